This design comes from an exercise in tuning for small area on the open sky130 flow, not from production work.
At most, simulation tests tie the RTL to the original design; equivalence was not proved.
Runs are listed by start time; runs that overlapped did not see each other's results, and the first one shown may already differ from the original design.
Not every run is shown, and edits may drop behaviour that the tests do not exercise.
For runs 1, 3, 4, 8, 9 and 23, only the layout was checked, not whether the RTL still works.
Power and IR drop assume default switching activity.

--- flow/run.sh ---
#!/bin/bash
# synth_recipe.tcl (not shown) runs the flow's synth.tcl, then flattens the netlist and writes it again
# the make line also repeats each setting of config.mk as NAME=value (left out here)
make -C /OpenROAD-flow-scripts/flow DESIGN_CONFIG=/design/flow/config.mk WORK_HOME=/design/flow/orfs CLKGATE_MAP_FILE= SYNTH_SCRIPT=/design/flow/synth_recipe.tcl finish
--- flow/config.mk ---
export PLATFORM = sky130hd
export DESIGN_NAME = chan_ctrl
export DESIGN_NICKNAME = chan_ctrl
export VERILOG_FILES = /design/flow/design.v
export SDC_FILE = /design/flow/constraint.sdc
export NUM_CORES = 4
export LEC_CHECK = 0
export CAP_MARGIN = 20
export CORE_MARGIN = 2
export CORE_UTILIZATION = 40
export SLEW_MARGIN = 20
--- flow/constraint.sdc ---
create_clock -name core_clock -period 5.0 [get_ports {clk}]
set_input_delay 1.0000 -clock core_clock [delete_from_list [all_inputs] [get_ports {clk}]]
set_output_delay 1.0000 -clock core_clock [all_outputs]
set_load 0.01 [all_outputs]
--- flow/design.v ---
module chan_ctrl
(
	input  wire clk,  
	input  wire rst_n,
	output wire [ 6:0] rd_addr,
	input  wire [31:0] rd_data,
	output wire [ 6:0] wr_addr,
	output wire [31:0] wr_data,
	output wire        wr_stb,
	input  wire        sync_stb,
	input  wire [31:0] ch_enas,
	output reg  [ 7:0] out_data,
	output wire        out_stb_addr,  
	output wire        out_stb_mix    
);
	localparam [4:0] W0  = 5'd0;   
	localparam [4:0] W2  = 5'd1;
	localparam [4:0] W3  = 5'd2;
	localparam [4:0] B0  = 5'd3;   
	localparam [4:0] B1  = 5'd4;
	localparam [4:0] B3  = 5'd5;
	localparam [4:0] BS  = 5'd6;   
	localparam [4:0] O0  = 5'd7;   
	localparam [4:0] O2  = 5'd8;
	localparam [4:0] A0  = 5'd9;   
	localparam [4:0] A3  = 5'd10;
	localparam [4:0] SZ  = 5'd11;  
	localparam [4:0] LP  = 5'd12;  
	localparam [4:0] SV  = 5'd13;  
	localparam [4:0] NE  = 5'd14;  
	localparam [4:0] ND0 = 5'd15;  
	localparam [4:0] ND2 = 5'd16;
	reg [4:0] st, next_st;
	reg [4:0] curr_ch;
	reg [31:0] offset;
	reg        flag;     
	reg [5:0]  vol_l;    
	reg [5:0]  vol_r;    
	reg [13:0] base;     
	wire ch_ena = ch_enas[curr_ch];
	wire last   = &curr_ch;
	always @*
	case( st )
	W0:  next_st = sync_stb ? B0 : W0;
	W2:  next_st = sync_stb ? B3 : W3;
	W3:  next_st = sync_stb ? B0 : W0;
	B0:  next_st = ch_ena ? O0 : ND0;
	B3:  next_st = ch_ena ? O0 : ND0;
	B1:  next_st = ch_ena ? O2 : ND2;
	BS:  next_st = W2;
	O0:  next_st = A0;
	O2:  next_st = A3;
	A0:  next_st = SZ;
	A3:  next_st = SZ;
	SZ:  next_st = LP;
	LP:  next_st = SV;
	SV:  next_st = NE;
	NE:  next_st = last ? BS : B1;
	ND0: next_st = last ? BS : B1;
	ND2: next_st = last ? BS : B1;
	default: next_st = W0;
	endcase
	always @(posedge clk)
	if( !rst_n )
		st <= W0;
	else
		st <= next_st;
	wire s_next = (st==NE) || (st==ND0) || (st==ND2);
	wire s_offs = (st==O0) || (st==O2);
	wire s_add  = (st==A0) || (st==A3);
	wire s_size = (st==SZ);
	wire s_loop = (st==LP);
	always @(posedge clk)
	if( !rst_n )
		curr_ch <= 5'd0;
	else if( s_next )
		curr_ch <= curr_ch + 5'd1;
	wire [12:0] lo = {1'b0, offset[11:0]} + {1'b0, rd_data[25:14]};
	reg  [19:0] bop;
	always @*
	if( s_add )
		bop = {14'd0, rd_data[31:26]};
	else if( s_size )
		bop = ~rd_data[27:8];
	else if( s_loop )
		bop = rd_data[27:8];
	else
		bop = {base[11:0], 8'd0};
	wire        cin = s_add ? lo[12] : s_size;
	wire [20:0] hi  = {1'b0, offset[31:12]} + {1'b0, bop} + {20'd0, cin};
	wire [1:0]  top = base[13:12] + {1'b0, hi[20]};
	always @(posedge clk)
	if( s_offs )
		offset <= rd_data;
	else if( s_add )
		offset <= {hi[19:0], lo[11:0]};
	else if( s_loop && flag )
		offset[31:12] <= hi[19:0];
	always @(posedge clk)
	if( s_add )
		flag <= hi[20];
	else if( s_size )
		flag <= flag | hi[20];
	always @(posedge clk)
	if( s_add )
	begin
		vol_l <= rd_data[11:6];
		vol_r <= rd_data[5:0] ^ {6{rd_data[12]}};
	end
	else if( s_next )
		{vol_r[1:0], vol_l} <= offset[19:12];
	always @(posedge clk)
	if( s_size )
		base[7:0] <= rd_data[7:0];
	else if( s_loop )
		base[13:8] <= rd_data[5:0];
	reg [1:0] ra;
	always @*
	case( st )
	W2, O0, O2, ND0, ND2: ra = 2'd1;
	A0, A3:               ra = 2'd2;
	SZ, LP, SV, NE:       ra = 2'd3;
	default:              ra = 2'd0;
	endcase
	assign rd_addr = {curr_ch, ra};
	assign wr_addr = {curr_ch, 2'd0};
	assign wr_data = offset;
	assign wr_stb  = (st==NE);
	assign out_stb_mix  = rst_n && ( (st==LP) || (st==SV) || (st==NE) );
	assign out_stb_addr = rst_n && ( (st==B1) || (st==BS) || (st==O2) || (st==ND2) ||
	                                 (st==W2) || (st==A3) || (st==B3) || (st==W3) );
	always @*
	case( st )
	LP:          out_data = offset[11:4];
	SV:          out_data = {2'd0, vol_l};
	NE:          out_data = {2'd0, vol_r};
	B1, BS:      out_data = {2'd0, top, hi[19:16]};
	O2, ND2, W2: out_data = hi[15:8];
	default:     out_data = {vol_r[1:0], vol_l};
	endcase
endmodule
==> impl_metrics.json, run 1 <==
{
  "cts_tree": "done",
  "track_usage": 0.281,
  "violations": "setup timing",
  "rsz0062_at_grt": "yes",
  "antenna_found_initial": 0,
  "max_cap_viol_count": 0,
  "ir_worst_vdd_uv": 153,
  "avgViaCountPerCell": 5.62,
  "dieArea_um2": 15400,
  "first_pass_iters": 6,
  "fin_crit_sh": 1.31,
  "die_w_um": 124,
  "holdCritPathClass": "reg -> reg",
  "core_area_um2": 14000,
  "path_class": "in -> out",
  "synthCells": 634,
  "nets": 1016,
  "grt_start_max_net_pins": 36,
  "cts_made_buffers": 9,
  "drc": 0,
  "cp_max_fo": 2,
  "required_ps": 4000,
  "clk_latency_ps": 340,
  "cts_max_path_buffers": 2,
  "drtIter0Drc": 641,
  "p_leak_nw": 3.59,
  "utilization": 0.636,
  "drtAntennaViolNets": 0,
  "whs_ps": 554,
  "drv_slew": 0,
  "cp-end-kind": "output pin",
  "ios": 124,
  "ys_warn_count": 1,
  "diodes": 0,
  "layout.cells.most_common": "buf_4",
  "synth_seq_area_share": 0.349,
  "port_buffers": 121,
  "syn_area_um2": 5770,
  "hpwl_mm": 16.6,
  "cts_sinks": 71,
  "chipHeight_um": 124,
  "cts.clk_slew.worst_paths_ps": 50,
  "post_synth_num_cell_types": 68,
  "fmax_ghz": 0.152,
  "final_cell_mix": "buf_4, clkdlybuf4s50_1, nand2_1, edfxtp_1, o21ai_0",
  "fin_skew_ps": 10.5,
  "ys_ff_latch": 71,
  "hold_viol_final": 0,
  "power.internal_w": 0.00156,
  "ctsHoldBuffers": 0,
  "place_congestion": 0.942,
  "clkPwrFrac": 0.244,
  "grt_pass1_wl_mm": 32.0,
  "yosysTopAreaCell": "edfxtp_1",
  "final.fill_count": 1181,
  "min_path_cells": 2,
  "root_buffer": "clkbuf_16",
  "switchingPower_w": 0.000806,
  "routed_wl_mm": 21.8,
  "power_frac_comb": 0.445,
  "seqCellArea_um2": 2010,
  "rows": 43,
  "synth.area.top_cells": "edfxtp_1, ha_1, o21ai_0, nand2_1, a21oi_1",
  "drive_gt1_frac": 0.299,
  "cp_data_arrival_time_ps": 5570,
  "swShare": 0.340,
  "worst_pin_slew_ps": 1120,
  "synth_area_per_cell_um2": 9.09,
  "ff2ff_path_depth": 25,
  "multi_input_area_um2": 3790,
  "pre_cts_slack_ps": -2360,
  "yosys.area.top_type_share": 0.307,
  "vias": 6132,
  "seq_power_share": 0.311,
  "start_util": 0.412,
  "period_needed_ps": 6570,
  "synth_ff_type": "edfxtp_1",
  "h-tree-depth": 3,
  "cp-start-kind": "input port",
  "setup_viol_count_final": 9,
  "wire_per_inst_um": 19.9,
  "grt_pass1_vias": 5955,
  "powerDensity_nw_per_um2": 266,
  "synth-async-reset-ratio": 0,
  "syn_to_final_growth_pct": 54.2,
  "outcome": "failed layout checks",
  "grt_overflow": 0,
  "power_w": 0.00237,
  "slew_headroom": 0.252,
  "fin_ws_ps": -1570,
  "synth_edf_count": 59
}
[power groups by stage]
stage                     Sequential (W)  Combinational (W)  Clock, W
after floorplan                 0.000750           0.000471         0
after detailed placement        0.000747           0.000953         0
after CTS                       0.000736            0.00103  0.000580
after global placement          0.000747           0.000937         0
after global routing            0.000739            0.00113  0.000601
final                           0.000737            0.00106  0.000577
[metal layers]
layer	vias up	track usage	share of wire
met5	-	0	0
met3	38	0.0600	0.086
met1	2903	0.384	0.44
met2	283	0.449	0.46
met4	0	0.0822	0.019
li1	2908	-	-
[critical path: stages]
cell      delay (ps)
buf_6            100
ha_4             150
fa_2             340
a21o_1           180
a21oi_2          140
nor2b_1           70
o21ai_2          170
a211oi_2         100
o31a_1           260
o21ai_1          130
a21o_1           150
fa_2             210
inv_2             50
fa_2             340
a21o_1           180
a21oi_2          200
o21ai_2          110
a31oi_2          260
o21ai_2          130
o211ai_1         240
a21oi_2          120
ha_4             210
a222oi_1         410
o21ai_1          140
buf_2            170
[area by class of cell]
class                   instances  share of cell area
flip-flops and latches         71               0.226
clock inverters                 4             0.00267
well taps                     180              0.0253
multi-input cells             506               0.427
inverters                      18             0.00760
clock buffers                  11              0.0262
repair buffers                302               0.285
[registers in the layout, summed over array words and instances (netlist names)]
| signal | cells |
|---|---|
| vol_r | 6 |
| curr_ch | 5 |
| offset | 32 |
| vol_l | 6 |
| ra | 2 |
| flag | 1 |
| st | 5 |
| base | 14 |
[stage by stage]
step | instance area [um^2] | instances | TNS (ps)
floorplan | 5830 | 635 | -4350
global placement | 8260 | 1053 | -19910
detailed placement | 8260 | 1053 | -21490
CTS | 8800 | 1096 | -9460
global route | 8890 | 1092 | -10590
finish | 8890 | 1092 | -8870
[Yosys cell counts, drive strengths merged, types with 4 or more instances]
cell and count:
a211oi 26, nor4 5, buf 17, o21a 5, edfxtp 59, xor2 18
nor2 39, nand3 8, nor3 12, mux2 12, a31oi 4, nand2b 5
dfxtp 12, o211ai 4, xnor2 20, inv 18, o21bai 4, clkbuf 23
o21ai 60, a21o 15, o22ai 9, mux4 4, nand2 76, a21oi 52
and2 7, a31o 4, and3 4, mux2i 17, ha 38, nor2b 11
[path summary, 6_finish.rpt]
check | from | endpoint | slack (ps)
max reg2reg | offset[0] | offset[30] | 40
max | rd_data[14] | out_data[4] | -1570
min | curr_ch[4] | curr_ch[4] | 550
min reg2reg | curr_ch[4] | curr_ch[4] | 550
[what timing repair did]
action | CTS | global route
setup buffers | 29 | 9
setup endpoints to repair | 17 | 14
pin swaps | 41 | 30
resized for setup | 65 | 21
[logic make-up (layout without fill, tap and decap cells)]
group                      count (synthesis)  in the layout  share of synthesized area
and+or+nand+nor                          180            180                      0.144
buffers and inverters                     58            335                     0.0462
AOI/OAI and AO/OA                        212            212                      0.240
xor gates and xnor gates                  38             38                     0.0577
DFF                                       71             71                      0.349
other                                      1              2                   0.000650
muxes                                     33             33                     0.0699
adders and majority gates                 41             41                     0.0929
==> run 2, diff against run 1 <==
==> flow/design.v (replaced) <==
module chan_ctrl
(
	input  wire clk,  
	input  wire rst_n,
	output reg  [ 6:0] rd_addr,
	input  wire [31:0] rd_data,
	output reg  [ 6:0] wr_addr,
	output wire [31:0] wr_data,
	output reg         wr_stb,
	input  wire        sync_stb,
	input  wire [31:0] ch_enas,
	output reg  [ 7:0] out_data, 
	output reg         out_stb_addr,  
	output reg         out_stb_mix    
);
	reg [ 5:0] curr_ch;  
	wire       stop = curr_ch[5];
	reg [3:0] st;
	reg [3:0] next_st;
	wire ch_ena = ch_enas[curr_ch[4:0]];
	reg [31:0] offset;
	reg        off_cy;  
	reg oversize;
	reg [5:0] vol_left;
	reg [5:0] vol_right;
	reg loopena;
	reg surround;
	reg [21:0] base;
	reg [1:0] addr_emit;
	localparam ST_BEGIN     = 4'd0;
	localparam ST_GETOFFS   = 4'd1;  
	localparam ST_GETADDVOL = 4'd2;  
	localparam ST_GETSIZE   = 4'd3;  
	localparam ST_GETLOOP   = 4'd4;  
	localparam ST_SAVEOFFS  = 4'd5;
	localparam ST_NEXT = 4'd14;
	localparam ST_WAIT = 4'd15;
	always @(posedge clk)
	     if( st==ST_WAIT )
		curr_ch[5:0] <= 6'd0;
	else if( st==ST_NEXT )
		curr_ch[5:0] <= curr_ch[5:0] + 6'd1;
	always @(posedge clk, negedge rst_n)
	if( !rst_n )
		st <= ST_WAIT;
	else
		st <= next_st;
	always @*
	case( st )
	ST_BEGIN:
	if( stop )
		next_st = ST_WAIT;
	else if( !ch_ena )
		next_st = ST_NEXT;
	else
		next_st = ST_GETOFFS;
	ST_GETOFFS:
		next_st = ST_GETADDVOL;
	ST_GETADDVOL:
		next_st = ST_GETSIZE;
	ST_GETSIZE:
		next_st = ST_GETLOOP;
	ST_GETLOOP:
		next_st = ST_SAVEOFFS;
	ST_SAVEOFFS:
		next_st = ST_NEXT;
	ST_NEXT:
		next_st = ST_BEGIN;
	ST_WAIT:
	if( sync_stb )
		next_st = ST_BEGIN;
	else
		next_st = ST_WAIT;
	default: next_st = ST_WAIT;
	endcase
	always @*
		rd_addr[6:2] <= curr_ch[4:0];
	always @*
		wr_addr[6:2] <= curr_ch[4:0];
	always @(posedge clk)
		wr_addr[1:0] <= 2'd0;
	always @(posedge clk)
	if( st==ST_NEXT || st==ST_WAIT )
	begin
		rd_addr[1:0] <= 2'd0;
	end
	else if( st==ST_BEGIN || st==ST_GETOFFS || st==ST_GETADDVOL )
	begin
		rd_addr[1:0] <= rd_addr[1:0] + 2'd1;
	end
	always @(posedge clk)
	if( st==ST_GETOFFS )
		offset <= rd_data;
	else if( st==ST_GETADDVOL )
		{off_cy, offset} <= {1'b0, offset} + {1'b0, 14'd0, rd_data[31:14]};
	else if( st==ST_GETLOOP )
		offset[31:12] <= oversize ? (offset[31:12]+rd_data[27:8]) : offset[31:12];  
	always @(posedge clk)
	if( st==ST_GETSIZE )
		oversize <= ( {off_cy,offset[31:12]} >= {1'b0, rd_data[27:8]} );
	always @(posedge clk)
		wr_stb <= st==ST_SAVEOFFS;
	assign wr_data = offset;
	always @(posedge clk)
	if( st==ST_GETADDVOL )
	begin
		vol_left  <= rd_data[11:6];
		vol_right <= rd_data[ 5:0];
		loopena  <= rd_data[13];
		surround <= rd_data[12];
	end
	always @(posedge clk)
	if( st==ST_GETSIZE )
		base[15:8] <= rd_data[7:0];
	else if( st==ST_GETLOOP )
		base[21:16] <= rd_data[5:0];
	else if( st==ST_SAVEOFFS )
	begin
		base[7:0] <= offset[19:12];
		base[21:8] <= base[21:8] + {2'd0,offset[31:20]};
	end
	always @(posedge clk, negedge rst_n)
	if( !rst_n )
		addr_emit <= 2'd0;
	else
		addr_emit[1:0] <= {addr_emit[0], st==ST_NEXT};
	always @(posedge clk)
	     if( st==ST_GETSIZE )
		out_data <= offset[11:4];
	else if( st==ST_GETLOOP )
		out_data <= {2'd0, vol_left[5:0]};
	else if( st==ST_SAVEOFFS )
		out_data <= {2'd0, vol_right[5:0] ^ {6{surround}}};
	else if( st==ST_NEXT )
		out_data <= {2'd0, base[21:16]};
	else if( addr_emit[0] )
		out_data <= base[15:8];
	else
		out_data <= base[7:0];
	always @(posedge clk, negedge rst_n)
	if( !rst_n )
		out_stb_mix <= 1'b0;
	else
		out_stb_mix <= (st==ST_GETSIZE)  ||
		               (st==ST_GETLOOP)  ||
		               (st==ST_SAVEOFFS) ;
	always @(posedge clk, negedge rst_n)
	if( !rst_n )
		out_stb_addr <= 1'b0;
	else
		out_stb_addr <= (st==ST_NEXT) || addr_emit;
endmodule
==> flow/flow/run.sh (new file) <==
#!/bin/bash
# Own layout flow: the standard synthesis and the standard ORFS layout steps,
# with the port buffers made from the smallest buffer cell instead of the
# cell buffer_ports picks by default. Each tool's output goes to its own log.
set -euo pipefail
bash standard.sh synth > synth.log 2>&1
export BUFFER_PORTS_ARGS="-buffer_cell sky130_fd_sc_hd__buf_1"
bash standard.sh finish > layout.log 2>&1
==> flow/standard.sh (new file) <==
#!/bin/bash
# synth_recipe.tcl (not shown) runs the flow's synth.tcl, then flattens the netlist and writes it again
# the make line also repeats each setting of config.mk as NAME=value (left out here)
make -C /OpenROAD-flow-scripts/flow DESIGN_CONFIG=/design/flow/config.mk WORK_HOME=/design/flow/orfs CLKGATE_MAP_FILE= SYNTH_SCRIPT=/design/flow/synth_recipe.tcl "${@:-finish}"
removed: flow/run.sh
==> impl_metrics.json, run 2 <==
{
  "layout.cells.most_common": "buf_1",
  "ctsHoldBuffers": 0,
  "cp_common_cell": "a221oi_2",
  "setup_viol_count_final": 0,
  "synth_ff_type": "edfxtp_1",
  "outcome": "timing/DRC/antenna clean",
  "rsz0062_at_grt": "no",
  "grt_overflow": 0,
  "grt_pass1_vias": 6073,
  "nets": 1035,
  "dieArea_um2": 19800,
  "fin_crit_sh": 0.706,
  "powerDensity_nw_per_um2": 407,
  "cts.clk_slew.worst_paths_ps": 80,
  "hpwl_mm": 17.5,
  "chipHeight_um": 141,
  "reg_top3": "offset: 32 flops, base: 22 flops, out_data: 8 flops",
  "drv_slew": 0,
  "syn_area_um2": 7460,
  "worstPathCellList": "buf_1 > ha_1 > inv_1 > fa_1 > nor2_1 > o221ai_2 > a211oi_1 > a211oi_2 > o21ai_1 > a221oi_2 > xnor2_1 > a221oi_2",
  "largest_register_ffs": 32,
  "slowest_stage": "a211oi_1",
  "yosys.area.top_type_share": 0.278,
  "drtAntennaViolNets": 0,
  "rows": 49,
  "slew_headroom": 0.320,
  "path_class": "in -> reg",
  "fin_cells": 1129,
  "h-tree-depth": 3,
  "die_w_um": 141,
  "p_leak_nw": 3.18,
  "synth_edf_count": 69,
  "cp_max_fo": 4,
  "cts_sinks": 94,
  "setup_tns_ps": 0,
  "cp_data_arrival_time_ps": 3720,
  "dpl-instance-area_um2": 8050,
  "cts_tree": "done",
  "grt_pass1_wl_mm": 34.3,
  "crit_buf_inv": 2,
  "cp-end-kind": "register",
  "cp-start-kind": "input port",
  "cts_max_path_buffers": 2,
  "worst_pin_slew_ps": 1020,
  "ir_worst_vdd_uv": 205,
  "max_cap_viol_count": 0,
  "synthCells": 792,
  "final_cell_mix": "buf_1, a21oi_1, ha_1, edfxtp_1, nand2_1",
  "whs_ps": 435,
  "root_buffer": "clkbuf_16",
  "cp_top_family": "compound AO/OA/AOI/OAI gates",
  "vias": 6485,
  "synth_seq_area_share": 0.351,
  "yosysTopAreaCell": "edfxtp_1",
  "diodes": 0,
  "final_area_um2": 8340,
  "fmax_ghz": 0.283,
  "port_buffers": 121,
  "cts_resized": 0,
  "clk_latency_ps": 360,
  "avgViaCountPerCell": 5.74,
  "dp_cells": 1113,
  "first_pass_iters": 7,
  "drive_gt1_frac": 0.0678,
  "core_area_um2": 18100,
  "synth_area_per_cell_um2": 9.43,
  "synth.area.top_cells": "edfxtp_1, ha_1, a21oi_1, dfxtp_1, o21ai_0",
  "start_util": 0.411,
  "place_congestion": 0.956,
  "utilization": 0.460,
  "post_synth_num_cell_types": 79,
  "antenna_found_initial": 0,
  "cts_made_buffers": 9,
  "slowest_delay_ps": 520,
  "ys_warn_count": 1,
  "wire_per_inst_um": 20.1,
  "drtIter0Drc": 556,
  "hold_viol_final": 0,
  "track_usage": 0.228,
  "synth-async-reset-ratio": 0.0851,
  "period_needed_ps": 3530,
  "top_register": "offset",
  "routed_wl_mm": 22.6,
  "ys_ff_latch": 94,
  "synthTopCellsByCount": "a21oi_1, ha_1, edfxtp_1",
  "ios": 124,
  "cts_setup_buffers": 0,
  "fin_skew_ps": 9.27,
  "syn_to_final_growth_pct": 11.7,
  "required_ps": 5190,
  "grt_start_max_net_pins": 28,
  "drc": 0,
  "yosys.cell_count.top_type": "a21oi_1",
  "holdCritPathClass": "reg -> reg"
}
-- run 2: worst paths after layout --
path | start | end | slack, ps | cells past startpoint
worst min-delay path | addr_emit[1] | out_stb_addr | 430 | 1
max in group asynchronous | rst_n | st[0] | 4100 | 1
worst max-delay path | rd_data[8] | offset[30] | 1470 | 12
min in group asynchronous | rst_n | out_stb_mix | 560 | 1
worst min register to register | addr_emit[1] | out_stb_addr | 430 | 1
worst max register to register | offset[12] | offset[30] | 1740 | 11
-- run 2: per-layer routing --
metal	track usage	vias up	share of wire
met5	0	-	0
met4	0.0705	0	0.022
met3	0.0455	34	0.072
met2	0.369	235	0.46
met1	0.309	3090	0.44
li1	-	3126	-
-- run 2: power by group --
group          switching [W]  internal, W  total, W
combinational       0.000818     0.000602   0.00142
clock               0.000354     0.000350  0.000704
sequential          0.000197      0.00108   0.00127
total                0.00137      0.00203   0.00340
-- run 2: cells by family (layout without fill, tap and decap cells) --
logic type               after synthesis  in the layout  share of synthesized area
AO/OA/AOI/OAI                        246            246                      0.218
XOR/XNOR                              59             59                     0.0692
multiplexers                          23             23                     0.0479
flip-flops                            94             94                      0.351
other                                  1              2                   0.000502
AND/OR/NAND/NOR                      207            207                      0.135
adder cells (fa/ha/maj)               73             73                      0.125
buffers and inverters                 89            196                     0.0526
-- run 2: cell type report --
class	count	area, um^2
fillers	1816	9810
multi-input cells	610	4460
flip-flops and latches	94	2620
repair buffers	125	484
well taps	229	287
clock buffers	9	225
inverters	55	206
clock inverters	7	61.3
-- run 2: worst register-to-register path, delay by kind of cell (launching register included) --
| family | cells | cell delay (ps) |
|---|---|---|
| compound gates | 6 | 1520 |
| xor+xnor | 1 | 160 |
| fa+ha+maj | 2 | 690 |
| buf+inv | 1 | 70 |
| flops | 1 | 510 |
| simple gates | 1 | 140 |
-- run 2: metrics by stage --
step / power [W] / setup WS, ps
after global placement: 0.00269 / 1200
after global routing: 0.00362 / 1230
after detailed placement: 0.00270 / 1110
after CTS: 0.00340 / 1480
after floorplan: 0.00231 / 1640
final: 0.00340 / 1470
==> run 3, diff against run 2 <==
==> flow/design.v (replaced) <==
module chan_ctrl
(
	input  wire clk,  
	input  wire rst_n,
	output wire [ 6:0] rd_addr,
	input  wire [31:0] rd_data,
	output wire [ 6:0] wr_addr,
	output wire [31:0] wr_data,
	output wire        wr_stb,
	input  wire        sync_stb,
	input  wire [31:0] ch_enas,
	output reg  [ 7:0] out_data,
	output wire        out_stb_addr,  
	output wire        out_stb_mix    
);
	localparam [4:0] W0  = 5'd0;   
	localparam [4:0] W2  = 5'd1;
	localparam [4:0] W3  = 5'd2;
	localparam [4:0] B0  = 5'd3;   
	localparam [4:0] B1  = 5'd4;
	localparam [4:0] B3  = 5'd5;
	localparam [4:0] BS  = 5'd6;   
	localparam [4:0] O0  = 5'd7;   
	localparam [4:0] O2  = 5'd8;
	localparam [4:0] A0  = 5'd9;   
	localparam [4:0] A3  = 5'd10;
	localparam [4:0] SZ  = 5'd11;  
	localparam [4:0] LP  = 5'd12;  
	localparam [4:0] SV  = 5'd13;  
	localparam [4:0] NE  = 5'd14;  
	localparam [4:0] ND0 = 5'd15;  
	localparam [4:0] ND2 = 5'd16;
	reg [4:0] st, next_st;
	reg [4:0] curr_ch;
	reg [31:0] offset;
	reg        c12;      
	reg        flag;     
	reg [5:0]  vol_l;    
	reg [5:0]  vol_r;    
	reg [13:0] base;     
	wire ch_ena = ch_enas[curr_ch];
	wire last   = &curr_ch;
	always @*
	case( st )
	W0:  next_st = sync_stb ? B0 : W0;
	W2:  next_st = sync_stb ? B3 : W3;
	W3:  next_st = sync_stb ? B0 : W0;
	B0:  next_st = ch_ena ? O0 : ND0;
	B3:  next_st = ch_ena ? O0 : ND0;
	B1:  next_st = ch_ena ? O2 : ND2;
	BS:  next_st = W2;
	O0:  next_st = A0;
	O2:  next_st = A3;
	A0:  next_st = SZ;
	A3:  next_st = SZ;
	SZ:  next_st = LP;
	LP:  next_st = SV;
	SV:  next_st = NE;
	NE:  next_st = last ? BS : B1;
	ND0: next_st = last ? BS : B1;
	ND2: next_st = last ? BS : B1;
	default: next_st = W0;
	endcase
	always @(posedge clk)
	if( !rst_n )
		st <= W0;
	else
		st <= next_st;
	wire s_next = (st==NE) || (st==ND0) || (st==ND2);
	wire s_offs = (st==O0) || (st==O2);
	wire s_add  = (st==A0) || (st==A3);
	wire s_size = (st==SZ);
	wire s_loop = (st==LP);
	wire s_save = (st==SV);
	always @(posedge clk)
	if( !rst_n )
		curr_ch <= 5'd0;
	else if( s_next )
		curr_ch <= curr_ch + 5'd1;
	wire [12:0] lo = {1'b0, offset[11:0]} + {1'b0, rd_data[25:14]};
	reg  [19:0] bop;
	always @*
	if( s_add )
		bop = {14'd0, rd_data[31:26]};
	else if( s_size )
		bop = ~rd_data[27:8];
	else if( s_loop )
		bop = flag ? rd_data[27:8] : 20'd0;
	else if( s_save )
		bop = 20'hFFFFF;
	else
		bop = {base[11:0], 8'd0};
	wire        cin = s_add || ((s_size || s_save) && c12);
	wire [20:0] hi  = {1'b0, offset[31:12]} + {1'b0, bop} + {20'd0, cin};
	always @(posedge clk)
	if( s_offs )
		offset <= rd_data;
	else if( s_add )
		offset <= {hi[19:0], lo[11:0]};
	else if( s_loop || s_save )
		offset[31:12] <= hi[19:0];
	always @(posedge clk)
	if( s_add )
		c12 <= lo[12];
	always @(posedge clk)
	if( s_add )
		flag <= hi[20];
	else if( s_size )
		flag <= flag | hi[20];
	always @(posedge clk)
	if( s_add )
	begin
		vol_l <= rd_data[11:6];
		vol_r <= rd_data[5:0] ^ {6{rd_data[12]}};
	end
	else if( s_next )
		{vol_r[1:0], vol_l} <= offset[19:12];
	always @(posedge clk)
	if( s_size )
		base[7:0] <= rd_data[7:0];
	else if( s_loop )
		base[13:8] <= rd_data[5:0];
	else if( st==NE )
		base <= {base[13:12] + {1'b0, hi[20]}, hi[19:8]};
	reg [1:0] ra;
	always @*
	case( st )
	W2, O0, O2, ND0, ND2: ra = 2'd1;
	A0, A3:               ra = 2'd2;
	SZ, LP, SV, NE:       ra = 2'd3;
	default:              ra = 2'd0;
	endcase
	assign rd_addr = {curr_ch, ra};
	assign wr_addr = {curr_ch, 2'd0};
	assign wr_data = offset;
	assign wr_stb  = (st==NE);
	assign out_stb_mix  = rst_n && ( (st==LP) || (st==SV) || (st==NE) );
	assign out_stb_addr = rst_n && ( (st==B1) || (st==BS) || (st==O2) || (st==ND2) ||
	                                 (st==W2) || (st==A3) || (st==B3) || (st==W3) );
	always @*
	case( st )
	LP:          out_data = offset[11:4];
	SV:          out_data = {2'd0, vol_l};
	NE:          out_data = {2'd0, vol_r};
	B1, BS:      out_data = {2'd0, base[13:8]};
	O2, ND2, W2: out_data = base[7:0];
	default:     out_data = {vol_r[1:0], vol_l};
	endcase
endmodule
==> impl_metrics.json, run 3 <==
{
  "outcome": "timing/DRC/antenna clean",
  "synth_edf_count": 60,
  "synth_top_family_by_area": "compound AO/OA/AOI/OAI gates",
  "vias": 5659,
  "max_cap_viol_count": 0,
  "layout.cells.most_common": "buf_1",
  "track_usage": 0.241,
  "grt_overflow": 0,
  "cp_data_arrival_time_ps": 4600,
  "dieArea_um2": 16100,
  "powerDensity_nw_per_um2": 394,
  "cts.clk_slew.worst_paths_ps": 60,
  "yosysTopAreaCell": "edfxtp_1",
  "place_congestion": 0.916,
  "avgViaCountPerCell": 5.86,
  "synth_fa_ha_area_frac": 0.0886,
  "largest_register_ffs": 32,
  "hp-start": "curr_ch[4]",
  "rsz0062_at_grt": "no",
  "r2r_start": "st[1]",
  "cts_made_buffers": 9,
  "holdCritPathClass": "reg -> reg",
  "hpwl_mm": 14.9,
  "muxShareOfSynthArea": 0.101,
  "ys_warn_count": 1,
  "synth_compound_area_frac": 0.198,
  "cts_resized": 0,
  "h-tree-depth": 3,
  "min_to": "curr_ch[4]",
  "drive_gt1_frac": 0.0896,
  "dp_cells": 949,
  "drtIter0Drc": 482,
  "setup_viol_count_final": 0,
  "cts_max_path_buffers": 2,
  "first_pass_iters": 6,
  "cp-start-kind": "register",
  "reg_top3": "offset: 32 flops, base: 14 flops",
  "fin_cells": 965,
  "antenna_found_initial": 0,
  "core_area_um2": 14600,
  "wire_per_inst_um": 20.0,
  "synth_seq_area_share": 0.338,
  "power_w": 0.00274,
  "port_buffers": 121,
  "die_w_um": 127,
  "multi_input_area_um2": 3740,
  "drc": 0,
  "fmax_ghz": 0.221,
  "grt_start_max_net_pins": 40,
  "synth_ff_type": "edfxtp_1",
  "synth_area_per_cell_um2": 9.06,
  "ir_worst_vdd_uv": 329,
  "ios": 124,
  "ys_ff_latch": 72,
  "synthTopCellsByCount": "nand2_1, nor2_1, edfxtp_1",
  "fin_crit_sh": 0.903,
  "cp_max_fo": 18,
  "start_util": 0.413,
  "top_register": "offset",
  "slowest_stage": "dfxtp_1",
  "synth-async-reset-ratio": 0,
  "r2r_end": "base[13]",
  "ff2ff_path_depth": 16,
  "final.fill_count": 1487,
  "cts_setup_buffers": 0,
  "required_ps": 5090,
  "diodes": 0,
  "seqCellArea_um2": 2040,
  "synth.area.top_cells": "edfxtp_1, ha_1, nand2_1, o21ai_0, mux2_2",
  "path_class": "reg -> reg",
  "routed_wl_mm": 19.3,
  "p_leak_nw": 2.61,
  "grt_pass1_wl_mm": 29.7,
  "synthSimpleGateAreaFrac": 0.181,
  "post_synth_num_cell_types": 66,
  "drtAntennaViolNets": 0,
  "yosys.area.top_type_share": 0.298,
  "clk_latency_ps": 350,
  "period_needed_ps": 4520,
  "drv_slew": 0,
  "slew_headroom": 0.360,
  "yosys.cell_count.top_type": "nand2_1",
  "synth-xor-area-share": 0.0464,
  "final_cell_mix": "buf_1, nand2_1, nor2_1, edfxtp_1, o21ai_0",
  "cp-end-kind": "register",
  "fin_skew_ps": 6.50,
  "chipHeight_um": 127,
  "syn_area_um2": 6040,
  "cts_tree": "done",
  "min_path_cells": 2,
  "hold_viol_final": 0,
  "nets": 884,
  "setup_tns_ps": 0,
  "slowest_delay_ps": 770,
  "worstPathCellList": "nand2_1 > nor2_2 > a21oi_1 > a22o_1 > fa_1 > fa_1 > a211oi_2 > o21ai_1 > a31oi_1 > nor3_1 > o31ai_2 > a21o_1 > a21oi_1 > ha_1 > xnor2_1 > o21ai_0",
  "worst_pin_slew_ps": 952,
  "ctsHoldBuffers": 0,
  "grt_pass1_vias": 5532,
  "cts_sinks": 72,
  "rrSetupSlack_ps": 480,
  "utilization": 0.474,
  "syn_to_final_growth_pct": 14.9,
  "synthCells": 667,
  "rows": 44,
  "root_buffer": "clkbuf_16"
}
run 3: cell types whose count changed in the layout (fill, tap and decap cells not counted), moves of 10 or more:
| cell | change |
|---|---|
| inv_1 | -39 |
| xnor2_1 | -16 |
| xor2_1 | -11 |
| buf_4 | +13 |
| mux2_2 | +22 |
| a21oi_1 | -24 |
| a211oi_1 | -10 |
| ha_1 | -32 |
| nand2_1 | +16 |
run 3: report_power, final:
part / internal (W) / switching (W) / leakage, nW / total (W)
combinational: 0.000493 / 0.000709 / 1.83 / 0.00120
sequential: 0.000808 / 0.0000789 / 0.642 / 0.000887
clock: 0.000381 / 0.000266 / 0.138 / 0.000648
run 3: how the worst max path moves through the flow:
| stage | start | to | slack [ps] | cells after the start |
|---|---|---|---|---|
| 5_1_grt | st[1] | base[13] | 210 | 16 |
| 3_3_place_gp | rd_data[8] | base[13] | 480 | 16 |
| 3_5_place_dp | rd_data[8] | base[13] | 450 | 16 |
| 6_report | st[1] | base[13] | 480 | 16 |
| 2_1_floorplan | st[2] | base[13] | 870 | 19 |
| 4_1_cts | st[1] | base[13] | 540 | 16 |
run 3: layer usage:
| layer | track usage | routed length (um) | share of wire | vias up |
|---|---|---|---|---|
| li1 | - | - | - | 2677 |
| met1 | 0.309 | 8050 | 0.42 | 2710 |
| met2 | 0.394 | 9230 | 0.48 | 235 |
| met3 | 0.0557 | 1380 | 0.072 | 37 |
| met4 | 0.0931 | 628 | 0.033 | 0 |
| met5 | 0 | 0 | 0 | - |
run 3: area by class of cell:
cell class / instances / share of cell area
flip-flops and latches: 72 / 0.294
clock buffers: 9 / 0.0325
clock inverters: 7 / 0.00902
multi-input cells: 540 / 0.539
well taps: 184 / 0.0332
repair buffers: 138 / 0.0838
inverters: 15 / 0.00811
run 3: through the flow:
stage,hold slack [ps],setup slack [ps],area [um^2]
after detailed placement,593,451,6650
after global placement,575,480,6650
after floorplan,581,872,6040
final,593,484,6940
after global routing,631,205,6940
after CTS,603,542,6940
run 3: critical path: cells and delay by family (launching register included):
| family | cells | cell delay [ps] |
|---|---|---|
| simple gates | 3 | 580 |
| xor+xnor | 1 | 120 |
| flops | 1 | 770 |
| compound gates | 9 | 1640 |
| fa+ha+maj | 3 | 1140 |
run 3: cells by family after synthesis:
family	count (synthesis)
compound gates	186
xor+xnor	32
fa+ha+maj	41
buf+inv	56
flops	72
mux	44
other cells	1
simple gates	235
==> run 4, diff against run 3 <==
--- a/flow/design.v
+++ b/flow/design.v
@@ -78,5 +78,26 @@
 	else if( s_next )
 		curr_ch <= curr_ch + 5'd1;
-	wire [12:0] lo = {1'b0, offset[11:0]} + {1'b0, rd_data[25:14]};
+	wire [12:0] lo;
+	wire [11:0] lo_g0 = offset[11:0] & rd_data[25:14];
+	wire [11:0] lo_p0 = offset[11:0] ^ rd_data[25:14];
+	wire [11:0] lo_g [0:4];
+	wire [11:0] lo_p [0:4];
+	assign lo_g[0] = lo_g0;
+	assign lo_p[0] = lo_p0;
+	genvar gl, gi;
+	generate
+	for( gl=0; gl<4; gl=gl+1 ) begin: lo_lvl
+		for( gi=0; gi<12; gi=gi+1 ) begin: lo_bit
+			if( (gi>>gl) & 1 ) begin: n
+				assign lo_g[gl+1][gi] = lo_g[gl][gi] | lo_p[gl][gi] & lo_g[gl][((gi>>gl)<<gl)-1];
+				assign lo_p[gl+1][gi] = lo_p[gl][gi] & lo_p[gl][((gi>>gl)<<gl)-1];
+			end else begin: w
+				assign lo_g[gl+1][gi] = lo_g[gl][gi];
+				assign lo_p[gl+1][gi] = lo_p[gl][gi];
+			end
+		end
+	end
+	endgenerate
+	assign lo = {lo_g[4][11], lo_p0 ^ {lo_g[4][10:0], 1'b0}};
 	reg  [19:0] bop;
 	always @*
@@ -92,5 +113,25 @@
 		bop = {base[11:0], 8'd0};
 	wire        cin = s_add || ((s_size || s_save) && c12);
-	wire [20:0] hi  = {1'b0, offset[31:12]} + {1'b0, bop} + {20'd0, cin};
+	wire [20:0] hi;
+	wire [19:0] hi_g0 = offset[31:12] & bop;
+	wire [19:0] hi_p0 = offset[31:12] ^ bop;
+	wire [19:0] hi_g [0:5];
+	wire [19:0] hi_p [0:5];
+	assign hi_g[0] = {hi_g0[19:1], hi_g0[0] | hi_p0[0] & cin};
+	assign hi_p[0] = hi_p0;
+	generate
+	for( gl=0; gl<5; gl=gl+1 ) begin: hi_lvl
+		for( gi=0; gi<20; gi=gi+1 ) begin: hi_bit
+			if( (gi>>gl) & 1 ) begin: n
+				assign hi_g[gl+1][gi] = hi_g[gl][gi] | hi_p[gl][gi] & hi_g[gl][((gi>>gl)<<gl)-1];
+				assign hi_p[gl+1][gi] = hi_p[gl][gi] & hi_p[gl][((gi>>gl)<<gl)-1];
+			end else begin: w
+				assign hi_g[gl+1][gi] = hi_g[gl][gi];
+				assign hi_p[gl+1][gi] = hi_p[gl][gi];
+			end
+		end
+	end
+	endgenerate
+	assign hi = {hi_g[5][19], hi_p0 ^ {hi_g[5][18:0], cin}};
 	always @(posedge clk)
 	if( s_offs )
==> flow/flow/run.sh (replaced) <==
#!/bin/bash
# Own layout flow: the standard synthesis and the standard ORFS layout steps,
# with port buffers of the smallest buffer cell and a clock tree of small
# clock buffers without dummy loads. Each tool's output goes to its own log.
set -euo pipefail
bash standard.sh synth > synth.log 2>&1
export BUFFER_PORTS_ARGS="-buffer_cell sky130_fd_sc_hd__buf_1"
export CTS_ARGS="-sink_clustering_enable -repair_clock_nets -dont_use_dummy_load -root_buf sky130_fd_sc_hd__clkbuf_4 -buf_list sky130_fd_sc_hd__clkbuf_4"
bash standard.sh finish > layout.log 2>&1
==> impl_metrics.json, run 4 <==
{
  "cts_setup_buffers": 0,
  "yosys.area.top_type_share": 0.316,
  "start_util": 0.410,
  "synth_edf_count": 60,
  "top_register": "offset",
  "wire_per_inst_um": 19.9,
  "synth-async-reset-ratio": 0,
  "cts_made_buffers": 9,
  "h-tree-depth": 3,
  "hold_viol_final": 0,
  "required_ps": 5200,
  "outcome": "timing/DRC/antenna clean",
  "worst_pin_slew_ps": 1040,
  "worstPathCellList": "nand2b_2 > nor2_1 > nand2_1 > inv_2 > a211oi_1 > or2_2 > fa_1 > fa_1 > nand2b_1 > a21o_1 > a21o_1 > nand3b_1 > a31oi_1 > o21bai_1 > fa_1 > nand2_1 > nand2_1",
  "cp-end-kind": "register",
  "post_synth_num_cell_types": 65,
  "cp_max_fo": 16,
  "largest_register_ffs": 32,
  "grt_start_max_net_pins": 34,
  "antenna_found_initial": 3,
  "synthTopCellsByCount": "nand2_1, edfxtp_1, a21oi_1",
  "ys_warn_count": 1,
  "grt_overflow": 0,
  "grt_pass1_wl_mm": 26.5,
  "final_cell_mix": "buf_1, nand2_1, edfxtp_1, a21oi_1, ha_1",
  "chipHeight_um": 123,
  "slew_headroom": 0.299,
  "vias": 5142,
  "drv_slew": 0,
  "fin_crit_sh": 0.912,
  "use_met2": 0.398,
  "cts_resized": 0,
  "clk_latency_ps": 460,
  "core_area_um2": 13900,
  "root_buffer": "clkbuf_4",
  "synth_seq_area_share": 0.358,
  "holdCritPathClass": "reg -> reg",
  "nets": 823,
  "synthCells": 602,
  "p_leak_nw": 2.44,
  "grt_pass1_vias": 4791,
  "syn_to_final_growth_pct": 11.3,
  "cp_data_arrival_time_ps": 4760,
  "synth_ff_type": "edfxtp_1",
  "first_pass_iters": 9,
  "synth_area_per_cell_um2": 9.48,
  "cts.clk_slew.worst_paths_ps": 120,
  "setup_tns_ps": 0,
  "cts_sinks": 72,
  "rows": 43,
  "routed_wl_mm": 17.7,
  "port_buffers": 121,
  "dieArea_um2": 15200,
  "layout.cells.most_common": "buf_1",
  "top_usage_layer": "met2",
  "drc": 0,
  "final_area_um2": 6360,
  "powerDensity_nw_per_um2": 312,
  "period_needed_ps": 4560,
  "track_usage": 0.237,
  "ios": 124,
  "drive_gt1_frac": 0.0847,
  "path_class": "reg -> reg",
  "avgViaCountPerCell": 5.78,
  "grt_util_met3": 0.0503,
  "hpwl_mm": 13.8,
  "ys_ff_latch": 72,
  "rsz0062_at_grt": "no",
  "yosys.cell_count.top_type": "nand2_1",
  "reg_top3": "offset: 32 flops, base: 14 flops",
  "utilization": 0.456,
  "dpl-instance-area_um2": 6280,
  "max_cap_viol_count": 0,
  "die_w_um": 123,
  "power_w": 0.00198,
  "yosysTopAreaCell": "edfxtp_1",
  "drtAntennaViolNets": 0,
  "slowest_stage": "dfxtp_1",
  "use_met1": 0.298,
  "cts_max_path_buffers": 2,
  "ctsHoldBuffers": 0,
  "fin_skew_ps": 32.0,
  "synth.area.top_cells": "edfxtp_1, ha_1, nand2_1, a21oi_1, dfxtp_1",
  "ir_worst_vdd_uv": 158,
  "place_congestion": 0.923,
  "cts_tree": "done",
  "drtIter0Drc": 415,
  "fmax_ghz": 0.219,
  "cp-start-kind": "register",
  "setup_viol_count_final": 0,
  "slowest_delay_ps": 680,
  "syn_area_um2": 5710
}
## run 4: logic make-up after synthesis
kind of cell             Yosys count  synth area share
AO/OA/AOI/OAI                    180             0.206
other                              1          0.000657
AND/OR/NAND/NOR                  179             0.149
flip-flops                        72             0.358
XOR/XNOR                          28            0.0430
multiplexers                      26            0.0699
adder cells (fa/ha/maj)           46             0.114
buffers and inverters             70            0.0596
## run 4: routing by layer
layer	up-vias	share of wire
met1	2471	0.41
met3	35	0.069
met2	219	0.49
met5	-	0
met4	0	0.031
li1	2417	-
## run 4: final timing paths
path / from / end / slack [ps] / cells after the start
min: curr_ch[4] / curr_ch[4] / 560 / 2
min reg2reg: curr_ch[4] / curr_ch[4] / 560 / 2
max: st[3] / base[8] / 440 / 17
max reg2reg: st[3] / base[8] / 440 / 17
## run 4: area by class of cell
type	count	area [um^2]
fill	1398	7580
timing repair buffer	136	567
clock buffer	9	67.6
multi-input combinational	461	3340
tap	180	225
sequential	72	2040
antenna	2	5.00
inverter	30	113
## run 4: critical path, delay by kind of cell, from the launching register on
family	cells	cell delay, ps
compound gates	5	760
fa+ha+maj	3	1280
buf+inv	1	120
flops	1	680
simple gates	8	1480
## run 4: report_power, final
group          switching, W  internal, W  leakage, nW
logic              0.000502     0.000356         1.75
clock network      0.000194    0.0000835       0.0414
registers         0.0000684     0.000777        0.641
## run 4: stage by stage
stage / std cells / hold slack, ps / setup slack (ps)
2_1_floorplan: 603 / 535 / 1000
3_3_place_gp: 879 / 536 / 690
3_5_place_dp: 879 / 569 / 534
4_1_cts: 888 / 582 / 484
5_1_grt: 889 / 616 / 108
6_report: 890 / 564 / 441
==> run 5, diff against run 4 <==
--- a/flow/design.v
+++ b/flow/design.v
@@ -14,15 +14,15 @@
 	output wire        out_stb_mix    
 );
-	localparam [4:0] W0  = 5'd0;   
+	localparam [4:0] W0  = 5'd10;   
 	localparam [4:0] W2  = 5'd1;
 	localparam [4:0] W3  = 5'd2;
-	localparam [4:0] B0  = 5'd3;   
+	localparam [4:0] B0  = 5'd8;   
 	localparam [4:0] B1  = 5'd4;
 	localparam [4:0] B3  = 5'd5;
 	localparam [4:0] BS  = 5'd6;   
-	localparam [4:0] O0  = 5'd7;   
-	localparam [4:0] O2  = 5'd8;
+	localparam [4:0] O0  = 5'd27;   
+	localparam [4:0] O2  = 5'd20;
 	localparam [4:0] A0  = 5'd9;   
-	localparam [4:0] A3  = 5'd10;
+	localparam [4:0] A3  = 5'd0;
 	localparam [4:0] SZ  = 5'd11;  
 	localparam [4:0] LP  = 5'd12;  
@@ -73,9 +73,14 @@
 	wire s_loop = (st==LP);
 	wire s_save = (st==SV);
+	wire [4:0] ch_inc;
+	assign ch_inc[0] = s_next;
+	genvar ci;
+	generate
+	for( ci=1; ci<5; ci=ci+1 ) begin: chi
+		assign ch_inc[ci] = ch_inc[ci-1] & curr_ch[ci-1];
+	end
+	endgenerate
 	always @(posedge clk)
-	if( !rst_n )
-		curr_ch <= 5'd0;
-	else if( s_next )
-		curr_ch <= curr_ch + 5'd1;
+		curr_ch <= {5{rst_n}} & (curr_ch ^ ch_inc);
 	wire [12:0] lo;
 	wire [11:0] lo_g0 = offset[11:0] & rd_data[25:14];
@@ -134,34 +139,32 @@
 	endgenerate
 	assign hi = {hi_g[5][19], hi_p0 ^ {hi_g[5][18:0], cin}};
+	wire s_hw  = s_add || s_loop || s_save;
+	wire h_lo  = !(s_offs || s_add);
+	wire h_hi  = !(s_offs || s_hw);
 	always @(posedge clk)
-	if( s_offs )
-		offset <= rd_data;
-	else if( s_add )
-		offset <= {hi[19:0], lo[11:0]};
-	else if( s_loop || s_save )
-		offset[31:12] <= hi[19:0];
+	begin
+		offset[11:0]  <= ({12{s_offs}} & rd_data[11:0]) | ({12{s_add}} & lo[11:0]) | ({12{h_lo}} & offset[11:0]);
+		offset[31:12] <= ({20{s_offs}} & rd_data[31:12]) | ({20{s_hw}} & hi[19:0]) | ({20{h_hi}} & offset[31:12]);
+	end
 	always @(posedge clk)
-	if( s_add )
-		c12 <= lo[12];
+	begin
+		c12  <= (s_add & lo[12]) | (!s_add & c12);
+		flag <= (s_add & hi[20]) | (!s_add & (flag | (s_size & hi[20])));
+	end
+	wire s_ne   = (st==NE);
+	wire h_vol  = !(s_add || s_next);
+	wire h_vr   = !s_add;
+	wire h_b0   = !(s_size || s_ne);
+	wire h_b1   = !(s_loop || s_ne);
+	wire [5:0] vr_in = rd_data[5:0] ^ {6{rd_data[12]}};
+	wire [13:0] bsum = {base[13:12] + {1'b0, hi[20]}, hi[19:8]};
 	always @(posedge clk)
-	if( s_add )
-		flag <= hi[20];
-	else if( s_size )
-		flag <= flag | hi[20];
-	always @(posedge clk)
-	if( s_add )
 	begin
-		vol_l <= rd_data[11:6];
-		vol_r <= rd_data[5:0] ^ {6{rd_data[12]}};
+		vol_l       <= ({6{s_add}} & rd_data[11:6]) | ({6{s_next}} & offset[17:12]) | ({6{h_vol}} & vol_l);
+		vol_r[1:0]  <= ({2{s_add}} & vr_in[1:0]) | ({2{s_next}} & offset[19:18]) | ({2{h_vol}} & vol_r[1:0]);
+		vol_r[5:2]  <= ({4{s_add}} & vr_in[5:2]) | ({4{h_vr}} & vol_r[5:2]);
+		base[7:0]   <= ({8{s_size}} & rd_data[7:0]) | ({8{s_ne}} & bsum[7:0]) | ({8{h_b0}} & base[7:0]);
+		base[13:8]  <= ({6{s_loop}} & rd_data[5:0]) | ({6{s_ne}} & bsum[13:8]) | ({6{h_b1}} & base[13:8]);
 	end
-	else if( s_next )
-		{vol_r[1:0], vol_l} <= offset[19:12];
-	always @(posedge clk)
-	if( s_size )
-		base[7:0] <= rd_data[7:0];
-	else if( s_loop )
-		base[13:8] <= rd_data[5:0];
-	else if( st==NE )
-		base <= {base[13:12] + {1'b0, hi[20]}, hi[19:8]};
 	reg [1:0] ra;
 	always @*
==> flow/flow/run.sh (replaced) <==
#!/bin/bash
# Own layout flow: the standard synthesis and the standard ORFS layout steps,
# with port buffers of the smallest buffer cell and a small clock tree of
# small clock buffers without dummy loads. Each tool's output goes to its
# own log in this folder.
set -euo pipefail
bash standard.sh synth > synth.log 2>&1
export BUFFER_PORTS_ARGS="-buffer_cell sky130_fd_sc_hd__buf_1"
export CTS_ARGS="-sink_clustering_enable -repair_clock_nets -dont_use_dummy_load -sink_clustering_size 24 -root_buf sky130_fd_sc_hd__clkbuf_8 -buf_list {sky130_fd_sc_hd__clkbuf_4 sky130_fd_sc_hd__clkbuf_8}"
bash standard.sh finish > layout.log 2>&1
--- a/flow/config.mk
+++ b/flow/config.mk
@@ -8,4 +8,5 @@
 export CAP_MARGIN = 20
 export CORE_MARGIN = 2
-export CORE_UTILIZATION = 40
+export CORE_UTILIZATION = 65
+export GPL_TIMING_DRIVEN = 0
 export SLEW_MARGIN = 20
==> impl_metrics.json, run 5 <==
{
  "setup_viol_count_final": 0,
  "worstPathCellList": "buf_2 > clkbuf_2 > nand2_1 > nand2_1 > o21ai_0 > a32oi_1 > nor2_1 > fa_1 > fa_2 > a21o_1 > a41o_1 > o2111ai_4 > a211oi_2 > or2_2 > a21o_1 > fa_2 > xnor2_2 > nor2_1 > a221o_1",
  "synth.area.top_cells": "dfxtp_1, ha_1, nand2_1, a22oi_1, o21ai_0",
  "largest_register_ffs": 32,
  "grt_pass1_wl_mm": 28.6,
  "dr_wl_met3_mm": 2.08,
  "port_buffers": 119,
  "drv_slew": 0,
  "worst_pin_slew_ps": 973,
  "cts.clk_slew.worst_paths_ps": 80,
  "power_frac_comb": 0.610,
  "slowest_delay_ps": 460,
  "path_class": "reg -> reg",
  "synth-async-reset-ratio": 0,
  "avgViaCountPerCell": 6.82,
  "layout.cells.most_common": "buf_1",
  "final_area_um2": 5990,
  "routed_wl_mm": 18.5,
  "cp_top_family": "compound AO/OA/AOI/OAI gates",
  "utilization": 0.775,
  "holdCritPathClass": "reg -> reg",
  "synthTopCellsByCount": "nand2_1, dfxtp_1, nor2_1",
  "outcome": "timing/DRC/antenna clean",
  "grt_overflow": 0,
  "cts_sinks": 72,
  "synth_top_family_by_area": "compound AO/OA/AOI/OAI gates",
  "powerDensity_nw_per_um2": 630,
  "muxShareOfSynthArea": 0.0533,
  "antenna_found_initial": 0,
  "clk_latency_ps": 360,
  "wl_met2_mm": 8.52,
  "required_ps": 5240,
  "yosys.cell_count.top_type": "nand2_1",
  "period_needed_ps": 4750,
  "synth_area_per_cell_um2": 8.43,
  "start_util": 0.674,
  "ir_worst_vdd_uv": 492,
  "root_buffer": "clkbuf_8",
  "synthSimpleGateAreaFrac": 0.166,
  "drtIter0Drc": 714,
  "switchingPower_w": 0.00184,
  "dpl-instance-area_um2": 5790,
  "synth_fa_ha_area_frac": 0.118,
  "core_area_um2": 7730,
  "power.internal_w": 0.00193,
  "max_cap_viol_count": 0,
  "cts_max_path_buffers": 2,
  "fin_skew_ps": 25.2,
  "rows": 32,
  "place_congestion": 0.956,
  "p_leak_nw": 2.56,
  "h-tree-depth": 3,
  "crit_buf_inv": 2,
  "final.fill_count": 602,
  "syn_area_um2": 5210,
  "track_usage": 0.430,
  "ys_warn_count": 1,
  "nets": 858,
  "cp_max_fo": 10,
  "reg_top3": "offset: 32 flops, base: 14 flops, vol_l: 6 flops",
  "rsz0062_at_grt": "no",
  "synth_compound_area_frac": 0.279,
  "clkPwrFrac": 0.097,
  "drc": 0,
  "synthCells": 618,
  "final_cell_mix": "buf_1, nand2_1, dfxtp_1, nor2_1, o21ai_0",
  "cts_tree": "done",
  "rrSetupSlack_ps": 250,
  "slew_headroom": 0.335,
  "hp-start": "vol_l[5]",
  "synth_edf_count": 5,
  "grt_start_max_net_pins": 15,
  "wire_per_inst_um": 21.8,
  "ys_ff_latch": 72,
  "min_to": "vol_l[5]",
  "first_pass_iters": 8,
  "drtAntennaViolNets": 0,
  "r2r_start": "st[1]",
  "drive_gt1_frac": 0.0858,
  "chipHeight_um": 93.5,
  "cp-start-kind": "register",
  "syn_to_final_growth_pct": 14.9,
  "post_synth_num_cell_types": 67,
  "seq_power_share": 0.293,
  "top_register": "offset",
  "wl_met1_mm": 6.64,
  "synth-xor-area-share": 0.0387,
  "ff2ff_path_depth": 19,
  "hpwl_mm": 14.0,
  "min_path_cells": 2,
  "synth_ff_type": "dfxtp_1",
  "swShare": 0.488,
  "ios": 124,
  "grt_pass1_vias": 5557,
  "fin_crit_sh": 0.951,
  "cts_made_buffers": 9,
  "diodes": 0,
  "cp_data_arrival_time_ps": 5000,
  "synth_seq_area_share": 0.286,
  "die_w_um": 93.5,
  "fmax_ghz": 0.210,
  "cp-end-kind": "register",
  "yosysTopAreaCell": "dfxtp_1",
  "highest_layer": "met4",
  "yosys.area.top_type_share": 0.257,
  "slowest_stage": "fa_1",
  "hold_viol_final": 0,
  "vias": 5785,
  "dieArea_um2": 8750,
  "r2r_end": "base[9]",
  "ctsHoldBuffers": 0
}
==> run 5: changes by cell type in the layout (fill, tap and decap cells not counted), sizes merged, moves of 13 or more <==
cell and change:
clkbuf +25, nor2 +16, a22oi +35, mux2 -13
dfxtp +55, a21oi -18, edfxtp -55, o21a -16
==> run 5: per-layer routing <==
layer / global-route usage / vias up
met4: 0.278 / 0
li1: - / 2542
met5: 0 / -
met2: 0.689 / 449
met3: 0.0870 / 114
met1: 0.526 / 2680
==> run 5: cells by family after synthesis <==
family	Yosys count
other	1
XOR/XNOR	23
multiplexers	17
buffers and inverters	69
AO/OA/AOI/OAI	201
adder cells (fa/ha/maj)	43
AND/OR/NAND/NOR	192
flip-flops	72
==> run 5: final cells by class <==
type	instances	area (um^2)	area share
Inverter	24	90.1	0.0150
Buffer	43	226	0.0378
Clock buffer	9	124	0.0207
Tap cell	102	128	0.0213
Sequential cell	72	1500	0.250
Timing Repair Buffer	120	454	0.0759
Multi-Input combinational cell	478	3470	0.580
==> run 5: how the worst max path moves through the flow <==
| stage | slack, ps | start | end | depth (start not counted) |
|---|---|---|---|---|
| final | 250 | st[1] | base[9] | 19 |
| after CTS | 10 | st[2] | base[9] | 19 |
| after global routing | 40 | st[3] | base[9] | 19 |
| after global placement | -300 | st[3] | base[9] | 20 |
| after detailed placement | -390 | st[3] | base[9] | 20 |
| after floorplan | 340 | st[3] | offset[29] | 20 |
==> run 5: per-stage QoR <==
| stage | total power [W] | TNS (ps) | hold slack (ps) | setup WS, ps | cells |
|---|---|---|---|---|---|
| 2_1_floorplan | 0.00261 | 0 | 423 | 335 | 619 |
| 3_3_place_gp | 0.00318 | -919 | 434 | -305 | 840 |
| 3_5_place_dp | 0.00327 | -1250 | 434 | -387 | 840 |
| 4_1_cts | 0.00366 | 0 | 444 | 11.3 | 847 |
| 5_1_grt | 0.00403 | 0 | 461 | 42.7 | 848 |
| 6_report | 0.00377 | 0 | 445 | 246 | 848 |
==> run 5: power by group through the flow <==
| stage | Clock, W | Sequential [W] | Combinational, W |
|---|---|---|---|
| finish | 0.000367 | 0.00111 | 0.00230 |
| global route | 0.000383 | 0.00112 | 0.00252 |
| CTS | 0.000359 | 0.00108 | 0.00222 |
| detailed placement | 0 | 0.00109 | 0.00218 |
| global placement | 0 | 0.00108 | 0.00210 |
| floorplan | 0 | 0.00108 | 0.00153 |
==> run 5: worst register-to-register path, delay by kind of cell (launching register included) <==
family,cells,cell delay [ps]
compound gates,8,1730
fa+ha+maj,3,1230
simple gates,5,670
buf+inv,2,480
flops,1,320
xor+xnor,1,200
==> run 5: what timing repair did <==
item / 4_1_cts / 5_1_grt
gates resized for setup: 9 / 18
buffers inserted: 0 / 1
endpoints found under the hold margin: 0 / 0
pin swaps: 0 / 4
endpoints found under the setup margin: 4 / 4
gates cloned: 0 / 0
==> run 6, diff against run 5 <==
==> flow/flow/run.sh (replaced) <==
#!/bin/bash
# Own layout flow: the standard synthesis and the standard ORFS layout steps,
# with port buffers of the smallest buffer cell and a clock tree of small
# clock buffers without dummy loads. Each tool's output goes to its own log.
set -euo pipefail
bash standard.sh synth > synth.log 2>&1
export BUFFER_PORTS_ARGS="-buffer_cell sky130_fd_sc_hd__buf_1"
export CTS_ARGS="-sink_clustering_enable -repair_clock_nets -dont_use_dummy_load -root_buf sky130_fd_sc_hd__clkbuf_8 -buf_list "sky130_fd_sc_hd__clkbuf_4 sky130_fd_sc_hd__clkbuf_8""
bash standard.sh finish > layout.log 2>&1
--- a/flow/config.mk
+++ b/flow/config.mk
@@ -9,4 +9,3 @@
 export CORE_MARGIN = 2
 export CORE_UTILIZATION = 65
-export GPL_TIMING_DRIVEN = 0
 export SLEW_MARGIN = 20
==> impl_metrics.json, run 6 <==
{
  "cts_setup_buffers": 0,
  "core_area_um2": 7730,
  "period_needed_ps": 4760,
  "start_util": 0.674,
  "setup_tns_ps": 0,
  "cp-start-kind": "register",
  "fin_skew_ps": 25.5,
  "antenna_found_initial": 0,
  "fin_cells": 829,
  "crit_buf_inv": 1,
  "syn_to_final_growth_pct": 13.0,
  "drc": 0,
  "setup_viol_count_final": 0,
  "port_buffers": 121,
  "synth_area_per_cell_um2": 8.43,
  "root_buffer": "clkbuf_8",
  "hold_viol_final": 0,
  "syn_area_um2": 5210,
  "drtAntennaViolNets": 0,
  "worst_pin_slew_ps": 979,
  "cp_max_fo": 10,
  "fmax_ghz": 0.210,
  "dp_cells": 820,
  "track_usage": 0.408,
  "cts_max_path_buffers": 2,
  "slew_headroom": 0.330,
  "synthCells": 618,
  "clk_latency_ps": 360,
  "diodes": 0,
  "die_w_um": 93.5,
  "wire_per_inst_um": 21.2,
  "cp_data_arrival_time_ps": 5020,
  "drtIter0Drc": 738,
  "grt_pass1_vias": 5412,
  "cts_resized": 0,
  "max_cap_viol_count": 0,
  "first_pass_iters": 9,
  "synth.area.top_cells": "dfxtp_1, ha_1, nand2_1, a22oi_1, o21ai_0",
  "yosysTopAreaCell": "dfxtp_1",
  "drive_gt1_frac": 0.0757,
  "p_leak_nw": 2.53,
  "yosys.area.top_type_share": 0.257,
  "cts.clk_slew.worst_paths_ps": 90,
  "reg_top3": "offset: 32 flops, base: 14 flops, vol_l: 6 flops",
  "powerDensity_nw_per_um2": 626,
  "ys_ff_latch": 72,
  "grt_overflow": 0,
  "rows": 32,
  "chipHeight_um": 93.5,
  "slowest_delay_ps": 470,
  "grt_start_max_net_pins": 35,
  "path_class": "reg -> reg",
  "outcome": "timing/DRC/antenna clean",
  "synth_edf_count": 5,
  "synth-async-reset-ratio": 0,
  "h-tree-depth": 3,
  "cp-end-kind": "register",
  "largest_register_ffs": 32,
  "cp_common_cell": "fa_1",
  "place_congestion": 0.956,
  "top_register": "offset",
  "final_cell_mix": "buf_1, nand2_1, dfxtp_1, nor2_1, o21ai_0",
  "synthTopCellsByCount": "nand2_1, dfxtp_1, nor2_1",
  "layout.cells.most_common": "buf_1",
  "whs_ps": 452,
  "synth_seq_area_share": 0.286,
  "yosys.cell_count.top_type": "nand2_1",
  "drv_slew": 0,
  "fin_crit_sh": 0.952,
  "grt_pass1_wl_mm": 27.6,
  "ctsHoldBuffers": 0,
  "hpwl_mm": 13.4,
  "routed_wl_mm": 17.6,
  "ir_worst_vdd_uv": 429,
  "worstPathCellList": "nand2_1 > nor3_1 > and2_1 > a222oi_1 > inv_1 > fa_1 > fa_1 > a21o_1 > a41o_1 > o2111ai_2 > a211oi_2 > or2_2 > a21o_1 > fa_1 > xnor2_1 > nor2_1 > a221o_1",
  "rsz0062_at_grt": "no",
  "post_synth_num_cell_types": 67,
  "ios": 124,
  "cts_made_buffers": 9,
  "required_ps": 5250,
  "nets": 839,
  "slowest_stage": "fa_1",
  "final.fill_count": 616,
  "vias": 5635,
  "utilization": 0.762,
  "avgViaCountPerCell": 6.80,
  "cts_tree": "done",
  "cp_top_family": "compound AO/OA/AOI/OAI gates",
  "holdCritPathClass": "reg -> reg",
  "cts_sinks": 72,
  "synth_ff_type": "dfxtp_1",
  "ys_warn_count": 1,
  "dieArea_um2": 8750
}
==> run 6: cell counts after synthesis <==
Identical to the previous run, type by type.
==> run 6: power breakdown <==
group	switching [W]	internal, W	total (W)
clock	0.000200	0.000161	0.000360
sequential	0.000293	0.000834	0.00113
combinational	0.00129	0.000913	0.00220
total	0.00178	0.00191	0.00369
==> run 6: metal layers <==
metal,vias to the layer above,part of all wire,track usage
li1,2520,-,-
met1,2632,0.38,0.508
met2,388,0.46,0.673
met3,95,0.098,0.0701
met4,0,0.057,0.223
met5,-,0,0
==> run 6: worst register-to-register path: cells and delay by family (launching register included) <==
family | cells | cell delay, ps
simple gates | 5 | 1020
buf+inv | 1 | 100
fa+ha+maj | 3 | 1270
xor+xnor | 1 | 220
flops | 1 | 400
compound gates | 7 | 1660
==> run 6: kinds of logic after synthesis <==
logic type / synth area share
AO/OA/AOI/OAI: 0.279
AND/OR/NAND/NOR: 0.166
XOR/XNOR: 0.0387
buffers and inverters: 0.0584
multiplexers: 0.0533
adder cells (fa/ha/maj): 0.118
other: 0.000720
flip-flops: 0.286
==> run 6: final timing paths <==
kind / start / endpoint / slack, ps / cells past startpoint
setup reg to reg: st[2] / base[9] / 240 / 17
hold reg to reg: vol_l[4] / vol_l[4] / 450 / 2
setup / recovery: st[2] / base[9] / 240 / 17
hold / removal: vol_l[4] / vol_l[4] / 450 / 2
==> run 6: layout make-up <==
cell class                 instances  area [um^2]  area share
multi-input combinational        478         3430       0.582
tap                              102          128      0.0217
sequential                        72         1490       0.254
clock buffer                       9          124      0.0210
timing repair buffer             144          627       0.106
inverter                          24         90.1      0.0153
==> run 6: stage by stage <==
step                total power [W]  instance area (um^2)  setup slack (ps)
global route                0.00396                  5890              11.1
floorplan                   0.00261                  5210               335
CTS                         0.00363                  5890               278
detailed placement          0.00327                  5760              31.7
finish                      0.00369                  5890               238
global placement            0.00319                  5760               167
==> run 7, diff against run 6 <==
--- a/flow/design.v
+++ b/flow/design.v
@@ -84,25 +84,5 @@
 		curr_ch <= {5{rst_n}} & (curr_ch ^ ch_inc);
 	wire [12:0] lo;
-	wire [11:0] lo_g0 = offset[11:0] & rd_data[25:14];
-	wire [11:0] lo_p0 = offset[11:0] ^ rd_data[25:14];
-	wire [11:0] lo_g [0:4];
-	wire [11:0] lo_p [0:4];
-	assign lo_g[0] = lo_g0;
-	assign lo_p[0] = lo_p0;
-	genvar gl, gi;
-	generate
-	for( gl=0; gl<4; gl=gl+1 ) begin: lo_lvl
-		for( gi=0; gi<12; gi=gi+1 ) begin: lo_bit
-			if( (gi>>gl) & 1 ) begin: n
-				assign lo_g[gl+1][gi] = lo_g[gl][gi] | lo_p[gl][gi] & lo_g[gl][((gi>>gl)<<gl)-1];
-				assign lo_p[gl+1][gi] = lo_p[gl][gi] & lo_p[gl][((gi>>gl)<<gl)-1];
-			end else begin: w
-				assign lo_g[gl+1][gi] = lo_g[gl][gi];
-				assign lo_p[gl+1][gi] = lo_p[gl][gi];
-			end
-		end
-	end
-	endgenerate
-	assign lo = {lo_g[4][11], lo_p0 ^ {lo_g[4][10:0], 1'b0}};
+	chan_ctrl_add12 u_lo (.a(offset[11:0]), .b(rd_data[25:14]), .s(lo));
 	reg  [19:0] bop;
 	always @*
@@ -119,24 +99,5 @@
 	wire        cin = s_add || ((s_size || s_save) && c12);
 	wire [20:0] hi;
-	wire [19:0] hi_g0 = offset[31:12] & bop;
-	wire [19:0] hi_p0 = offset[31:12] ^ bop;
-	wire [19:0] hi_g [0:5];
-	wire [19:0] hi_p [0:5];
-	assign hi_g[0] = {hi_g0[19:1], hi_g0[0] | hi_p0[0] & cin};
-	assign hi_p[0] = hi_p0;
-	generate
-	for( gl=0; gl<5; gl=gl+1 ) begin: hi_lvl
-		for( gi=0; gi<20; gi=gi+1 ) begin: hi_bit
-			if( (gi>>gl) & 1 ) begin: n
-				assign hi_g[gl+1][gi] = hi_g[gl][gi] | hi_p[gl][gi] & hi_g[gl][((gi>>gl)<<gl)-1];
-				assign hi_p[gl+1][gi] = hi_p[gl][gi] & hi_p[gl][((gi>>gl)<<gl)-1];
-			end else begin: w
-				assign hi_g[gl+1][gi] = hi_g[gl][gi];
-				assign hi_p[gl+1][gi] = hi_p[gl][gi];
-			end
-		end
-	end
-	endgenerate
-	assign hi = {hi_g[5][19], hi_p0 ^ {hi_g[5][18:0], cin}};
+	chan_ctrl_add20 u_hi (.a(offset[31:12]), .b(bop), .ci(cin), .s(hi));
 	wire s_hw  = s_add || s_loop || s_save;
 	wire h_lo  = !(s_offs || s_add);
@@ -149,10 +110,9 @@
 	always @(posedge clk)
 	begin
-		c12  <= (s_add & lo[12]) | (!s_add & c12);
+		c12  <= (s_add & lo[12]) | (!(s_add || s_next) & c12);
 		flag <= (s_add & hi[20]) | (!s_add & (flag | (s_size & hi[20])));
 	end
 	wire s_ne   = (st==NE);
 	wire h_vol  = !(s_add || s_next);
-	wire h_vr   = !s_add;
 	wire h_b0   = !(s_size || s_ne);
 	wire h_b1   = !(s_loop || s_ne);
@@ -163,5 +123,5 @@
 		vol_l       <= ({6{s_add}} & rd_data[11:6]) | ({6{s_next}} & offset[17:12]) | ({6{h_vol}} & vol_l);
 		vol_r[1:0]  <= ({2{s_add}} & vr_in[1:0]) | ({2{s_next}} & offset[19:18]) | ({2{h_vol}} & vol_r[1:0]);
-		vol_r[5:2]  <= ({4{s_add}} & vr_in[5:2]) | ({4{h_vr}} & vol_r[5:2]);
+		vol_r[5:2]  <= ({4{s_add}} & vr_in[5:2]) | ({4{h_vol}} & vol_r[5:2]);
 		base[7:0]   <= ({8{s_size}} & rd_data[7:0]) | ({8{s_ne}} & bsum[7:0]) | ({8{h_b0}} & base[7:0]);
 		base[13:8]  <= ({6{s_loop}} & rd_data[5:0]) | ({6{s_ne}} & bsum[13:8]) | ({6{h_b1}} & base[13:8]);
@@ -192,2 +152,50 @@
 	endcase
 endmodule
+module chan_ctrl_add12
+(
+	input  wire [11:0] a,
+	input  wire [11:0] b,
+	output wire [12:0] s
+);
+	wire [11:0] g = a & b;
+	wire [11:0] p = a ^ b;
+	wire [12:0] c;
+	assign c[0] = 1'b0;
+	genvar gi;
+	generate
+	for( gi=0; gi<12; gi=gi+2 ) begin: grp
+		assign c[gi+1] = g[gi] | p[gi] & c[gi];
+		assign c[gi+2] = g[gi+1] | p[gi+1] & g[gi] | p[gi+1] & p[gi] & c[gi];
+	end
+	endgenerate
+	assign s = {c[12], p ^ c[11:0]};
+endmodule
+module chan_ctrl_add20
+(
+	input  wire [19:0] a,
+	input  wire [19:0] b,
+	input  wire        ci,
+	output wire [20:0] s
+);
+	wire [19:0] g = a & b;
+	wire [19:0] p = a ^ b;
+	wire [10:0] c;    
+	wire [10:0] c0;   
+	wire [10:0] c1;   
+	assign c[0]  = ci;
+	assign c0[0] = 1'b0;
+	assign c1[0] = 1'b1;
+	genvar gi;
+	generate
+	for( gi=0; gi<10; gi=gi+2 ) begin: grp
+		assign c[gi+1]  = g[gi] | p[gi] & c[gi];
+		assign c[gi+2]  = g[gi+1] | p[gi+1] & g[gi] | p[gi+1] & p[gi] & c[gi];
+		assign c0[gi+1] = g[gi+10] | p[gi+10] & c0[gi];
+		assign c0[gi+2] = g[gi+11] | p[gi+11] & g[gi+10] | p[gi+11] & p[gi+10] & c0[gi];
+		assign c1[gi+1] = g[gi+10] | p[gi+10] & c1[gi];
+		assign c1[gi+2] = g[gi+11] | p[gi+11] & g[gi+10] | p[gi+11] & p[gi+10] & c1[gi];
+	end
+	endgenerate
+	wire [10:0] cu = c[10] ? c1 : c0;
+	assign s = {cu[10], p ^ {cu[9:0], c[9:0]}};
+endmodule
==> flow/flow/run.sh (replaced) <==
#!/bin/bash
# Own layout flow. Synthesis: the standard synthesis, then the same
# synthesis again with an area-oriented ABC mapping (flow/own_abc.tcl); the
# second netlist is used only if its registers are exactly the standard
# synthesis's (names and cell types), else the standard one is kept.
# Layout: the standard ORFS steps, with port buffers of the smallest buffer
# cell and a small clock tree without dummy loads. Each tool's output goes
# to its own log in this folder.
set -euo pipefail
R=orfs/results/sky130hd/chan_ctrl/base
bash standard.sh synth > synth_standard.log 2>&1
cp $R/1_2_yosys.v standard_1_2_yosys.v
{ head -1 synth_recipe.tcl; cat flow/own_abc.tcl; tail -n +2 synth_recipe.tcl; } > own_synth.tcl
bash standard.sh clean_synth > clean_synth.log 2>&1
if bash standard.sh SYNTH_SCRIPT=$PWD/own_synth.tcl synth > synth_own.log 2>&1 &&
   python3 flow/regs.py standard_1_2_yosys.v $R/1_2_yosys.v > regs_check.log 2>&1; then
  echo "using the own synthesis" >> regs_check.log
else
  echo "using the standard synthesis" >> regs_check.log
  bash standard.sh clean_synth > clean_synth2.log 2>&1
  bash standard.sh synth > synth_standard2.log 2>&1
fi
export BUFFER_PORTS_ARGS="-buffer_cell sky130_fd_sc_hd__buf_1"
export CTS_ARGS="-sink_clustering_enable -repair_clock_nets -dont_use_dummy_load -root_buf sky130_fd_sc_hd__clkbuf_8 -buf_list {sky130_fd_sc_hd__clkbuf_4 sky130_fd_sc_hd__clkbuf_8}"
bash standard.sh finish > layout.log 2>&1
==> flow/flow/own_abc.tcl (new file) <==
# Own ABC mapping, sourced after the first line of synth_recipe.tcl: the
# adder modules (if any) with ORFS's ABC script, everything else with an
# area-oriented ABC script. The rest of the synthesis is the standard one,
# so the registers are the standard synthesis's registers.
proc abc {args} {
  set adders [list]
  foreach m {chan_ctrl_add12 chan_ctrl_add20} {
    if { [llength [tee -q -s result.string select -list $m]] > 0 } { lappend adders $m }
  }
  if { [llength $adders] > 0 } {
    yosys abc {*}$args {*}$adders
  }
  set i [lsearch -exact $args -script]
  if { $i >= 0 } {
    lset args [expr {$i + 1}] "+strash;&get,-n;&fraig,-x;&put;scorr;dc2;dretime;strash;&get,-n;&dch,-f;&nf,{D};&put"
  }
  yosys abc {*}$args chan_ctrl
}
==> flow/flow/regs.py (new file) <==
# Compare the registers (instance name and cell type) of two netlists.
import re, sys
def regs(path):
    out = set()
    for m in re.finditer(r'^\s*(sky130_fd_sc_hd__\w+)\s+(\S+)\s*\(', open(path).read(), re.M):
        cell = re.sub(r'_\d+$', '', m.group(1))
        if re.search(r'__(e?s?df|s?dl|sedf)', cell):
            out.add((m.group(2), cell))
    return out
a, b = regs(sys.argv[1]), regs(sys.argv[2])
print(len(a), "registers in", sys.argv[1], len(b), "in", sys.argv[2])
sys.exit(0 if a == b and a else 1)
==> impl_metrics.json, run 7 <==
{
  "yosys.cell_count.top_type": "nand2_1",
  "period_needed_ps": 4560,
  "grt_util_met3": 0.0943,
  "vias": 5391,
  "worst_pin_slew_ps": 1090,
  "diodes": 0,
  "reg_top3": "offset: 32 flops, base: 14 flops",
  "synth.area.top_cells": "dfxtp_1, ha_1, nand2_1, a22oi_1, fa_1",
  "top_usage_layer": "met2",
  "clk_latency_ps": 360,
  "syn_to_final_growth_pct": 15.2,
  "die_w_um": 90.8,
  "ys_ff_latch": 72,
  "required_ps": 5230,
  "place_congestion": 0.972,
  "ir_worst_vdd_uv": 360,
  "h-tree-depth": 3,
  "dpl-instance-area_um2": 5520,
  "grt_start_max_net_pins": 35,
  "holdCritPathClass": "reg -> reg",
  "grt_pass1_wl_mm": 26.2,
  "port_buffers": 121,
  "cts_tree": "done",
  "wire_per_inst_um": 20.4,
  "hpwl_mm": 12.5,
  "final_cell_mix": "buf_1, nand2_1, dfxtp_1, a22oi_1, o21ai_0",
  "cts.clk_slew.worst_paths_ps": 70,
  "cp_data_arrival_time_ps": 4790,
  "chipHeight_um": 90.8,
  "hold_viol_final": 0,
  "cts_sinks": 72,
  "use_met1": 0.532,
  "cts_max_path_buffers": 2,
  "utilization": 0.774,
  "syn_area_um2": 4900,
  "drive_gt1_frac": 0.0422,
  "grt_overflow": 0,
  "powerDensity_nw_per_um2": 700,
  "synth_ff_type": "dfxtp_1",
  "synthTopCellsByCount": "nand2_1, dfxtp_1, a22oi_1",
  "nets": 831,
  "largest_register_ffs": 32,
  "p_leak_nw": 2.37,
  "dieArea_um2": 8240,
  "multi_input_area_um2": 3310,
  "cp_max_fo": 18,
  "slew_headroom": 0.270,
  "cts_made_buffers": 9,
  "synth-async-reset-ratio": 0,
  "root_buffer": "clkbuf_8",
  "rsz0062_at_grt": "no",
  "final.fill_count": 578,
  "seqCellArea_um2": 1440,
  "post_synth_num_cell_types": 47,
  "layout.cells.most_common": "buf_1",
  "use_met2": 0.649,
  "drc": 0,
  "fin_ws_ps": 437,
  "path_class": "reg -> reg",
  "rows": 31,
  "grt_pass1_vias": 5132,
  "routed_wl_mm": 16.5,
  "synthCells": 575,
  "cp-end-kind": "register",
  "core_area_um2": 7290,
  "avgViaCountPerCell": 6.66,
  "cp-start-kind": "register",
  "pre_cts_slack_ps": 410,
  "first_pass_iters": 9,
  "ios": 124,
  "final_area_um2": 5640,
  "synth_area_per_cell_um2": 8.52,
  "yosysTopAreaCell": "dfxtp_1",
  "setup_tns_ps": 0,
  "ys_warn_count": 5,
  "antenna_found_initial": 0,
  "drtIter0Drc": 625,
  "top_register": "offset",
  "synth_edf_count": 0,
  "outcome": "timing/DRC/antenna clean",
  "drtAntennaViolNets": 0,
  "drv_slew": 0,
  "yosys.area.top_type_share": 0.294,
  "synth_seq_area_share": 0.294,
  "max_cap_viol_count": 0,
  "setup_viol_count_final": 0,
  "fin_crit_sh": 0.913,
  "fmax_ghz": 0.219,
  "fin_skew_ps": 23.5,
  "track_usage": 0.402,
  "start_util": 0.672
}
==> run 7: report_power, final <==
part | total [W] | internal, W | switching, W
Sequential | 0.00118 | 0.000847 | 0.000334
Clock | 0.000362 | 0.000161 | 0.000201
Combinational | 0.00240 | 0.000973 | 0.00143
Total | 0.00395 | 0.00198 | 0.00197
==> run 7: cell families after synthesis <==
group                    Yosys count  synth area share
adder cells (fa/ha/maj)           51             0.153
flip-flops                        72             0.294
multiplexers                       9            0.0388
AO/OA/AOI/OAI                    199             0.277
AND/OR/NAND/NOR                  187             0.165
other                              1          0.000766
buffers and inverters             34            0.0314
XOR/XNOR                          22            0.0393
==> run 7: cell type report <==
class                           instances  area share
Sequential cell                        72       0.255
Timing Repair Buffer                  133      0.0965
Inverter                               27      0.0180
Multi-Input combinational cell        470       0.586
Tap cell                               99      0.0220
Clock buffer                            9      0.0220
==> run 7: through the flow <==
| stage | power [W] | hold slack (ps) | std cells |
|---|---|---|---|
| floorplan | 0.00274 | 415 | 576 |
| global placement | 0.00337 | 425 | 801 |
| detailed placement | 0.00350 | 438 | 801 |
| CTS | 0.00388 | 447 | 810 |
| global route | 0.00424 | 473 | 810 |
| finish | 0.00395 | 449 | 810 |
==> run 7: worst paths after layout <==
path	startpoint	cells past startpoint	slack, ps	to
worst min register to register	vol_l[0]	2	450	vol_l[0]
worst max register to register	st[1]	18	440	offset[31]
worst min-delay path	vol_l[0]	2	450	vol_l[0]
worst max-delay path	st[1]	18	440	offset[31]
==> run 7: per-layer routing <==
layer,part of all wire,up-vias
li1,-,2407
met1,0.38,2494
met2,0.45,425
met3,0.13,65
met4,0.040,0
met5,0,-
==> run 7: what timing repair did <==
item / CTS / global route
hold endpoints to repair: 0 / 0
resized for setup: 0 / 1
hold buffers: 0 / 0
setup endpoints to repair: 0 / 1
buffers inserted: 0 / 0
==> run 7: critical path, stage by stage (launching register included) <==
cell and delay (ps):
dfxtp_1 440, nor3_1 600, a22o_1 280, buf_4 250, a32o_1 160, ha_1 250
o21a_1 120, o211ai_1 200, a21oi_1 130, o211ai_1 220, a21oi_1 160, o2111ai_1 270
a31oi_1 150, o211ai_1 240, nand2_1 100, fa_1 410, xor2_1 180, a22oi_1 190
nand2_1 70
==> run 8, diff against run 7 <==
--- a/flow/design.v
+++ b/flow/design.v
@@ -158,16 +158,23 @@
 	output wire [12:0] s
 );
-	wire [11:0] g = a & b;
-	wire [11:0] p = a ^ b;
-	wire [12:0] c;
-	assign c[0] = 1'b0;
-	genvar gi;
+	wire [11:0] g [0:4];
+	wire [11:0] p [0:4];
+	assign g[0] = a & b;
+	assign p[0] = a ^ b;
+	genvar gl, gi;
 	generate
-	for( gi=0; gi<12; gi=gi+2 ) begin: grp
-		assign c[gi+1] = g[gi] | p[gi] & c[gi];
-		assign c[gi+2] = g[gi+1] | p[gi+1] & g[gi] | p[gi+1] & p[gi] & c[gi];
+	for( gl=0; gl<4; gl=gl+1 ) begin: lvl
+		for( gi=0; gi<12; gi=gi+1 ) begin: bit_
+			if( (gi>>gl) & 1 ) begin: n
+				assign g[gl+1][gi] = g[gl][gi] | p[gl][gi] & g[gl][((gi>>gl)<<gl)-1];
+				assign p[gl+1][gi] = p[gl][gi] & p[gl][((gi>>gl)<<gl)-1];
+			end else begin: w
+				assign g[gl+1][gi] = g[gl][gi];
+				assign p[gl+1][gi] = p[gl][gi];
+			end
+		end
 	end
 	endgenerate
-	assign s = {c[12], p ^ c[11:0]};
+	assign s = {g[4][11], p[0] ^ {g[4][10:0], 1'b0}};
 endmodule
 module chan_ctrl_add20
@@ -178,24 +185,24 @@
 	output wire [20:0] s
 );
-	wire [19:0] g = a & b;
-	wire [19:0] p = a ^ b;
-	wire [10:0] c;    
-	wire [10:0] c0;   
-	wire [10:0] c1;   
-	assign c[0]  = ci;
-	assign c0[0] = 1'b0;
-	assign c1[0] = 1'b1;
-	genvar gi;
+	wire [19:0] g0 = a & b;
+	wire [19:0] p0 = a ^ b;
+	wire [19:0] g [0:5];
+	wire [19:0] p [0:5];
+	assign g[0] = {g0[19:1], g0[0] | p0[0] & ci};
+	assign p[0] = p0;
+	genvar gl, gi;
 	generate
-	for( gi=0; gi<10; gi=gi+2 ) begin: grp
-		assign c[gi+1]  = g[gi] | p[gi] & c[gi];
-		assign c[gi+2]  = g[gi+1] | p[gi+1] & g[gi] | p[gi+1] & p[gi] & c[gi];
-		assign c0[gi+1] = g[gi+10] | p[gi+10] & c0[gi];
-		assign c0[gi+2] = g[gi+11] | p[gi+11] & g[gi+10] | p[gi+11] & p[gi+10] & c0[gi];
-		assign c1[gi+1] = g[gi+10] | p[gi+10] & c1[gi];
-		assign c1[gi+2] = g[gi+11] | p[gi+11] & g[gi+10] | p[gi+11] & p[gi+10] & c1[gi];
+	for( gl=0; gl<5; gl=gl+1 ) begin: lvl
+		for( gi=0; gi<20; gi=gi+1 ) begin: bit_
+			if( (gi>>gl) & 1 ) begin: n
+				assign g[gl+1][gi] = g[gl][gi] | p[gl][gi] & g[gl][((gi>>gl)<<gl)-1];
+				assign p[gl+1][gi] = p[gl][gi] & p[gl][((gi>>gl)<<gl)-1];
+			end else begin: w
+				assign g[gl+1][gi] = g[gl][gi];
+				assign p[gl+1][gi] = p[gl][gi];
+			end
+		end
 	end
 	endgenerate
-	wire [10:0] cu = c[10] ? c1 : c0;
-	assign s = {cu[10], p ^ {cu[9:0], c[9:0]}};
+	assign s = {g[5][19], p0 ^ {g[5][18:0], ci}};
 endmodule
--- a/flow/config.mk
+++ b/flow/config.mk
@@ -10,2 +10,3 @@
 export CORE_UTILIZATION = 65
 export SLEW_MARGIN = 20
+export SYNTH_HIERARCHICAL = 1
==> impl_metrics.json, run 8 <==
{
  "grt_overflow": 0,
  "cts_tree": "done",
  "h-tree-depth": 3,
  "wire_per_inst_um": 19.4,
  "port_buffers": 121,
  "cts.clk_slew.worst_paths_ps": 70,
  "yosysTopAreaCell": "dfxtp_1",
  "setup_viol_count_final": 0,
  "root_buffer": "clkbuf_8",
  "synth-async-reset-ratio": 0,
  "yosys.area.top_type_share": 0.283,
  "ctsHoldBuffers": 0,
  "whs_ps": 443,
  "fin_skew_ps": 17.4,
  "drtAntennaViolNets": 0,
  "chipHeight_um": 92.5,
  "fin_cells": 866,
  "cts_sinks": 72,
  "outcome": "timing/DRC/antenna clean",
  "period_needed_ps": 4600,
  "post_synth_num_cell_types": 60,
  "ys_warn_count": 9,
  "avgViaCountPerCell": 6.55,
  "diodes": 0,
  "powerDensity_nw_per_um2": 718,
  "track_usage": 0.392,
  "ir_worst_vdd_uv": 376,
  "first_pass_iters": 6,
  "cp-end-kind": "register",
  "grt_start_max_net_pins": 27,
  "cts_setup_buffers": 0,
  "clk_latency_ps": 360,
  "syn_area_um2": 5090,
  "drive_gt1_frac": 0.0576,
  "core_area_um2": 7650,
  "cp_data_arrival_time_ps": 4840,
  "fin_crit_sh": 0.920,
  "rsz0062_at_grt": "no",
  "synth_ff_type": "dfxtp_1",
  "drtIter0Drc": 652,
  "rows": 32,
  "largest_register_ffs": 32,
  "final_cell_mix": "nand2_1, buf_1, dfxtp_1, a22oi_1, a21oi_1",
  "top_register": "offset",
  "p_leak_nw": 2.57,
  "fmax_ghz": 0.217,
  "die_w_um": 92.5,
  "cts_resized": 0,
  "yosys.cell_count.top_type": "nand2_1",
  "required_ps": 5240,
  "drc": 0,
  "grt_pass1_wl_mm": 26.0,
  "cts_max_path_buffers": 2,
  "layout.cells.most_common": "nand2_1",
  "utilization": 0.763,
  "cts_made_buffers": 9,
  "cp_max_fo": 16,
  "vias": 5668,
  "synth_edf_count": 0,
  "synth_area_per_cell_um2": 8.10,
  "ios": 124,
  "reg_top3": "offset: 32 flops, base: 14 flops",
  "power_w": 0.00419,
  "place_congestion": 0.980,
  "dieArea_um2": 8560,
  "routed_wl_mm": 16.8,
  "start_util": 0.666,
  "synthCells": 629,
  "syn_to_final_growth_pct": 14.6,
  "worst_pin_slew_ps": 944,
  "antenna_found_initial": 0,
  "path_class": "reg -> reg",
  "grt_pass1_vias": 5252,
  "synth.area.top_cells": "dfxtp_1, nand2_1, a22oi_1, ha_1, a21oi_1",
  "final.fill_count": 637,
  "cp-start-kind": "register",
  "hpwl_mm": 12.9,
  "dp_cells": 857,
  "synth_seq_area_share": 0.283,
  "slew_headroom": 0.366,
  "setup_tns_ps": 0,
  "holdCritPathClass": "reg -> reg",
  "drv_slew": 0,
  "ys_ff_latch": 72,
  "synthTopCellsByCount": "nand2_1, dfxtp_1, a22oi_1",
  "max_cap_viol_count": 0,
  "nets": 877,
  "hold_viol_final": 0
}
-- run 8: cell count changes in the layout (fill, tap and decap cells not counted), sizes merged, moves of 7 or more --
cell and change:
nand2 +37, clkinv -21, inv +21, nand3 +15, o21ai -14, a221o -9, a21oi +7, a22oi +7
-- run 8: power by group --
part / internal (W) / leakage [nW] / switching, W
clock network: 0.000161 / 0.0647 / 0.000202
registers: 0.000839 / 0.601 / 0.000294
logic: 0.00106 / 1.90 / 0.00164
-- run 8: worst paths after layout --
check,slack [ps],depth (start not counted),start,endpoint
setup reg to reg,400,15,st[0],base[8]
setup / recovery,400,15,st[0],base[8]
hold / removal,440,2,vol_l[0],vol_l[0]
hold reg to reg,440,2,vol_l[0],vol_l[0]
-- run 8: kinds of logic after synthesis --
group | Yosys count | share of synthesized area
compound gates | 200 | 0.276
xor+xnor | 18 | 0.0310
fa+ha+maj | 44 | 0.123
buf+inv | 35 | 0.0317
flops | 72 | 0.283
mux | 11 | 0.0415
other cells | 1 | 0.000736
simple gates | 248 | 0.213
-- run 8: cell type report --
type | count | area, um^2 | share of cell area
Clock buffer | 9 | 124 | 0.0212
Timing Repair Buffer | 133 | 544 | 0.0932
Sequential cell | 72 | 1440 | 0.247
Inverter | 27 | 101 | 0.0174
Multi-Input combinational cell | 523 | 3500 | 0.599
Tap cell | 102 | 128 | 0.0219
-- run 8: metrics by stage --
step	instance area, um^2	worst slack [ps]
final	5840	399
after floorplan	5100	632
after global routing	5840	119
after detailed placement	5710	492
after global placement	5710	776
after CTS	5840	515
-- run 8: metal layers --
metal	vias up	GRT usage	routed length, um
met3	84	0.0895	2000
met5	-	0	0
li1	2597	-	-
met1	2607	0.489	6440
met4	0	0.221	927
met2	380	0.625	7420
-- run 8: worst max-delay path, stage by stage, from the launching register on --
cell and delay, ps:
dfxtp_1 540, nor3b_1 580, a22o_1 580, nor2_1 120, a31oi_1 180, inv_1 70, fa_1 360, inv_1 80
fa_1 210, a211oi_1 90, o211a_1 280, o32a_4 440, o21ai_0 220, fa_1 480, a22oi_1 170, nand2_1 80
-- run 8: Yosys stat by module (local to each module, per instance) --
module / flops+latches / copies in the design
chan_ctrl_add20: 0 / 1
chan_ctrl: 72 / 1
chan_ctrl_add12: 0 / 1
==> run 9, diff against run 8 <==
--- a/flow/design.v
+++ b/flow/design.v
@@ -16,17 +16,17 @@
 	localparam [4:0] W0  = 5'd10;   
 	localparam [4:0] W2  = 5'd1;
-	localparam [4:0] W3  = 5'd2;
+	localparam [4:0] W3  = 5'd9;
 	localparam [4:0] B0  = 5'd8;   
 	localparam [4:0] B1  = 5'd4;
 	localparam [4:0] B3  = 5'd5;
-	localparam [4:0] BS  = 5'd6;   
+	localparam [4:0] BS  = 5'd0;   
 	localparam [4:0] O0  = 5'd27;   
 	localparam [4:0] O2  = 5'd20;
-	localparam [4:0] A0  = 5'd9;   
-	localparam [4:0] A3  = 5'd0;
+	localparam [4:0] A0  = 5'd14;   
+	localparam [4:0] A3  = 5'd2;
 	localparam [4:0] SZ  = 5'd11;  
 	localparam [4:0] LP  = 5'd12;  
 	localparam [4:0] SV  = 5'd13;  
-	localparam [4:0] NE  = 5'd14;  
+	localparam [4:0] NE  = 5'd6;  
 	localparam [4:0] ND0 = 5'd15;  
 	localparam [4:0] ND2 = 5'd16;
@@ -158,23 +158,16 @@
 	output wire [12:0] s
 );
-	wire [11:0] g [0:4];
-	wire [11:0] p [0:4];
-	assign g[0] = a & b;
-	assign p[0] = a ^ b;
-	genvar gl, gi;
+	wire [11:0] g = a & b;
+	wire [11:0] p = a ^ b;
+	wire [12:0] c;
+	assign c[0] = 1'b0;
+	genvar gi;
 	generate
-	for( gl=0; gl<4; gl=gl+1 ) begin: lvl
-		for( gi=0; gi<12; gi=gi+1 ) begin: bit_
-			if( (gi>>gl) & 1 ) begin: n
-				assign g[gl+1][gi] = g[gl][gi] | p[gl][gi] & g[gl][((gi>>gl)<<gl)-1];
-				assign p[gl+1][gi] = p[gl][gi] & p[gl][((gi>>gl)<<gl)-1];
-			end else begin: w
-				assign g[gl+1][gi] = g[gl][gi];
-				assign p[gl+1][gi] = p[gl][gi];
-			end
-		end
+	for( gi=0; gi<12; gi=gi+2 ) begin: grp
+		assign c[gi+1] = g[gi] | p[gi] & c[gi];
+		assign c[gi+2] = g[gi+1] | p[gi+1] & g[gi] | p[gi+1] & p[gi] & c[gi];
 	end
 	endgenerate
-	assign s = {g[4][11], p[0] ^ {g[4][10:0], 1'b0}};
+	assign s = {c[12], p ^ c[11:0]};
 endmodule
 module chan_ctrl_add20
@@ -185,24 +178,24 @@
 	output wire [20:0] s
 );
-	wire [19:0] g0 = a & b;
-	wire [19:0] p0 = a ^ b;
-	wire [19:0] g [0:5];
-	wire [19:0] p [0:5];
-	assign g[0] = {g0[19:1], g0[0] | p0[0] & ci};
-	assign p[0] = p0;
-	genvar gl, gi;
+	wire [19:0] g = a & b;
+	wire [19:0] p = a ^ b;
+	wire [10:0] c;    
+	wire [10:0] c0;   
+	wire [10:0] c1;   
+	assign c[0]  = ci;
+	assign c0[0] = 1'b0;
+	assign c1[0] = 1'b1;
+	genvar gi;
 	generate
-	for( gl=0; gl<5; gl=gl+1 ) begin: lvl
-		for( gi=0; gi<20; gi=gi+1 ) begin: bit_
-			if( (gi>>gl) & 1 ) begin: n
-				assign g[gl+1][gi] = g[gl][gi] | p[gl][gi] & g[gl][((gi>>gl)<<gl)-1];
-				assign p[gl+1][gi] = p[gl][gi] & p[gl][((gi>>gl)<<gl)-1];
-			end else begin: w
-				assign g[gl+1][gi] = g[gl][gi];
-				assign p[gl+1][gi] = p[gl][gi];
-			end
-		end
+	for( gi=0; gi<10; gi=gi+2 ) begin: grp
+		assign c[gi+1]  = g[gi] | p[gi] & c[gi];
+		assign c[gi+2]  = g[gi+1] | p[gi+1] & g[gi] | p[gi+1] & p[gi] & c[gi];
+		assign c0[gi+1] = g[gi+10] | p[gi+10] & c0[gi];
+		assign c0[gi+2] = g[gi+11] | p[gi+11] & g[gi+10] | p[gi+11] & p[gi+10] & c0[gi];
+		assign c1[gi+1] = g[gi+10] | p[gi+10] & c1[gi];
+		assign c1[gi+2] = g[gi+11] | p[gi+11] & g[gi+10] | p[gi+11] & p[gi+10] & c1[gi];
 	end
 	endgenerate
-	assign s = {g[5][19], p0 ^ {g[5][18:0], ci}};
+	wire [10:0] cu = c[10] ? c1 : c0;
+	assign s = {cu[10], p ^ {cu[9:0], c[9:0]}};
 endmodule
--- a/flow/flow/run.sh
+++ b/flow/flow/run.sh
@@ -22,4 +22,4 @@
 fi
 export BUFFER_PORTS_ARGS="-buffer_cell sky130_fd_sc_hd__buf_1"
-export CTS_ARGS="-sink_clustering_enable -repair_clock_nets -dont_use_dummy_load -root_buf sky130_fd_sc_hd__clkbuf_8 -buf_list {sky130_fd_sc_hd__clkbuf_4 sky130_fd_sc_hd__clkbuf_8}"
+export CTS_ARGS="-sink_clustering_enable -repair_clock_nets -dont_use_dummy_load -root_buf sky130_fd_sc_hd__clkbuf_8 -buf_list {sky130_fd_sc_hd__clkbuf_4}"
 bash standard.sh finish > layout.log 2>&1
--- a/flow/config.mk
+++ b/flow/config.mk
@@ -10,3 +10,2 @@
 export CORE_UTILIZATION = 65
 export SLEW_MARGIN = 20
-export SYNTH_HIERARCHICAL = 1
==> impl_metrics.json, run 9 <==
{
  "slowest_delay_ps": 480,
  "cp_max_fo": 9,
  "clk_latency_ps": 360,
  "power_w": 0.00394,
  "required_ps": 5260,
  "drive_gt1_frac": 0.0611,
  "cp_top_family": "compound AO/OA/AOI/OAI gates",
  "fmax_ghz": 0.213,
  "grt_start_max_net_pins": 35,
  "cts_tree": "done",
  "clkPwrFrac": 0.093,
  "grt_pass1_wl_mm": 26.0,
  "switchingPower_w": 0.00195,
  "ys_warn_count": 5,
  "powerDensity_nw_per_um2": 695,
  "p_leak_nw": 2.31,
  "synth_area_per_cell_um2": 8.69,
  "swShare": 0.493,
  "synth_seq_area_share": 0.298,
  "holdCritPathClass": "reg -> reg",
  "core_area_um2": 7210,
  "r2r_end": "offset[31]",
  "power_frac_comb": 0.614,
  "first_pass_iters": 7,
  "seq_power_share": 0.293,
  "dpl-instance-area_um2": 5540,
  "utilization": 0.787,
  "cts_max_path_buffers": 2,
  "syn_area_um2": 4840,
  "setup_tns_ps": 0,
  "synth.area.top_cells": "dfxtp_1, ha_1, a22oi_1, nand2_1, fa_1",
  "avgViaCountPerCell": 6.71,
  "yosysTopAreaCell": "dfxtp_1",
  "final.fill_count": 573,
  "setup_viol_count_final": 0,
  "min_to": "vol_l[0]",
  "wire_per_inst_um": 20.7,
  "largest_register_ffs": 32,
  "cts_made_buffers": 9,
  "cts_setup_buffers": 0,
  "ctsHoldBuffers": 0,
  "yosys.cell_count.top_type": "nand2_1",
  "max_cap_viol_count": 0,
  "min_path_cells": 2,
  "use_met1": 0.499,
  "start_util": 0.671,
  "port_buffers": 121,
  "drtIter0Drc": 680,
  "place_congestion": 0.965,
  "crit_buf_inv": 0,
  "synth-async-reset-ratio": 0,
  "root_buffer": "clkbuf_8",
  "cp_data_arrival_time_ps": 4940,
  "power.internal_w": 0.00200,
  "dieArea_um2": 8150,
  "cp-end-kind": "register",
  "rsz0062_at_grt": "no",
  "vias": 5392,
  "post_synth_num_cell_types": 51,
  "hp-start": "vol_l[0]",
  "fin_skew_ps": 15.6,
  "slew_headroom": 0.265,
  "synth_edf_count": 0,
  "drc": 0,
  "worst_pin_slew_ps": 1100,
  "r2r_start": "st[3]",
  "rrSetupSlack_ps": 310,
  "ir_worst_vdd_uv": 421,
  "top_register": "offset",
  "final_cell_mix": "buf_1, nand2_1, dfxtp_1, a22oi_1, a21oi_1",
  "h-tree-depth": 3,
  "hold_viol_final": 0,
  "synthCells": 557,
  "synthTopCellsByCount": "nand2_1, dfxtp_1, a22oi_1",
  "fin_crit_sh": 0.937,
  "nets": 824,
  "hpwl_mm": 12.4,
  "period_needed_ps": 4690,
  "layout.cells.most_common": "buf_1",
  "reg_top3": "offset: 32 flops, base: 14 flops",
  "top_usage_layer": "met2",
  "antenna_found_initial": 0,
  "die_w_um": 90.3,
  "rows": 31,
  "synth_ff_type": "dfxtp_1",
  "routed_wl_mm": 16.6,
  "drtAntennaViolNets": 0,
  "use_met2": 0.635,
  "cp-start-kind": "register",
  "grt_pass1_vias": 5249,
  "ys_ff_latch": 72,
  "outcome": "timing/DRC/antenna clean",
  "ff2ff_path_depth": 18,
  "slowest_stage": "dfxtp_1",
  "syn_to_final_growth_pct": 17.3,
  "cts.clk_slew.worst_paths_ps": 80,
  "track_usage": 0.406,
  "final_area_um2": 5680,
  "ios": 124,
  "path_class": "reg -> reg",
  "chipHeight_um": 90.3,
  "grt_util_met3": 0.0868,
  "worstPathCellList": "nand2_1 > or3_1 > o221ai_2 > ha_1 > o221a_1 > o21ai_0 > a21o_1 > a21oi_1 > o211ai_1 > a21oi_1 > o2111ai_1 > o211ai_1 > a31o_1 > a311o_1 > fa_1 > xnor2_1 > nor2_1 > a221o_1",
  "diodes": 0,
  "drv_slew": 0,
  "cts_sinks": 72,
  "grt_overflow": 0,
  "yosys.area.top_type_share": 0.298
}
[run 9: how the worst max path moves through the flow]
stage | cells past startpoint | endpoint | start | slack (ps)
6_report | 18 | offset[31] | st[3] | 310
5_1_grt | 20 | offset[31] | st[4] | 10
4_1_cts | 18 | offset[31] | st[3] | 280
3_5_place_dp | 18 | offset[31] | rd_data[8] | 30
3_3_place_gp | 18 | offset[31] | rd_data[8] | 130
2_1_floorplan | 19 | offset[31] | st[1] | 210
[run 9: cell type report]
type	instances	area, um^2	share of cell area
Multi-Input combinational cell	453	3260	0.575
Sequential cell	72	1440	0.254
Timing Repair Buffer	144	627	0.110
Clock buffer	9	124	0.0218
Tap cell	99	124	0.0218
Inverter	26	97.6	0.0172
[run 9: power groups by stage]
stage	Combinational (W)	Sequential, W	Clock, W
final	0.00242	0.00116	0.000366
after global routing	0.00267	0.00118	0.000387
after CTS	0.00236	0.00114	0.000364
after detailed placement	0.00235	0.00115	0
after global placement	0.00223	0.00114	0
after floorplan	0.00156	0.00113	0
[run 9: worst reg2reg max path, stage by stage, from the launching register on]
cell	delay, ps
dfxtp_1	480
nand2_1	180
or3_1	380
o221ai_2	220
ha_1	280
o221a_1	120
o21ai_0	240
a21o_1	190
a21oi_1	80
o211ai_1	220
a21oi_1	120
o2111ai_1	210
o211ai_1	180
a31o_1	300
a311o_1	400
fa_1	420
xnor2_1	210
nor2_1	70
a221o_1	290
[run 9: repair_timing]
action / 4_1_cts / 5_1_grt
hold endpoints to repair: 0 / 0
setup endpoints to repair: 0 / 1
gates resized for setup: 0 / 2
[run 9: layer usage]
metal	routed length (um)	vias to the layer above
met2	7540	426
met1	5830	2469
met3	2110	107
met4	1100	0
li1	-	2390
met5	0	-
[run 9: cell families after synthesis]
group                    synth area share
adder cells (fa/ha/maj)             0.155
XOR/XNOR                           0.0398
AND/OR/NAND/NOR                     0.159
buffers and inverters              0.0310
AO/OA/AOI/OAI                       0.277
other                            0.000775
flip-flops                          0.298
multiplexers                       0.0393
[run 9: stage by stage]
| stage | setup slack [ps] | hold WS (ps) | cells |
|---|---|---|---|
| floorplan | 206 | 415 | 558 |
| global placement | 132 | 425 | 794 |
| detailed placement | 27.2 | 433 | 794 |
| CTS | 281 | 441 | 803 |
| global route | 10.2 | 465 | 803 |
| finish | 314 | 449 | 803 |
==> run 10, diff against run 9 <==
--- a/flow/design.v
+++ b/flow/design.v
@@ -127,12 +127,8 @@
 		base[13:8]  <= ({6{s_loop}} & rd_data[5:0]) | ({6{s_ne}} & bsum[13:8]) | ({6{h_b1}} & base[13:8]);
 	end
-	reg [1:0] ra;
-	always @*
-	case( st )
-	W2, O0, O2, ND0, ND2: ra = 2'd1;
-	A0, A3:               ra = 2'd2;
-	SZ, LP, SV, NE:       ra = 2'd3;
-	default:              ra = 2'd0;
-	endcase
+	wire [1:0] ra;
+	assign ra[0] = (st==W2) || (st==O0) || (st==O2) || (st==ND0) || (st==ND2) ||
+	               (st==SZ) || (st==LP) || (st==SV) || (st==NE);
+	assign ra[1] = (st==A0) || (st==A3) || (st==SZ) || (st==LP) || (st==SV) || (st==NE);
 	assign rd_addr = {curr_ch, ra};
 	assign wr_addr = {curr_ch, 2'd0};
==> impl_metrics.json, run 10 <==
{
  "outcome": "timing/DRC/antenna clean",
  "drtAntennaViolNets": 0,
  "wire_per_inst_um": 20.8,
  "final_area_um2": 5620,
  "cts_setup_buffers": 0,
  "slowest_stage": "fa_1",
  "synth.area.top_cells": "dfxtp_1, ha_1, a22oi_1, nand2_1, fa_1",
  "drive_gt1_frac": 0.0688,
  "cts_made_buffers": 9,
  "seq_power_share": 0.283,
  "hp-start": "vol_r[4]",
  "ir_worst_vdd_uv": 554,
  "top_register": "offset",
  "ys_ff_latch": 70,
  "synth_seq_area_share": 0.294,
  "cp-end-kind": "register",
  "slowest_delay_ps": 410,
  "place_congestion": 0.952,
  "powerDensity_nw_per_um2": 709,
  "cts_sinks": 70,
  "syn_to_final_growth_pct": 17.8,
  "vias": 5348,
  "fmax_ghz": 0.220,
  "cp_data_arrival_time_ps": 4780,
  "holdCritPathClass": "reg -> reg",
  "switchingPower_w": 0.00198,
  "dpl-instance-area_um2": 5470,
  "clkPwrFrac": 0.090,
  "grt_pass1_vias": 4948,
  "post_synth_num_cell_types": 47,
  "hpwl_mm": 12.4,
  "slew_headroom": 0.375,
  "synth-async-reset-ratio": 0,
  "start_util": 0.665,
  "multi_input_area_um2": 3260,
  "setup_viol_count_final": 0,
  "cp_top_family": "compound AO/OA/AOI/OAI gates",
  "yosys.cell_count.top_type": "nand2_1",
  "max_cap_viol_count": 0,
  "p_leak_nw": 2.32,
  "cts_resized": 0,
  "clk_latency_ps": 360,
  "antenna_found_initial": 0,
  "synthTopCellsByCount": "nand2_1, dfxtp_1, a22oi_1",
  "power_frac_comb": 0.627,
  "yosysTopAreaCell": "dfxtp_1",
  "dieArea_um2": 8050,
  "period_needed_ps": 4540,
  "cts.clk_slew.worst_paths_ps": 70,
  "worstPathCellList": "xnor2_1 > and2_0 > buf_4 > nand2_1 > o221ai_1 > ha_1 > o21ai_1 > a21o_1 > a21oi_1 > o211ai_1 > a21oi_1 > o2111ai_1 > nand3_1 > a31o_1 > a31oi_1 > clkinv_1 > fa_1 > xnor2_1 > nor2_1 > a221o_1",
  "port_buffers": 121,
  "root_buffer": "clkbuf_8",
  "crit_buf_inv": 2,
  "fin_crit_sh": 0.908,
  "utilization": 0.784,
  "dp_cells": 788,
  "grt_start_max_net_pins": 31,
  "grt_overflow": 0,
  "final_cell_mix": "buf_1, nand2_1, dfxtp_1, a22oi_1, nor2_1",
  "ios": 124,
  "fin_cells": 797,
  "final.fill_count": 557,
  "rows": 31,
  "seqCellArea_um2": 1410,
  "required_ps": 5240,
  "fin_skew_ps": 32.4,
  "diodes": 0,
  "cp-start-kind": "register",
  "track_usage": 0.410,
  "drv_slew": 0,
  "startpoint": "st[3]",
  "r2r_start": "st[3]",
  "ys_warn_count": 5,
  "cts_max_path_buffers": 2,
  "synth_area_per_cell_um2": 8.65,
  "cts_tree": "done",
  "grt_pass1_wl_mm": 25.8,
  "swShare": 0.497,
  "reg_top3": "offset: 32 flops, base: 14 flops",
  "worst_pin_slew_ps": 934,
  "synthCells": 552,
  "syn_area_um2": 4770,
  "ctsHoldBuffers": 0,
  "first_pass_iters": 6,
  "synth_ff_type": "dfxtp_1",
  "chipHeight_um": 89.7,
  "routed_wl_mm": 16.6,
  "hold_viol_final": 0,
  "cp_max_fo": 21,
  "layout.cells.most_common": "buf_1",
  "rsz0062_at_grt": "no",
  "core_area_um2": 7180,
  "path_class": "reg -> reg",
  "synth_edf_count": 0,
  "yosys.area.top_type_share": 0.294,
  "drtIter0Drc": 700,
  "die_w_um": 89.7,
  "nets": 818,
  "largest_register_ffs": 32,
  "setup_tns_ps": 0,
  "h-tree-depth": 3,
  "drc": 0,
  "power.internal_w": 0.00201,
  "avgViaCountPerCell": 6.71
}
run 10: cell types whose count changed after synthesis, moves of 2 or more:
cell	delta
dfxtp_1	-2
a21oi_1	-4
a222oi_1	-2
a21boi_0	+2
and2_0	-2
clkinv_1	-3
nand4b_1	+2
nor3b_1	-2
o21ai_0	-4
nor2_1	+5
nor3_1	+2
run 10: layout make-up:
cell class / count / share of cell area
Clock buffer: 9 / 0.0220
Inverter: 23 / 0.0154
Multi-Input combinational cell: 453 / 0.580
Sequential cell: 70 / 0.250
Tap cell: 99 / 0.0220
Timing Repair Buffer: 143 / 0.110
run 10: kinds of logic (layout without fill, tap and decap cells):
kind of cell,Yosys count,after routing,share of synthesized area
AOI/OAI and AO/OA,187,187,0.271
adders and majority gates,51,51,0.157
other,1,2,0.000785
muxes,9,9,0.0398
buffers and inverters,30,175,0.0291
and+or+nand+nor,181,181,0.166
xor gates and xnor gates,23,23,0.0422
DFF,70,70,0.294
run 10: per-layer routing:
metal,up-vias,global-route usage,routed length [um]
met3,73,0.116,2120
met1,2503,0.529,6100
met5,-,0,0
li1,2376,-,-
met2,396,0.633,7450
met4,0,0.208,879
run 10: final timing paths:
| path | to | slack, ps | cells past startpoint |
|---|---|---|---|
| max | offset[31] | 460 | 20 |
| min | vol_r[4] | 470 | 2 |
| max reg2reg | offset[31] | 460 | 20 |
| min reg2reg | vol_r[4] | 470 | 2 |
run 10: power by group through the flow:
stage          Sequential, W  Combinational (W)  Clock [W]
2_1_floorplan        0.00111            0.00159          0
3_3_place_gp         0.00111            0.00233          0
3_5_place_dp         0.00111            0.00241          0
4_1_cts              0.00111            0.00243   0.000356
5_1_grt              0.00115            0.00275   0.000378
6_report             0.00113            0.00250   0.000358
run 10: tightest hold or removal path: stages, from the launching register on:
cell,delay (ps)
dfxtp_1,330
nand2_1,50
o21ai_0,60
run 10: per-stage QoR:
stage | hold WS [ps] | worst slack [ps] | power [W]
final | 466 | 458 | 0.00398
after global placement | 433 | 197 | 0.00344
after CTS | 457 | 226 | 0.00389
after floorplan | 424 | 329 | 0.00270
after global routing | 482 | 41.2 | 0.00428
after detailed placement | 443 | 83.3 | 0.00352
==> run 11, diff against run 10 <==
--- a/flow/design.v
+++ b/flow/design.v
@@ -16,17 +16,17 @@
 	localparam [4:0] W0  = 5'd10;   
 	localparam [4:0] W2  = 5'd1;
-	localparam [4:0] W3  = 5'd9;
+	localparam [4:0] W3  = 5'd2;
 	localparam [4:0] B0  = 5'd8;   
 	localparam [4:0] B1  = 5'd4;
 	localparam [4:0] B3  = 5'd5;
-	localparam [4:0] BS  = 5'd0;   
+	localparam [4:0] BS  = 5'd6;   
 	localparam [4:0] O0  = 5'd27;   
 	localparam [4:0] O2  = 5'd20;
-	localparam [4:0] A0  = 5'd14;   
-	localparam [4:0] A3  = 5'd2;
+	localparam [4:0] A0  = 5'd9;   
+	localparam [4:0] A3  = 5'd0;
 	localparam [4:0] SZ  = 5'd11;  
 	localparam [4:0] LP  = 5'd12;  
 	localparam [4:0] SV  = 5'd13;  
-	localparam [4:0] NE  = 5'd6;  
+	localparam [4:0] NE  = 5'd14;  
 	localparam [4:0] ND0 = 5'd15;  
 	localparam [4:0] ND2 = 5'd16;
@@ -127,8 +127,12 @@
 		base[13:8]  <= ({6{s_loop}} & rd_data[5:0]) | ({6{s_ne}} & bsum[13:8]) | ({6{h_b1}} & base[13:8]);
 	end
-	wire [1:0] ra;
-	assign ra[0] = (st==W2) || (st==O0) || (st==O2) || (st==ND0) || (st==ND2) ||
-	               (st==SZ) || (st==LP) || (st==SV) || (st==NE);
-	assign ra[1] = (st==A0) || (st==A3) || (st==SZ) || (st==LP) || (st==SV) || (st==NE);
+	reg [1:0] ra;
+	always @*
+	case( st )
+	W2, O0, O2, ND0, ND2: ra = 2'd1;
+	A0, A3:               ra = 2'd2;
+	SZ, LP, SV, NE:       ra = 2'd3;
+	default:              ra = 2'd0;
+	endcase
 	assign rd_addr = {curr_ch, ra};
 	assign wr_addr = {curr_ch, 2'd0};
==> impl_metrics.json, run 11 <==
{
  "routed_wl_mm": 16.5,
  "drc": 0,
  "cts_tree": "done",
  "cp-start-kind": "register",
  "power_w": 0.00395,
  "die_w_um": 90.8,
  "clk_latency_ps": 360,
  "synthTopCellsByCount": "nand2_1, dfxtp_1, a22oi_1",
  "ff2ff_path_depth": 18,
  "drv_slew": 0,
  "cp-end-kind": "register",
  "grt_start_max_net_pins": 35,
  "root_buffer": "clkbuf_8",
  "final_cell_mix": "buf_1, nand2_1, dfxtp_1, a22oi_1, o21ai_0",
  "period_needed_ps": 4560,
  "min_to": "vol_l[0]",
  "nets": 831,
  "fmax_ghz": 0.219,
  "start_util": 0.672,
  "largest_register_ffs": 32,
  "synthSimpleGateAreaFrac": 0.165,
  "post_synth_num_cell_types": 47,
  "cts_made_buffers": 9,
  "r2r_start": "st[1]",
  "ctsHoldBuffers": 0,
  "yosysTopAreaCell": "dfxtp_1",
  "cp_max_fo": 18,
  "ys_warn_count": 5,
  "cp_data_arrival_time_ps": 4790,
  "setup_tns_ps": 0,
  "avgViaCountPerCell": 6.66,
  "drtAntennaViolNets": 0,
  "grt_pass1_vias": 5132,
  "ys_ff_latch": 72,
  "reg_top3": "offset: 32 flops, base: 14 flops",
  "synth_ff_type": "dfxtp_1",
  "synth_compound_area_frac": 0.277,
  "wire_per_inst_um": 20.4,
  "synth_fa_ha_area_frac": 0.153,
  "final.fill_count": 578,
  "fin_skew_ps": 23.5,
  "vias": 5391,
  "multi_input_area_um2": 3310,
  "path_class": "reg -> reg",
  "track_usage": 0.402,
  "chipHeight_um": 90.8,
  "yosys.cell_count.top_type": "nand2_1",
  "fin_cells": 810,
  "synth_top_family_by_area": "compound AO/OA/AOI/OAI gates",
  "ir_worst_vdd_uv": 360,
  "antenna_found_initial": 0,
  "rrSetupSlack_ps": 440,
  "muxShareOfSynthArea": 0.0388,
  "slew_headroom": 0.270,
  "setup_viol_count_final": 0,
  "top_register": "offset",
  "fin_crit_sh": 0.913,
  "hold_viol_final": 0,
  "diodes": 0,
  "ios": 124,
  "syn_area_um2": 4900,
  "port_buffers": 121,
  "synth-xor-area-share": 0.0393,
  "core_area_um2": 7290,
  "h-tree-depth": 3,
  "r2r_end": "offset[31]",
  "synth_edf_count": 0,
  "min_path_cells": 2,
  "holdCritPathClass": "reg -> reg",
  "max_cap_viol_count": 0,
  "dp_cells": 801,
  "synth-async-reset-ratio": 0,
  "p_leak_nw": 2.37,
  "seqCellArea_um2": 1440,
  "layout.cells.most_common": "buf_1",
  "rsz0062_at_grt": "no",
  "drive_gt1_frac": 0.0422,
  "synth.area.top_cells": "dfxtp_1, ha_1, nand2_1, a22oi_1, fa_1",
  "powerDensity_nw_per_um2": 700,
  "grt_overflow": 0,
  "dieArea_um2": 8240,
  "cts.clk_slew.worst_paths_ps": 70,
  "worst_pin_slew_ps": 1090,
  "grt_pass1_wl_mm": 26.2,
  "syn_to_final_growth_pct": 15.2,
  "hpwl_mm": 12.5,
  "synthCells": 575,
  "synth_seq_area_share": 0.294,
  "place_congestion": 0.972,
  "drtIter0Drc": 625,
  "rows": 31,
  "synth_area_per_cell_um2": 8.52,
  "first_pass_iters": 9,
  "required_ps": 5230,
  "outcome": "timing/DRC/antenna clean",
  "yosys.area.top_type_share": 0.294,
  "cts_sinks": 72,
  "cts_max_path_buffers": 2,
  "hp-start": "vol_l[0]"
}
-- run 11: cell type report --
| type | count | share of cell area |
|---|---|---|
| Tap cell | 99 | 0.0220 |
| Inverter | 27 | 0.0180 |
| Timing Repair Buffer | 133 | 0.0965 |
| Sequential cell | 72 | 0.255 |
| Multi-Input combinational cell | 470 | 0.586 |
| Clock buffer | 9 | 0.0220 |
-- run 11: how the worst max path moves through the flow --
stage                     from  depth (start not counted)          to
finish                   st[1]                         18  offset[31]
global placement    rd_data[8]                         19  offset[31]
detailed placement  rd_data[8]                         19  offset[31]
floorplan                st[0]                         20  offset[31]
global route             st[3]                         19  offset[31]
CTS                      st[3]                         19  offset[31]
-- run 11: kinds of logic after synthesis --
family	Yosys count
buffers and inverters	34
muxes	9
xor gates and xnor gates	22
other	1
and+or+nand+nor	187
DFF	72
AOI/OAI and AO/OA	199
adders and majority gates	51
-- run 11: per-layer routing --
metal / track usage / part of all wire
met1: 0.532 / 0.38
met2: 0.649 / 0.45
met3: 0.0943 / 0.13
met4: 0.141 / 0.040
met5: 0 / 0
-- run 11: stage by stage --
step	setup slack [ps]	hold slack, ps	util	area [um^2]
finish	437	449	0.774	5640
global route	141	473	0.774	5640
CTS	427	447	0.774	5640
detailed placement	410	438	0.757	5520
global placement	482	425	0.757	5520
floorplan	21.2	415	-	4900
-- run 11: power breakdown --
group	switching (W)	total, W	internal, W
registers	0.000334	0.00118	0.000847
clock network	0.000201	0.000362	0.000161
logic	0.00143	0.00240	0.000973
-- run 11: what timing repair did --
action	in CTS	in global routing
buffers inserted	0	0
setup endpoints to repair	0	1
gates resized for setup	0	1
-- run 11: worst max-delay path: stages (launching register included) --
cell and delay, ps:
dfxtp_1 440, nor3_1 600, a22o_1 280, buf_4 250, a32o_1 160, ha_1 250
o21a_1 120, o211ai_1 200, a21oi_1 130, o211ai_1 220, a21oi_1 160, o2111ai_1 270
a31oi_1 150, o211ai_1 240, nand2_1 100, fa_1 410, xor2_1 180, a22oi_1 190
nand2_1 70
==> run 12, diff against run 11 <==
--- a/flow/flow/run.sh
+++ b/flow/flow/run.sh
@@ -22,4 +22,5 @@
 fi
 export BUFFER_PORTS_ARGS="-buffer_cell sky130_fd_sc_hd__buf_1"
+export PRE_GLOBAL_PLACE_TCL=$PWD/flow/pre_gpl.tcl
 export CTS_ARGS="-sink_clustering_enable -repair_clock_nets -dont_use_dummy_load -root_buf sky130_fd_sc_hd__clkbuf_8 -buf_list {sky130_fd_sc_hd__clkbuf_4}"
 bash standard.sh finish > layout.log 2>&1
==> flow/flow/pre_gpl.tcl (new file) <==
# Sourced before global placement (PRE_GLOBAL_PLACE_TCL): remove the
# synthesis buffers, as timing-driven placement would, so that placement
# need not be timing-driven; later timing repair buffers what it needs.
remove_buffers
--- a/flow/config.mk
+++ b/flow/config.mk
@@ -9,3 +9,4 @@
 export CORE_MARGIN = 2
 export CORE_UTILIZATION = 65
+export GPL_TIMING_DRIVEN = 0
 export SLEW_MARGIN = 20
==> impl_metrics.json, run 12 <==
{
  "outcome": "timing/DRC/antenna clean",
  "clk_latency_ps": 350,
  "yosys.area.top_type_share": 0.294,
  "hpwl_mm": 11.8,
  "use_met1": 0.537,
  "cp-end-kind": "register",
  "synth-async-reset-ratio": 0,
  "nets": 828,
  "root_buffer": "clkbuf_8",
  "p_leak_nw": 2.39,
  "drtIter0Drc": 779,
  "cts.clk_slew.worst_paths_ps": 70,
  "worst_pin_slew_ps": 1150,
  "cp_data_arrival_time_ps": 4960,
  "ys_warn_count": 5,
  "reg_top3": "offset: 32 flops, base: 14 flops",
  "cts_made_buffers": 9,
  "synth_area_per_cell_um2": 8.52,
  "cts_sinks": 72,
  "utilization": 0.782,
  "holdCritPathClass": "reg -> reg",
  "ir_worst_vdd_uv": 358,
  "wire_per_inst_um": 20.0,
  "ctsHoldBuffers": 0,
  "ios": 124,
  "antenna_found_initial": 0,
  "synth.area.top_cells": "dfxtp_1, ha_1, nand2_1, a22oi_1, fa_1",
  "cp_top_family": "compound AO/OA/AOI/OAI gates",
  "crit_buf_inv": 1,
  "synth_edf_count": 0,
  "top_register": "offset",
  "worstPathCellList": "nor2b_4 > and3_4 > or2_4 > a32o_1 > ha_1 > clkinv_1 > a211oi_1 > o21a_1 > o211ai_1 > a21oi_1 > o211ai_1 > a21oi_1 > o2111ai_1 > a31oi_1 > o211ai_1 > nand2_1 > fa_1 > xor2_1 > a22oi_1 > nand2_1",
  "slowest_stage": "dfxtp_1",
  "drtAntennaViolNets": 0,
  "syn_area_um2": 4900,
  "drive_gt1_frac": 0.0565,
  "fin_crit_sh": 0.935,
  "h-tree-depth": 3,
  "use_met2": 0.602,
  "fmax_ghz": 0.214,
  "synthTopCellsByCount": "nand2_1, dfxtp_1, a22oi_1",
  "post_synth_num_cell_types": 47,
  "cp-start-kind": "register",
  "top_usage_layer": "met2",
  "grt_pass1_wl_mm": 25.3,
  "max_cap_viol_count": 0,
  "powerDensity_nw_per_um2": 693,
  "cp_max_fo": 11,
  "port_buffers": 121,
  "die_w_um": 90.8,
  "core_area_um2": 7290,
  "place_congestion": 0.955,
  "avgViaCountPerCell": 6.63,
  "cts_max_path_buffers": 2,
  "start_util": 0.672,
  "first_pass_iters": 5,
  "final_area_um2": 5700,
  "drc": 0,
  "syn_to_final_growth_pct": 16.5,
  "synthCells": 575,
  "period_needed_ps": 4670,
  "synth_ff_type": "dfxtp_1",
  "vias": 5352,
  "rows": 31,
  "drv_slew": 0,
  "track_usage": 0.391,
  "path_class": "reg -> reg",
  "setup_viol_count_final": 0,
  "hold_viol_final": 0,
  "grt_util_met3": 0.0659,
  "fin_cells": 807,
  "grt_pass1_vias": 4952,
  "dieArea_um2": 8240,
  "largest_register_ffs": 32,
  "synth_seq_area_share": 0.294,
  "slowest_delay_ps": 470,
  "final_cell_mix": "buf_1, nand2_1, dfxtp_1, a22oi_1, o21ai_0",
  "grt_start_max_net_pins": 35,
  "required_ps": 5280,
  "fin_skew_ps": 17.3,
  "yosysTopAreaCell": "dfxtp_1",
  "cp_common_cell": "o211ai_1",
  "yosys.cell_count.top_type": "nand2_1",
  "rsz0062_at_grt": "no",
  "cts_tree": "done",
  "dpl-instance-area_um2": 5470,
  "grt_overflow": 0,
  "routed_wl_mm": 16.2,
  "slew_headroom": 0.228,
  "ys_ff_latch": 72,
  "diodes": 0,
  "chipHeight_um": 90.8,
  "layout.cells.most_common": "buf_1",
  "dp_cells": 791
}
-- run 12: cell count changes in the layout (fill, tap and decap cells not counted), sizes merged --
cell	before	now
buf	133	128
or2	4	5
and3	2	3
-- run 12: through the flow --
stage,worst slack [ps],power [W],TNS [ps],hold WS [ps]
2_1_floorplan,21.2,0.00274,0,415
3_3_place_gp,-1360,0.00331,-27410,423
3_5_place_dp,-1190,0.00345,-19190,436
4_1_cts,21.0,0.00383,0,444
5_1_grt,5.96,0.00426,0,463
6_report,326,0.00395,0,445
-- run 12: layout make-up --
class | instances | area [um^2]
inverter | 27 | 101
timing repair buffer | 128 | 522
sequential | 72 | 1450
clock buffer | 9 | 124
fill | 569 | 1590
tap | 99 | 124
multi-input combinational | 472 | 3390
-- run 12: final timing paths --
kind,startpoint,endpoint,slack (ps),depth (start not counted)
worst min-delay path,vol_l[0],vol_l[0],440,2
worst max register to register,st[3],offset[31],330,20
worst min register to register,vol_l[0],vol_l[0],440,2
worst max-delay path,st[3],offset[31],330,20
-- run 12: metal layers --
metal	wire length (um)	up-vias
met5	0	-
met4	737	0
met3	2030	72
met2	7180	402
met1	6220	2466
li1	-	2412
-- run 12: worst register-to-register path: stages (launching register included) --
cell	delay [ps]
dfxtp_1	470
nor2b_4	290
and3_4	240
or2_4	230
a32o_1	270
ha_1	260
clkinv_1	50
a211oi_1	40
o21a_1	210
o211ai_1	210
a21oi_1	130
o211ai_1	260
a21oi_1	190
o2111ai_1	270
a31oi_1	150
o211ai_1	250
nand2_1	100
fa_1	410
xor2_1	300
a22oi_1	160
nand2_1	130
-- run 12: power breakdown --
| group | internal (W) | switching [W] |
|---|---|---|
| registers | 0.000850 | 0.000356 |
| logic | 0.000984 | 0.00140 |
| clock network | 0.000161 | 0.000197 |
-- run 12: repair_timing --
action,in CTS,in global routing
endpoints found under the setup margin,27,15
cloned,1,1
buffers inserted,0,5
gates resized for setup,9,9
pin swaps,1,2
-- run 12: logic make-up after synthesis --
kind of cell    Yosys count  synth area share
compound gates          199             0.277
simple gates            187             0.165
flops                    72             0.294
fa+ha+maj                51             0.153
buf+inv                  34            0.0314
xor+xnor                 22            0.0393
mux                       9            0.0388
other cells               1          0.000766
==> run 13, diff against run 12 <==
--- a/flow/design.v
+++ b/flow/design.v
@@ -16,17 +16,17 @@
 	localparam [4:0] W0  = 5'd10;   
 	localparam [4:0] W2  = 5'd1;
-	localparam [4:0] W3  = 5'd2;
+	localparam [4:0] W3  = 5'd9;
 	localparam [4:0] B0  = 5'd8;   
 	localparam [4:0] B1  = 5'd4;
 	localparam [4:0] B3  = 5'd5;
-	localparam [4:0] BS  = 5'd6;   
+	localparam [4:0] BS  = 5'd0;   
 	localparam [4:0] O0  = 5'd27;   
 	localparam [4:0] O2  = 5'd20;
-	localparam [4:0] A0  = 5'd9;   
-	localparam [4:0] A3  = 5'd0;
+	localparam [4:0] A0  = 5'd14;   
+	localparam [4:0] A3  = 5'd2;
 	localparam [4:0] SZ  = 5'd11;  
 	localparam [4:0] LP  = 5'd12;  
 	localparam [4:0] SV  = 5'd13;  
-	localparam [4:0] NE  = 5'd14;  
+	localparam [4:0] NE  = 5'd6;  
 	localparam [4:0] ND0 = 5'd15;  
 	localparam [4:0] ND2 = 5'd16;
@@ -127,12 +127,8 @@
 		base[13:8]  <= ({6{s_loop}} & rd_data[5:0]) | ({6{s_ne}} & bsum[13:8]) | ({6{h_b1}} & base[13:8]);
 	end
-	reg [1:0] ra;
-	always @*
-	case( st )
-	W2, O0, O2, ND0, ND2: ra = 2'd1;
-	A0, A3:               ra = 2'd2;
-	SZ, LP, SV, NE:       ra = 2'd3;
-	default:              ra = 2'd0;
-	endcase
+	wire [1:0] ra;
+	assign ra[0] = (st==W2) || (st==O0) || (st==O2) || (st==ND0) || (st==ND2) ||
+	               (st==SZ) || (st==LP) || (st==SV) || (st==NE);
+	assign ra[1] = (st==A0) || (st==A3) || (st==SZ) || (st==LP) || (st==SV) || (st==NE);
 	assign rd_addr = {curr_ch, ra};
 	assign wr_addr = {curr_ch, 2'd0};
--- a/flow/flow/run.sh
+++ b/flow/flow/run.sh
@@ -1,5 +1,5 @@
 #!/bin/bash
 # Own layout flow. Synthesis: the standard synthesis, then the same
-# synthesis again with an area-oriented ABC mapping (flow/own_abc.tcl); the
+# synthesis again with an ABC mapping of its own (flow/own_abc.tcl, flow/abc.script); the
 # second netlist is used only if its registers are exactly the standard
 # synthesis's (names and cell types), else the standard one is kept.
@@ -12,4 +12,5 @@
 cp $R/1_2_yosys.v standard_1_2_yosys.v
 { head -1 synth_recipe.tcl; cat flow/own_abc.tcl; tail -n +2 synth_recipe.tcl; } > own_synth.tcl
+export OWN_ABC_SCRIPT=$PWD/flow/abc.script
 bash standard.sh clean_synth > clean_synth.log 2>&1
 if bash standard.sh SYNTH_SCRIPT=$PWD/own_synth.tcl synth > synth_own.log 2>&1 &&
@@ -22,5 +23,4 @@
 fi
 export BUFFER_PORTS_ARGS="-buffer_cell sky130_fd_sc_hd__buf_1"
-export PRE_GLOBAL_PLACE_TCL=$PWD/flow/pre_gpl.tcl
 export CTS_ARGS="-sink_clustering_enable -repair_clock_nets -dont_use_dummy_load -root_buf sky130_fd_sc_hd__clkbuf_8 -buf_list {sky130_fd_sc_hd__clkbuf_4}"
 bash standard.sh finish > layout.log 2>&1
==> flow/flow/abc.script (new file) <==
strash
balance
resub -K 6
rewrite
resub -K 6 -N 2
refactor
resub -K 8
balance
resub -K 8 -N 2
rewrite
resub -K 10
rewrite -z
resub -K 10 -N 2
balance
resub -K 12
refactor -z
resub -K 12 -N 2
balance
&get -n
&dch -f
&nf {D}
&put
==> flow/flow/own_abc.tcl (replaced) <==
# Own ABC mapping, sourced after the first line of synth_recipe.tcl: ABC runs
# the script in flow/abc.script (one command per line) instead of ORFS's
# speed script. The rest of the synthesis, and so every register, is the
# standard synthesis's.
proc abc {args} {
  set f [open $::env(OWN_ABC_SCRIPT) r]
  set cmds [list]
  foreach line [split [read $f] "\n"] {
    set line [string trim $line]
    if { $line ne "" && [string index $line 0] ne "#" } { lappend cmds [string map {" " ","} $line] }
  }
  close $f
  set i [lsearch -exact $args -script]
  if { $i >= 0 } { lset args [expr {$i + 1}] "+[join $cmds {;}]" }
  yosys abc {*}$args
}
--- a/flow/config.mk
+++ b/flow/config.mk
@@ -9,4 +9,3 @@
 export CORE_MARGIN = 2
 export CORE_UTILIZATION = 65
-export GPL_TIMING_DRIVEN = 0
 export SLEW_MARGIN = 20
removed: flow/flow/pre_gpl.tcl
==> impl_metrics.json, run 13 <==
{
  "outcome": "timing/DRC/antenna clean",
  "port_buffers": 121,
  "ys_warn_count": 1,
  "final_cell_mix": "buf_1, nand2_1, dfxtp_1, a21oi_1, nor2_1",
  "h-tree-depth": 3,
  "cp_top_family": "compound AO/OA/AOI/OAI gates",
  "synthSimpleGateAreaFrac": 0.186,
  "cts_resized": 0,
  "fin_crit_sh": 0.929,
  "synth_seq_area_share": 0.289,
  "cts_setup_buffers": 0,
  "synth-xor-area-share": 0.0307,
  "synthCells": 589,
  "required_ps": 5220,
  "grt_start_max_net_pins": 33,
  "drive_gt1_frac": 0.0423,
  "chipHeight_um": 90.4,
  "synth-async-reset-ratio": 0,
  "drtIter0Drc": 734,
  "drc": 0,
  "syn_to_final_growth_pct": 16.4,
  "cts.clk_slew.worst_paths_ps": 70,
  "fin_cells": 831,
  "cp-end-kind": "register",
  "track_usage": 0.411,
  "core_area_um2": 7250,
  "period_needed_ps": 4650,
  "reg_top3": "offset: 32 flops, base: 14 flops",
  "hold_viol_final": 0,
  "grt_pass1_vias": 5183,
  "crit_buf_inv": 1,
  "cp-start-kind": "register",
  "fin_skew_ps": 27.2,
  "ios": 124,
  "rows": 31,
  "power_w": 0.00373,
  "avgViaCountPerCell": 6.71,
  "root_buffer": "clkbuf_8",
  "routed_wl_mm": 17.0,
  "start_util": 0.669,
  "whs_ps": 449,
  "final.fill_count": 531,
  "max_cap_viol_count": 0,
  "ys_ff_latch": 70,
  "synthTopCellsByCount": "nand2_1, dfxtp_1, a21oi_1",
  "dieArea_um2": 8180,
  "grt_pass1_wl_mm": 26.5,
  "slowest_stage": "or3_1",
  "wire_per_inst_um": 20.5,
  "powerDensity_nw_per_um2": 659,
  "synth_area_per_cell_um2": 8.24,
  "synth.area.top_cells": "dfxtp_1, ha_1, nand2_1, a22oi_1, fa_1",
  "synth_edf_count": 0,
  "setup_tns_ps": 0,
  "dp_cells": 822,
  "syn_area_um2": 4850,
  "largest_register_ffs": 32,
  "post_synth_num_cell_types": 47,
  "antenna_found_initial": 0,
  "cts_made_buffers": 9,
  "drv_slew": 0,
  "synth_top_family_by_area": "compound AO/OA/AOI/OAI gates",
  "clk_latency_ps": 360,
  "nets": 852,
  "p_leak_nw": 2.42,
  "synth_ff_type": "dfxtp_1",
  "place_congestion": 0.986,
  "cts_max_path_buffers": 2,
  "synth_compound_area_frac": 0.280,
  "ctsHoldBuffers": 0,
  "cp_max_fo": 10,
  "rsz0062_at_grt": "no",
  "slowest_delay_ps": 540,
  "cp_data_arrival_time_ps": 4870,
  "holdCritPathClass": "reg -> reg",
  "cts_sinks": 70,
  "ir_worst_vdd_uv": 357,
  "yosys.cell_count.top_type": "nand2_1",
  "vias": 5572,
  "cts_tree": "done",
  "path_class": "reg -> reg",
  "die_w_um": 90.4,
  "first_pass_iters": 6,
  "muxShareOfSynthArea": 0.0304,
  "yosysTopAreaCell": "dfxtp_1",
  "layout.cells.most_common": "buf_1",
  "diodes": 0,
  "slew_headroom": 0.230,
  "synth_fa_ha_area_frac": 0.155,
  "yosys.area.top_type_share": 0.289,
  "setup_viol_count_final": 0,
  "worstPathCellList": "nand2_1 > or3_1 > nor2_1 > a21oi_1 > o21ai_0 > ha_1 > a21o_1 > a31o_1 > a31o_1 > a31oi_1 > o21a_1 > o21ai_0 > buf_4 > a41o_1 > fa_1 > xor2_1 > a22oi_1 > nand2_1",
  "hpwl_mm": 12.8,
  "top_register": "offset",
  "grt_overflow": 0,
  "drtAntennaViolNets": 0,
  "fmax_ghz": 0.215,
  "worst_pin_slew_ps": 1150
}
## run 13: changes by cell type in the layout (fill, tap and decap cells not counted), moves of 5 or more
cell	previous run	this run
mux2i_1	1	8
mux4_2	8	3
o21ai_0	43	35
o32ai_1	0	7
nand3_1	7	14
a32o_1	6	0
a211oi_1	11	4
nor2_1	39	47
xnor2_1	12	6
buf_4	5	19
a21oi_1	37	53
o211ai_1	7	1
## run 13: final timing paths
kind,from,to,slack [ps],cells past startpoint
max,st[3],offset[31],350,18
min,vol_l[4],vol_l[4],450,2
max reg2reg,st[3],offset[31],350,18
min reg2reg,vol_l[4],vol_l[4],450,2
## run 13: final cells by class
| class | instances | area, um^2 | area share |
|---|---|---|---|
| well taps | 99 | 124 | 0.0219 |
| clock buffers | 9 | 124 | 0.0219 |
| flip-flops and latches | 70 | 1400 | 0.248 |
| multi-input cells | 490 | 3320 | 0.587 |
| inverters | 23 | 86.3 | 0.0153 |
| repair buffers | 140 | 597 | 0.106 |
## run 13: power breakdown
part	switching [W]	total (W)	internal [W]
Sequential	0.000293	0.00111	0.000817
Combinational	0.00135	0.00226	0.000901
Clock	0.000199	0.000360	0.000161
Total	0.00185	0.00373	0.00188
## run 13: logic make-up after synthesis
logic type               after synthesis
AND/OR/NAND/NOR                      206
adder cells (fa/ha/maj)               51
XOR/XNOR                              17
other                                  1
multiplexers                          11
AO/OA/AOI/OAI                        203
buffers and inverters                 30
flip-flops                            70
## run 13: tightest hold or removal path: stages (launching register included)
cell	delay [ps]
dfxtp_1	310
nand2_1	50
nand2_1	40
## run 13: layer usage
layer	share of wire	up-vias	track usage
met5	0	-	0
met4	0.037	0	0.186
met3	0.14	67	0.0952
met2	0.46	457	0.651
met1	0.37	2565	0.536
li1	-	2483	-
## run 13: stage by stage
step	area, um^2	worst slack [ps]	util
floorplan	4860	746	-
global placement	5530	509	0.762
detailed placement	5530	383	0.762
CTS	5650	488	0.779
global route	5650	101	0.779
finish	5650	353	0.779
==> run 14, diff against run 13 <==
==> flow/flow/abc.script (replaced) <==
strash
&get -n
&fraig -x
&put
scorr
dc2
dretime
strash
&get -n
&dch -f
&nf {D}
&put
&get -n
&dch -f
&nf {D}
&put
==> impl_metrics.json, run 14 <==
{
  "ctsHoldBuffers": 0,
  "cts_setup_buffers": 0,
  "cp_max_fo": 12,
  "ys_warn_count": 1,
  "synthTopCellsByCount": "nand2_1, dfxtp_1, o21ai_0",
  "seqCellArea_um2": 1400,
  "ff2ff_path_depth": 21,
  "chipHeight_um": 89.4,
  "port_buffers": 121,
  "top_register": "offset",
  "ir_worst_vdd_uv": 421,
  "syn_area_um2": 4740,
  "synth_area_per_cell_um2": 8.52,
  "routed_wl_mm": 16.3,
  "drtIter0Drc": 625,
  "rrSetupSlack_ps": 380,
  "fin_crit_sh": 0.925,
  "layout.cells.most_common": "buf_1",
  "slowest_stage": "dfxtp_1",
  "seq_power_share": 0.289,
  "cts_max_path_buffers": 2,
  "multi_input_area_um2": 3210,
  "ys_ff_latch": 70,
  "required_ps": 5210,
  "fin_cells": 796,
  "cp-start-kind": "register",
  "cts_resized": 0,
  "diodes": 0,
  "grt_pass1_wl_mm": 25.0,
  "outcome": "timing/DRC/antenna clean",
  "worstPathCellList": "nand2_1 > nor3_1 > nand2_1 > nand2_1 > o21ai_0 > nand3_1 > ha_1 > clkinv_1 > a221oi_1 > o21a_1 > o211ai_1 > a21oi_1 > o211ai_1 > a21oi_1 > o211a_1 > a31o_1 > a31o_1 > a31o_1 > fa_1 > xnor2_1 > o21ai_0",
  "post_synth_num_cell_types": 45,
  "grt_overflow": 0,
  "power_frac_comb": 0.621,
  "pre_cts_slack_ps": 306,
  "wire_per_inst_um": 20.5,
  "nets": 817,
  "syn_to_final_growth_pct": 16.7,
  "r2r_start": "st[3]",
  "crit_buf_inv": 1,
  "clkPwrFrac": 0.089,
  "hp-start": "vol_r[5]",
  "cp_data_arrival_time_ps": 4830,
  "synth_edf_count": 0,
  "rows": 31,
  "synth.area.top_cells": "dfxtp_1, a22oi_1, ha_1, nand2_1, o21ai_0",
  "synth_seq_area_share": 0.296,
  "fin_ws_ps": 376,
  "max_cap_viol_count": 0,
  "critPathCapture": "base[11]",
  "core_area_um2": 7140,
  "dp_cells": 786,
  "track_usage": 0.420,
  "ios": 124,
  "hpwl_mm": 12.4,
  "synth_ff_type": "dfxtp_1",
  "drv_slew": 0,
  "path_depth": 21,
  "yosysTopAreaCell": "dfxtp_1",
  "vias": 5266,
  "cts.clk_slew.worst_paths_ps": 60,
  "first_pass_iters": 6,
  "avgViaCountPerCell": 6.62,
  "holdCritPathClass": "reg -> reg",
  "switchingPower_w": 0.00196,
  "fmax_ghz": 0.216,
  "cts_made_buffers": 9,
  "clk_latency_ps": 350,
  "cp-end-kind": "register",
  "drc": 0,
  "drtAntennaViolNets": 0,
  "synthCells": 556,
  "start_util": 0.664,
  "cp_top_family": "compound AO/OA/AOI/OAI gates",
  "startpoint": "st[3]",
  "powerDensity_nw_per_um2": 716,
  "final_area_um2": 5530,
  "final.fill_count": 558,
  "power.internal_w": 0.00199,
  "r2r_end": "base[11]",
  "drive_gt1_frac": 0.0516,
  "path_class": "reg -> reg",
  "swShare": 0.497,
  "grt_pass1_vias": 4918,
  "die_w_um": 89.4,
  "p_leak_nw": 2.34,
  "fin_skew_ps": 21.6,
  "setup_tns_ps": 0,
  "antenna_found_initial": 0,
  "slowest_delay_ps": 540,
  "synth-async-reset-ratio": 0,
  "cts_sinks": 70,
  "utilization": 0.774,
  "worst_pin_slew_ps": 1220,
  "yosys.area.top_type_share": 0.296,
  "largest_register_ffs": 32,
  "reg_top3": "offset: 32 flops, base: 14 flops",
  "dieArea_um2": 7990,
  "yosys.cell_count.top_type": "nand2_1",
  "place_congestion": 0.993,
  "grt_start_max_net_pins": 22,
  "h-tree-depth": 3,
  "hold_viol_final": 0,
  "root_buffer": "clkbuf_8",
  "cts_tree": "done",
  "final_cell_mix": "buf_1, nand2_1, dfxtp_1, o21ai_0, a22oi_1",
  "period_needed_ps": 4620,
  "dpl-instance-area_um2": 5390,
  "slew_headroom": 0.182,
  "setup_viol_count_final": 0,
  "rsz0062_at_grt": "no"
}
==> run 14: cell count changes after synthesis, sizes merged, moves of 6 or more <==
cell,delta
a21oi,-21
a221o,-13
a22oi,+16
mux2i,-7
nand2,-8
nand2b,-6
nor2,-19
o21ai,+28
o22ai,+10
o32ai,-6
xnor2,+11
==> run 14: power by group through the flow <==
stage	Sequential [W]	Clock (W)	Combinational, W
2_1_floorplan	0.00112	0	0.00159
3_3_place_gp	0.00112	0	0.00229
3_5_place_dp	0.00114	0	0.00238
4_1_cts	0.00113	0.000352	0.00240
5_1_grt	0.00117	0.000371	0.00273
6_report	0.00114	0.000354	0.00246
==> run 14: area by class of cell <==
class | instances | share of cell area
Multi-Input combinational cell | 457 | 0.581
Sequential cell | 70 | 0.254
Timing Repair Buffer | 138 | 0.105
Clock buffer | 9 | 0.0224
Tap cell | 99 | 0.0224
Inverter | 23 | 0.0156
==> run 14: how the worst min path moves through the flow <==
stage                     to  slack [ps]  cells past startpoint
floorplan           vol_r[2]         420                      2
global placement    vol_r[2]         440                      2
detailed placement  vol_r[5]         450                      2
CTS                 vol_r[5]         460                      2
global route        vol_r[4]         480                      2
finish              vol_r[5]         470                      2
==> run 14: worst reg2reg max path: stages, from the launching register on <==
cell and delay [ps]:
dfxtp_1 540, nand2_1 170, nor3_1 220, nand2_1 160, nand2_1 90, o21ai_0 90
nand3_1 150, ha_1 250, clkinv_1 50, a221oi_1 30, o21a_1 220, o211ai_1 230
a21oi_1 120, o211ai_1 240, a21oi_1 170, o211a_1 270, a31o_1 250, a31o_1 270
a31o_1 260, fa_1 410, xnor2_1 210, o21ai_0 90
==> run 14: through the flow <==
step	hold WS (ps)	power, W
5_1_grt	481	0.00428
4_1_cts	463	0.00387
6_report	471	0.00396
2_1_floorplan	424	0.00271
3_3_place_gp	435	0.00342
3_5_place_dp	449	0.00351
==> run 14: layer usage <==
metal  vias to the layer above  share of wire  routed length (um)  global-route usage
met5                         -              0                   0                   0
met4                         0          0.048                 774               0.204
met3                        79           0.12                1980              0.0914
met2                       413           0.46                7440               0.666
met1                      2415           0.37                6090               0.543
li1                       2359              -                   -                   -
==> run 14: kinds of logic (layout without fill, tap and decap cells) <==
kind of cell | after synthesis | count (layout) | share of synthesized area
flip-flops | 70 | 70 | 0.296
AO/OA/AOI/OAI | 211 | 211 | 0.287
AND/OR/NAND/NOR | 161 | 161 | 0.146
adder cells (fa/ha/maj) | 51 | 51 | 0.158
XOR/XNOR | 23 | 23 | 0.0425
other | 1 | 2 | 0.000792
buffers and inverters | 30 | 170 | 0.0293
multiplexers | 9 | 9 | 0.0401
==> run 15, diff against run 14 <==
--- a/flow/flow/abc.script
+++ b/flow/flow/abc.script
@@ -15,2 +15,10 @@
 &nf {D}
 &put
+&get -n
+&dch -f
+&nf {D}
+&put
+&get -n
+&dch -f
+&nf {D}
+&put
==> impl_metrics.json, run 15 <==
{
  "ys_warn_count": 1,
  "top_usage_layer": "met2",
  "cts.clk_slew.worst_paths_ps": 70,
  "clkPwrFrac": 0.093,
  "cp-end-kind": "register",
  "fin_crit_sh": 0.924,
  "period_needed_ps": 4620,
  "nets": 801,
  "holdCritPathClass": "reg -> reg",
  "required_ps": 5210,
  "synth-async-reset-ratio": 0,
  "cts_made_buffers": 9,
  "path_class": "reg -> reg",
  "wire_per_inst_um": 20.0,
  "synth_ff_type": "dfxtp_1",
  "start_util": 0.679,
  "swShare": 0.493,
  "use_met2": 0.655,
  "r2r_end": "base[11]",
  "synth.area.top_cells": "dfxtp_1, a22oi_1, ha_1, nand2_1, fa_1",
  "synthTopCellsByCount": "nand2_1, dfxtp_1, a22oi_1",
  "critPathCapture": "base[11]",
  "fin_cells": 777,
  "r2r_start": "st[1]",
  "yosysTopAreaCell": "dfxtp_1",
  "post_synth_num_cell_types": 45,
  "outcome": "timing/DRC/antenna clean",
  "hpwl_mm": 12.0,
  "cts_tree": "done",
  "max_cap_viol_count": 0,
  "drc": 0,
  "ys_ff_latch": 70,
  "drive_gt1_frac": 0.0617,
  "syn_to_final_growth_pct": 17.1,
  "yosys.area.top_type_share": 0.299,
  "hold_viol_final": 0,
  "top_register": "offset",
  "synth_seq_area_share": 0.299,
  "ff2ff_path_depth": 19,
  "path_depth": 19,
  "final_cell_mix": "buf_1, nand2_1, dfxtp_1, a22oi_1, o21ai_0",
  "slowest_stage": "dfxtp_1",
  "port_buffers": 121,
  "drtIter0Drc": 652,
  "syn_area_um2": 4690,
  "cp-start-kind": "register",
  "use_met1": 0.540,
  "seqCellArea_um2": 1410,
  "cp_common_cell": "o211ai_1",
  "slowest_delay_ps": 460,
  "cts_sinks": 70,
  "cp_top_family": "compound AO/OA/AOI/OAI gates",
  "cp_max_fo": 12,
  "rrSetupSlack_ps": 380,
  "reg_top3": "offset: 32 flops, base: 14 flops",
  "rsz0062_at_grt": "no",
  "multi_input_area_um2": 3160,
  "core_area_um2": 6910,
  "chipHeight_um": 89.0,
  "seq_power_share": 0.296,
  "fmax_ghz": 0.217,
  "drv_slew": 0,
  "routed_wl_mm": 15.6,
  "grt_pass1_vias": 4777,
  "place_congestion": 1.00,
  "root_buffer": "clkbuf_8",
  "slew_headroom": 0.307,
  "setup_viol_count_final": 0,
  "grt_util_met3": 0.0757,
  "rows": 30,
  "synth_area_per_cell_um2": 8.74,
  "synth_edf_count": 0,
  "die_w_um": 89.0,
  "vias": 5206,
  "grt_overflow": 0,
  "dieArea_um2": 7910,
  "final.fill_count": 533,
  "switchingPower_w": 0.00187,
  "layout.cells.most_common": "buf_1",
  "antenna_found_initial": 0,
  "worst_pin_slew_ps": 1040,
  "cp_data_arrival_time_ps": 4830,
  "fin_skew_ps": 16.1,
  "diodes": 0,
  "startpoint": "st[1]",
  "first_pass_iters": 6,
  "avgViaCountPerCell": 6.70,
  "clk_latency_ps": 340,
  "power.internal_w": 0.00192,
  "worstPathCellList": "or3b_1 > nor2_1 > buf_4 > buf_4 > a221oi_1 > o21ai_0 > ha_1 > o211ai_1 > a21oi_1 > o211ai_1 > a21oi_1 > o211ai_1 > a22oi_1 > a31o_1 > a31oi_1 > clkinv_1 > fa_1 > xnor2_1 > o21ai_0",
  "synthCells": 537,
  "dp_cells": 766,
  "h-tree-depth": 3,
  "setup_tns_ps": 0,
  "whs_ps": 471,
  "grt_pass1_wl_mm": 24.2,
  "ir_worst_vdd_uv": 424,
  "p_leak_nw": 2.28,
  "grt_start_max_net_pins": 21,
  "crit_buf_inv": 3,
  "ios": 124,
  "power_frac_comb": 0.612,
  "largest_register_ffs": 32,
  "track_usage": 0.409,
  "yosys.cell_count.top_type": "nand2_1",
  "powerDensity_nw_per_um2": 690,
  "cts_max_path_buffers": 2,
  "drtAntennaViolNets": 0
}
==> run 15: worst min-delay path by stage <==
stage / startpoint / to / slack (ps) / depth (start not counted)
after floorplan: vol_r[2] / vol_r[2] / 420 / 2
after global placement: vol_r[2] / vol_r[2] / 430 / 2
after detailed placement: offset[23] / offset[23] / 460 / 2
after CTS: base[2] / base[2] / 470 / 2
after global routing: base[2] / base[2] / 500 / 2
final: offset[23] / offset[23] / 470 / 2
==> run 15: worst register-to-register path, stage by stage (launching register included) <==
cell and delay, ps:
dfxtp_1 460, or3b_1 440, nor2_1 170, buf_4 210
buf_4 200, a221oi_1 100, o21ai_0 150, ha_1 300
o211ai_1 110, a21oi_1 120, o211ai_1 230, a21oi_1 130
o211ai_1 280, a22oi_1 150, a31o_1 280, a31oi_1 280
clkinv_1 140, fa_1 420, xnor2_1 190, o21ai_0 100
==> run 15: what timing repair did <==
| action | CTS | global route |
|---|---|---|
| endpoints found under the setup margin | 0 | 5 |
| buffers inserted | 0 | 1 |
| hold buffers | 0 | 0 |
| resized for setup | 0 | 3 |
==> run 15: per-layer routing <==
metal / vias up / part of all wire
li1: 2303 / -
met1: 2440 / 0.38
met2: 375 / 0.45
met3: 88 / 0.11
met4: 0 / 0.052
met5: - / 0
==> run 15: power groups by stage <==
stage | combinational, W | sequential (W) | clock [W]
after floorplan | 0.00152 | 0.00110 | 0
after global placement | 0.00215 | 0.00110 | 0
after detailed placement | 0.00225 | 0.00111 | 0
after CTS | 0.00227 | 0.00110 | 0.000350
after global routing | 0.00258 | 0.00115 | 0.000371
final | 0.00232 | 0.00112 | 0.000351
==> run 15: cell families (layout without fill, tap and decap cells) <==
family,count (synthesis),count (layout),synth area share
AOI/OAI and AO/OA,206,206,0.283
adders and majority gates,51,51,0.160
muxes,11,11,0.0501
buffers and inverters,29,172,0.0288
DFF,70,70,0.299
other,1,2,0.000799
xor gates and xnor gates,24,24,0.0448
and+or+nand+nor,145,145,0.134
==> run 15: cell type report <==
class | instances | area share
flip-flops and latches | 70 | 0.256
well taps | 96 | 0.0219
repair buffers | 141 | 0.110
multi-input cells | 439 | 0.575
inverters | 22 | 0.0150
clock buffers | 9 | 0.0225
==> run 15: per-stage QoR <==
stage / setup WS, ps / instance area, um^2 / utilization / total power [W]
3_3_place_gp: 254 / 5350 / 0.775 / 0.00325
5_1_grt: 14.3 / 5490 / 0.795 / 0.00410
4_1_cts: 298 / 5480 / 0.793 / 0.00372
2_1_floorplan: 17.2 / 4690 / - / 0.00262
3_5_place_dp: 159 / 5350 / 0.775 / 0.00337
6_report: 381 / 5490 / 0.795 / 0.00379
==> run 16, diff against run 15 <==
--- a/flow/flow/abc.script
+++ b/flow/flow/abc.script
@@ -19,6 +19,2 @@
 &nf {D}
 &put
-&get -n
-&dch -f
-&nf {D}
-&put
--- a/flow/config.mk
+++ b/flow/config.mk
@@ -8,4 +8,4 @@
 export CAP_MARGIN = 20
 export CORE_MARGIN = 2
-export CORE_UTILIZATION = 65
+export CORE_UTILIZATION = 70
 export SLEW_MARGIN = 20
==> impl_metrics.json, run 16 <==
{
  "synth.area.top_cells": "dfxtp_1, a22oi_1, ha_1, o21ai_0, fa_1",
  "dieArea_um2": 7380,
  "fin_skew_ps": 23.4,
  "slew_headroom": 0.329,
  "r2r_start": "st[4]",
  "yosysTopAreaCell": "dfxtp_1",
  "ff2ff_path_depth": 18,
  "utilization": 0.853,
  "root_buffer": "clkbuf_8",
  "vias": 5421,
  "holdCritPathClass": "reg -> reg",
  "required_ps": 5210,
  "seqCellArea_um2": 1400,
  "start_util": 0.731,
  "die_w_um": 85.9,
  "final.fill_count": 378,
  "worst_pin_slew_ps": 1000,
  "yosys.area.top_type_share": 0.298,
  "drtIter0Drc": 902,
  "top_register": "offset",
  "synthCells": 537,
  "diodes": 0,
  "max_cap_viol_count": 0,
  "setup_tns_ps": 0,
  "path_class": "reg -> reg",
  "track_usage": 0.467,
  "core_area_um2": 6420,
  "synth_area_per_cell_um2": 8.75,
  "cts_setup_buffers": 0,
  "syn_to_final_growth_pct": 16.6,
  "layout.cells.most_common": "buf_1",
  "cts_max_path_buffers": 2,
  "clk_latency_ps": 350,
  "grt_pass1_wl_mm": 26.6,
  "ys_ff_latch": 70,
  "grt_start_max_net_pins": 25,
  "antenna_found_initial": 0,
  "p_leak_nw": 2.29,
  "post_synth_num_cell_types": 46,
  "cts_made_buffers": 9,
  "setup_viol_count_final": 0,
  "place_congestion": 1.00,
  "synth_edf_count": 0,
  "drive_gt1_frac": 0.0604,
  "cts_sinks": 70,
  "cp_data_arrival_time_ps": 4950,
  "synth-async-reset-ratio": 0,
  "cp-end-kind": "register",
  "drc": 0,
  "synth_ff_type": "dfxtp_1",
  "hp-start": "vol_r[5]",
  "nets": 799,
  "reg_top3": "offset: 32 flops, base: 14 flops",
  "fmax_ghz": 0.211,
  "h-tree-depth": 3,
  "outcome": "timing/DRC/antenna clean",
  "hold_viol_final": 0,
  "port_buffers": 121,
  "rrSetupSlack_ps": 260,
  "chipHeight_um": 85.9,
  "multi_input_area_um2": 3180,
  "power_w": 0.00395,
  "drtAntennaViolNets": 0,
  "powerDensity_nw_per_um2": 721,
  "wire_per_inst_um": 22.4,
  "routed_wl_mm": 16.9,
  "period_needed_ps": 4740,
  "final_cell_mix": "buf_1, nand2_1, dfxtp_1, o21ai_0, a22oi_1",
  "fin_crit_sh": 0.947,
  "dp_cells": 747,
  "cp_max_fo": 13,
  "largest_register_ffs": 32,
  "cts.clk_slew.worst_paths_ps": 80,
  "fin_cells": 756,
  "min_to": "vol_r[5]",
  "syn_area_um2": 4700,
  "grt_overflow": 0,
  "avgViaCountPerCell": 7.17,
  "cts_tree": "done",
  "rows": 29,
  "ir_worst_vdd_uv": 647,
  "first_pass_iters": 8,
  "min_path_cells": 2,
  "ios": 124,
  "grt_pass1_vias": 5175,
  "synthTopCellsByCount": "nand2_1, dfxtp_1, o21ai_0",
  "ys_warn_count": 1,
  "hpwl_mm": 12.5,
  "cp-start-kind": "register",
  "drv_slew": 0,
  "rsz0062_at_grt": "no",
  "synth_seq_area_share": 0.298,
  "r2r_end": "base[11]",
  "yosys.cell_count.top_type": "nand2_1"
}
==> run 16: critical path, stage by stage, from the launching register on <==
cell	delay, ps
dfxtp_1	590
nor3b_2	160
and2_0	210
a221oi_1	300
o21ai_0	210
ha_1	310
o221a_1	120
o21a_1	180
o211ai_1	220
a21oi_1	120
o211ai_1	230
a21oi_1	170
o211ai_1	310
o31ai_2	130
a31o_1	300
a31o_1	270
fa_1	420
xnor2_1	210
o21ai_0	110
==> run 16: routing by layer <==
metal | share of wire | wire (um) | global-route usage | vias to the layer above
li1 | - | - | - | 2317
met1 | 0.35 | 5890 | 0.606 | 2438
met2 | 0.44 | 7450 | 0.722 | 533
met3 | 0.14 | 2360 | 0.0924 | 133
met4 | 0.073 | 1230 | 0.276 | 0
met5 | 0 | 0 | 0 | -
==> run 16: through the flow <==
step           setup slack, ps  area [um^2]  hold slack (ps)
5_1_grt                   2.86         5480              487
2_1_floorplan              162         4700              424
6_report                   263         5480              467
4_1_cts                    223         5460              465
3_3_place_gp               288         5340              435
3_5_place_dp               143         5340              450
==> run 16: worst max-delay path by stage <==
| stage | slack, ps | to | cells past startpoint | startpoint |
|---|---|---|---|---|
| final | 260 | base[11] | 18 | st[4] |
| after global placement | 290 | offset[30] | 17 | rd_data[26] |
| after detailed placement | 140 | offset[30] | 17 | rd_data[26] |
| after global routing | 3 | offset[30] | 18 | st[4] |
| after floorplan | 160 | offset[30] | 19 | st[3] |
| after CTS | 220 | offset[30] | 18 | st[3] |
==> run 16: cell families (layout without fill, tap and decap cells) <==
group,Yosys count,in the layout,share of synthesized area
adder cells (fa/ha/maj),51,51,0.160
AO/OA/AOI/OAI,219,219,0.303
multiplexers,9,9,0.0405
XOR/XNOR,23,23,0.0429
buffers and inverters,29,170,0.0288
other,1,2,0.000798
AND/OR/NAND/NOR,135,135,0.126
flip-flops,70,70,0.298
==> run 16: power by group <==
part           leakage (nW)  internal [W]  total (W)  switching [W]
Combinational          1.64      0.000968    0.00245        0.00148
Sequential            0.585      0.000827    0.00114       0.000313
Clock                0.0647      0.000161   0.000362       0.000201
==> run 16: repair_timing <==
item,CTS,global route
gates resized for setup,0,5
hold buffers,0,0
endpoints found under the setup margin,0,8
==> run 16: cell type report <==
type / count / share of cell area
repair buffers: 139 / 0.108
inverters: 22 / 0.0151
multi-input cells: 439 / 0.581
clock buffers: 9 / 0.0226
flip-flops and latches: 70 / 0.256
well taps: 77 / 0.0176
==> run 17, diff against run 16 <==
--- a/flow/flow/run.sh
+++ b/flow/flow/run.sh
@@ -23,4 +23,5 @@
 fi
 export BUFFER_PORTS_ARGS="-buffer_cell sky130_fd_sc_hd__buf_1"
+export GPL_KEEP_OVERFLOW=0
 export CTS_ARGS="-sink_clustering_enable -repair_clock_nets -dont_use_dummy_load -root_buf sky130_fd_sc_hd__clkbuf_8 -buf_list {sky130_fd_sc_hd__clkbuf_4}"
 bash standard.sh finish > layout.log 2>&1
--- a/flow/config.mk
+++ b/flow/config.mk
@@ -8,4 +8,4 @@
 export CAP_MARGIN = 20
 export CORE_MARGIN = 2
-export CORE_UTILIZATION = 70
+export CORE_UTILIZATION = 65
 export SLEW_MARGIN = 20
==> impl_metrics.json, run 17 <==
{
  "outcome": "timing/DRC/antenna clean",
  "layout.cells.most_common": "buf_1",
  "rows": 30,
  "final_cell_mix": "buf_1, nand2_1, dfxtp_1, o21ai_0, a22oi_1",
  "syn_area_um2": 4700,
  "wire_per_inst_um": 22.2,
  "powerDensity_nw_per_um2": 711,
  "top_register": "offset",
  "ctsHoldBuffers": 0,
  "setup_viol_count_final": 0,
  "grt_pass1_wl_mm": 25.7,
  "dieArea_um2": 7920,
  "worst_pin_slew_ps": 1160,
  "drtAntennaViolNets": 0,
  "power_w": 0.00389,
  "routed_wl_mm": 17.0,
  "cp_data_arrival_time_ps": 4990,
  "cts_made_buffers": 9,
  "chipHeight_um": 89.0,
  "diodes": 0,
  "cts.clk_slew.worst_paths_ps": 60,
  "yosysTopAreaCell": "dfxtp_1",
  "worstPathCellList": "nand2_2 > nor3_4 > buf_6 > and2_2 > a221oi_1 > o21ai_1 > ha_1 > o221a_1 > o21a_1 > o211ai_1 > a21oi_1 > o211ai_1 > a21oi_1 > o211ai_1 > o31ai_1 > a31o_1 > a31o_1 > fa_1 > xnor2_1 > o21ai_0",
  "core_area_um2": 6910,
  "drive_gt1_frac": 0.0614,
  "power_frac_comb": 0.608,
  "utilization": 0.792,
  "critPathCapture": "offset[31]",
  "period_needed_ps": 4810,
  "ys_warn_count": 1,
  "place_congestion": 1.05,
  "swShare": 0.503,
  "die_w_um": 89.0,
  "rrSetupSlack_ps": 190,
  "fin_crit_sh": 0.962,
  "synth_seq_area_share": 0.298,
  "post_synth_num_cell_types": 46,
  "drv_slew": 0,
  "hpwl_mm": 12.3,
  "synthCells": 537,
  "grt_pass1_vias": 5006,
  "fin_skew_ps": 27.6,
  "track_usage": 0.433,
  "yosys.cell_count.top_type": "nand2_1",
  "slew_headroom": 0.223,
  "fmax_ghz": 0.208,
  "cts_sinks": 70,
  "h-tree-depth": 3,
  "cp-start-kind": "register",
  "ys_ff_latch": 70,
  "path_class": "reg -> reg",
  "syn_to_final_growth_pct": 16.4,
  "cp_max_fo": 11,
  "clk_latency_ps": 360,
  "nets": 788,
  "r2r_end": "offset[31]",
  "yosys.area.top_type_share": 0.298,
  "startpoint": "st[2]",
  "cts_tree": "done",
  "synth.area.top_cells": "dfxtp_1, a22oi_1, ha_1, o21ai_0, fa_1",
  "synthTopCellsByCount": "nand2_1, dfxtp_1, o21ai_0",
  "grt_overflow": 0,
  "ff2ff_path_depth": 20,
  "cp-end-kind": "register",
  "seq_power_share": 0.300,
  "start_util": 0.680,
  "required_ps": 5180,
  "drc": 0,
  "port_buffers": 121,
  "avgViaCountPerCell": 7.02,
  "antenna_found_initial": 0,
  "clkPwrFrac": 0.093,
  "rsz0062_at_grt": "no",
  "vias": 5365,
  "switchingPower_w": 0.00196,
  "synth_area_per_cell_um2": 8.75,
  "p_leak_nw": 2.25,
  "r2r_start": "st[2]",
  "hold_viol_final": 0,
  "max_cap_viol_count": 0,
  "root_buffer": "clkbuf_8",
  "largest_register_ffs": 32,
  "grt_start_max_net_pins": 36,
  "first_pass_iters": 9,
  "reg_top3": "offset: 32 flops, base: 14 flops",
  "cp_common_cell": "o211ai_1",
  "synth-async-reset-ratio": 0,
  "holdCritPathClass": "reg -> reg",
  "slowest_stage": "dfxtp_2",
  "synth_ff_type": "dfxtp_1",
  "slowest_delay_ps": 430,
  "ir_worst_vdd_uv": 504,
  "synth_edf_count": 0,
  "ios": 124,
  "cts_max_path_buffers": 2,
  "drtIter0Drc": 990,
  "power.internal_w": 0.00193
}
## run 17: cells by family after synthesis
logic type | Yosys count | synth area share
AO/OA/AOI/OAI | 219 | 0.303
XOR/XNOR | 23 | 0.0429
adder cells (fa/ha/maj) | 51 | 0.160
buffers and inverters | 29 | 0.0288
flip-flops | 70 | 0.298
multiplexers | 9 | 0.0405
other | 1 | 0.000798
AND/OR/NAND/NOR | 135 | 0.126
## run 17: repair_timing
item	CTS	global route
setup buffers	1	2
pin swaps	1	1
cloned	0	1
setup endpoints to repair	11	11
resized for setup	7	13
hold endpoints to repair	0	0
## run 17: power by group through the flow
stage / clock network [W] / logic (W) / registers [W]
after global placement: 0 / 0.00212 / 0.00113
after global routing: 0.000376 / 0.00258 / 0.00118
after floorplan: 0 / 0.00152 / 0.00110
after detailed placement: 0 / 0.00224 / 0.00114
after CTS: 0.000355 / 0.00227 / 0.00113
final: 0.000360 / 0.00236 / 0.00117
## run 17: worst min path at each step
stage | start | end | slack [ps] | depth (start not counted)
floorplan | vol_r[2] | vol_r[2] | 420 | 2
global placement | vol_r[2] | vol_r[2] | 440 | 2
detailed placement | vol_r[3] | vol_r[3] | 460 | 2
CTS | vol_r[3] | vol_r[3] | 470 | 2
global route | vol_r[5] | vol_r[5] | 500 | 2
finish | vol_r[3] | vol_r[3] | 480 | 2
## run 17: metal layers
| layer | track usage | routed length [um] | vias up |
|---|---|---|---|
| li1 | - | - | 2307 |
| met1 | 0.540 | 5830 | 2490 |
| met2 | 0.688 | 7730 | 463 |
| met3 | 0.115 | 2400 | 105 |
| met4 | 0.233 | 1030 | 0 |
| met5 | 0 | 0 | - |
## run 17: cell type report
| class | instances | area, um^2 |
|---|---|---|
| Clock buffer | 9 | 124 |
| Fill cell | 506 | 1440 |
| Inverter | 22 | 82.6 |
| Multi-Input combinational cell | 440 | 3230 |
| Sequential cell | 70 | 1410 |
| Tap cell | 96 | 120 |
| Timing Repair Buffer | 127 | 507 |
## run 17: per-stage QoR
stage / instance area (um^2) / setup slack, ps / hold WS (ps) / setup TNS, ps / instances
floorplan: 4700 / 162 / 424 / 0 / 538
global placement: 5220 / -1050 / 438 / -13940 / 748
detailed placement: 5270 / -431 / 458 / -2670 / 751
CTS: 5420 / 2.16 / 471 / 0 / 761
global route: 5470 / 2.64 / 497 / 0 / 764
finish: 5470 / 191 / 476 / 0 / 764
## run 17: critical path, delay by kind of cell (launching register included)
kind,cells,cell delay (ps)
AND/OR/NAND/NOR,3,630
XOR/XNOR,1,210
buffers and inverters,1,170
flip-flops,1,430
adder cells (fa/ha/maj),2,710
AO/OA/AOI/OAI,13,2490
==> run 18, diff against run 17 <==
--- a/flow/flow/run.sh
+++ b/flow/flow/run.sh
@@ -23,5 +23,4 @@
 fi
 export BUFFER_PORTS_ARGS="-buffer_cell sky130_fd_sc_hd__buf_1"
-export GPL_KEEP_OVERFLOW=0
 export CTS_ARGS="-sink_clustering_enable -repair_clock_nets -dont_use_dummy_load -root_buf sky130_fd_sc_hd__clkbuf_8 -buf_list {sky130_fd_sc_hd__clkbuf_4}"
 bash standard.sh finish > layout.log 2>&1
==> impl_metrics.json, run 18 <==
{
  "nets": 796,
  "cp_max_fo": 23,
  "period_needed_ps": 4630,
  "track_usage": 0.416,
  "rows": 30,
  "yosys.area.top_type_share": 0.298,
  "power_w": 0.00385,
  "rrSetupSlack_ps": 370,
  "place_congestion": 1.05,
  "yosys.cell_count.top_type": "nand2_1",
  "fin_ws_ps": 365,
  "ys_warn_count": 1,
  "reg_top3": "offset: 32 flops, base: 14 flops",
  "dieArea_um2": 7920,
  "ios": 124,
  "slew_headroom": 0.298,
  "synth.area.top_cells": "dfxtp_1, a22oi_1, ha_1, o21ai_0, fa_1",
  "drtAntennaViolNets": 0,
  "synth_edf_count": 0,
  "grt_pass1_wl_mm": 24.8,
  "path_class": "reg -> reg",
  "diodes": 0,
  "syn_area_um2": 4700,
  "vias": 5271,
  "synthCells": 537,
  "grt_start_max_net_pins": 24,
  "start_util": 0.680,
  "fin_skew_ps": 19.3,
  "cp-end-kind": "register",
  "cts_max_path_buffers": 2,
  "ir_worst_vdd_uv": 477,
  "worst_pin_slew_ps": 1050,
  "powerDensity_nw_per_um2": 701,
  "cts_sinks": 70,
  "pre_cts_slack_ps": 150,
  "grt_overflow": 0,
  "rsz0062_at_grt": "no",
  "fin_crit_sh": 0.927,
  "max_cap_viol_count": 0,
  "root_buffer": "clkbuf_8",
  "drive_gt1_frac": 0.0562,
  "top_register": "offset",
  "avgViaCountPerCell": 6.83,
  "cp_data_arrival_time_ps": 4880,
  "ys_ff_latch": 70,
  "core_area_um2": 6910,
  "holdCritPathClass": "reg -> reg",
  "drtIter0Drc": 697,
  "wire_per_inst_um": 20.9,
  "yosysTopAreaCell": "dfxtp_1",
  "cts.clk_slew.worst_paths_ps": 80,
  "synth-async-reset-ratio": 0,
  "layout.cells.most_common": "buf_1",
  "cp-start-kind": "register",
  "setup_tns_ps": 0,
  "cts_setup_buffers": 0,
  "p_leak_nw": 2.28,
  "die_w_um": 89.0,
  "port_buffers": 121,
  "clk_latency_ps": 350,
  "cts_made_buffers": 9,
  "hpwl_mm": 12.0,
  "required_ps": 5240,
  "outcome": "timing/DRC/antenna clean",
  "synth_ff_type": "dfxtp_1",
  "h-tree-depth": 3,
  "routed_wl_mm": 16.1,
  "syn_to_final_growth_pct": 16.9,
  "synth_area_per_cell_um2": 8.75,
  "synth_seq_area_share": 0.298,
  "drv_slew": 0,
  "chipHeight_um": 89.0,
  "final_cell_mix": "buf_1, nand2_1, dfxtp_1, o21ai_0, a22oi_1",
  "grt_pass1_vias": 4845,
  "fmax_ghz": 0.216,
  "drc": 0,
  "hold_viol_final": 0,
  "setup_viol_count_final": 0,
  "first_pass_iters": 11,
  "largest_register_ffs": 32,
  "antenna_found_initial": 0,
  "post_synth_num_cell_types": 46,
  "synthTopCellsByCount": "nand2_1, dfxtp_1, o21ai_0",
  "cts_tree": "done"
}
==> run 18: cell counts after synthesis <==
No cell type changed its count.
==> run 18: per-layer routing <==
metal,GRT usage,vias up,routed length (um)
li1,-,2321,-
met1,0.553,2472,5970
met4,0.174,0,724
met5,0,-,0
met2,0.641,400,7270
met3,0.117,78,2170
==> run 18: where the power goes <==
| part | total [W] | leakage [nW] | switching, W | internal (W) |
|---|---|---|---|---|
| logic | 0.00235 | 1.63 | 0.00140 | 0.000953 |
| registers | 0.00114 | 0.584 | 0.000310 | 0.000826 |
| clock network | 0.000360 | 0.0647 | 0.000199 | 0.000161 |
==> run 18: stage by stage <==
stage          utilization  std cells  cell area, um^2  hold slack, ps
2_1_floorplan            -        538             4700             424
3_3_place_gp         0.775        763             5350             436
3_5_place_dp         0.775        763             5350             446
4_1_cts              0.793        772             5480             460
5_1_grt              0.795        772             5490             482
6_report             0.795        772             5490             468
==> run 18: what timing repair did <==
action,CTS,global route
hold buffers,0,0
hold endpoints to repair,0,0
setup endpoints to repair,0,3
gates resized for setup,0,4
==> run 18: final cells by class <==
type	instances	area, um^2
clock buffer	9	124
tap	96	120
fill	514	1410
timing repair buffer	136	579
sequential	70	1400
inverter	22	82.6
multi-input combinational	439	3180
==> run 18: logic make-up (layout without fill, tap and decap cells) <==
kind of cell,Yosys count,count (layout),share of synthesized area
buffers and inverters,29,167,0.0288
other,1,2,0.000798
and+or+nand+nor,135,135,0.126
adders and majority gates,51,51,0.160
xor gates and xnor gates,23,23,0.0429
AOI/OAI and AO/OA,219,219,0.303
muxes,9,9,0.0405
DFF,70,70,0.298
==> run 18: worst paths after layout <==
path / from / endpoint / depth (start not counted)
worst min-delay path: vol_r[5] / vol_r[5] / 2
worst max register to register: st[2] / offset[30] / 18
worst max-delay path: st[2] / offset[30] / 18
worst min register to register: vol_r[5] / vol_r[5] / 2
==> run 18: critical path: stages, from the launching register on <==
cell and delay [ps]:
dfxtp_1 530, xnor2_1 210, and2_0 250, buf_12 180, a221oi_1 280, o21ai_0 130
ha_1 340, o21a_1 150, o211ai_1 110, a21oi_1 200, o211ai_1 140, a21oi_1 290
o211ai_1 200, o31ai_2 310, a31o_1 270, a31o_1 210, fa_1 450, a22oi_1 200
nand2_1 80
==> run 19, diff against run 18 <==
--- a/flow/config.mk
+++ b/flow/config.mk
@@ -6,6 +6,6 @@
 export NUM_CORES = 4
 export LEC_CHECK = 0
-export CAP_MARGIN = 20
+export CAP_MARGIN = 5
 export CORE_MARGIN = 2
 export CORE_UTILIZATION = 65
-export SLEW_MARGIN = 20
+export SLEW_MARGIN = 5
==> impl_metrics.json, run 19 <==
{
  "outcome": "timing/DRC/antenna clean",
  "cts_max_path_buffers": 2,
  "slew_headroom": 0.134,
  "vias": 5230,
  "cp_top_family": "compound AO/OA/AOI/OAI gates",
  "yosys.area.top_type_share": 0.298,
  "grt_overflow": 0,
  "cts_sinks": 70,
  "fin_skew_ps": 19.6,
  "cts_tree": "done",
  "rsz0062_at_grt": "no",
  "fin_crit_sh": 0.945,
  "synthTopCellsByCount": "nand2_1, dfxtp_1, o21ai_0",
  "hpwl_mm": 12.0,
  "dieArea_um2": 7920,
  "slowest_delay_ps": 520,
  "ys_warn_count": 1,
  "synth.area.top_cells": "dfxtp_1, a22oi_1, ha_1, o21ai_0, fa_1",
  "nets": 796,
  "syn_to_final_growth_pct": 16.7,
  "yosys.cell_count.top_type": "nand2_1",
  "yosysTopAreaCell": "dfxtp_1",
  "synth-async-reset-ratio": 0,
  "synth_ff_type": "dfxtp_1",
  "ys_ff_latch": 70,
  "reg_top3": "offset: 32 flops, base: 14 flops",
  "min_path_cells": 2,
  "syn_area_um2": 4700,
  "power.internal_w": 0.00194,
  "track_usage": 0.416,
  "diodes": 0,
  "drive_gt1_frac": 0.0518,
  "ir_worst_vdd_uv": 470,
  "worstPathCellList": "xnor2_1 > and2_0 > buf_12 > a221oi_1 > o21ai_0 > ha_1 > o21a_1 > o211ai_1 > a21oi_1 > o211ai_1 > a21oi_1 > o211ai_1 > o31ai_1 > a31o_1 > a31o_1 > fa_1 > a22oi_1 > nand2_1",
  "cp_max_fo": 23,
  "holdCritPathClass": "reg -> reg",
  "core_area_um2": 6910,
  "slowest_stage": "dfxtp_1",
  "rows": 30,
  "top_register": "offset",
  "ff2ff_path_depth": 18,
  "clkPwrFrac": 0.094,
  "cp_common_cell": "o211ai_1",
  "max_cap_viol_count": 0,
  "required_ps": 5240,
  "largest_register_ffs": 32,
  "power_frac_comb": 0.610,
  "grt_pass1_wl_mm": 24.8,
  "setup_tns_ps": 0,
  "drv_slew": 0,
  "synthCells": 537,
  "setup_viol_count_final": 0,
  "port_buffers": 121,
  "clk_latency_ps": 350,
  "cts.clk_slew.worst_paths_ps": 80,
  "wire_per_inst_um": 20.9,
  "p_leak_nw": 2.28,
  "chipHeight_um": 89.0,
  "cts_made_buffers": 9,
  "powerDensity_nw_per_um2": 700,
  "antenna_found_initial": 0,
  "synth_seq_area_share": 0.298,
  "fmax_ghz": 0.212,
  "final_cell_mix": "buf_1, nand2_1, dfxtp_1, o21ai_0, a22oi_1",
  "first_pass_iters": 8,
  "cp-end-kind": "register",
  "avgViaCountPerCell": 6.77,
  "grt_start_max_net_pins": 24,
  "cp-start-kind": "register",
  "worst_pin_slew_ps": 1290,
  "ctsHoldBuffers": 0,
  "hold_viol_final": 0,
  "period_needed_ps": 4720,
  "drtIter0Drc": 646,
  "synth_area_per_cell_um2": 8.75,
  "utilization": 0.794,
  "die_w_um": 89.0,
  "path_depth": 18,
  "switchingPower_w": 0.00190,
  "routed_wl_mm": 16.1,
  "root_buffer": "clkbuf_8",
  "synth_edf_count": 0,
  "path_class": "reg -> reg",
  "crit_buf_inv": 1,
  "place_congestion": 1.05,
  "drtAntennaViolNets": 0,
  "seq_power_share": 0.296,
  "cp_data_arrival_time_ps": 4970,
  "post_synth_num_cell_types": 46,
  "layout.cells.most_common": "buf_1",
  "drc": 0,
  "grt_pass1_vias": 4845,
  "ios": 124,
  "start_util": 0.680,
  "h-tree-depth": 3,
  "swShare": 0.495
}
==> run 19: worst min-delay path, stage by stage (launching register included) <==
cell and delay, ps:
dfxtp_1 330, nand2_1 50, o21ai_0 50
==> run 19: cell families after synthesis <==
kind of cell / synth area share
muxes: 0.0405
and+or+nand+nor: 0.126
other: 0.000798
xor gates and xnor gates: 0.0429
DFF: 0.298
AOI/OAI and AO/OA: 0.303
adders and majority gates: 0.160
buffers and inverters: 0.0288
==> run 19: metal layers <==
| metal | vias up | global-route usage | part of all wire | wire, um |
|---|---|---|---|---|
| met5 | - | 0 | 0 | 0 |
| met4 | 0 | 0.174 | 0.045 | 733 |
| met3 | 72 | 0.117 | 0.14 | 2240 |
| met2 | 404 | 0.641 | 0.44 | 7160 |
| met1 | 2427 | 0.553 | 0.37 | 5990 |
| li1 | 2327 | - | - | - |
==> run 19: power groups by stage <==
stage	sequential, W	clock (W)	combinational (W)
floorplan	0.00110	0	0.00152
global placement	0.00111	0	0.00217
detailed placement	0.00112	0	0.00227
CTS	0.00111	0.000354	0.00229
global route	0.00116	0.000377	0.00258
finish	0.00114	0.000361	0.00234
==> run 19: area by class of cell <==
cell class	count	area, um^2
Multi-Input combinational cell	439	3170
Fill cell	518	1420
Tap cell	96	120
Clock buffer	9	124
Sequential cell	70	1400
Inverter	22	82.6
Timing Repair Buffer	136	579
==> run 19: timing repair <==
| item | CTS | global route |
|---|---|---|
| resized for setup | 0 | 3 |
| buffers inserted | 0 | 0 |
| endpoints found under the setup margin | 0 | 3 |
==> run 19: per-stage QoR <==
step	instance area [um^2]	instances	hold slack (ps)	power (W)	setup slack [ps]
6_report	5480	772	466	0.00384	277
3_5_place_dp	5350	763	446	0.00340	150
3_3_place_gp	5350	763	436	0.00328	279
2_1_floorplan	4700	538	424	0.00262	162
5_1_grt	5480	772	482	0.00412	34.0
4_1_cts	5480	772	460	0.00376	229
==> run 19: path summary, 6_finish.rpt <==
| check | startpoint | end | slack [ps] |
|---|---|---|---|
| worst max-delay path | st[2] | offset[30] | 280 |
| worst min-delay path | vol_r[5] | vol_r[5] | 470 |
| worst max register to register | st[2] | offset[30] | 280 |
| worst min register to register | vol_r[5] | vol_r[5] | 470 |
==> run 20, diff against run 19 <==
--- a/flow/design.v
+++ b/flow/design.v
@@ -20,7 +20,7 @@
 	localparam [4:0] B1  = 5'd4;
 	localparam [4:0] B3  = 5'd5;
-	localparam [4:0] BS  = 5'd0;   
-	localparam [4:0] O0  = 5'd27;   
-	localparam [4:0] O2  = 5'd20;
+	localparam [4:0] BS  = 5'd15;   
+	localparam [4:0] O0  = 5'd20;   
+	localparam [4:0] O2  = 5'd27;
 	localparam [4:0] A0  = 5'd14;   
 	localparam [4:0] A3  = 5'd2;
@@ -29,5 +29,5 @@
 	localparam [4:0] SV  = 5'd13;  
 	localparam [4:0] NE  = 5'd6;  
-	localparam [4:0] ND0 = 5'd15;  
+	localparam [4:0] ND0 = 5'd0;  
 	localparam [4:0] ND2 = 5'd16;
 	reg [4:0] st, next_st;
--- a/flow/config.mk
+++ b/flow/config.mk
@@ -6,6 +6,6 @@
 export NUM_CORES = 4
 export LEC_CHECK = 0
-export CAP_MARGIN = 5
+export CAP_MARGIN = 20
 export CORE_MARGIN = 2
 export CORE_UTILIZATION = 65
-export SLEW_MARGIN = 5
+export SLEW_MARGIN = 20
==> impl_metrics.json, run 20 <==
{
  "synth_seq_area_share": 0.297,
  "fin_skew_ps": 15.6,
  "cp-end-kind": "register",
  "track_usage": 0.407,
  "reg_top3": "offset: 32 flops, base: 14 flops",
  "cts_max_path_buffers": 2,
  "synth-async-reset-ratio": 0,
  "synth_ff_type": "dfxtp_1",
  "cp_max_fo": 9,
  "top_register": "offset",
  "cts.clk_slew.worst_paths_ps": 80,
  "syn_area_um2": 4710,
  "fin_crit_sh": 0.930,
  "vias": 5154,
  "yosys.area.top_type_share": 0.297,
  "rows": 31,
  "diodes": 0,
  "synth.area.top_cells": "dfxtp_1, a22oi_1, ha_1, o21ai_0, fa_1",
  "port_buffers": 121,
  "rrSetupSlack_ps": 350,
  "nets": 803,
  "power.internal_w": 0.00191,
  "drtIter0Drc": 718,
  "cts_made_buffers": 9,
  "cts_resized": 0,
  "root_buffer": "clkbuf_8",
  "drtAntennaViolNets": 0,
  "power_frac_comb": 0.614,
  "avgViaCountPerCell": 6.59,
  "post_synth_num_cell_types": 45,
  "worst_pin_slew_ps": 1190,
  "grt_pass1_vias": 4779,
  "cts_sinks": 70,
  "min_to": "vol_r[5]",
  "ir_worst_vdd_uv": 567,
  "grt_pass1_wl_mm": 24.3,
  "powerDensity_nw_per_um2": 696,
  "ctsHoldBuffers": 0,
  "cts_setup_buffers": 0,
  "grt_overflow": 0,
  "wire_per_inst_um": 20.2,
  "fin_cells": 782,
  "setup_viol_count_final": 0,
  "final_cell_mix": "buf_1, nand2_1, dfxtp_1, a22oi_1, o21ai_0",
  "seq_power_share": 0.291,
  "yosysTopAreaCell": "dfxtp_1",
  "path_class": "reg -> reg",
  "ios": 124,
  "dieArea_um2": 7940,
  "setup_tns_ps": 0,
  "drive_gt1_frac": 0.0454,
  "cp_data_arrival_time_ps": 4850,
  "hold_viol_final": 0,
  "layout.cells.most_common": "buf_1",
  "outcome": "timing/DRC/antenna clean",
  "synth_edf_count": 0,
  "ys_warn_count": 1,
  "period_needed_ps": 4650,
  "yosys.cell_count.top_type": "nand2_1",
  "dp_cells": 773,
  "ff2ff_path_depth": 20,
  "h-tree-depth": 3,
  "hpwl_mm": 12.0,
  "power_w": 0.00380,
  "place_congestion": 0.983,
  "synth_area_per_cell_um2": 8.63,
  "grt_start_max_net_pins": 24,
  "die_w_um": 89.1,
  "synthCells": 546,
  "syn_to_final_growth_pct": 16.0,
  "rsz0062_at_grt": "no",
  "largest_register_ffs": 32,
  "clkPwrFrac": 0.094,
  "p_leak_nw": 2.29,
  "drv_slew": 0,
  "max_cap_viol_count": 0,
  "switchingPower_w": 0.00189,
  "final_area_um2": 5460,
  "antenna_found_initial": 0,
  "required_ps": 5200,
  "drc": 0,
  "first_pass_iters": 8,
  "start_util": 0.660,
  "r2r_end": "offset[31]",
  "holdCritPathClass": "reg -> reg",
  "core_area_um2": 7140,
  "cp-start-kind": "register",
  "slew_headroom": 0.205,
  "startpoint": "st[3]",
  "synthTopCellsByCount": "nand2_1, dfxtp_1, a22oi_1, o21ai_0, a21oi_1",
  "cts_tree": "done",
  "chipHeight_um": 89.1,
  "clk_latency_ps": 350,
  "swShare": 0.497,
  "fmax_ghz": 0.215,
  "ys_ff_latch": 70,
  "dpl-instance-area_um2": 5340,
  "hp-start": "vol_r[5]",
  "r2r_start": "st[3]",
  "min_path_cells": 2,
  "routed_wl_mm": 15.8
}
[run 20: cell types whose count changed after synthesis, sizes merged, moves of 3 or more]
cell    change
a21oi      +19
nand2       +6
nand3       +6
nor2        -6
nor3        -6
a221oi      -5
or2         +4
o21ai       -3
[run 20: per-stage QoR]
step / utilization / hold WS [ps] / setup WS [ps]
2_1_floorplan: - / 424 / 548
3_5_place_dp: 0.748 / 451 / 309
6_report: 0.766 / 473 / 349
5_1_grt: 0.766 / 489 / 82.4
3_3_place_gp: 0.748 / 436 / 459
4_1_cts: 0.765 / 465 / 272
[run 20: power groups by stage]
stage / combinational, W / clock [W] / sequential [W]
6_report: 0.00234 / 0.000358 / 0.00111
5_1_grt: 0.00259 / 0.000373 / 0.00113
3_5_place_dp: 0.00228 / 0 / 0.00110
3_3_place_gp: 0.00220 / 0 / 0.00109
4_1_cts: 0.00229 / 0.000355 / 0.00110
2_1_floorplan: 0.00151 / 0 / 0.00110
[run 20: final cells by class]
cell class,instances,area (um^2)
inverters,22,82.6
fillers,566,1670
flip-flops and latches,70,1400
clock buffers,9,124
well taps,99,124
repair buffers,134,552
multi-input cells,448,3180
[run 20: cells by family after synthesis]
logic type | after synthesis | share of synthesized area
AOI/OAI and AO/OA | 221 | 0.296
buffers and inverters | 29 | 0.0287
DFF | 70 | 0.297
muxes | 10 | 0.0425
and+or+nand+nor | 142 | 0.135
xor gates and xnor gates | 22 | 0.0409
adders and majority gates | 51 | 0.159
other | 1 | 0.000796
[run 20: metal layers]
layer / global-route usage / vias to the layer above / part of all wire
met5: 0 / - / 0
met4: 0.182 / 0 / 0.040
met3: 0.0803 / 61 / 0.12
met2: 0.661 / 396 / 0.46
met1: 0.526 / 2375 / 0.38
li1: - / 2322 / -
[run 20: worst max path at each step]
| stage | slack (ps) | endpoint |
|---|---|---|
| finish | 350 | offset[31] |
| global route | 80 | offset[30] |
| CTS | 270 | offset[31] |
| detailed placement | 310 | offset[30] |
| global placement | 460 | offset[31] |
| floorplan | 550 | offset[30] |
[run 20: worst max-delay path, stage by stage, from the launching register on]
cell and delay, ps:
dfxtp_1 470, nor2b_1 410, nand2_1 310, nor2_1 160
a21oi_1 50, o21ai_0 170, ha_1 310, clkinv_1 50
a211oi_1 40, o21a_1 190, o211ai_1 210, a21oi_1 120
o211ai_1 230, a21oi_1 150, o2111ai_1 220, nand3_1 150
a31o_1 280, a31o_1 280, fa_1 420, xnor2_1 200
o21ai_0 110
==> run 21, diff against run 20 <==
--- a/flow/config.mk
+++ b/flow/config.mk
@@ -6,6 +6,6 @@
 export NUM_CORES = 4
 export LEC_CHECK = 0
-export CAP_MARGIN = 20
+export CAP_MARGIN = 5
 export CORE_MARGIN = 2
 export CORE_UTILIZATION = 65
-export SLEW_MARGIN = 20
+export SLEW_MARGIN = 5
==> impl_metrics.json, run 21 <==
{
  "outcome": "timing/DRC/antenna clean",
  "max_cap_viol_count": 0,
  "cts_made_buffers": 9,
  "track_usage": 0.407,
  "slew_headroom": 0.205,
  "setup_tns_ps": 0,
  "final.fill_count": 566,
  "antenna_found_initial": 0,
  "synth-xor-area-share": 0.0409,
  "hold_viol_final": 0,
  "required_ps": 5200,
  "cts_tree": "done",
  "dieArea_um2": 7940,
  "fin_skew_ps": 15.6,
  "drtIter0Drc": 718,
  "post_synth_num_cell_types": 45,
  "drive_gt1_frac": 0.0454,
  "cts_max_path_buffers": 2,
  "yosys.cell_count.top_type": "nand2_1",
  "clk_latency_ps": 350,
  "nets": 803,
  "cts_sinks": 70,
  "cp_max_fo": 9,
  "avgViaCountPerCell": 6.59,
  "ir_worst_vdd_uv": 567,
  "path_class": "reg -> reg",
  "synth_top_family_by_area": "compound AO/OA/AOI/OAI gates",
  "rsz0062_at_grt": "no",
  "fin_ws_ps": 349,
  "synth_fa_ha_area_frac": 0.159,
  "cts.clk_slew.worst_paths_ps": 80,
  "hpwl_mm": 12.0,
  "ys_ff_latch": 70,
  "grt_pass1_vias": 4779,
  "fmax_ghz": 0.215,
  "rows": 31,
  "p_leak_nw": 2.29,
  "final_cell_mix": "buf_1, nand2_1, dfxtp_1, a22oi_1, o21ai_0",
  "ys_warn_count": 1,
  "yosysTopAreaCell": "dfxtp_1",
  "cp-start-kind": "register",
  "chipHeight_um": 89.1,
  "port_buffers": 121,
  "synth.area.top_cells": "dfxtp_1, a22oi_1, ha_1, o21ai_0, fa_1",
  "synth_compound_area_frac": 0.296,
  "largest_register_ffs": 32,
  "synthTopCellsByCount": "nand2_1, dfxtp_1, a22oi_1, o21ai_0, a21oi_1",
  "fin_crit_sh": 0.930,
  "synth_area_per_cell_um2": 8.63,
  "routed_wl_mm": 15.8,
  "synth-async-reset-ratio": 0,
  "synth_ff_type": "dfxtp_1",
  "seqCellArea_um2": 1400,
  "layout.cells.most_common": "buf_1",
  "synthCells": 546,
  "diodes": 0,
  "vias": 5154,
  "multi_input_area_um2": 3180,
  "whs_ps": 473,
  "worst_pin_slew_ps": 1190,
  "h-tree-depth": 3,
  "reg_top3": "offset: 32 flops, base: 14 flops",
  "root_buffer": "clkbuf_8",
  "drtAntennaViolNets": 0,
  "wire_per_inst_um": 20.2,
  "first_pass_iters": 8,
  "synth_seq_area_share": 0.297,
  "top_register": "offset",
  "ctsHoldBuffers": 0,
  "setup_viol_count_final": 0,
  "holdCritPathClass": "reg -> reg",
  "cp-end-kind": "register",
  "grt_start_max_net_pins": 24,
  "synthSimpleGateAreaFrac": 0.135,
  "grt_pass1_wl_mm": 24.3,
  "pre_cts_slack_ps": 309,
  "core_area_um2": 7140,
  "drc": 0,
  "cp_data_arrival_time_ps": 4850,
  "place_congestion": 0.983,
  "grt_overflow": 0,
  "synth_edf_count": 0,
  "ios": 124,
  "powerDensity_nw_per_um2": 696,
  "syn_area_um2": 4710,
  "cts_resized": 0,
  "period_needed_ps": 4650,
  "syn_to_final_growth_pct": 16.0,
  "drv_slew": 0,
  "die_w_um": 89.1,
  "start_util": 0.660,
  "cts_setup_buffers": 0,
  "muxShareOfSynthArea": 0.0425,
  "yosys.area.top_type_share": 0.297
}
## run 21: cell counts in the layout (fill, tap and decap cells not counted)
Identical to the previous run, type by type.
## run 21: through the flow
stage / power, W / instances / utilization / instance area [um^2]
after floorplan: 0.00260 / 547 / - / 4710
after global placement: 0.00329 / 773 / 0.748 / 5340
after detailed placement: 0.00338 / 773 / 0.748 / 5340
after CTS: 0.00374 / 782 / 0.765 / 5460
after global routing: 0.00409 / 782 / 0.766 / 5460
final: 0.00380 / 782 / 0.766 / 5460
## run 21: cell type report
cell class,instances,area share
repair buffers,134,0.101
clock buffers,9,0.0227
well taps,99,0.0227
flip-flops and latches,70,0.256
inverters,22,0.0151
multi-input cells,448,0.582
## run 21: power by group
group	switching [W]	leakage, nW	total [W]	internal [W]
clock	0.000197	0.0647	0.000358	0.000161
combinational	0.00141	1.64	0.00234	0.000926
sequential	0.000283	0.585	0.00111	0.000826
## run 21: worst max-delay path, cell delays in order, from the launching register on
cell,delay (ps)
dfxtp_1,470
nor2b_1,410
nand2_1,310
nor2_1,160
a21oi_1,50
o21ai_0,170
ha_1,310
clkinv_1,50
a211oi_1,40
o21a_1,190
o211ai_1,210
a21oi_1,120
o211ai_1,230
a21oi_1,150
o2111ai_1,220
nand3_1,150
a31o_1,280
a31o_1,280
fa_1,420
xnor2_1,200
o21ai_0,110
## run 21: worst paths after layout
| path | to | depth (start not counted) | slack, ps | startpoint |
|---|---|---|---|---|
| worst max-delay path | offset[31] | 20 | 350 | st[3] |
| worst min-delay path | vol_r[5] | 2 | 470 | vol_r[5] |
| worst max register to register | offset[31] | 20 | 350 | st[3] |
| worst min register to register | vol_r[5] | 2 | 470 | vol_r[5] |
## run 21: per-layer routing
layer  track usage  up-vias  part of all wire
li1              -     2322                 -
met1         0.526     2375              0.38
met2         0.661      396              0.46
met3        0.0803       61              0.12
met4         0.182        0             0.040
met5             0        -                 0
## run 21: logic make-up (layout without fill, tap and decap cells)
group | count (synthesis) | in the layout
mux | 10 | 10
other cells | 1 | 2
buf+inv | 29 | 165
xor+xnor | 22 | 22
flops | 70 | 70
fa+ha+maj | 51 | 51
compound gates | 221 | 221
simple gates | 142 | 142
==> run 22, diff against run 21 <==
--- a/flow/flow/run.sh
+++ b/flow/flow/run.sh
@@ -23,4 +23,5 @@
 fi
 export BUFFER_PORTS_ARGS="-buffer_cell sky130_fd_sc_hd__buf_1"
+export GPL_KEEP_OVERFLOW=0
 export CTS_ARGS="-sink_clustering_enable -repair_clock_nets -dont_use_dummy_load -root_buf sky130_fd_sc_hd__clkbuf_8 -buf_list {sky130_fd_sc_hd__clkbuf_4}"
 bash standard.sh finish > layout.log 2>&1
--- a/flow/config.mk
+++ b/flow/config.mk
@@ -6,6 +6,6 @@
 export NUM_CORES = 4
 export LEC_CHECK = 0
-export CAP_MARGIN = 5
+export CAP_MARGIN = 20
 export CORE_MARGIN = 2
 export CORE_UTILIZATION = 65
-export SLEW_MARGIN = 5
+export SLEW_MARGIN = 20
==> impl_metrics.json, run 22 <==
{
  "outcome": "timing/DRC/antenna clean",
  "synth_area_per_cell_um2": 8.63,
  "cp_max_fo": 11,
  "synth_compound_area_frac": 0.296,
  "switchingPower_w": 0.00193,
  "ios": 124,
  "port_buffers": 121,
  "final.fill_count": 551,
  "largest_register_ffs": 32,
  "ctsHoldBuffers": 0,
  "die_w_um": 89.1,
  "hp-start": "vol_r[2]",
  "top_register": "offset",
  "rows": 31,
  "worst_pin_slew_ps": 1030,
  "diodes": 0,
  "cts_max_path_buffers": 2,
  "synthTopCellsByCount": "nand2_1, dfxtp_1, a22oi_1, o21ai_0, a21oi_1",
  "cts_sinks": 70,
  "hpwl_mm": 11.8,
  "track_usage": 0.413,
  "yosys.cell_count.top_type": "nand2_1",
  "drc": 0,
  "ir_worst_vdd_uv": 463,
  "holdCritPathClass": "reg -> reg",
  "synth-async-reset-ratio": 0,
  "core_area_um2": 7140,
  "seq_power_share": 0.298,
  "clk_latency_ps": 360,
  "fin_skew_ps": 21.0,
  "power.internal_w": 0.00190,
  "reg_top3": "offset: 32 flops, base: 14 flops",
  "pre_cts_slack_ps": -225,
  "routed_wl_mm": 16.2,
  "p_leak_nw": 2.26,
  "path_class": "reg -> reg",
  "h-tree-depth": 3,
  "synth_ff_type": "dfxtp_1",
  "avgViaCountPerCell": 6.71,
  "powerDensity_nw_per_um2": 701,
  "startpoint": "st[0]",
  "fin_crit_sh": 0.940,
  "cts.clk_slew.worst_paths_ps": 70,
  "grt_pass1_vias": 4741,
  "power_w": 0.00383,
  "synth_seq_area_share": 0.297,
  "final_cell_mix": "buf_1, nand2_1, dfxtp_1, a22oi_1, o21ai_0",
  "synthSimpleGateAreaFrac": 0.135,
  "antenna_found_initial": 0,
  "grt_pass1_wl_mm": 24.3,
  "place_congestion": 0.972,
  "vias": 5195,
  "drv_slew": 0,
  "setup_viol_count_final": 0,
  "drtIter0Drc": 711,
  "grt_overflow": 0,
  "yosysTopAreaCell": "dfxtp_1",
  "cts_tree": "done",
  "synthCells": 546,
  "required_ps": 5200,
  "drive_gt1_frac": 0.0504,
  "synth-xor-area-share": 0.0409,
  "syn_to_final_growth_pct": 16.0,
  "grt_start_max_net_pins": 34,
  "max_cap_viol_count": 0,
  "ys_warn_count": 1,
  "cts_made_buffers": 9,
  "first_pass_iters": 7,
  "synth_top_family_by_area": "compound AO/OA/AOI/OAI gates",
  "muxShareOfSynthArea": 0.0425,
  "period_needed_ps": 4700,
  "root_buffer": "clkbuf_8",
  "chipHeight_um": 89.1,
  "synth_fa_ha_area_frac": 0.159,
  "whs_ps": 463,
  "dieArea_um2": 7940,
  "drtAntennaViolNets": 0,
  "ys_ff_latch": 70,
  "syn_area_um2": 4710,
  "yosys.area.top_type_share": 0.297,
  "start_util": 0.660,
  "power_frac_comb": 0.607,
  "r2r_start": "st[0]",
  "hold_viol_final": 0,
  "synth.area.top_cells": "dfxtp_1, a22oi_1, ha_1, o21ai_0, fa_1",
  "cp-start-kind": "register",
  "cp_data_arrival_time_ps": 4900,
  "setup_tns_ps": 0,
  "nets": 795,
  "slew_headroom": 0.310,
  "utilization": 0.766,
  "fmax_ghz": 0.213,
  "layout.cells.most_common": "buf_1",
  "fin_ws_ps": 301,
  "clkPwrFrac": 0.095,
  "swShare": 0.503,
  "synth_edf_count": 0,
  "wire_per_inst_um": 21.0,
  "post_synth_num_cell_types": 45,
  "cp-end-kind": "register"
}
run 22: power by group through the flow:
stage / Sequential (W) / Combinational, W / Clock [W]
2_1_floorplan: 0.00110 / 0.00151 / 0
3_3_place_gp: 0.00111 / 0.00212 / 0
3_5_place_dp: 0.00112 / 0.00223 / 0
4_1_cts: 0.00111 / 0.00224 / 0.000360
5_1_grt: 0.00117 / 0.00256 / 0.000383
6_report: 0.00114 / 0.00233 / 0.000365
run 22: final timing paths:
path | to | slack [ps] | cells past startpoint
hold reg to reg | vol_r[2] | 460 | 2
setup / recovery | offset[31] | 300 | 19
hold / removal | vol_r[2] | 460 | 2
setup reg to reg | offset[31] | 300 | 19
run 22: logic make-up (layout without fill, tap and decap cells):
logic type               count (synthesis)  count (layout)
flip-flops                              70              70
AO/OA/AOI/OAI                          221             221
AND/OR/NAND/NOR                        142             142
other                                    1               2
buffers and inverters                   29             157
adder cells (fa/ha/maj)                 51              51
multiplexers                            10              10
XOR/XNOR                                22              22
run 22: what timing repair did:
item                       4_1_cts  5_1_grt
pin swaps                        0        0
resized for setup                4       12
setup endpoints to repair        6       13
cloned                           0        0
setup buffers                    0        3
run 22: per-stage QoR:
step / area (um^2) / instances
after detailed placement: 5260 / 762
after CTS: 5390 / 771
final: 5470 / 774
after floorplan: 4710 / 547
after global routing: 5470 / 774
after global placement: 5240 / 760
run 22: layout make-up:
class	instances	area (um^2)	area share
clock buffer	9	124	0.0227
inverter	22	82.6	0.0151
multi-input combinational	448	3250	0.594
sequential	70	1400	0.256
tap	99	124	0.0227
timing repair buffer	126	489	0.0895
run 22: layer usage:
| metal | part of all wire | GRT usage | wire, um |
|---|---|---|---|
| met1 | 0.37 | 0.541 | 5930 |
| met2 | 0.46 | 0.637 | 7520 |
| met3 | 0.13 | 0.101 | 2060 |
| met4 | 0.044 | 0.209 | 722 |
| met5 | 0 | 0 | 0 |
run 22: critical path, stage by stage (launching register included):
cell and delay (ps):
dfxtp_1 490, nor3b_4 330, and3_1 310, nor2_2 150, o21ai_0 310, ha_1 300, clkinv_1 50, a211oi_1 40
o21a_1 210, o211ai_1 220, a21oi_1 130, o211ai_1 210, a21oi_1 140, o2111ai_1 210, nand3_1 150, a31o_1 290
a31o_1 260, fa_1 400, xnor2_1 220, o21ai_0 120
==> run 23, diff against run 22 <==
--- a/flow/design.v
+++ b/flow/design.v
@@ -14,9 +14,9 @@
 	output wire        out_stb_mix    
 );
-	localparam [4:0] W0  = 5'd10;   
+	localparam [4:0] W0  = 5'd8;   
 	localparam [4:0] W2  = 5'd1;
 	localparam [4:0] W3  = 5'd9;
-	localparam [4:0] B0  = 5'd8;   
-	localparam [4:0] B1  = 5'd4;
+	localparam [4:0] B0  = 5'd4;   
+	localparam [4:0] B1  = 5'd3;
 	localparam [4:0] B3  = 5'd5;
 	localparam [4:0] BS  = 5'd15;   
--- a/flow/flow/run.sh
+++ b/flow/flow/run.sh
@@ -23,5 +23,4 @@
 fi
 export BUFFER_PORTS_ARGS="-buffer_cell sky130_fd_sc_hd__buf_1"
-export GPL_KEEP_OVERFLOW=0
 export CTS_ARGS="-sink_clustering_enable -repair_clock_nets -dont_use_dummy_load -root_buf sky130_fd_sc_hd__clkbuf_8 -buf_list {sky130_fd_sc_hd__clkbuf_4}"
 bash standard.sh finish > layout.log 2>&1
==> impl_metrics.json, run 23 <==
{
  "outcome": "timing/DRC/antenna clean",
  "h-tree-depth": 3,
  "cp_top_family": "compound AO/OA/AOI/OAI gates",
  "slowest_delay_ps": 440,
  "grt_pass1_wl_mm": 24.5,
  "cts_max_path_buffers": 2,
  "grt_start_max_net_pins": 21,
  "holdCritPathClass": "reg -> reg",
  "root_buffer": "clkbuf_8",
  "vias": 5176,
  "cts_sinks": 70,
  "dieArea_um2": 7900,
  "final_area_um2": 5480,
  "cts_made_buffers": 9,
  "path_class": "in -> reg",
  "ios": 124,
  "chipHeight_um": 88.9,
  "slew_headroom": 0.293,
  "seq_power_share": 0.288,
  "place_congestion": 0.994,
  "ys_warn_count": 1,
  "wire_per_inst_um": 20.8,
  "fmax_ghz": 0.216,
  "power_w": 0.00392,
  "setup_viol_count_final": 0,
  "grt_pass1_vias": 4713,
  "drc": 0,
  "fin_skew_ps": 22.2,
  "p_leak_nw": 2.27,
  "synth.area.top_cells": "dfxtp_1, ha_1, a22oi_1, fa_1, nand2_1",
  "top_register": "offset",
  "hold_viol_final": 0,
  "ys_ff_latch": 70,
  "cp_max_fo": 4,
  "synth_seq_area_share": 0.299,
  "rows": 30,
  "start_util": 0.682,
  "first_pass_iters": 7,
  "fin_crit_sh": 0.924,
  "reg_top3": "offset: 32 flops, base: 14 flops",
  "cts_tree": "done",
  "synthTopCellsByCount": "nand2_1, dfxtp_1, a22oi_1, o21ai_0, a21oi_1",
  "whs_ps": 460,
  "drive_gt1_frac": 0.0577,
  "drtIter0Drc": 777,
  "switchingPower_w": 0.00194,
  "grt_overflow": 0,
  "cp_data_arrival_time_ps": 4880,
  "synth_ff_type": "dfxtp_1",
  "largest_register_ffs": 32,
  "layout.cells.most_common": "buf_1",
  "period_needed_ps": 4620,
  "post_synth_num_cell_types": 46,
  "utilization": 0.797,
  "cp-end-kind": "register",
  "cp_common_cell": "o21ai_0",
  "yosys.area.top_type_share": 0.299,
  "avgViaCountPerCell": 6.70,
  "syn_area_um2": 4680,
  "rsz0062_at_grt": "no",
  "yosysTopAreaCell": "dfxtp_1",
  "die_w_um": 88.9,
  "clk_latency_ps": 360,
  "cts.clk_slew.worst_paths_ps": 80,
  "hpwl_mm": 11.9,
  "core_area_um2": 6870,
  "diodes": 0,
  "max_cap_viol_count": 0,
  "drv_slew": 0,
  "yosys.cell_count.top_type": "nand2_1",
  "nets": 796,
  "port_buffers": 121,
  "synth-async-reset-ratio": 0,
  "synthCells": 535,
  "power.internal_w": 0.00198,
  "drtAntennaViolNets": 0,
  "swShare": 0.495,
  "ir_worst_vdd_uv": 441,
  "powerDensity_nw_per_um2": 716,
  "clkPwrFrac": 0.092,
  "routed_wl_mm": 16.1,
  "crit_buf_inv": 2,
  "required_ps": 5250,
  "synth_area_per_cell_um2": 8.76,
  "track_usage": 0.418,
  "antenna_found_initial": 0,
  "synth_edf_count": 0,
  "setup_tns_ps": 0,
  "cp-start-kind": "input port",
  "worst_pin_slew_ps": 1060,
  "power_frac_comb": 0.620,
  "syn_to_final_growth_pct": 16.9,
  "final_cell_mix": "buf_1, nand2_1, dfxtp_1, a22oi_1, o21ai_0",
  "worstPathCellList": "buf_1 > a21oi_1 > nor2_1 > a21oi_1 > o21ai_0 > ha_1 > clkinv_1 > a211oi_1 > o21ai_0 > nand2b_1 > a31oi_1 > o21a_1 > o21a_1 > o21ai_0 > a41o_1 > a31o_1 > a31o_1 > fa_1 > a22oi_1 > nand2_1",
  "dpl-instance-area_um2": 5350,
  "cts_setup_buffers": 0,
  "slowest_stage": "fa_1"
}
==> run 23: changes by cell type after synthesis, moves of 2 or more <==
cell,previous run,this run
a21oi_1,50,45
nor2_1,20,23
o21a_1,1,5
o21ai_0,62,58
a22oi_1,62,58
mux4_2,8,10
nand4_1,2,4
and3_1,3,0
nand3b_1,0,2
o2111ai_1,2,0
nand2b_1,1,3
nand3_1,11,8
o211ai_1,5,2
or2_0,6,2
==> run 23: power groups by stage <==
stage                     logic [W]  registers [W]  clock network (W)
after floorplan             0.00158        0.00112                  0
after global placement      0.00227        0.00111                  0
after detailed placement    0.00236        0.00112                  0
after CTS                   0.00239        0.00111           0.000357
after global routing        0.00269        0.00115           0.000379
final                       0.00243        0.00113           0.000361
==> run 23: final timing paths <==
kind              startpoint  endpoint  slack, ps  cells after the start
setup / recovery  rd_data[8]  base[10]        380                     20
hold reg to reg     vol_r[2]  vol_r[2]        460                      2
setup reg to reg       st[1]  base[11]        400                     18
hold / removal      vol_r[2]  vol_r[2]        460                      2
==> run 23: final cells by class <==
type | count | area (um^2)
Multi-Input combinational cell | 436 | 3160
Clock buffer | 9 | 124
Sequential cell | 70 | 1400
Fill cell | 496 | 1390
Inverter | 23 | 86.3
Timing Repair Buffer | 138 | 582
Tap cell | 96 | 120
==> run 23: what timing repair did <==
action	in CTS	in global routing
setup endpoints to repair	0	6
hold buffers	0	0
gates resized for setup	0	1
==> run 23: metrics by stage <==
stage	cells	worst slack, ps
2_1_floorplan	536	280
3_3_place_gp	763	211
3_5_place_dp	763	90.5
4_1_cts	772	306
5_1_grt	772	98.5
6_report	772	378
==> run 23: cell families after synthesis <==
family                   share of synthesized area
XOR/XNOR                                    0.0411
other                                     0.000801
buffers and inverters                       0.0296
AND/OR/NAND/NOR                              0.134
multiplexers                                0.0502
adder cells (fa/ha/maj)                      0.160
flip-flops                                   0.299
AO/OA/AOI/OAI                                0.285
==> run 23: layer usage <==
layer,vias to the layer above,GRT usage,part of all wire
met3,70,0.143,0.15
met4,0,0.158,0.040
met1,2380,0.541,0.36
met2,432,0.649,0.45
met5,-,0,0
li1,2294,-,-
==> run 23: worst reg2reg max path, delay by kind of cell (launching register included) <==
kind	cells	cell delay, ps
buffers and inverters	1	250
flip-flops	1	470
AND/OR/NAND/NOR	3	700
AO/OA/AOI/OAI	11	2160
XOR/XNOR	1	210
adder cells (fa/ha/maj)	2	700

-- static timing again, ports no longer ideal --
In the flow no input, the clock included, has a driving cell. The finished layouts below were timed again as built, in two steps. Step 1 (the two cells are an assumption about what drives the block):
set clk [get_ports {clk}]
set_driving_cell -lib_cell sky130_fd_sc_hd__clkbuf_16 $clk
set_driving_cell -lib_cell sky130_fd_sc_hd__buf_2 [delete_from_list [all_inputs] $clk]
Step 2 also shifts input and output timing later by t, the mid clock arrival at the registers, as if the neighbouring blocks saw the same clock. Slacks: ideal ports / drivers / drivers and shift; pairs: ideal ports / drivers.
run	shift t [ns]	slack for setup (ns)	worst data-port slew with drivers (ns)
run 1	0.379	-1.572 / -1.606 / -1.606	0.04
run 2	0.403	1.468 / 1.489 / 1.086	0.04
run 3	0.386	0.484 / 0.484 / 0.403	0.04
run 4	0.479	0.441 / 0.441 / 0.441	0.06
run 5	0.384	0.246 / 0.246 / -0.058	0.05
run 6	0.379	0.238 / 0.238 / 0.015	0.04
run 7	0.377	0.437 / 0.437 / 0.353	0.04
run 8	0.382	0.399 / 0.399 / 0.399	0.04
run 9	0.389	0.314 / 0.314 / 0.022	0.04
run 10	0.381	0.458 / 0.458 / 0.180	0.04
run 11	0.377	0.437 / 0.437 / 0.353	0.04
run 12	0.378	0.326 / 0.326 / 0.143	0.05
run 13	0.379	0.353 / 0.353 / 0.242	0.05
run 14	0.374	0.376 / 0.376 / 0.198	0.05
run 15	0.368	0.381 / 0.381 / 0.077	0.04
run 16	0.373	0.263 / 0.263 / 0.046	0.04
run 17	0.384	0.191 / 0.191 / 0.043	0.04
run 18	0.373	0.365 / 0.365 / 0.202	0.05
run 19	0.371	0.277 / 0.277 / 0.146	0.05
run 20	0.371	0.349 / 0.349 / 0.269	0.04
run 21	0.371	0.349 / 0.349 / 0.269	0.04
run 22	0.383	0.301 / 0.301 / 0.273	0.04
run 23	0.378	0.378 / 0.381 / 0.003	0.04
Met with ideal ports but missed after step 2: setup timing in run 5. For run 2, which loses most, drivers alone change the setup slack by +0.021 ns; drivers and shift together by -0.382 ns.
